From an optimization exercise on the open Yosys and OpenROAD flow, aimed at small area; shortcuts taken in it are not production practice. RTL that was checked went through simulation tests only; none was proved equivalent to the original. Runs are listed by start time; runs that overlapped did not see each other's results, and the first one shown may already differ from the original design. Some runs may be left out. An edit can pass the tests and still lose a function that they never use. Function not checked in runs 1 to 3 and 10 to 12: the RTL went through the layout flow alone. No activity file was given, so power comes from the tool's default toggle rates. The clock port is modelled as an ideal driver; clocking choices that lean on that would not hold on a real chip.

**design/flow/config.mk**
```make
export PLATFORM = sky130hd
export DESIGN_NAME = systolic
export DESIGN_NICKNAME = systolic
export VERILOG_FILES = /design/flow/design.v
export SDC_FILE = /design/flow/constraint.sdc
export NUM_CORES = 4
export LEC_CHECK = 0
export CAP_MARGIN = 20
export CORE_MARGIN = 2
export CORE_UTILIZATION = 45
export PLACE_DENSITY = 0.6
export SLEW_MARGIN = 20
```
**design/flow/constraint.sdc**
```tcl
create_clock -name core_clock -period 8.0 [get_ports {CLK}]
set_input_delay 1.6000 -clock core_clock [delete_from_list [all_inputs] [get_ports {CLK}]]
set_output_delay 1.6000 -clock core_clock [all_outputs]
set_load 0.01 [all_outputs]
```
**design/flow/design.v**
```verilog
module pe(
    input CLK,
    input [3-1:0] Row_ID,
    input signed [8-1:0] Data_I_In, 
    input signed [8-1:0] Data_W_In,
    input EN_W_In,
    input [3-1:0] EN_ID_In,
    input signed [24-1:0] Psum_In,
    input [16-1:0] Addr_P_In,
    input [1-1:0] Valid_P_In,
    output reg [8-1:0] Data_I_Out,
    output reg signed [8-1:0] Data_W_Out,
    output reg EN_W_Out,
    output reg [3-1:0] EN_ID_Out,
    output reg signed [24-1:0] Psum_Out,
    output reg [16-1:0]   Addr_P_Out,
    output reg [1-1:0]  Valid_P_Out
);
reg signed [8-1:0] Data_W_Buf;
wire signed [8:0] Data_I_Signed = {1'b0, Data_I_In};
always @(posedge CLK) begin
    Data_I_Out <= Data_I_In;
    Data_W_Out <= Data_W_In;
    EN_W_Out <= EN_W_In;
    EN_ID_Out <= EN_ID_In;
    Addr_P_Out <= Addr_P_In;
    Valid_P_Out <= Valid_P_In;
    if (EN_W_In && (EN_ID_In == Row_ID)) 
        Data_W_Buf <= Data_W_In;
    Psum_Out <= Data_I_In * Data_W_Buf + Psum_In;
end
endmodule
module systolic(
    input CLK,
    input [8*8-1:0] i_Data_I_In,
    input [4*8-1:0] i_Data_W_In,
    input [4-1:0] i_EN_W_In,
    input [3-1:0] i_EN_ID_In,
    input [4*24-1:0] i_Psum_In,
    output [4*24-1:0] o_Psum_Out,
    input  [4*16-1:0] i_Addr_P_In,
    input  [4*1-1:0] i_Valid_P_In,
    output [4*16-1:0] o_Addr_P_Out,
    output [4*1-1:0] o_Valid_P_Out
);
wire [4*8*8-1:0] Data_I_In;
wire [4*8*8-1:0] Data_I_Out;
wire [4*8*8-1:0] Data_W_In;
wire [4*8*8-1:0] Data_W_Out;
wire [4*8-1:0] EN_W_In;
wire [4*8-1:0] EN_W_Out;
wire [4*8*3-1:0] EN_ID_In;
wire [4*8*3-1:0] EN_ID_Out;
wire [4*8*24-1:0] Psum_In;
wire [4*8*24-1:0] Psum_Out;
wire [4*8*16-1:0] Addr_P_In;
wire [4*8*1-1:0] Valid_P_In;
wire [4*8*16-1:0] Addr_P_Out;
wire [4*8*1-1:0] Valid_P_Out;
genvar i, j;
generate
    for(i = 0; i < 4; i = i + 1) begin: loop_pe_col
        assign o_Addr_P_Out[16 * i +:16] = Addr_P_Out[16 * i + 16 * 4 * (8 - 1) +: 16];
        assign o_Valid_P_Out[1 * i +:1] = Valid_P_Out[1 * i + 1 * 4 * (8 - 1) +: 1];
        assign o_Psum_Out[24 * i +:24] = Psum_Out[24 * i + 24 * 4 * (8 - 1) +: 24];
        for(j = 0; j < 8; j = j + 1) begin: loop_pe_row
            pe pe_inst (
                .CLK(CLK),
                .Row_ID(j),
                .Data_I_In(Data_I_In[8 * i + 8 * 4 * j +: 8]),
                .Data_I_Out(Data_I_Out[8 * i + 8 * 4 * j +: 8]),
                .Data_W_In(Data_W_In[8 * i + 8 * 4 * j +: 8]),
                .Data_W_Out(Data_W_Out[8 * i + 8 * 4 * j +: 8]),
                .EN_W_In(EN_W_In[i + 4 * j]),
                .EN_W_Out(EN_W_Out[i + 4 * j]),
                .EN_ID_In(EN_ID_In[3 * i + 3 * 4 * j +: 3]),
                .EN_ID_Out(EN_ID_Out[3 * i + 3 * 4 * j +: 3]),
                .Psum_In(Psum_In[24 * i + 24 * 4 * j +: 24]),
                .Psum_Out(Psum_Out[24 * i + 24 * 4 * j +: 24]),
                .Addr_P_In(Addr_P_In[16 * i + 16 * 4 * j +: 16]),
                .Valid_P_In(Valid_P_In[1 * i + 1 * 4 * j +: 1]),
                .Addr_P_Out(Addr_P_Out[16 * i + 16 * 4 * j +: 16]),
                .Valid_P_Out(Valid_P_Out[1 * i + 1 * 4 * j +: 1])
            );
            if (j > 0) begin  
                assign Data_W_In[8 * i + 8 * 4 * j +: 8] = Data_W_Out[8 * i + 8 * 4 * (j - 1) +: 8];
                assign EN_W_In[i + 4 * j] = EN_W_Out[i + 4 * (j - 1)];
                assign EN_ID_In[3 * i + 3 * 4 * j +: 3] = EN_ID_Out[3 * i + 3 * 4 * (j - 1) +: 3];
                assign Psum_In[24 * i + 24 * 4 * j +: 24] = Psum_Out[24 * i + 24 * 4 * (j - 1) +: 24];
                assign Addr_P_In[16 * i + 16 * 4 * j +: 16] = Addr_P_Out[16 * i + 16 * 4 * (j - 1) +: 16];
                assign Valid_P_In[1 * i + 1 * 4 * j +: 1] = Valid_P_Out[1 * i + 1 * 4 * (j - 1) +: 1];
            end
            else begin  
                assign Data_W_In[8 * i + 8 * 4 * j +: 8] = i_Data_W_In[8 * i +: 8];
                assign EN_W_In[i + 4 * j] = i_EN_W_In[i];
                assign EN_ID_In[3 * i + 3 * 4 * j +: 3] = i_EN_ID_In[3 * 0 +: 3];
                assign Psum_In[24 * i + 24 * 4 * j +: 24] = i_Psum_In[24 * i +: 24];
                assign Addr_P_In[16 * i + 16 * 4 * j +: 16] = i_Addr_P_In[16 * i +: 16];
                assign Valid_P_In[1 * i + 1 * 4 * j +: 1] = i_Valid_P_In[1 * i +: 1];
            end
            if (i > 0) begin  
                assign Data_I_In[8 * i + 8 * 4 * j +: 8] = Data_I_Out[8 * (i - 1) + 8 * 4 * j +: 8];
            end
            else begin  
                assign Data_I_In[8 * i + 8 * 4 * j +: 8] = i_Data_I_In[8 * j +: 8];
            end
        end
    end
endgenerate
endmodule
```
**design/flow/run.sh**
```bash
#!/bin/bash
# synth_recipe.tcl (not shown) runs the flow's synth.tcl, then flattens the netlist and writes it again
# the make line also repeats each setting of config.mk as NAME=value (left out here)
make -C /OpenROAD-flow-scripts/flow DESIGN_CONFIG=/design/flow/config.mk WORK_HOME=/design/flow/orfs CLKGATE_MAP_FILE= SYNTH_SCRIPT=/design/flow/synth_recipe.tcl finish
```
==> notes.md, run 1 <==
GRT Total Usage: 0.1911
Compound-Gate Fraction of Synth Area: 0.08334
post-synthesis adder-cell area fraction: 0.3704
WHS Endpoint: loop_pe_col[2].loop_pe_row[1].pe_inst.EN_W_Out
met2 usage: 0.3120
XOR/XNOR share of the synthesized area: 0.06831
design area: 174000 µm²
Residual DRC: 0
Inserted Clock Buffers: 233
Max Freq: 136.7 MHz
die width: 591.3 µm
relative slew slack: 0.3090
number of global-route vias before repair: 101877
Initial DRT Pass Iterations: 5
met1 Track Usage GR: 0.2745
GR peak layer: met2
cts hold-fix bufs: 0
top cell type's share of synthesized area: 0.2311
routability congestion estimate: 0.8576
synth warn: 33
clock slew at reported path FFs: 60 ps
H-tree depth: 4
IO Count: 432
Cell variety after synth: 92
status: timing/DRC/antenna clean
Post-synth EDFFs: 256
fillers: 31763
pin count of the biggest net entering global routing: 18
Synth Register Bits: 2033
fin util: 0.5069
R2R setup slack: 690 ps
final worst-path cycle share: 0.9143
RSZ-0062 raised after global routing: no
DR vias: 100621
hpwl dp: 275600 µm
# resized after CTS: 0
largest family of logic cells by synthesized area: adder cells
Starting Density: 0.4522
MaxCap Viol Count: 0
num rows: 215
WL final: 330600 µm
WS Path Type: flip-flop to flip-flop
die area: 349600 µm²
Hold Crit Depth: 0
grt total ovfl: 0
Worst Setup Start Kind: flip-flop
CTS tree: yes
Req. time, crit path: 8750 ps
commonest cells after routing, fill and taps aside: inv_1 (2868), fa_1 (1792), dfxtp_1 (1777)
Critical Path AT: 8070 ps
core area: 343300 µm²
Die Ht: 591.3 µm
Initial DRC Count: 4256
Most used DFF post-synth: dfxtp_1
Post-Synthesis Net Count: 19104
postcts setup bufs: 0
Tmin final: 7315 ps
met3 usage: 0.02212
critical path peak fanout: 8
Simple-Gate Fraction of Synth Area: 0.1270
R2R depth: 26
clock root buffer: clkbuf_16
most area-consuming cells after synthesis: fa_1 (23%), dfxtp_1 (23%), ha_1 (14%), inv_1 (6.9%), and2_1 (5.8%)
most common cell after layout, fill and taps aside: inv_1
Post-Syn Instances: 15316
Setup crit end kind: flip-flop
multiplexer share of the synthesized area: 0.002451
area leader, netlist: fa_1
first-pass GRT wire length: 539200 µm
Worst Hold Class: flip-flop to flip-flop
Avg Inst Size Synth: 10.13 µm²
Slew @ Worst Pin: 1029 ps
initial antenna violation count: 12
Mapped Area: 155200 µm²
Post-DP Area: 166000 µm²
Clock Tree Buf Depth: 4
Worst-Skew Late Latency: 940 ps
Final Max Tran Viols: 0
clk sinks: 2033
asr flop ratio synth: 0
I/O Buffers: 431
vias per cell: 4.828
Routed WL per cell: 15.86 µm
Final #Nets: 19862
layout cell share with drive strength beyond 1: 0.03901
final setup vio count: 0
Post-DRT Antenna Nets: 0
final hold vios: 0
RR Endpoint: loop_pe_col[2].loop_pe_row[2].pe_inst.Psum_Out[23]
area grow syn2layout: 12.10%
min-delay src: loop_pe_col[2].loop_pe_row[0].pe_inst.EN_W_Out
Clock Skew: 64.35 ps
sequential element share of the synthesized area: 0.2787
-- stage by stage --
step	setup WS, ps	setup TNS, ps	cells	hold WS (ps)
global placement	-88.26	-91.92	20396	309.6
global route	300.1	0	20834	310.2
detailed placement	-99.59	-177.8	20396	312.1
finish	685.3	0	20843	309.5
floorplan	498.7	0	15316	309.6
CTS	629.8	0	20833	306.3
-- worst max path at each step --
stage	startpoint	end	slack, ps
6_report	flip-flop	loop_pe_col[2].loop_pe_row[2].pe_inst.Psum_Out[23]	690
5_1_grt	flip-flop	loop_pe_col[2].loop_pe_row[2].pe_inst.Psum_Out[23]	300
4_1_cts	flip-flop	loop_pe_col[2].loop_pe_row[2].pe_inst.Psum_Out[23]	630
3_5_place_dp	i_Data_I_In[28]	loop_pe_col[0].loop_pe_row[3].pe_inst.Psum_Out[23]	-100
3_3_place_gp	i_Data_I_In[29]	loop_pe_col[0].loop_pe_row[3].pe_inst.Psum_Out[23]	-90
2_1_floorplan	i_Data_I_In[29]	loop_pe_col[0].loop_pe_row[3].pe_inst.Psum_Out[23]	500
-- per-layer routing --
metal	part of all wire	vias to the layer above
met5	0.00011	-
met4	0.017	6
met3	0.034	334
met2	0.46	1283
met1	0.49	48584
li1	-	50414
-- cells by family after synthesis --
group / count (synthesis)
adders and majority gates: 3520
DFF: 2033
xor gates and xnor gates: 1198
buffers and inverters: 2880
AOI/OAI and AO/OA: 1988
muxes: 34
and+or+nand+nor: 3663
-- flip-flops by register name (all words and copies together), names as in the netlist --
| signal | count |
|---|---|
| loop_pe_col.loop_pe_row.pe_inst.Addr_P_Out | 512 |
| loop_pe_col.loop_pe_row.pe_inst.EN_W_Out | 28 |
| loop_pe_col.loop_pe_row.pe_inst.Valid_P_Out | 32 |
| loop_pe_col.loop_pe_row.pe_inst.Psum_Out | 768 |
| loop_pe_col.loop_pe_row.pe_inst.EN_ID_Out | 21 |
| loop_pe_col.loop_pe_row.pe_inst.Data_I_Out | 192 |
| loop_pe_col.loop_pe_row.pe_inst.Data_W_Out | 224 |
| loop_pe_col.loop_pe_row.pe_inst.Data_W_Buf | 256 |
-- synth_stat cells, types with 12 or more instances --
cell type	count
a2111oi_0	17
a2111oi_2	17
a211o_1	17
a211oi_1	56
a21o_1	259
a21oi_1	700
a31o_2	21
a31oi_1	62
a41oi_1	17
and2_1	1447
and3_1	97
and4_1	16
dfxtp_1	1777
edfxtp_1	256
fa_1	1792
ha_1	1728
inv_1	2868
mux2_2	32
nand2_1	669
nand2b_1	138
nand3_1	163
nand3b_1	13
nand4_1	32
nor2_1	489
nor2b_1	273
nor3_1	189
nor4_1	16
o2111ai_1	12
o211ai_1	29
o21a_1	123
o21ai_0	247
o21ai_1	67
o21bai_1	152
o31a_1	14
o31ai_1	31
o41ai_1	17
or2_2	37
or3_1	47
xnor2_1	921
xor2_1	269
-- cell type report --
type                    instances  area [µm²]  area share
flip-flops and latches       2033       43260      0.2486
inverters                    2868       10770     0.06187
multi-input cells           10403      101100      0.5813
clock inverters               153        1674    0.009622
clock buffers                 284        6324     0.03634
repair buffers                535        5095     0.02928
well taps                    4557        5702     0.03277
diodes                         10       25.02   0.0001438
-- critical path, cell delays in order (launching register included) --
cell	delay, ps
edfxtp_1	510
and2_1	230
fa_1	500
inv_1	50
fa_1	510
inv_1	60
fa_1	540
inv_1	70
fa_1	480
inv_1	40
ha_1	320
a2111oi_0	430
nor3_1	140
and4_1	250
o31a_1	290
o21ai_1	120
nand2b_1	80
xnor2_1	360
buf_4	250
ha_1	300
and3_1	190
a21oi_1	100
o21ai_1	130
o41ai_1	490
o21bai_1	110
a21oi_1	200
xnor3_1	400
Power of run 1 is left out: the tool's default activity adds up to more than one toggle a clock period on the data nets, which glitch-free logic cannot reach.
==> run 2, diff against run 1 <==
==> design/flow/design.v (replaced) <==
module pe #(parameter ROW = 0) (
    input CLK,
    input [7:0] Data_I_In,
    input [7:0] Data_W_In,
    input EN_W_In,
    input [3-1:0] EN_ID_In,
    input [23:0] Psum_In,
    input [15:0] Addr_P_In,
    input Valid_P_In,
    output reg [7:0] Data_I_Out,
    output reg [7:0] Data_W_Out,
    output reg EN_W_Out,
    output reg [23:0] Psum_Out,
    output reg [15:0] Addr_P_Out,
    output reg Valid_P_Out
);
reg [7:0] Data_W_Buf;
wire [23:0] sum;
generate
    if (ROW == 8 - 1) begin : g_last
        mac_k u_mac (.a(Data_I_In), .w(Data_W_Buf), .p(Psum_In), .s(sum));
    end else begin : g_mid
        mac u_mac (.a(Data_I_In), .w(Data_W_Buf), .p(Psum_In), .s(sum));
    end
endgenerate
always @(posedge CLK) begin
    Data_I_Out <= Data_I_In;
    Data_W_Out <= Data_W_In;
    EN_W_Out <= EN_W_In;
    Addr_P_Out <= Addr_P_In;
    Valid_P_Out <= Valid_P_In;
    if (EN_W_In && (EN_ID_In == ROW))
        Data_W_Buf <= Data_W_In;
    Psum_Out <= sum;
end
endmodule
module mac (
    input  [7:0]  a,
    input  [7:0]  w,
    input  [23:0] p,
    output [23:0] s
);
wire one0 = w[0];
wire two0 = w[1] & ~w[0];
wire neg0 = w[1];
wire one1 = w[2] ^ w[1];
wire two1 = (w[3] & ~w[2] & ~w[1]) | (~w[3] & w[2] & w[1]);
wire neg1 = w[3];
wire one2 = w[4] ^ w[3];
wire two2 = (w[5] & ~w[4] & ~w[3]) | (~w[5] & w[4] & w[3]);
wire neg2 = w[5];
wire one3 = w[6] ^ w[5];
wire two3 = (w[7] & ~w[6] & ~w[5]) | (~w[7] & w[6] & w[5]);
wire neg3 = w[7];
wire x0_0 = ((one0 & a[0])) ^ neg0;
wire x0_1 = ((one0 & a[1]) | (two0 & a[0])) ^ neg0;
wire x0_2 = ((one0 & a[2]) | (two0 & a[1])) ^ neg0;
wire x0_3 = ((one0 & a[3]) | (two0 & a[2])) ^ neg0;
wire x0_4 = ((one0 & a[4]) | (two0 & a[3])) ^ neg0;
wire x0_5 = ((one0 & a[5]) | (two0 & a[4])) ^ neg0;
wire x0_6 = ((one0 & a[6]) | (two0 & a[5])) ^ neg0;
wire x0_7 = ((one0 & a[7]) | (two0 & a[6])) ^ neg0;
wire x0_8 = ~(((one0 & a[7]) | (two0 & a[7])) ^ neg0);
wire x1_0 = ((one1 & a[0])) ^ neg1;
wire x1_1 = ((one1 & a[1]) | (two1 & a[0])) ^ neg1;
wire x1_2 = ((one1 & a[2]) | (two1 & a[1])) ^ neg1;
wire x1_3 = ((one1 & a[3]) | (two1 & a[2])) ^ neg1;
wire x1_4 = ((one1 & a[4]) | (two1 & a[3])) ^ neg1;
wire x1_5 = ((one1 & a[5]) | (two1 & a[4])) ^ neg1;
wire x1_6 = ((one1 & a[6]) | (two1 & a[5])) ^ neg1;
wire x1_7 = ((one1 & a[7]) | (two1 & a[6])) ^ neg1;
wire x1_8 = ~(((one1 & a[7]) | (two1 & a[7])) ^ neg1);
wire x2_0 = ((one2 & a[0])) ^ neg2;
wire x2_1 = ((one2 & a[1]) | (two2 & a[0])) ^ neg2;
wire x2_2 = ((one2 & a[2]) | (two2 & a[1])) ^ neg2;
wire x2_3 = ((one2 & a[3]) | (two2 & a[2])) ^ neg2;
wire x2_4 = ((one2 & a[4]) | (two2 & a[3])) ^ neg2;
wire x2_5 = ((one2 & a[5]) | (two2 & a[4])) ^ neg2;
wire x2_6 = ((one2 & a[6]) | (two2 & a[5])) ^ neg2;
wire x2_7 = ((one2 & a[7]) | (two2 & a[6])) ^ neg2;
wire x2_8 = ~(((one2 & a[7]) | (two2 & a[7])) ^ neg2);
wire x3_0 = ((one3 & a[0])) ^ neg3;
wire x3_1 = ((one3 & a[1]) | (two3 & a[0])) ^ neg3;
wire x3_2 = ((one3 & a[2]) | (two3 & a[1])) ^ neg3;
wire x3_3 = ((one3 & a[3]) | (two3 & a[2])) ^ neg3;
wire x3_4 = ((one3 & a[4]) | (two3 & a[3])) ^ neg3;
wire x3_5 = ((one3 & a[5]) | (two3 & a[4])) ^ neg3;
wire x3_6 = ((one3 & a[6]) | (two3 & a[5])) ^ neg3;
wire x3_7 = ((one3 & a[7]) | (two3 & a[6])) ^ neg3;
wire x3_8 = ~(((one3 & a[7]) | (two3 & a[7])) ^ neg3);
wire s0 = neg0 ^ p[0] ^ x0_0;
wire c0 = (neg0 & p[0]) | (neg0 & x0_0) | (p[0] & x0_0);
assign s[0] = s0;   
wire s1 = p[1] ^ x0_1 ^ c0;
wire c1 = (p[1] & x0_1) | (p[1] & c0) | (x0_1 & c0);
assign s[1] = s1;   
wire s2 = neg1 ^ p[2] ^ x0_2;
wire c2 = (neg1 & p[2]) | (neg1 & x0_2) | (p[2] & x0_2);
wire s3 = x1_0 ^ s2 ^ c1;
wire c3 = (x1_0 & s2) | (x1_0 & c1) | (s2 & c1);
assign s[2] = s3;   
wire s4 = p[3] ^ x0_3 ^ x1_1;
wire c4 = (p[3] & x0_3) | (p[3] & x1_1) | (x0_3 & x1_1);
wire s5 = c2 ^ s4 ^ c3;
wire c5 = (c2 & s4) | (c2 & c3) | (s4 & c3);
assign s[3] = s5;   
wire s6 = neg2 ^ p[4] ^ x0_4;
wire c6 = (neg2 & p[4]) | (neg2 & x0_4) | (p[4] & x0_4);
wire s7 = x1_2 ^ x2_0 ^ c4;
wire c7 = (x1_2 & x2_0) | (x1_2 & c4) | (x2_0 & c4);
wire s8 = s6 ^ s7 ^ c5;
wire c8 = (s6 & s7) | (s6 & c5) | (s7 & c5);
assign s[4] = s8;   
wire s9 = p[5] ^ x0_5 ^ x1_3;
wire c9 = (p[5] & x0_5) | (p[5] & x1_3) | (x0_5 & x1_3);
wire s10 = x2_1 ^ c6 ^ s9;
wire c10 = (x2_1 & c6) | (x2_1 & s9) | (c6 & s9);
wire s11 = c7 ^ s10 ^ c8;
wire c11 = (c7 & s10) | (c7 & c8) | (s10 & c8);
assign s[5] = s11;   
wire s12 = neg3 ^ p[6] ^ x0_6;
wire c12 = (neg3 & p[6]) | (neg3 & x0_6) | (p[6] & x0_6);
wire s13 = x1_4 ^ x2_2 ^ x3_0;
wire c13 = (x1_4 & x2_2) | (x1_4 & x3_0) | (x2_2 & x3_0);
wire s14 = c9 ^ s12 ^ s13;
wire c14 = (c9 & s12) | (c9 & s13) | (s12 & s13);
wire s15 = c10 ^ s14 ^ c11;
wire c15 = (c10 & s14) | (c10 & c11) | (s14 & c11);
assign s[6] = s15;   
wire s16 = p[7] ^ x0_7 ^ x1_5;
wire c16 = (p[7] & x0_7) | (p[7] & x1_5) | (x0_7 & x1_5);
wire s17 = x2_3 ^ x3_1 ^ c12;
wire c17 = (x2_3 & x3_1) | (x2_3 & c12) | (x3_1 & c12);
wire s18 = c13 ^ s16 ^ c14;
wire c18 = (c13 & s16) | (c13 & c14) | (s16 & c14);
wire s19 = s17 ^ s18 ^ c15;
wire c19 = (s17 & s18) | (s17 & c15) | (s18 & c15);
assign s[7] = s19;   
wire s20 = p[8] ^ x0_8 ^ x1_6;
wire c20 = (p[8] & x0_8) | (p[8] & x1_6) | (x0_8 & x1_6);
wire s21 = x2_4 ^ x3_2 ^ c16;
wire c21 = (x2_4 & x3_2) | (x2_4 & c16) | (x3_2 & c16);
wire s22 = s20 ^ c17 ^ s21;
wire c22 = (s20 & c17) | (s20 & s21) | (c17 & s21);
wire s23 = c18 ^ s22 ^ c19;
wire c23 = (c18 & s22) | (c18 & c19) | (s22 & c19);
assign s[8] = s23;   
wire s24 = p[9] ^ x1_7 ^ x2_5;
wire c24 = (p[9] & x1_7) | (p[9] & x2_5) | (x1_7 & x2_5);
wire s25 = x3_3 ^ c20 ^ s24;
wire c25 = (x3_3 & c20) | (x3_3 & s24) | (c20 & s24);
wire s26 = c21 ^ s25 ^ c22;
wire c26 = (c21 & s25) | (c21 & c22) | (s25 & c22);
wire s27 = s26 ^ c23;
wire c27 = s26 & c23;
assign s[9] = s27;   
wire s28 = p[10] ^ x1_8 ^ x2_6;
wire c28 = (p[10] & x1_8) | (p[10] & x2_6) | (x1_8 & x2_6);
wire s29 = x3_4 ^ c24 ^ s28;
wire c29 = (x3_4 & c24) | (x3_4 & s28) | (c24 & s28);
wire s30 = c25 ^ s29 ^ c26;
wire c30 = (c25 & s29) | (c25 & c26) | (s29 & c26);
wire s31 = s30 ^ c27;
wire c31 = s30 & c27;
assign s[10] = s31;   
wire s32 = p[11] ^ x2_7 ^ x3_5;
wire c32 = (p[11] & x2_7) | (p[11] & x3_5) | (x2_7 & x3_5);
wire s33 = c28 ^ s32 ^ c29;
wire c33 = (c28 & s32) | (c28 & c29) | (s32 & c29);
wire s34 = s33 ^ c30 ^ c31;
wire c34 = (s33 & c30) | (s33 & c31) | (c30 & c31);
assign s[11] = s34;   
wire s35 = p[12] ^ x2_8 ^ x3_6;
wire c35 = (p[12] & x2_8) | (p[12] & x3_6) | (x2_8 & x3_6);
wire s36 = c32 ^ s35 ^ c33;
wire c36 = (c32 & s35) | (c32 & c33) | (s35 & c33);
wire s37 = s36 ^ c34;
wire c37 = s36 & c34;
assign s[12] = s37;   
wire s38 = p[13] ^ x3_7 ^ c35;
wire c38 = (p[13] & x3_7) | (p[13] & c35) | (x3_7 & c35);
wire s39 = s38 ^ c36 ^ c37;
wire c39 = (s38 & c36) | (s38 & c37) | (c36 & c37);
assign s[13] = s39;   
wire s40 = p[14] ^ x3_8 ^ c38;
wire c40 = (p[14] & x3_8) | (p[14] & c38) | (x3_8 & c38);
wire s41 = s40 ^ c39;
wire c41 = s40 & c39;
assign s[14] = s41;   
wire s42 = p[15] ^ c40 ^ c41;
wire c42 = (p[15] & c40) | (p[15] & c41) | (c40 & c41);
assign s[15] = s42;   
wire s43 = p[16] ^ c42;
wire c43 = p[16] & c42;
assign s[16] = s43;   
wire s44 = p[17] ^ c43;
wire c44 = p[17] & c43;
assign s[17] = s44;   
wire s45 = p[18] ^ c44;
wire c45 = p[18] & c44;
assign s[18] = s45;   
wire s46 = p[19] ^ c45;
wire c46 = p[19] & c45;
assign s[19] = s46;   
wire s47 = p[20] ^ c46;
wire c47 = p[20] & c46;
assign s[20] = s47;   
wire s48 = p[21] ^ c47;
wire c48 = p[21] & c47;
assign s[21] = s48;   
wire s49 = p[22] ^ c48;
wire c49 = p[22] & c48;
assign s[22] = s49;   
wire s50 = p[23] ^ c49;
assign s[23] = s50;   
endmodule
module mac_k (
    input  [7:0]  a,
    input  [7:0]  w,
    input  [23:0] p,
    output [23:0] s
);
wire one0 = w[0];
wire two0 = w[1] & ~w[0];
wire neg0 = w[1];
wire one1 = w[2] ^ w[1];
wire two1 = (w[3] & ~w[2] & ~w[1]) | (~w[3] & w[2] & w[1]);
wire neg1 = w[3];
wire one2 = w[4] ^ w[3];
wire two2 = (w[5] & ~w[4] & ~w[3]) | (~w[5] & w[4] & w[3]);
wire neg2 = w[5];
wire one3 = w[6] ^ w[5];
wire two3 = (w[7] & ~w[6] & ~w[5]) | (~w[7] & w[6] & w[5]);
wire neg3 = w[7];
wire x0_0 = ((one0 & a[0])) ^ neg0;
wire x0_1 = ((one0 & a[1]) | (two0 & a[0])) ^ neg0;
wire x0_2 = ((one0 & a[2]) | (two0 & a[1])) ^ neg0;
wire x0_3 = ((one0 & a[3]) | (two0 & a[2])) ^ neg0;
wire x0_4 = ((one0 & a[4]) | (two0 & a[3])) ^ neg0;
wire x0_5 = ((one0 & a[5]) | (two0 & a[4])) ^ neg0;
wire x0_6 = ((one0 & a[6]) | (two0 & a[5])) ^ neg0;
wire x0_7 = ((one0 & a[7]) | (two0 & a[6])) ^ neg0;
wire x0_8 = ~(((one0 & a[7]) | (two0 & a[7])) ^ neg0);
wire x1_0 = ((one1 & a[0])) ^ neg1;
wire x1_1 = ((one1 & a[1]) | (two1 & a[0])) ^ neg1;
wire x1_2 = ((one1 & a[2]) | (two1 & a[1])) ^ neg1;
wire x1_3 = ((one1 & a[3]) | (two1 & a[2])) ^ neg1;
wire x1_4 = ((one1 & a[4]) | (two1 & a[3])) ^ neg1;
wire x1_5 = ((one1 & a[5]) | (two1 & a[4])) ^ neg1;
wire x1_6 = ((one1 & a[6]) | (two1 & a[5])) ^ neg1;
wire x1_7 = ((one1 & a[7]) | (two1 & a[6])) ^ neg1;
wire x1_8 = ~(((one1 & a[7]) | (two1 & a[7])) ^ neg1);
wire x2_0 = ((one2 & a[0])) ^ neg2;
wire x2_1 = ((one2 & a[1]) | (two2 & a[0])) ^ neg2;
wire x2_2 = ((one2 & a[2]) | (two2 & a[1])) ^ neg2;
wire x2_3 = ((one2 & a[3]) | (two2 & a[2])) ^ neg2;
wire x2_4 = ((one2 & a[4]) | (two2 & a[3])) ^ neg2;
wire x2_5 = ((one2 & a[5]) | (two2 & a[4])) ^ neg2;
wire x2_6 = ((one2 & a[6]) | (two2 & a[5])) ^ neg2;
wire x2_7 = ((one2 & a[7]) | (two2 & a[6])) ^ neg2;
wire x2_8 = ~(((one2 & a[7]) | (two2 & a[7])) ^ neg2);
wire x3_0 = ((one3 & a[0])) ^ neg3;
wire x3_1 = ((one3 & a[1]) | (two3 & a[0])) ^ neg3;
wire x3_2 = ((one3 & a[2]) | (two3 & a[1])) ^ neg3;
wire x3_3 = ((one3 & a[3]) | (two3 & a[2])) ^ neg3;
wire x3_4 = ((one3 & a[4]) | (two3 & a[3])) ^ neg3;
wire x3_5 = ((one3 & a[5]) | (two3 & a[4])) ^ neg3;
wire x3_6 = ((one3 & a[6]) | (two3 & a[5])) ^ neg3;
wire x3_7 = ((one3 & a[7]) | (two3 & a[6])) ^ neg3;
wire x3_8 = ~(((one3 & a[7]) | (two3 & a[7])) ^ neg3);
wire s0 = neg0 ^ p[0] ^ x0_0;
wire c0 = (neg0 & p[0]) | (neg0 & x0_0) | (p[0] & x0_0);
assign s[0] = s0;   
wire s1 = p[1] ^ x0_1 ^ c0;
wire c1 = (p[1] & x0_1) | (p[1] & c0) | (x0_1 & c0);
assign s[1] = s1;   
wire s2 = neg1 ^ p[2] ^ x0_2;
wire c2 = (neg1 & p[2]) | (neg1 & x0_2) | (p[2] & x0_2);
wire s3 = x1_0 ^ s2 ^ c1;
wire c3 = (x1_0 & s2) | (x1_0 & c1) | (s2 & c1);
assign s[2] = s3;   
wire s4 = p[3] ^ x0_3 ^ x1_1;
wire c4 = (p[3] & x0_3) | (p[3] & x1_1) | (x0_3 & x1_1);
wire s5 = c2 ^ s4 ^ c3;
wire c5 = (c2 & s4) | (c2 & c3) | (s4 & c3);
assign s[3] = s5;   
wire s6 = neg2 ^ p[4] ^ x0_4;
wire c6 = (neg2 & p[4]) | (neg2 & x0_4) | (p[4] & x0_4);
wire s7 = x1_2 ^ x2_0 ^ c4;
wire c7 = (x1_2 & x2_0) | (x1_2 & c4) | (x2_0 & c4);
wire s8 = s6 ^ s7 ^ c5;
wire c8 = (s6 & s7) | (s6 & c5) | (s7 & c5);
assign s[4] = s8;   
wire s9 = p[5] ^ x0_5 ^ x1_3;
wire c9 = (p[5] & x0_5) | (p[5] & x1_3) | (x0_5 & x1_3);
wire s10 = x2_1 ^ c6 ^ s9;
wire c10 = (x2_1 & c6) | (x2_1 & s9) | (c6 & s9);
wire s11 = c7 ^ s10 ^ c8;
wire c11 = (c7 & s10) | (c7 & c8) | (s10 & c8);
assign s[5] = s11;   
wire s12 = neg3 ^ p[6] ^ x0_6;
wire c12 = (neg3 & p[6]) | (neg3 & x0_6) | (p[6] & x0_6);
wire s13 = x1_4 ^ x2_2 ^ x3_0;
wire c13 = (x1_4 & x2_2) | (x1_4 & x3_0) | (x2_2 & x3_0);
wire s14 = c9 ^ s12 ^ s13;
wire c14 = (c9 & s12) | (c9 & s13) | (s12 & s13);
wire s15 = c10 ^ s14 ^ c11;
wire c15 = (c10 & s14) | (c10 & c11) | (s14 & c11);
assign s[6] = s15;   
wire s16 = p[7] ^ x0_7 ^ x1_5;
wire c16 = (p[7] & x0_7) | (p[7] & x1_5) | (x0_7 & x1_5);
wire s17 = x2_3 ^ x3_1 ^ c12;
wire c17 = (x2_3 & x3_1) | (x2_3 & c12) | (x3_1 & c12);
wire s18 = c13 ^ s16 ^ c14;
wire c18 = (c13 & s16) | (c13 & c14) | (s16 & c14);
wire s19 = s17 ^ s18 ^ c15;
wire c19 = (s17 & s18) | (s17 & c15) | (s18 & c15);
assign s[7] = s19;   
wire s20 = p[8] ^ x0_8 ^ x1_6;
wire c20 = (p[8] & x0_8) | (p[8] & x1_6) | (x0_8 & x1_6);
wire s21 = x2_4 ^ x3_2 ^ c16;
wire c21 = (x2_4 & x3_2) | (x2_4 & c16) | (x3_2 & c16);
wire s22 = s20 ^ c17 ^ s21;
wire c22 = (s20 & c17) | (s20 & s21) | (c17 & s21);
wire s23 = c18 ^ s22 ^ c19;
wire c23 = (c18 & s22) | (c18 & c19) | (s22 & c19);
assign s[8] = s23;   
wire s24 = p[9] ^ x1_7 ^ x2_5;
wire c24 = (p[9] & x1_7) | (p[9] & x2_5) | (x1_7 & x2_5);
wire s25 = x3_3 ^ c20 ^ s24;
wire c25 = (x3_3 & c20) | (x3_3 & s24) | (c20 & s24);
wire s26 = c21 ^ s25 ^ c22;
wire c26 = (c21 & s25) | (c21 & c22) | (s25 & c22);
wire s27 = s26 ^ c23;
wire c27 = s26 & c23;
assign s[9] = s27;   
wire s28 = p[10] ^ x1_8 ^ x2_6;
wire c28 = (p[10] & x1_8) | (p[10] & x2_6) | (x1_8 & x2_6);
wire s29 = x3_4 ^ c24 ^ s28;
wire c29 = (x3_4 & c24) | (x3_4 & s28) | (c24 & s28);
wire s30 = c25 ^ s29 ^ c26;
wire c30 = (c25 & s29) | (c25 & c26) | (s29 & c26);
wire s31 = s30 ^ c27;
wire c31 = s30 & c27;
assign s[10] = s31;   
wire s32 = 1'b1 ^ p[11] ^ x2_7;
wire c32 = (1'b1 & p[11]) | (1'b1 & x2_7) | (p[11] & x2_7);
wire s33 = x3_5 ^ c28 ^ s32;
wire c33 = (x3_5 & c28) | (x3_5 & s32) | (c28 & s32);
wire s34 = c29 ^ s33 ^ c30;
wire c34 = (c29 & s33) | (c29 & c30) | (s33 & c30);
wire s35 = s34 ^ c31;
wire c35 = s34 & c31;
assign s[11] = s35;   
wire s36 = 1'b1 ^ p[12] ^ x2_8;
wire c36 = (1'b1 & p[12]) | (1'b1 & x2_8) | (p[12] & x2_8);
wire s37 = x3_6 ^ c32 ^ s36;
wire c37 = (x3_6 & c32) | (x3_6 & s36) | (c32 & s36);
wire s38 = c33 ^ s37 ^ c34;
wire c38 = (c33 & s37) | (c33 & c34) | (s37 & c34);
wire s39 = s38 ^ c35;
wire c39 = s38 & c35;
assign s[12] = s39;   
wire s40 = p[13] ^ x3_7 ^ c36;
wire c40 = (p[13] & x3_7) | (p[13] & c36) | (x3_7 & c36);
wire s41 = c37 ^ s40 ^ c38;
wire c41 = (c37 & s40) | (c37 & c38) | (s40 & c38);
wire s42 = s41 ^ c39;
wire c42 = s41 & c39;
assign s[13] = s42;   
wire s43 = 1'b1 ^ p[14] ^ x3_8;
wire c43 = (1'b1 & p[14]) | (1'b1 & x3_8) | (p[14] & x3_8);
wire s44 = s43 ^ c40 ^ c41;
wire c44 = (s43 & c40) | (s43 & c41) | (c40 & c41);
wire s45 = s44 ^ c42;
wire c45 = s44 & c42;
assign s[14] = s45;   
wire s46 = p[15] ^ c43 ^ c44;
wire c46 = (p[15] & c43) | (p[15] & c44) | (c43 & c44);
wire s47 = s46 ^ c45;
wire c47 = s46 & c45;
assign s[15] = s47;   
wire s48 = 1'b1 ^ p[16] ^ c46;
wire c48 = (1'b1 & p[16]) | (1'b1 & c46) | (p[16] & c46);
wire s49 = s48 ^ c47;
wire c49 = s48 & c47;
assign s[16] = s49;   
wire s50 = p[17] ^ c48 ^ c49;
wire c50 = (p[17] & c48) | (p[17] & c49) | (c48 & c49);
assign s[17] = s50;   
wire s51 = 1'b1 ^ p[18] ^ c50;
wire c51 = (1'b1 & p[18]) | (1'b1 & c50) | (p[18] & c50);
assign s[18] = s51;   
wire s52 = 1'b1 ^ p[19] ^ c51;
wire c52 = (1'b1 & p[19]) | (1'b1 & c51) | (p[19] & c51);
assign s[19] = s52;   
wire s53 = 1'b1 ^ p[20] ^ c52;
wire c53 = (1'b1 & p[20]) | (1'b1 & c52) | (p[20] & c52);
assign s[20] = s53;   
wire s54 = 1'b1 ^ p[21] ^ c53;
wire c54 = (1'b1 & p[21]) | (1'b1 & c53) | (p[21] & c53);
assign s[21] = s54;   
wire s55 = 1'b1 ^ p[22] ^ c54;
wire c55 = (1'b1 & p[22]) | (1'b1 & c54) | (p[22] & c54);
assign s[22] = s55;   
wire s56 = 1'b1 ^ p[23] ^ c55;
assign s[23] = s56;   
endmodule
module systolic(
    input CLK,
    input [8*8-1:0] i_Data_I_In,
    input [4*8-1:0] i_Data_W_In,
    input [4-1:0] i_EN_W_In,
    input [3-1:0] i_EN_ID_In,
    input [4*24-1:0] i_Psum_In,
    output [4*24-1:0] o_Psum_Out,
    input  [4*16-1:0] i_Addr_P_In,
    input  [4*1-1:0] i_Valid_P_In,
    output [4*16-1:0] o_Addr_P_Out,
    output [4*1-1:0] o_Valid_P_Out
);
reg [3-1:0] id_q [0:8-2];
integer k;
always @(posedge CLK) begin
    id_q[0] <= i_EN_ID_In;
    for (k = 1; k < 8 - 1; k = k + 1)
        id_q[k] <= id_q[k-1];
end
genvar c, r;
generate
    for (c = 0; c < 4; c = c + 1) begin : col
        wire [7:0]  i_d [0:8-1];    
        wire [7:0]  w_d [0:8-1];
        wire        e_d [0:8-1];
        wire [23:0] p_d [0:8-1];
        wire [15:0] a_d [0:8-1];
        wire        v_d [0:8-1];
        for (r = 0; r < 8; r = r + 1) begin : row
            wire [7:0]  a_in;
            wire [7:0]  w_in;
            wire        e_in;
            wire [2:0]  id_in;
            wire [23:0] p_in;
            wire [15:0] ad_in;
            wire        v_in;
            if (c == 0) begin : g_a0
                assign a_in = i_Data_I_In[8*r +: 8];
            end else begin : g_an
                assign a_in = col[c-1].i_d[r];
            end
            if (r == 0) begin : g_r0
                assign w_in  = i_Data_W_In[8*c +: 8];
                assign e_in  = i_EN_W_In[c];
                assign id_in = i_EN_ID_In;
                assign p_in  = i_Psum_In[24*c +: 24];
                assign ad_in = i_Addr_P_In[16*c +: 16];
                assign v_in  = i_Valid_P_In[c];
            end else begin : g_rn
                assign w_in  = w_d[r-1];
                assign e_in  = e_d[r-1];
                assign id_in = id_q[r-1];
                assign p_in  = p_d[r-1];
                assign ad_in = a_d[r-1];
                assign v_in  = v_d[r-1];
            end
            pe #(.ROW(r)) u_pe (
                .CLK(CLK),
                .Data_I_In(a_in), .Data_W_In(w_in), .EN_W_In(e_in), .EN_ID_In(id_in),
                .Psum_In(p_in), .Addr_P_In(ad_in), .Valid_P_In(v_in),
                .Data_I_Out(i_d[r]), .Data_W_Out(w_d[r]), .EN_W_Out(e_d[r]),
                .Psum_Out(p_d[r]), .Addr_P_Out(a_d[r]), .Valid_P_Out(v_d[r]));
        end
        assign o_Psum_Out[24*c +: 24]  = p_d[8-1];
        assign o_Addr_P_Out[16*c +: 16] = a_d[8-1];
        assign o_Valid_P_Out[c]         = v_d[8-1];
    end
endgenerate
endmodule
==> run 2 against run 1 <==
  * Sequential share of layout area grew 6.4 points
  * Final area fell by 21%
  * Routed wire length fell by 16%
  * Critical path depth increased by 5
  * Worst hold slack improved by 8.1 ps
==> notes.md, run 2 <==
R2R setup slack: 260 ps
most area-consuming cells after synthesis: dfxtp_1 (30%), fa_1 (20%), edfxtp_1 (6.4%), inv_1 (4.9%), ha_1 (3.9%)
crit path launch: i_Psum_In[50]
crit-path most repeated cell: fa_2
synth warn: 11
status: timing/DRC/antenna clean
routability congestion estimate: 0.8702
Cell variety after synth: 69
RSZ-0062 raised after global routing: yes
final hold vios: 0
WL final: 279200 µm
CTS tree: yes
Post-DRT Antenna Nets: 0
peak supply drop: 0.1819 mV
core area: 265800 µm²
Worst Setup Start Kind: input pin
Req. time, crit path: 8750 ps
final setup vio count: 0
initial antenna violation count: 15
final cell count without fillers: 15705
pin count of the biggest net entering global routing: 48
H-tree depth: 4
crit-path max cell delay: 510 ps
Avg Inst Size Synth: 10.33 µm²
grt total ovfl: 0
GRT Total Usage: 0.2005
area leader, netlist: dfxtp_1
cts hold-fix bufs: 0
die area: 272000 µm²
Clock Tree Buf Depth: 4
relative slew slack: 0.3909
top-count cell post-synth: dfxtp_1
Inserted Clock Buffers: 228
fin util: 0.5200
asr flop ratio synth: 0
critical path peak fanout: 1
R2R depth: 31
DR vias: 82941
Worst-Skew Late Latency: 900 ps
first-pass GRT wire length: 444500 µm
Setup crit end kind: flip-flop
Worst path slowest cell: fa_1
Post-synth EDFFs: 256
clock slew at reported path FFs: 60 ps
Final Max Tran Viols: 0
die width: 521.5 µm
clk sinks: 2033
RR Endpoint: col[2].row[2].u_pe.Psum_Out[23]
number of flip-flops in the largest register: 768
placed cells: 15248
number of global-route vias before repair: 80741
Largest regs: col.row.u_pe.Psum_Out: 768 flops, col.row.u_pe.Addr_P_Out: 512 flops, col.row.u_pe.Data_W_Buf: 256 flops
Max Freq: 127.7 MHz
Post-Syn Instances: 11663
Slew @ Worst Pin: 912.3 ps
Initial DRT Pass Iterations: 8
Tot Pwr: 43.35 mW
commonest cells after routing, fill and taps aside: dfxtp_1 (1776), inv_1 (1528), fa_1 (1050)
Post-DP Area: 129700 µm²
hpwl dp: 215500 µm
vias per cell: 5.281
Initial DRC Count: 5626
min-delay src: col[0].row[3].u_pe.Addr_P_Out[15]
Routed WL per cell: 17.78 µm
Die Ht: 521.5 µm
layout cell share with drive strength beyond 1: 0.1351
num rows: 189
area grow syn2layout: 14.68%
Synth Register Bits: 2033
Tmin final: 7830 ps
IO Count: 432
P per Cell Area: 313.7 nW/µm²
Final #Nets: 13832
sequential element share of the synthesized area: 0.3590
Pleak: 59.63 nW
design area: 138200 µm²
top cells by count, synth: dfxtp_1 (1777), inv_1 (1569), fa_1 (1216)
Post-Synthesis Net Count: 13523
Critical Path AT: 8580 ps
most flop-heavy register: col.row.u_pe.Psum_Out
fillers: 23705
most common cell after layout, fill and taps aside: dfxtp_1
R2R Path Start: col[2].row[2].u_pe.Data_W_Buf[1]
Most used DFF post-synth: dfxtp_1
final worst-path cycle share: 0.9787
Residual DRC: 0
Mapped Area: 120500 µm²
Worst Hold Class: flip-flop to flip-flop
Clock Skew: 58.70 ps
MaxCap Viol Count: 0
top cell type's share of synthesized area: 0.2952
Starting Density: 0.4534
I/O Buffers: 431
clock root buffer: clkbuf_16
WS Path Type: input pin to flip-flop
CP endpoint: col[2].row[0].u_pe.Psum_Out[23]
[run 2: changes by cell type after synthesis, sizes merged, moves of 314 or more]
cell / change
fa: -576
and2: -1336
ha: -1352
xnor2: -754
inv: -1295
buf: +759
nand2: -314
[run 2: how the worst min path moves through the flow]
stage / slack, ps / endpoint / cells past startpoint
after floorplan: 310 / col[0].row[1].u_pe.Addr_P_Out[0] / 0
after global placement: 310 / col[2].row[4].u_pe.Addr_P_Out[3] / 0
after detailed placement: 310 / col[0].row[1].u_pe.Addr_P_Out[3] / 0
after CTS: 310 / col[1].row[2].u_pe.Addr_P_Out[11] / 0
after global routing: 320 / col[1].row[2].u_pe.Addr_P_Out[11] / 0
final: 320 / col[0].row[4].u_pe.Addr_P_Out[15] / 0
[run 2: per-layer routing]
layer,global-route usage,vias up,wire (µm)
met5,0,-,41
met4,0.04614,8,6085
met3,0.02526,383,12570
met2,0.3258,2050,128400
met1,0.2847,40349,132100
li1,-,40151,-
[run 2: layout make-up]
cell class              count  area [µm²]  share of cell area
diodes                     12       30.03           0.0002173
flip-flops and latches   2033       43260              0.3130
multi-input cells        7007       67170              0.4860
clock inverters           115        1324            0.009578
clock buffers             303        6487             0.04694
inverters                1590        5974             0.04323
well taps                3533        4420             0.03198
repair buffers           1112        9538             0.06901
[run 2: metrics by stage]
| step | TNS, ps | setup slack [ps] | hold slack [ps] |
|---|---|---|---|
| final | 0 | 170.4 | 317.6 |
| after global routing | -8.195 | -4.178 | 321.7 |
| after CTS | 0 | 0.6386 | 306.3 |
| after detailed placement | -30100 | -1007 | 312.1 |
| after global placement | -25060 | -954.9 | 309.5 |
| after floorplan | -17.67 | -17.67 | 309.6 |
[run 2: power by group]
group          internal, mW  switching (mW)
combinational          8.45            9.98
sequential             13.1            1.16
clock                  6.38            4.31
[run 2: kinds of logic after synthesis]
family / Yosys count / synth area share
multiplexers: 98 / 0.008638
buffers and inverters: 2623 / 0.09177
AND/OR/NAND/NOR: 1963 / 0.08654
adder cells (fa/ha/maj): 1843 / 0.2619
flip-flops: 2033 / 0.3590
AO/OA/AOI/OAI: 2714 / 0.1637
XOR/XNOR: 389 / 0.02846
[run 2: worst max-delay path, delay by kind of cell]
kind                       cells  cell delay (ps)
adders and majority gates     22             5910
xor gates and xnor gates       1              150
buffers and inverters          8              900
[run 2: timing repair]
action	in CTS	in global routing
gates resized for setup	46	126
setup endpoints to repair	25	50
buffers inserted	12	15
pin swaps	10	49
==> run 3, diff against run 2 <==
--- a/design/flow/config.mk
+++ b/design/flow/config.mk
@@ -6,4 +6,5 @@
 export NUM_CORES = 4
 export LEC_CHECK = 0
+export ABC_AREA = 1
 export CAP_MARGIN = 20
 export CORE_MARGIN = 2
==> run 3 against run 2 <==
  * Still clean
  * Non-clock buffer count is 242 lower
  * Final area shrank 8.2%
  * Worst hold slack worse by 13 ps
  * First-iteration DRC count is 10% lower
  * Total power decreased by 3.4%
  * Clock power decreased by 4%
  * Sequential power is essentially flat
  * Critical endpoint unchanged
==> notes.md, run 3 <==
P per Cell Area: 329.9 nW/µm²
most flop-heavy register: col.row.u_pe.Psum_Out
most area-consuming cells after synthesis: dfxtp_1 (33%), fa_1 (22%), nand2_1 (11%), edfxtp_1 (7.0%), nand3_1 (6.6%)
GRT Total Usage: 0.1990
synth warn: 11
Req. time, crit path: 8760 ps
Worst path slowest cell: fa_1
Largest regs: col.row.u_pe.Psum_Out: 768 flops, col.row.u_pe.Addr_P_Out: 512 flops, col.row.u_pe.Data_W_Buf: 256 flops
Slew @ Worst Pin: 949.9 ps
number of global-route vias before repair: 75836
I/O Buffers: 431
relative slew slack: 0.3644
Mapped Area: 109400 µm²
number of flip-flops in the largest register: 768
Post-Syn Instances: 12061
Die Ht: 497 µm
IO Count: 432
Inserted Clock Buffers: 213
clock slew at reported path FFs: 60 ps
H-tree depth: 4
num rows: 180
Post-DRT Antenna Nets: 0
area leader, netlist: dfxtp_1
Initial DRC Count: 5058
critical path peak fanout: 1
Simple-Gate Fraction of Synth Area: 0.1982
Setup crit end kind: flip-flop
Clock Tree Buf Depth: 3
peak supply drop: 0.2639 mV
DR vias: 77089
crit-path max cell delay: 540 ps
top cells by count, synth: nand2_1 (3277), inv_1 (1833), dfxtp_1 (1777)
Most used DFF post-synth: dfxtp_1
final setup vio count: 0
XOR/XNOR share of the synthesized area: 0.01866
core area: 241200 µm²
routability congestion estimate: 0.8927
layout cell share with drive strength beyond 1: 0.1016
clk sinks: 2033
Post-Synthesis Net Count: 13921
WS Path Type: input pin to flip-flop
clock root buffer: clkbuf_16
sequential element share of the synthesized area: 0.3955
first-pass GRT wire length: 398900 µm
Compound-Gate Fraction of Synth Area: 0.03490
Max Freq: 128.2 MHz
hpwl dp: 199300 µm
status: timing/DRC/antenna clean
final hold vios: 0
die area: 247000 µm²
top-count cell post-synth: nand2_1
Tmin final: 7797 ps
area grow syn2layout: 16.05%
Initial DRT Pass Iterations: 8
Clock Skew: 78.05 ps
Routed WL per cell: 15.41 µm
Avg Inst Size Synth: 9.068 µm²
WL final: 247300 µm
setup tns final: 0 ps
CTS tree: yes
cts hold-fix bufs: 0
asr flop ratio synth: 0
Starting Density: 0.4534
Worst-Skew Late Latency: 890 ps
Final Max Tran Viols: 0
grt total ovfl: 0
vias per cell: 4.802
top cell type's share of synthesized area: 0.3253
pin count of the biggest net entering global routing: 19
DP Worst Slack: -1026 ps
Worst Hold Class: flip-flop to flip-flop
Pleak: 63.03 nW
fillers: 21660
final worst setup slack: 202.6 ps
Post-synth EDFFs: 256
final worst-path cycle share: 0.9747
multiplexer share of the synthesized area: 0
R2R setup slack: 330 ps
Residual DRC: 0
most common cell after layout, fill and taps aside: nand2_1
commonest cells after routing, fill and taps aside: nand2_1 (3270), inv_1 (1807), dfxtp_1 (1777)
MaxCap Viol Count: 0
Cell variety after synth: 35
Worst Setup Start Kind: input pin
largest family of logic cells by synthesized area: adder cells
initial antenna violation count: 23
Synth Register Bits: 2033
Critical Path AT: 8560 ps
post-synthesis adder-cell area fraction: 0.2656
Final #Nets: 14537
die width: 497 µm
-- run 3: cell types whose count changed after synthesis, moves of 249 or more --
| cell | previous run | this run |
|---|---|---|
| nand3_1 | 221 | 1432 |
| a21oi_1 | 496 | 135 |
| nand2_1 | 354 | 3277 |
| buf_2 | 660 | 187 |
| inv_1 | 1569 | 1833 |
| maj3_1 | 249 | 0 |
| a21o_1 | 309 | 0 |
-- run 3: layout make-up --
class | count | area, µm² | share of cell area
Antenna cell | 6 | 15.01 | 0.0001183
Clock buffer | 293 | 6193 | 0.04880
Clock inverter | 108 | 1415 | 0.01115
Inverter | 1885 | 7086 | 0.05583
Multi-Input combinational cell | 7674 | 57290 | 0.4513
Sequential cell | 2033 | 43260 | 0.3409
Tap cell | 3185 | 3985 | 0.03140
Timing Repair Buffer | 870 | 7680 | 0.06051
-- run 3: worst max-delay path: cells and delay by family --
family | cells | cell delay (ps)
xor gates and xnor gates | 1 | 160
adders and majority gates | 22 | 5900
buffers and inverters | 8 | 900
-- run 3: worst paths after layout --
path,startpoint,endpoint,cells past startpoint
max,i_Psum_In[50],col[2].row[0].u_pe.Psum_Out[23],31
min,col[1].row[5].u_pe.Data_W_Out[3],col[1].row[6].u_pe.Data_W_Out[3],0
max reg2reg,col[2].row[3].u_pe.Data_W_Buf[0],col[2].row[3].u_pe.Psum_Out[23],32
min reg2reg,col[1].row[5].u_pe.Data_W_Out[3],col[1].row[6].u_pe.Data_W_Out[3],0
-- run 3: logic make-up (layout without fill, tap and decap cells) --
kind of cell | count (synthesis) | in the layout
simple gates | 5156 | 5156
buf+inv | 2354 | 3156
flops | 2033 | 2033
fa+ha+maj | 1592 | 1592
compound gates | 693 | 693
xor+xnor | 233 | 233
other cells | 0 | 6
-- run 3: metal layers --
layer,up-vias,wire [µm],GRT usage
li1,38427,-,-
met1,36282,114500,0.2745
met2,1937,114400,0.3257
met3,419,12350,0.03031
met4,24,6006,0.05483
met5,-,148,0
-- run 3: repair_timing --
item	in CTS	in global routing
endpoints found under the setup margin	13	60
pin swaps	6	40
resized for setup	28	140
gates cloned	0	0
buffers inserted	3	41
-- run 3: through the flow --
stage	cell area (µm²)	instances	hold slack, ps	util	power, mW
2_1_floorplan	109800	12061	309.6	-	26.14
3_3_place_gp	118600	15603	309.5	0.4915	31.57
3_5_place_dp	118600	15603	312.1	0.4915	32.00
4_1_cts	126300	16007	303.0	0.5234	42.76
5_1_grt	126900	16049	316.5	0.5261	46.70
6_report	126900	16054	304.5	0.5262	41.87
-- run 3: report_power, final --
part	switching [mW]	internal (mW)	total [mW]
Clock	4.29	6.02	10.3
Sequential	1.06	13.1	14.1
Combinational	9.56	7.86	17.4
Total	14.9	27.0	41.9
==> run 4, diff against run 3 <==
==> design/flow/design.v (replaced) <==
module mac (
    input  [7:0]  a,
    input  [7:0]  w,
    input  [23:0] p,
    output [23:0] s
);
wire one0 = w[0];
wire two0 = w[1] & ~w[0];
wire neg0 = w[1];
wire one1, two1;
benc e1 (.hi(w[3]), .mid(w[2]), .lo(w[1]), .one(one1), .two(two1));
wire neg1 = w[3];
wire one2, two2;
benc e2 (.hi(w[5]), .mid(w[4]), .lo(w[3]), .one(one2), .two(two2));
wire neg2 = w[5];
wire one3, two3;
benc e3 (.hi(w[7]), .mid(w[6]), .lo(w[5]), .one(one3), .two(two3));
wire neg3 = w[7];
wire x0_0;
bpp0 p0_0 (.one(one0), .neg(neg0), .a1(a[0]), .x(x0_0));
wire x0_1;
bpp p0_1 (.one(one0), .two(two0), .neg(neg0), .a1(a[1]), .a0(a[0]), .x(x0_1));
wire x0_2;
bpp p0_2 (.one(one0), .two(two0), .neg(neg0), .a1(a[2]), .a0(a[1]), .x(x0_2));
wire x0_3;
bpp p0_3 (.one(one0), .two(two0), .neg(neg0), .a1(a[3]), .a0(a[2]), .x(x0_3));
wire x0_4;
bpp p0_4 (.one(one0), .two(two0), .neg(neg0), .a1(a[4]), .a0(a[3]), .x(x0_4));
wire x0_5;
bpp p0_5 (.one(one0), .two(two0), .neg(neg0), .a1(a[5]), .a0(a[4]), .x(x0_5));
wire x0_6;
bpp p0_6 (.one(one0), .two(two0), .neg(neg0), .a1(a[6]), .a0(a[5]), .x(x0_6));
wire x0_7;
bpp p0_7 (.one(one0), .two(two0), .neg(neg0), .a1(a[7]), .a0(a[6]), .x(x0_7));
wire x0_8;
bpp8 p0_8 (.one(one0), .two(two0), .neg(neg0), .a1(a[7]), .x(x0_8));
wire x1_0;
bpp0 p1_0 (.one(one1), .neg(neg1), .a1(a[0]), .x(x1_0));
wire x1_1;
bpp p1_1 (.one(one1), .two(two1), .neg(neg1), .a1(a[1]), .a0(a[0]), .x(x1_1));
wire x1_2;
bpp p1_2 (.one(one1), .two(two1), .neg(neg1), .a1(a[2]), .a0(a[1]), .x(x1_2));
wire x1_3;
bpp p1_3 (.one(one1), .two(two1), .neg(neg1), .a1(a[3]), .a0(a[2]), .x(x1_3));
wire x1_4;
bpp p1_4 (.one(one1), .two(two1), .neg(neg1), .a1(a[4]), .a0(a[3]), .x(x1_4));
wire x1_5;
bpp p1_5 (.one(one1), .two(two1), .neg(neg1), .a1(a[5]), .a0(a[4]), .x(x1_5));
wire x1_6;
bpp p1_6 (.one(one1), .two(two1), .neg(neg1), .a1(a[6]), .a0(a[5]), .x(x1_6));
wire x1_7;
bpp p1_7 (.one(one1), .two(two1), .neg(neg1), .a1(a[7]), .a0(a[6]), .x(x1_7));
wire x1_8;
bpp8 p1_8 (.one(one1), .two(two1), .neg(neg1), .a1(a[7]), .x(x1_8));
wire x2_0;
bpp0 p2_0 (.one(one2), .neg(neg2), .a1(a[0]), .x(x2_0));
wire x2_1;
bpp p2_1 (.one(one2), .two(two2), .neg(neg2), .a1(a[1]), .a0(a[0]), .x(x2_1));
wire x2_2;
bpp p2_2 (.one(one2), .two(two2), .neg(neg2), .a1(a[2]), .a0(a[1]), .x(x2_2));
wire x2_3;
bpp p2_3 (.one(one2), .two(two2), .neg(neg2), .a1(a[3]), .a0(a[2]), .x(x2_3));
wire x2_4;
bpp p2_4 (.one(one2), .two(two2), .neg(neg2), .a1(a[4]), .a0(a[3]), .x(x2_4));
wire x2_5;
bpp p2_5 (.one(one2), .two(two2), .neg(neg2), .a1(a[5]), .a0(a[4]), .x(x2_5));
wire x2_6;
bpp p2_6 (.one(one2), .two(two2), .neg(neg2), .a1(a[6]), .a0(a[5]), .x(x2_6));
wire x2_7;
bpp p2_7 (.one(one2), .two(two2), .neg(neg2), .a1(a[7]), .a0(a[6]), .x(x2_7));
wire x2_8;
bpp8 p2_8 (.one(one2), .two(two2), .neg(neg2), .a1(a[7]), .x(x2_8));
wire x3_0;
bpp0 p3_0 (.one(one3), .neg(neg3), .a1(a[0]), .x(x3_0));
wire x3_1;
bpp p3_1 (.one(one3), .two(two3), .neg(neg3), .a1(a[1]), .a0(a[0]), .x(x3_1));
wire x3_2;
bpp p3_2 (.one(one3), .two(two3), .neg(neg3), .a1(a[2]), .a0(a[1]), .x(x3_2));
wire x3_3;
bpp p3_3 (.one(one3), .two(two3), .neg(neg3), .a1(a[3]), .a0(a[2]), .x(x3_3));
wire x3_4;
bpp p3_4 (.one(one3), .two(two3), .neg(neg3), .a1(a[4]), .a0(a[3]), .x(x3_4));
wire x3_5;
bpp p3_5 (.one(one3), .two(two3), .neg(neg3), .a1(a[5]), .a0(a[4]), .x(x3_5));
wire x3_6;
bpp p3_6 (.one(one3), .two(two3), .neg(neg3), .a1(a[6]), .a0(a[5]), .x(x3_6));
wire x3_7;
bpp p3_7 (.one(one3), .two(two3), .neg(neg3), .a1(a[7]), .a0(a[6]), .x(x3_7));
wire x3_8;
bpp8 p3_8 (.one(one3), .two(two3), .neg(neg3), .a1(a[7]), .x(x3_8));
wire c0;
fa u0 (.a(neg0), .b(p[0]), .ci(x0_0), .s(s[0]), .co(c0));
wire c1;
fa u1 (.a(p[1]), .b(x0_1), .ci(c0), .s(s[1]), .co(c1));
wire s2, c2;
fa u2 (.a(neg1), .b(p[2]), .ci(x0_2), .s(s2), .co(c2));
wire c3;
fa u3 (.a(x1_0), .b(s2), .ci(c1), .s(s[2]), .co(c3));
wire s4, c4;
fa u4 (.a(p[3]), .b(x0_3), .ci(x1_1), .s(s4), .co(c4));
wire c5;
fa u5 (.a(c2), .b(s4), .ci(c3), .s(s[3]), .co(c5));
wire s6, c6;
fa u6 (.a(neg2), .b(p[4]), .ci(x0_4), .s(s6), .co(c6));
wire s7, c7;
fa u7 (.a(x1_2), .b(x2_0), .ci(c4), .s(s7), .co(c7));
wire c8;
fa u8 (.a(s6), .b(s7), .ci(c5), .s(s[4]), .co(c8));
wire s9, c9;
fa u9 (.a(p[5]), .b(x0_5), .ci(x1_3), .s(s9), .co(c9));
wire s10, c10;
fa u10 (.a(x2_1), .b(c6), .ci(s9), .s(s10), .co(c10));
wire c11;
fa u11 (.a(c7), .b(s10), .ci(c8), .s(s[5]), .co(c11));
wire s12, c12;
fa u12 (.a(neg3), .b(p[6]), .ci(x0_6), .s(s12), .co(c12));
wire s13, c13;
fa u13 (.a(x1_4), .b(x2_2), .ci(x3_0), .s(s13), .co(c13));
wire s14, c14;
fa u14 (.a(c9), .b(s12), .ci(s13), .s(s14), .co(c14));
wire c15;
fa u15 (.a(c10), .b(s14), .ci(c11), .s(s[6]), .co(c15));
wire s16, c16;
fa u16 (.a(p[7]), .b(x0_7), .ci(x1_5), .s(s16), .co(c16));
wire s17, c17;
fa u17 (.a(x2_3), .b(x3_1), .ci(c12), .s(s17), .co(c17));
wire s18, c18;
fa u18 (.a(c13), .b(s16), .ci(c14), .s(s18), .co(c18));
wire c19;
fa u19 (.a(s17), .b(s18), .ci(c15), .s(s[7]), .co(c19));
wire s20, c20;
fa u20 (.a(p[8]), .b(x0_8), .ci(x1_6), .s(s20), .co(c20));
wire s21, c21;
fa u21 (.a(x2_4), .b(x3_2), .ci(c16), .s(s21), .co(c21));
wire s22, c22;
fa u22 (.a(s20), .b(c17), .ci(s21), .s(s22), .co(c22));
wire c23;
fa u23 (.a(c18), .b(s22), .ci(c19), .s(s[8]), .co(c23));
wire s24, c24;
fa u24 (.a(p[9]), .b(x1_7), .ci(x2_5), .s(s24), .co(c24));
wire s25, c25;
fa u25 (.a(x3_3), .b(c20), .ci(s24), .s(s25), .co(c25));
wire s26, c26;
fa u26 (.a(c21), .b(s25), .ci(c22), .s(s26), .co(c26));
wire c27;
ha u27 (.a(s26), .b(c23), .s(s[9]), .co(c27));
wire s28, c28;
fa u28 (.a(p[10]), .b(x1_8), .ci(x2_6), .s(s28), .co(c28));
wire s29, c29;
fa u29 (.a(x3_4), .b(c24), .ci(s28), .s(s29), .co(c29));
wire s30, c30;
fa u30 (.a(c25), .b(s29), .ci(c26), .s(s30), .co(c30));
wire c31;
ha u31 (.a(s30), .b(c27), .s(s[10]), .co(c31));
wire s32, c32;
fa u32 (.a(p[11]), .b(x2_7), .ci(x3_5), .s(s32), .co(c32));
wire s33, c33;
fa u33 (.a(c28), .b(s32), .ci(c29), .s(s33), .co(c33));
wire c34;
fa u34 (.a(s33), .b(c30), .ci(c31), .s(s[11]), .co(c34));
wire s35, c35;
fa u35 (.a(p[12]), .b(x2_8), .ci(x3_6), .s(s35), .co(c35));
wire s36, c36;
fa u36 (.a(c32), .b(s35), .ci(c33), .s(s36), .co(c36));
wire c37;
ha u37 (.a(s36), .b(c34), .s(s[12]), .co(c37));
wire s38, c38;
fa u38 (.a(p[13]), .b(x3_7), .ci(c35), .s(s38), .co(c38));
wire c39;
fa u39 (.a(s38), .b(c36), .ci(c37), .s(s[13]), .co(c39));
wire s40, c40;
fa u40 (.a(p[14]), .b(x3_8), .ci(c38), .s(s40), .co(c40));
wire c41;
ha u41 (.a(s40), .b(c39), .s(s[14]), .co(c41));
wire c42;
fa u42 (.a(p[15]), .b(c40), .ci(c41), .s(s[15]), .co(c42));
wire c43;
ha u43 (.a(p[16]), .b(c42), .s(s[16]), .co(c43));
wire c44;
ha u44 (.a(p[17]), .b(c43), .s(s[17]), .co(c44));
wire c45;
ha u45 (.a(p[18]), .b(c44), .s(s[18]), .co(c45));
wire c46;
ha u46 (.a(p[19]), .b(c45), .s(s[19]), .co(c46));
wire c47;
ha u47 (.a(p[20]), .b(c46), .s(s[20]), .co(c47));
wire c48;
ha u48 (.a(p[21]), .b(c47), .s(s[21]), .co(c48));
wire c49;
ha u49 (.a(p[22]), .b(c48), .s(s[22]), .co(c49));
wire s50 = p[23] ^ c49;
assign s[23] = s50;   
endmodule
module mac_k (
    input  [7:0]  a,
    input  [7:0]  w,
    input  [23:0] p,
    output [23:0] s
);
wire one0 = w[0];
wire two0 = w[1] & ~w[0];
wire neg0 = w[1];
wire one1, two1;
benc e1 (.hi(w[3]), .mid(w[2]), .lo(w[1]), .one(one1), .two(two1));
wire neg1 = w[3];
wire one2, two2;
benc e2 (.hi(w[5]), .mid(w[4]), .lo(w[3]), .one(one2), .two(two2));
wire neg2 = w[5];
wire one3, two3;
benc e3 (.hi(w[7]), .mid(w[6]), .lo(w[5]), .one(one3), .two(two3));
wire neg3 = w[7];
wire x0_0;
bpp0 p0_0 (.one(one0), .neg(neg0), .a1(a[0]), .x(x0_0));
wire x0_1;
bpp p0_1 (.one(one0), .two(two0), .neg(neg0), .a1(a[1]), .a0(a[0]), .x(x0_1));
wire x0_2;
bpp p0_2 (.one(one0), .two(two0), .neg(neg0), .a1(a[2]), .a0(a[1]), .x(x0_2));
wire x0_3;
bpp p0_3 (.one(one0), .two(two0), .neg(neg0), .a1(a[3]), .a0(a[2]), .x(x0_3));
wire x0_4;
bpp p0_4 (.one(one0), .two(two0), .neg(neg0), .a1(a[4]), .a0(a[3]), .x(x0_4));
wire x0_5;
bpp p0_5 (.one(one0), .two(two0), .neg(neg0), .a1(a[5]), .a0(a[4]), .x(x0_5));
wire x0_6;
bpp p0_6 (.one(one0), .two(two0), .neg(neg0), .a1(a[6]), .a0(a[5]), .x(x0_6));
wire x0_7;
bpp p0_7 (.one(one0), .two(two0), .neg(neg0), .a1(a[7]), .a0(a[6]), .x(x0_7));
wire x0_8;
bpp8 p0_8 (.one(one0), .two(two0), .neg(neg0), .a1(a[7]), .x(x0_8));
wire x1_0;
bpp0 p1_0 (.one(one1), .neg(neg1), .a1(a[0]), .x(x1_0));
wire x1_1;
bpp p1_1 (.one(one1), .two(two1), .neg(neg1), .a1(a[1]), .a0(a[0]), .x(x1_1));
wire x1_2;
bpp p1_2 (.one(one1), .two(two1), .neg(neg1), .a1(a[2]), .a0(a[1]), .x(x1_2));
wire x1_3;
bpp p1_3 (.one(one1), .two(two1), .neg(neg1), .a1(a[3]), .a0(a[2]), .x(x1_3));
wire x1_4;
bpp p1_4 (.one(one1), .two(two1), .neg(neg1), .a1(a[4]), .a0(a[3]), .x(x1_4));
wire x1_5;
bpp p1_5 (.one(one1), .two(two1), .neg(neg1), .a1(a[5]), .a0(a[4]), .x(x1_5));
wire x1_6;
bpp p1_6 (.one(one1), .two(two1), .neg(neg1), .a1(a[6]), .a0(a[5]), .x(x1_6));
wire x1_7;
bpp p1_7 (.one(one1), .two(two1), .neg(neg1), .a1(a[7]), .a0(a[6]), .x(x1_7));
wire x1_8;
bpp8 p1_8 (.one(one1), .two(two1), .neg(neg1), .a1(a[7]), .x(x1_8));
wire x2_0;
bpp0 p2_0 (.one(one2), .neg(neg2), .a1(a[0]), .x(x2_0));
wire x2_1;
bpp p2_1 (.one(one2), .two(two2), .neg(neg2), .a1(a[1]), .a0(a[0]), .x(x2_1));
wire x2_2;
bpp p2_2 (.one(one2), .two(two2), .neg(neg2), .a1(a[2]), .a0(a[1]), .x(x2_2));
wire x2_3;
bpp p2_3 (.one(one2), .two(two2), .neg(neg2), .a1(a[3]), .a0(a[2]), .x(x2_3));
wire x2_4;
bpp p2_4 (.one(one2), .two(two2), .neg(neg2), .a1(a[4]), .a0(a[3]), .x(x2_4));
wire x2_5;
bpp p2_5 (.one(one2), .two(two2), .neg(neg2), .a1(a[5]), .a0(a[4]), .x(x2_5));
wire x2_6;
bpp p2_6 (.one(one2), .two(two2), .neg(neg2), .a1(a[6]), .a0(a[5]), .x(x2_6));
wire x2_7;
bpp p2_7 (.one(one2), .two(two2), .neg(neg2), .a1(a[7]), .a0(a[6]), .x(x2_7));
wire x2_8;
bpp8 p2_8 (.one(one2), .two(two2), .neg(neg2), .a1(a[7]), .x(x2_8));
wire x3_0;
bpp0 p3_0 (.one(one3), .neg(neg3), .a1(a[0]), .x(x3_0));
wire x3_1;
bpp p3_1 (.one(one3), .two(two3), .neg(neg3), .a1(a[1]), .a0(a[0]), .x(x3_1));
wire x3_2;
bpp p3_2 (.one(one3), .two(two3), .neg(neg3), .a1(a[2]), .a0(a[1]), .x(x3_2));
wire x3_3;
bpp p3_3 (.one(one3), .two(two3), .neg(neg3), .a1(a[3]), .a0(a[2]), .x(x3_3));
wire x3_4;
bpp p3_4 (.one(one3), .two(two3), .neg(neg3), .a1(a[4]), .a0(a[3]), .x(x3_4));
wire x3_5;
bpp p3_5 (.one(one3), .two(two3), .neg(neg3), .a1(a[5]), .a0(a[4]), .x(x3_5));
wire x3_6;
bpp p3_6 (.one(one3), .two(two3), .neg(neg3), .a1(a[6]), .a0(a[5]), .x(x3_6));
wire x3_7;
bpp p3_7 (.one(one3), .two(two3), .neg(neg3), .a1(a[7]), .a0(a[6]), .x(x3_7));
wire x3_8;
bpp8 p3_8 (.one(one3), .two(two3), .neg(neg3), .a1(a[7]), .x(x3_8));
wire c0;
fa u0 (.a(neg0), .b(p[0]), .ci(x0_0), .s(s[0]), .co(c0));
wire c1;
fa u1 (.a(p[1]), .b(x0_1), .ci(c0), .s(s[1]), .co(c1));
wire s2, c2;
fa u2 (.a(neg1), .b(p[2]), .ci(x0_2), .s(s2), .co(c2));
wire c3;
fa u3 (.a(x1_0), .b(s2), .ci(c1), .s(s[2]), .co(c3));
wire s4, c4;
fa u4 (.a(p[3]), .b(x0_3), .ci(x1_1), .s(s4), .co(c4));
wire c5;
fa u5 (.a(c2), .b(s4), .ci(c3), .s(s[3]), .co(c5));
wire s6, c6;
fa u6 (.a(neg2), .b(p[4]), .ci(x0_4), .s(s6), .co(c6));
wire s7, c7;
fa u7 (.a(x1_2), .b(x2_0), .ci(c4), .s(s7), .co(c7));
wire c8;
fa u8 (.a(s6), .b(s7), .ci(c5), .s(s[4]), .co(c8));
wire s9, c9;
fa u9 (.a(p[5]), .b(x0_5), .ci(x1_3), .s(s9), .co(c9));
wire s10, c10;
fa u10 (.a(x2_1), .b(c6), .ci(s9), .s(s10), .co(c10));
wire c11;
fa u11 (.a(c7), .b(s10), .ci(c8), .s(s[5]), .co(c11));
wire s12, c12;
fa u12 (.a(neg3), .b(p[6]), .ci(x0_6), .s(s12), .co(c12));
wire s13, c13;
fa u13 (.a(x1_4), .b(x2_2), .ci(x3_0), .s(s13), .co(c13));
wire s14, c14;
fa u14 (.a(c9), .b(s12), .ci(s13), .s(s14), .co(c14));
wire c15;
fa u15 (.a(c10), .b(s14), .ci(c11), .s(s[6]), .co(c15));
wire s16, c16;
fa u16 (.a(p[7]), .b(x0_7), .ci(x1_5), .s(s16), .co(c16));
wire s17, c17;
fa u17 (.a(x2_3), .b(x3_1), .ci(c12), .s(s17), .co(c17));
wire s18, c18;
fa u18 (.a(c13), .b(s16), .ci(c14), .s(s18), .co(c18));
wire c19;
fa u19 (.a(s17), .b(s18), .ci(c15), .s(s[7]), .co(c19));
wire s20, c20;
fa u20 (.a(p[8]), .b(x0_8), .ci(x1_6), .s(s20), .co(c20));
wire s21, c21;
fa u21 (.a(x2_4), .b(x3_2), .ci(c16), .s(s21), .co(c21));
wire s22, c22;
fa u22 (.a(s20), .b(c17), .ci(s21), .s(s22), .co(c22));
wire c23;
fa u23 (.a(c18), .b(s22), .ci(c19), .s(s[8]), .co(c23));
wire s24, c24;
fa u24 (.a(p[9]), .b(x1_7), .ci(x2_5), .s(s24), .co(c24));
wire s25, c25;
fa u25 (.a(x3_3), .b(c20), .ci(s24), .s(s25), .co(c25));
wire s26, c26;
fa u26 (.a(c21), .b(s25), .ci(c22), .s(s26), .co(c26));
wire c27;
ha u27 (.a(s26), .b(c23), .s(s[9]), .co(c27));
wire s28, c28;
fa u28 (.a(p[10]), .b(x1_8), .ci(x2_6), .s(s28), .co(c28));
wire s29, c29;
fa u29 (.a(x3_4), .b(c24), .ci(s28), .s(s29), .co(c29));
wire s30, c30;
fa u30 (.a(c25), .b(s29), .ci(c26), .s(s30), .co(c30));
wire c31;
ha u31 (.a(s30), .b(c27), .s(s[10]), .co(c31));
wire s32 = ~(p[11] ^ x2_7);
wire c32 = p[11] | x2_7;
wire s33, c33;
fa u33 (.a(x3_5), .b(s32), .ci(c28), .s(s33), .co(c33));
wire s34, c34;
fa u34 (.a(c29), .b(s33), .ci(c30), .s(s34), .co(c34));
wire c35;
ha u35 (.a(s34), .b(c31), .s(s[11]), .co(c35));
wire s36 = ~(p[12] ^ x2_8);
wire c36 = p[12] | x2_8;
wire s37, c37;
fa u37 (.a(x3_6), .b(c32), .ci(s36), .s(s37), .co(c37));
wire s38, c38;
fa u38 (.a(s37), .b(c33), .ci(c34), .s(s38), .co(c38));
wire c39;
ha u39 (.a(s38), .b(c35), .s(s[12]), .co(c39));
wire s40, c40;
fa u40 (.a(p[13]), .b(x3_7), .ci(c36), .s(s40), .co(c40));
wire s41, c41;
fa u41 (.a(c37), .b(s40), .ci(c38), .s(s41), .co(c41));
wire c42;
ha u42 (.a(s41), .b(c39), .s(s[13]), .co(c42));
wire s43 = ~(p[14] ^ x3_8);
wire c43 = p[14] | x3_8;
wire s44, c44;
fa u44 (.a(s43), .b(c40), .ci(c41), .s(s44), .co(c44));
wire c45;
ha u45 (.a(s44), .b(c42), .s(s[14]), .co(c45));
wire s46, c46;
fa u46 (.a(p[15]), .b(c43), .ci(c44), .s(s46), .co(c46));
wire c47;
ha u47 (.a(s46), .b(c45), .s(s[15]), .co(c47));
wire s48 = ~(p[16] ^ c46);
wire c48 = p[16] | c46;
wire c49;
ha u49 (.a(s48), .b(c47), .s(s[16]), .co(c49));
wire c50;
fa u50 (.a(p[17]), .b(c48), .ci(c49), .s(s[17]), .co(c50));
wire s51 = ~(p[18] ^ c50);
wire c51 = p[18] | c50;
assign s[18] = s51;   
wire s52 = ~(p[19] ^ c51);
wire c52 = p[19] | c51;
assign s[19] = s52;   
wire s53 = ~(p[20] ^ c52);
wire c53 = p[20] | c52;
assign s[20] = s53;   
wire s54 = ~(p[21] ^ c53);
wire c54 = p[21] | c53;
assign s[21] = s54;   
wire s55 = ~(p[22] ^ c54);
wire c55 = p[22] | c54;
assign s[22] = s55;   
wire s56 = ~(p[23] ^ c55);
wire c56 = p[23] | c55;
assign s[23] = s56;   
endmodule
module fa (input a, input b, input ci, output s, output co);
assign s = a ^ b ^ ci;
assign co = (a & b) | (a & ci) | (b & ci);
endmodule
module ha (input a, input b, output s, output co);
assign s = a ^ b;
assign co = a & b;
endmodule
module benc (input hi, input mid, input lo, output one, output two);
assign one = mid ^ lo;
assign two = (hi & ~mid & ~lo) | (~hi & mid & lo);
endmodule
module bpp (input one, input two, input neg, input a1, input a0, output x);
assign x = ((one & a1) | (two & a0)) ^ neg;
endmodule
module bpp0 (input one, input neg, input a1, output x);
assign x = (one & a1) ^ neg;
endmodule
module bpp8 (input one, input two, input neg, input a1, output x);
assign x = ~(((one | two) & a1) ^ neg);
endmodule
module systolic(
    input CLK,
    input [8*8-1:0] i_Data_I_In,
    input [4*8-1:0] i_Data_W_In,
    input [4-1:0] i_EN_W_In,
    input [3-1:0] i_EN_ID_In,
    input [4*24-1:0] i_Psum_In,
    output [4*24-1:0] o_Psum_Out,
    input  [4*16-1:0] i_Addr_P_In,
    input  [4*1-1:0] i_Valid_P_In,
    output [4*16-1:0] o_Addr_P_Out,
    output [4*1-1:0] o_Valid_P_Out
);
reg [8*8*3-1:0]  i_q;     
reg [8*7*4-1:0]  w_q;     
reg [7*4-1:0]    e_q;     
reg [3*7-1:0]    id_q;    
reg [8*8*4-1:0]  wb_q;    
reg [24*8*4-1:0] p_q;     
reg [16*8*4-1:0] a_q;     
reg [8*4-1:0]    v_q;     
genvar c, r;
generate
    for (r = 0; r < 8 - 1; r = r + 1) begin : idp
        if (r == 0) begin : g0
            always @(posedge CLK) id_q[2:0] <= i_EN_ID_In;
        end else begin : gn
            always @(posedge CLK) id_q[3*r +: 3] <= id_q[3*(r-1) +: 3];
        end
    end
    for (c = 0; c < 4; c = c + 1) begin : col
        for (r = 0; r < 8; r = r + 1) begin : row
            wire [7:0]  a_in;
            wire [7:0]  w_in;
            wire        e_in;
            wire [2:0]  id_in;
            wire [23:0] p_in;
            wire [15:0] ad_in;
            wire        v_in;
            wire [23:0] sum;
            if (c == 0) begin : g_a0
                assign a_in = i_Data_I_In[8*r +: 8];
            end else begin : g_an
                assign a_in = i_q[8*(8*(c-1)+r) +: 8];
            end
            if (r == 0) begin : g_r0
                assign w_in  = i_Data_W_In[8*c +: 8];
                assign e_in  = i_EN_W_In[c];
                assign id_in = i_EN_ID_In;
                assign p_in  = i_Psum_In[24*c +: 24];
                assign ad_in = i_Addr_P_In[16*c +: 16];
                assign v_in  = i_Valid_P_In[c];
            end else begin : g_rn
                assign w_in  = w_q[8*(7*c+r-1) +: 8];
                assign e_in  = e_q[7*c+r-1];
                assign id_in = id_q[3*(r-1) +: 3];
                assign p_in  = p_q[24*(8*c+r-1) +: 24];
                assign ad_in = a_q[16*(8*c+r-1) +: 16];
                assign v_in  = v_q[8*c+r-1];
            end
            if (r == 8 - 1) begin : g_last
                mac_k u_mac (.a(a_in), .w(wb_q[8*(8*c+r) +: 8]), .p(p_in), .s(sum));
            end else begin : g_mid
                mac u_mac (.a(a_in), .w(wb_q[8*(8*c+r) +: 8]), .p(p_in), .s(sum));
                always @(posedge CLK) begin
                    w_q[8*(7*c+r) +: 8] <= w_in;
                    e_q[7*c+r] <= e_in;
                end
            end
            if (c < 4 - 1) begin : g_i
                always @(posedge CLK) i_q[8*(8*c+r) +: 8] <= a_in;
            end
            always @(posedge CLK) begin
                if (e_in && (id_in == r))
                    wb_q[8*(8*c+r) +: 8] <= w_in;
                p_q[24*(8*c+r) +: 24] <= sum;
                a_q[16*(8*c+r) +: 16] <= ad_in;
                v_q[8*c+r] <= v_in;
            end
        end
        assign o_Psum_Out[24*c +: 24]  = p_q[24*(8*c+7) +: 24];
        assign o_Addr_P_Out[16*c +: 16] = a_q[16*(8*c+7) +: 16];
        assign o_Valid_P_Out[c]         = v_q[8*c+7];
    end
endgenerate
endmodule
--- a/design/flow/config.mk
+++ b/design/flow/config.mk
@@ -6,5 +6,4 @@
 export NUM_CORES = 4
 export LEC_CHECK = 0
-export ABC_AREA = 1
 export CAP_MARGIN = 20
 export CORE_MARGIN = 2
@@ -12,2 +11,4 @@
 export PLACE_DENSITY = 0.6
 export SLEW_MARGIN = 20
+export SYNTH_HIERARCHICAL = 1
+export SYNTH_MINIMUM_KEEP_SIZE = 0
==> run 4 against run 3 <==
  * Flip-flop and latch count did not move
  * Synthesized cell count fell by 45%
  * Sequential power rose by 5%
  * Worst setup slack got worse by 92 ps
  * Clock power barely moved
  * Global-route usage shrank 0.20 points
  * Clock skew shrank 18 ps
  * Combinational power is 5% higher
  * Routed wire length decreased by 9.4%
  * Non-clock buffer count up 135
  * Critical path depth is 5 lower
  * Clock-buffer cell count is 6 lower
  * Largest cell class unchanged
  * Largest power group unchanged
  * Highest routed layer unchanged
==> notes.md, run 4 <==
Worst Setup Start Kind: input pin
Final #Nets: 9659
WL final: 224000 µm
Pleak: 45.47 nW
top cells by count, synth: dfxtp_1 (1777), fa_1 (1248), xnor2_1 (1024)
clock root buffer: clkbuf_16
Inserted Clock Buffers: 211
vias per cell: 4.888
Worst-Skew Late Latency: 860 ps
Worst Hold Class: flip-flop to flip-flop
Post-Syn Instances: 6665
Crit path buffers/inverters: 1
placed cells: 10504
Initial DRC Count: 2368
final worst-path cycle share: 0.9862
clk sinks: 2033
Post-Synthesis Net Count: 8557
GRT Total Usage: 0.1970
grt total ovfl: 0
cts hold-fix bufs: 0
H-tree depth: 4
Clock Skew: 59.59 ps
R2R depth: 26
die area: 228100 µm²
Largest regs: p_q: 768 flops, a_q: 512 flops, wb_q: 256 flops
largest family of logic cells by synthesized area: adder cells
Post-synth EDFFs: 256
number of flip-flops in the largest register: 768
Clock Tree Buf Depth: 3
Tmin final: 7890 ps
crit-path most repeated cell: fa_2
Routed WL per cell: 20.48 µm
WHS Endpoint: w_q[38]
MaxCap Viol Count: 0
XOR/XNOR share of the synthesized area: 0.1111
synth warn: 7
commonest cells after routing, fill and taps aside: dfxtp_1 (1773), fa_1 (1102), xnor2_1 (1009)
P per Cell Area: 358.6 nW/µm²
layout cell share with drive strength beyond 1: 0.2931
setup tns final: 0 ps
Starting Density: 0.4537
die width: 477.6 µm
pin count of the biggest net entering global routing: 18
WL met2: 104700 µm
Simple-Gate Fraction of Synth Area: 0.01958
critical path peak fanout: 2
RR Endpoint: p_q[527]
top-count cell post-synth: dfxtp_1
Tot Pwr: 43.43 mW
peak supply drop: 0.2133 mV
crit-path max cell delay: 510 ps
DR WL met3: 9884 µm
number of global-route vias before repair: 58476
area leader, netlist: dfxtp_1
hpwl dp: 183200 µm
Synth Register Bits: 2033
Hold Crit Depth: 0
final hold vios: 0
Compound-Gate Fraction of Synth Area: 0.1341
sequential element share of the synthesized area: 0.4286
fin util: 0.5442
Critical Path AT: 8590 ps
Initial DRT Pass Iterations: 5
Slew @ Worst Pin: 1060 ps
final cell count without fillers: 10936
most area-consuming cells after synthesis: dfxtp_1 (35%), fa_1 (25%), a22oi_2 (11%), xnor2_1 (8.9%), edfxtp_1 (7.6%)
initial antenna violation count: 25
R2R Path Start: wb_q[169]
Mapped Area: 100900 µm²
Max Freq: 126.7 MHz
routability congestion estimate: 0.9132
wl on met1: 99910 µm
Cell variety after synth: 19
cell family with most CP delay: adder cells
uppermost routed layer: met5
asr flop ratio synth: 0
Most used DFF post-synth: dfxtp_1
core area: 222500 µm²
Req. time, crit path: 8700 ps
CTS tree: yes
status: timing/DRC/antenna clean
Setup crit end kind: flip-flop
Residual DRC: 0
multiplexer share of the synthesized area: 0
top cell type's share of synthesized area: 0.3524
Post-DRT Antenna Nets: 0
Worst path slowest cell: clkdlybuf4s50_1
post-synthesis adder-cell area fraction: 0.2941
RSZ-0062 raised after global routing: yes
Avg Inst Size Synth: 15.15 µm²
final setup vio count: 0
R2R setup slack: 250 ps
Die Ht: 477.6 µm
clock slew at reported path FFs: 60 ps
IO Count: 432
first-pass GRT wire length: 346600 µm
DR vias: 53454
WS Path Type: input pin to flip-flop
relative slew slack: 0.2918
DP Worst Slack: -905.7 ps
num rows: 173
final worst setup slack: 110.3 ps
most flop-heavy register: p_q
area grow syn2layout: 19.95%
most common cell after layout, fill and taps aside: dfxtp_1
I/O Buffers: 431
min-delay src: w_q[30]
Final Max Tran Viols: 0
## run 4: cell count changes after synthesis, sizes merged, moves of 36 or more
cell | previous run | this run
nand2 | 3333 | 224
inv | 1881 | 108
nand3 | 1432 | 0
xnor2 | 4 | 1024
a22oi | 0 | 896
o21ai | 480 | 128
nor2 | 344 | 0
buf | 294 | 116
clkbuf | 175 | 0
a21oi | 135 | 0
nand2b | 0 | 96
o22ai | 21 | 96
nor3 | 36 | 0
## run 4: worst max path at each step
stage,startpoint,end,slack [ps],depth (start not counted)
3_3_place_gp,i_Data_I_In[48],p_q[167],-870,27
4_1_cts,wb_q[177],p_q[551],10,26
3_5_place_dp,i_Psum_In[48],p_q[407],-910,25
6_report,i_Data_I_In[18],p_q[71],110,26
2_1_floorplan,i_Data_I_In[32],p_q[119],-180,27
5_1_grt,wb_q[177],p_q[551],-50,26
## run 4: cell type report
type                       instances  area [µm²]
antenna                            7       17.52
clock buffer                     287        6279
clock inverter                   113        1399
fill                           18387      101400
inverter                         108       405.4
multi-input combinational       4408       57300
sequential                      2033       43270
tap                             2975        3722
timing repair buffer            1005        8698
## run 4: logic make-up (layout without fill, tap and decap cells)
| kind of cell | after synthesis | count (layout) |
|---|---|---|
| flip-flops | 2033 | 2033 |
| adder cells (fa/ha/maj) | 1624 | 1624 |
| XOR/XNOR | 1280 | 1280 |
| AO/OA/AOI/OAI | 1120 | 1120 |
| AND/OR/NAND/NOR | 384 | 384 |
| buffers and inverters | 224 | 1513 |
| other | 0 | 7 |
## run 4: per-module statistics from Yosys (local to each module, per instance)
module	times used	cells inside	flip-flops and latches
systolic	1	2129	2033
mac_k	4	44	0
benc	96	4	0
mac	28	3	0
bpp	896	2	0
fa	1248	1	0
bpp8	128	2	0
bpp0	128	2	0
ha	340	1	0
## run 4: routing by layer
layer	global-route usage	up-vias
met2	0.3203	961
met1	0.2601	27016
met3	0.03643	373
li1	-	25080
met5	0	-
met4	0.07814	24
## run 4: power breakdown
| group | switching (mW) | total, mW | internal, mW | leakage [nW] |
|---|---|---|---|---|
| Sequential | 1.57 | 14.8 | 13.2 | 17.3 |
| Combinational | 9.22 | 18.3 | 9.06 | 24.4 |
| Clock | 4.29 | 10.4 | 6.08 | 3.72 |
| Total | 15.1 | 43.4 | 28.3 | 45.5 |
## run 4: metrics by stage
stage               instance area (µm²)  hold WS, ps
CTS                              120600        290.2
finish                           121100        301.9
global route                     121100        298.4
detailed placement               112900        312.1
floorplan                        101600        309.6
global placement                 112900        309.5
## run 4: what timing repair did
action	in CTS	in global routing
pin swaps	0	54
resized for setup	1	82
setup endpoints to repair	1	50
buffers inserted	0	25
==> run 5, diff against run 4 <==
--- a/design/flow/config.mk
+++ b/design/flow/config.mk
@@ -8,6 +8,8 @@
 export CAP_MARGIN = 20
 export CORE_MARGIN = 2
-export CORE_UTILIZATION = 45
-export PLACE_DENSITY = 0.6
+export CORE_UTILIZATION = 55
+export CTS_BUF_LIST = sky130_fd_sc_hd__clkbuf_4 sky130_fd_sc_hd__clkbuf_8
+export CTS_CLUSTER_SIZE = 30
+export PLACE_DENSITY = 0.7
 export SLEW_MARGIN = 20
 export SYNTH_HIERARCHICAL = 1
==> run 5 against run 4 <==
  * Total power is 0.52% higher
  * Highest routed layer unchanged
  * Flip-flop and latch count unchanged
  * Sequential power about the same
  * Critical path type unchanged
  * Fmax grew 1.2%
  * Global-route usage up 4.9 points
  * Final area shrank 0.99%
==> notes.md, run 5 <==
number of flip-flops in the largest register: 768
layout cell share with drive strength beyond 1: 0.3108
Largest regs: p_q: 768 flops, a_q: 512 flops, wb_q: 256 flops
initial antenna violation count: 16
MaxCap Viol Count: 0
area grow syn2layout: 18.77%
area leader, netlist: dfxtp_1
clock slew at reported path FFs: 60 ps
Clock power frac: 0.225
Final Max Tran Viols: 0
Post-DP Area: 111900 µm²
post-synthesis adder-cell area fraction: 0.2941
Switching Share: 0.3532
Req. time, crit path: 8900 ps
die width: 432.4 µm
XOR/XNOR share of the synthesized area: 0.1111
clk sinks: 2033
Worst Hold Class: flip-flop to flip-flop
number of global-route vias before repair: 59955
synth warn: 7
RSZ-0062 raised after global routing: yes
R2R depth: 26
relative slew slack: 0.2927
Die Ht: 432.4 µm
Post-Syn Instances: 6665
Pleak: 45.46 nW
DR vias: 54562
multiplexer share of the synthesized area: 0
sequential element share of the synthesized area: 0.4286
status: timing/DRC/antenna clean
Clock Tree Buf Depth: 4
CTS tree: yes
min-delay src: a_q[408]
clock root buffer: clkbuf_8
die area: 187000 µm²
WS Path Type: input pin to flip-flop
Worst Setup Start Kind: input pin
R2R setup slack: 230 ps
Inserted Clock Buffers: 342
peak supply drop: 0.1959 mV
Slew @ Worst Pin: 1058 ps
core area: 182700 µm²
Flop pwr share: 0.341
GRT Total Usage: 0.2463
first-pass GRT wire length: 350300 µm
final setup vio count: 0
routability congestion estimate: 0.9245
Setup crit end kind: flip-flop
IO Count: 432
P per Cell Area: 364.1 nW/µm²
Initial DRC Count: 2337
Post-synth EDFFs: 256
Simple-Gate Fraction of Synth Area: 0.01958
critical path peak fanout: 2
Gate power share: 0.434
Mapped Area: 100900 µm²
I/O Buffers: 431
H-tree depth: 5
pin count of the biggest net entering global routing: 17
Post-Synthesis Net Count: 8557
Initial DRT Pass Iterations: 5
Hold Crit Depth: 0
placed cells: 9889
commonest cells after routing, fill and taps aside: dfxtp_1 (1773), fa_1 (1098), xnor2_1 (1012)
design area: 119900 µm²
most common cell after layout, fill and taps aside: dfxtp_1
Critical Path AT: 8690 ps
Routed WL per cell: 21.50 µm
Tmin final: 7796 ps
top-count cell post-synth: dfxtp_1
final cell count without fillers: 10536
R2R Path Start: wb_q[224]
most flop-heavy register: p_q
P_sw: 15.42 mW
Clock Skew: 71.61 ps
Compound-Gate Fraction of Synth Area: 0.1341
WL final: 226500 µm
top cell type's share of synthesized area: 0.3524
internal power: 28.23 mW
Cell variety after synth: 19
fillers: 13273
final hold vios: 0
vias per cell: 5.179
Final #Nets: 9778
Synth Register Bits: 2033
Residual DRC: 0
asr flop ratio synth: 0
grt total ovfl: 0
RR Endpoint: p_q[695]
WHS Endpoint: a_q[424]
final worst-path cycle share: 0.9745
hpwl dp: 185000 µm
top cells by count, synth: dfxtp_1 (1777), fa_1 (1248), xnor2_1 (1024)
Worst-Skew Late Latency: 1050 ps
Most used DFF post-synth: dfxtp_1
Post-DRT Antenna Nets: 0
num rows: 157
Max Freq: 128.3 MHz
most area-consuming cells after synthesis: dfxtp_1 (35%), fa_1 (25%), a22oi_2 (11%), xnor2_1 (8.9%), edfxtp_1 (7.6%)
Starting Density: 0.5526
Avg Inst Size Synth: 15.15 µm²
largest family of logic cells by synthesized area: adder cells
==> run 5: kinds of logic (layout without fill, tap and decap cells) <==
logic type,count (synthesis),count (layout)
XOR/XNOR,1280,1280
adder cells (fa/ha/maj),1624,1624
AO/OA/AOI/OAI,1120,1120
flip-flops,2033,2033
other,0,7
AND/OR/NAND/NOR,384,384
buffers and inverters,224,1703
==> run 5: routing by layer <==
layer  track usage  up-vias  share of wire
met5             0        -        0.00044
met4       0.09687       14          0.039
met3       0.03945      385          0.036
met2        0.4281     1027           0.51
met1        0.3072    27744           0.42
li1              -    25392              -
==> run 5: Yosys stat by module (local to each module, per instance) <==
module    copies in the design  flip-flops and latches  cell area [µm²]  cells inside
mac_k                        4                       0            274.0            44
systolic                     1                    2033            44080          2129
benc                        96                       0            31.28             4
ha                         340                       0            12.51             1
fa                        1248                       0            20.02             1
bpp8                       128                       0            17.52             2
bpp0                       128                       0            12.51             2
bpp                        896                       0            21.27             2
mac                         28                       0            22.52             3
==> run 5: how the worst max path moves through the flow <==
stage,to,startpoint,slack (ps)
6_report,p_q[47],i_Data_I_In[8],200
5_1_grt,p_q[335],wb_q[105],-80
4_1_cts,p_q[455],wb_q[145],30
3_5_place_dp,p_q[407],i_Psum_In[48],-860
3_3_place_gp,p_q[407],i_Psum_In[48],-820
2_1_floorplan,p_q[119],i_Data_I_In[32],-180
==> run 5: final cells by class <==
cell class                      instances  area [µm²]  share of cell area
Tap cell                             2385        2984             0.02489
Clock inverter                         97        1104            0.009204
Multi-Input combinational cell       4408       57240              0.4774
Antenna cell                            7       17.52           0.0001461
Sequential cell                      2033       43270              0.3609
Timing Repair Buffer                  993        8556             0.07136
Clock buffer                          505        6325             0.05275
Inverter                              108       405.4            0.003381
==> run 5: power by group through the flow <==
stage               clock, mW  combinational [mW]  sequential, mW
floorplan                   0                11.8            14.6
global placement            0                18.7            15.1
detailed placement          0                19.1            15.2
CTS                      10.1                19.4            15.0
global route             10.6                21.9            15.1
finish                   9.83                18.9            14.9
==> run 5: per-stage QoR <==
| stage | setup TNS [ps] | power, mW | hold WS [ps] | utilization | setup slack [ps] |
|---|---|---|---|---|---|
| 2_1_floorplan | -1568 | 26.37 | 309.6 | - | -180.2 |
| 3_3_place_gp | -26050 | 33.88 | 309.5 | 0.6128 | -817.9 |
| 3_5_place_dp | -29710 | 34.29 | 312.1 | 0.6128 | -864.8 |
| 4_1_cts | 0 | 44.51 | 309.5 | 0.6535 | 33.49 |
| 5_1_grt | -105.4 | 47.58 | 321.1 | 0.6562 | -76.18 |
| 6_report | 0 | 43.65 | 312.3 | 0.6563 | 204.4 |
==> run 5: timing repair <==
action | in CTS | in global routing
gates cloned | 0 | 0
buffers inserted | 0 | 38
pin swaps | 0 | 13
hold buffers | 0 | 0
setup endpoints to repair | 2 | 36
gates resized for setup | 2 | 60
==> run 5: worst max-delay path, cell delays in order <==
cell and delay, ps:
clkdlybuf4s50_1 480, nand2_1 90, xnor2_2 180, fa_2 360, fa_2 360, fa_2 370
fa_2 350, fa_2 360, fa_2 370, fa_2 350, fa_2 350, fa_2 340
ha_1 190, ha_2 180, fa_2 330, ha_2 180, fa_1 360, ha_2 180
fa_2 330, ha_2 170, ha_1 180, ha_1 180, ha_1 180, ha_1 180
ha_1 180, ha_1 180, xor2_1 150
==> run 6, diff against run 5 <==
==> design/flow/flow/run.sh (new file) <==
#!/bin/bash
# Own layout flow: the standard synthesis, then area recovery on its netlist
# (flow/downsize.py puts combinational cells that abc sized up back to drive 1;
# registers are untouched), then the standard layout from floorplan to finish.
# Each step writes its full output to its own log file in this folder.
set -euo pipefail
R=orfs/results/$FLOW_PLATFORM/systolic/base
bash standard.sh synth > synth.log 2>&1
python3 flow/downsize.py $R/1_2_yosys.v \
  $FLOW_HOME/platforms/$FLOW_PLATFORM/lib/sky130_fd_sc_hd__tt_025C_1v80.lib > downsize.log 2>&1
rm -f $R/1_synth.odb
bash standard.sh finish > layout.log 2>&1
==> design/flow/flow/downsize.py (new file) <==
#!/usr/bin/env python3
"""Area recovery on the synthesised netlist: every combinational cell that abc
sized up (drive strength 2 or more) goes back to its drive-1 variant when the
library has one.  Flip-flops, buffers and adder cells are left as they are; the
layout's own repair steps size cells up again where timing needs it."""
import re
import sys

net, lib = sys.argv[1], sys.argv[2]
cells = set(re.findall(r'cell\s*\(\s*"?(sky130_fd_sc_hd__\w+?)"?\s*\)', open(lib).read()))
keep = re.compile(r"sky130_fd_sc_hd__(df|edf|sdf|dl|buf|clk|fa_|ha_|conb|tap|fill|decap|diode)")
text = open(net).read()
count = {}


def sub(m):
    name = m.group(0)
    if keep.match(name):
        return name
    base, drive = m.group(1), m.group(2)
    small = f"{base}_1"
    if drive not in ("1", "0") and small in cells:
        count[name] = count.get(name, 0) + 1
        return small
    return name


text = re.sub(r"\b(sky130_fd_sc_hd__\w+?)_(\d+)\b", sub, text)
open(net, "w").write(text)
for k, v in sorted(count.items()):
    print(f"{k} -> _1: {v}")
==> design/flow/standard.sh (new file) <==
#!/bin/bash
# synth_recipe.tcl (not shown) runs the flow's synth.tcl, then flattens the netlist and writes it again
# the make line also repeats each setting of config.mk as NAME=value (left out here)
make -C /OpenROAD-flow-scripts/flow DESIGN_CONFIG=/design/flow/config.mk WORK_HOME=/design/flow/orfs CLKGATE_MAP_FILE= SYNTH_SCRIPT=/design/flow/synth_recipe.tcl "${@:-finish}"
--- a/design/flow/config.mk
+++ b/design/flow/config.mk
@@ -8,8 +8,6 @@
 export CAP_MARGIN = 20
 export CORE_MARGIN = 2
-export CORE_UTILIZATION = 55
-export CTS_BUF_LIST = sky130_fd_sc_hd__clkbuf_4 sky130_fd_sc_hd__clkbuf_8
-export CTS_CLUSTER_SIZE = 30
-export PLACE_DENSITY = 0.7
+export CORE_UTILIZATION = 45
+export PLACE_DENSITY = 0.6
 export SLEW_MARGIN = 20
 export SYNTH_HIERARCHICAL = 1
removed: design/flow/run.sh
==> run 6 against run 5 <==
  * First-iteration DRC count up 23%
  * Sequential power about the same
  * Synthesized cell count did not move
  * Combinational power shrank 7%
  * Core utilization down 11 points
  * Largest cell class unchanged
  * Largest power group unchanged
  * Worst setup slack got worse by 95 ps
  * Clock skew fell by 28 ps
==> notes.md, run 6 <==
Routed WL per cell: 18.57 µm
Inserted Clock Buffers: 213
GRT Total Usage: 0.1846
first-pass GRT wire length: 317500 µm
Multi-input gate area: 51940 µm²
fillers: 17443
IO Count: 432
grt total ovfl: 0
Post-DRT Antenna Nets: 0
final worst-path cycle share: 0.9864
Worst Hold Class: flip-flop to flip-flop
Max Freq: 126.7 MHz
clk sinks: 2033
die width: 464.4 µm
Die Ht: 464.4 µm
hold_ws: 299.9 ps
Setup crit end kind: flip-flop
Post-Syn Instances: 6665
I/O Buffers: 431
clock root buffer: clkbuf_16
area grow syn2layout: 20.31%
met2 usage: 0.3010
number of flip-flops in the largest register: 768
met3 usage: 0.03001
setup tns final: 0 ps
synth warn: 7
die area: 215700 µm²
Reg area: 43260 µm²
Residual DRC: 0
pin count of the biggest net entering global routing: 17
Avg Inst Size Synth: 14.31 µm²
Tmin final: 7891 ps
routability congestion estimate: 0.8878
Post-DP Area: 106300 µm²
Clock Skew: 43.80 ps
design area: 114800 µm²
core area: 210200 µm²
Mapped Area: 95380 µm²
fin util: 0.5459
critical path peak fanout: 1
Worst-Skew Late Latency: 860 ps
MaxCap Viol Count: 0
layout cell share with drive strength beyond 1: 0.1441
Req. time, crit path: 8740 ps
Pleak: 44.47 nW
most common cell after layout, fill and taps aside: dfxtp_1
Clock Tree Buf Depth: 3
GR peak layer: met2
cts hold-fix bufs: 0
vias per cell: 4.931
clock slew at reported path FFs: 60 ps
Largest regs: p_q: 768 flops, a_q: 512 flops, wb_q: 256 flops
WL final: 198100 µm
initial antenna violation count: 13
peak supply drop: 0.2377 mV
status: timing/DRC/antenna clean
relative slew slack: 0.3290
Slew @ Worst Pin: 1004 ps
DR vias: 52615
hpwl dp: 158700 µm
most flop-heavy register: p_q
Final #Nets: 9567
Initial DRC Count: 2882
Final Max Tran Viols: 0
Tot Pwr: 42.56 mW
P per Cell Area: 370.9 nW/µm²
number of global-route vias before repair: 56638
CTS tree: yes
met1 Track Usage GR: 0.2547
Starting Density: 0.4538
Critical Path AT: 8630 ps
H-tree depth: 4
Initial DRT Pass Iterations: 6
Post-Synthesis Net Count: 8557
Worst Setup Start Kind: input pin
final hold vios: 0
commonest cells after routing, fill and taps aside: dfxtp_1 (1777), fa_1 (1083), xnor2_1 (1007)
WS Path Type: input pin to flip-flop
final setup vio count: 0
num rows: 168
run 6: area by class of cell:
type                    count  share of cell area
diodes                      3          0.00006542
clock buffers             288             0.05324
clock inverters           114             0.01339
inverters                 108            0.003533
multi-input cells        4408              0.4526
flip-flops and latches   2033              0.3770
well taps                2805             0.03058
repair buffers            911             0.06959
run 6: worst max-delay path, cell delays in order:
cell             delay (ps)
clkdlybuf4s50_1         430
fa_2                    360
fa_2                    400
fa_2                    370
fa_2                    380
fa_2                    380
fa_2                    380
fa_2                    370
fa_2                    370
fa_2                    370
ha_4                    180
ha_4                    150
fa_2                    370
ha_4                    170
fa_2                    330
ha_2                    200
fa_2                    470
ha_2                    210
ha_1                    180
ha_2                    170
ha_2                    160
ha_2                    160
ha_2                    160
ha_2                    160
xor2_1                  150
run 6: power breakdown:
group	switching (mW)	internal, mW	leakage [nW]	total [mW]
Combinational	8.81	8.72	23.4	17.5
Sequential	1.44	13.2	17.3	14.6
Clock	4.20	6.20	3.74	10.4
run 6: worst paths after layout:
| check | start | endpoint | slack, ps | cells past startpoint |
|---|---|---|---|---|
| max | i_Psum_In[48] | p_q[407] | 110 | 25 |
| min | a_q[483] | a_q[499] | 300 | 0 |
| max reg2reg | wb_q[104] | p_q[335] | 220 | 26 |
| min reg2reg | a_q[483] | a_q[499] | 300 | 0 |
run 6: repair_timing:
action | CTS | global route
hold endpoints to repair | 0 | 0
endpoints found under the setup margin | 7 | 53
buffers inserted | 0 | 32
resized for setup | 7 | 140
pin swaps | 2 | 58
run 6: routing by layer:
layer	part of all wire	vias to the layer above
li1	-	24874
met1	0.46	26369
met2	0.47	1069
met3	0.040	295
met4	0.023	8
met5	0.00026	-
run 6: metrics by stage:
| stage | worst slack (ps) | cells |
|---|---|---|
| 2_1_floorplan | -285.9 | 6665 |
| 3_3_place_gp | -916.4 | 10233 |
| 3_5_place_dp | -995.7 | 10233 |
| 4_1_cts | -11.55 | 10635 |
| 5_1_grt | -35.12 | 10669 |
| 6_report | 109.0 | 10670 |
==> run 7, diff against run 6 <==
==> design/flow/flow/run.sh (replaced) <==
#!/bin/bash
# Own layout flow: the standard synthesis, then area recovery on its netlist
# (flow/downsize.py puts combinational cells that abc sized up back to drive 1;
# registers are untouched), then the standard layout from floorplan to finish,
# with a clock tree built from larger sink clusters and without dummy loads.
# Each step writes its full output to its own log file in this folder.
set -euo pipefail
R=orfs/results/$FLOW_PLATFORM/systolic/base
bash standard.sh synth > synth.log 2>&1
python3 flow/downsize.py $R/1_2_yosys.v \
  $FLOW_HOME/platforms/$FLOW_PLATFORM/lib/sky130_fd_sc_hd__tt_025C_1v80.lib > downsize.log 2>&1
rm -f $R/1_synth.odb
bash standard.sh \
  CTS_ARGS="-sink_clustering_enable -repair_clock_nets -dont_use_dummy_load -sink_clustering_size 24 -sink_clustering_max_diameter 120" \
  finish > layout.log 2>&1
--- a/design/flow/config.mk
+++ b/design/flow/config.mk
@@ -8,6 +8,6 @@
 export CAP_MARGIN = 20
 export CORE_MARGIN = 2
-export CORE_UTILIZATION = 45
-export PLACE_DENSITY = 0.6
+export CORE_UTILIZATION = 55
+export PLACE_DENSITY = 0.7
 export SLEW_MARGIN = 20
 export SYNTH_HIERARCHICAL = 1
==> run 7 against run 6 <==
  * Still clean
  * Global-route usage grew 3.0 points
  * Fmax about the same
  * Synthesized cell count unchanged
  * Flip-flop and latch count unchanged
  * Critical path type unchanged
  * Critical endpoint is now p_q[599]
  * Largest power group unchanged
==> notes.md, run 7 <==
Final #Nets: 9439
most common cell after layout, fill and taps aside: dfxtp_1
Post-Syn Instances: 6665
Worst Hold Class: flip-flop to flip-flop
vias per cell: 5.289
commonest cells after routing, fill and taps aside: dfxtp_1 (1776), fa_1 (1081), xnor2_1 (1010)
Initial DRC Count: 3241
Inserted Clock Buffers: 94
H-tree depth: 3
Worst path slowest cell: fa_2
clock root buffer: clkbuf_16
layout cell share with drive strength beyond 1: 0.1178
status: timing/DRC/antenna clean
CTS tree: yes
synth warn: 7
Multi-input gate area: 52110 µm²
Routed WL per cell: 19.22 µm
DR vias: 52127
I/O Buffers: 431
Reg area: 43260 µm²
die area: 176800 µm²
crit-path max cell delay: 460 ps
Pleak: 41.81 nW
placed cells: 9730
CP Depth: 25
Post-DP Area: 105700 µm²
routability congestion estimate: 0.9036
core area: 171900 µm²
fillers: 13201
number of global-route vias before repair: 55224
Post-Synthesis Net Count: 8557
number of flip-flops in the largest register: 768
pin count of the biggest net entering global routing: 25
Final Max Tran Viols: 0
die width: 420.4 µm
final worst-path cycle share: 0.9860
critical path peak fanout: 1
Tot Pwr: 37.32 mW
Largest regs: p_q: 768 flops, a_q: 512 flops, wb_q: 256 flops
Slew @ Worst Pin: 1005 ps
IO Count: 432
WS Path Type: input pin to flip-flop
Starting Density: 0.5548
final cell count without fillers: 9856
Setup crit end kind: flip-flop
Req. time, crit path: 8630 ps
R2R depth: 26
clock slew at reported path FFs: 100 ps
design area: 108900 µm²
Mapped Area: 95380 µm²
Clock Skew: 36.12 ps
Avg Inst Size Synth: 14.31 µm²
cell family with most CP delay: adder cells
crit-path most repeated cell: fa_2
Post-DRT Antenna Nets: 0
num rows: 152
Crit path buffers/inverters: 1
WL final: 189400 µm
Hold Crit Depth: 0
most flop-heavy register: p_q
Tmin final: 7888 ps
hpwl dp: 153100 µm
P per Cell Area: 342.6 nW/µm²
initial antenna violation count: 3
Worst-Skew Late Latency: 740 ps
final setup vio count: 0
relative slew slack: 0.3285
cts hold-fix bufs: 0
Max Freq: 126.8 MHz
final hold vios: 0
Die Ht: 420.4 µm
grt total ovfl: 0
Clock Tree Buf Depth: 3
area grow syn2layout: 14.20%
clk sinks: 2033
Residual DRC: 0
Worst Setup Start Kind: input pin
GRT Total Usage: 0.2147
Critical Path AT: 8520 ps
first-pass GRT wire length: 300600 µm
Initial DRT Pass Iterations: 6
MaxCap Viol Count: 0
peak supply drop: 0.2319 mV
[run 7: cell type report]
type                            instances  area share
Antenna cell                            1  0.00002297
Clock buffer                           94     0.02160
Inverter                              108    0.003722
Multi-Input combinational cell       4408      0.4784
Sequential cell                      2033      0.3972
Tap cell                             2310     0.02653
Timing Repair Buffer                  902     0.07255
[run 7: power by group]
group	internal [mW]	switching, mW	leakage [nW]
registers	13.2	1.42	17.3
clock network	2.10	3.00	1.16
logic	8.83	8.79	23.3
[run 7: worst paths after layout]
path	start	to	slack [ps]
worst max register to register	wb_q[169]	p_q[527]	210
worst max-delay path	i_Psum_In[72]	p_q[599]	110
worst min register to register	a_q[301]	a_q[317]	320
worst min-delay path	a_q[301]	a_q[317]	320
[run 7: what timing repair did]
action | 4_1_cts | 5_1_grt
resized for setup | 6 | 188
setup buffers | 0 | 31
pin swaps | 4 | 119
endpoints found under the setup margin | 6 | 61
endpoints found under the hold margin | 0 | 0
[run 7: per-stage QoR]
step                      hold WS (ps)    util  TNS (ps)  setup slack [ps]
after floorplan                  309.6       -     -1540            -285.9
after global placement           309.6  0.6146    -26220            -889.7
after detailed placement         312.1  0.6146    -28950            -966.5
after CTS                        311.5  0.6284    -61.46            -61.46
after global routing             329.7  0.6336    -127.6            -27.38
final                            318.5  0.6336         0             112.0
[run 7: layer usage]
layer | part of all wire | track usage | wire length [µm] | vias to the layer above
met5 | 0.00012 | 0 | 23 | -
met4 | 0.024 | 0.05303 | 4627 | 4
met3 | 0.039 | 0.03075 | 7472 | 240
met2 | 0.49 | 0.3633 | 92420 | 1085
met1 | 0.45 | 0.2923 | 84890 | 26372
li1 | - | - | - | 24426
==> run 8, diff against run 7 <==
--- a/design/flow/flow/run.sh
+++ b/design/flow/flow/run.sh
@@ -3,5 +3,5 @@
 # (flow/downsize.py puts combinational cells that abc sized up back to drive 1;
 # registers are untouched), then the standard layout from floorplan to finish,
-# with a clock tree built from larger sink clusters and without dummy loads.
+# with a clock tree built from larger sink clusters and without dummy loads, and drive-1 port buffers.
 # Each step writes its full output to its own log file in this folder.
 set -euo pipefail
@@ -13,3 +13,4 @@
 bash standard.sh \
   CTS_ARGS="-sink_clustering_enable -repair_clock_nets -dont_use_dummy_load -sink_clustering_size 24 -sink_clustering_max_diameter 120" \
+  BUFFER_PORTS_ARGS="-buffer_cell sky130_fd_sc_hd__buf_1" \
   finish > layout.log 2>&1
==> run 8 against run 7 <==
  * Non-clock buffer count shrank 7
  * Worst setup slack gained 110 ps
  * Total power shrank 1.7%
  * Flip-flop and latch count is the same
  * Highest routed layer unchanged
==> notes.md, run 8 <==
Post-Syn Instances: 6665
Initial DRC Count: 2810
min-delay src: a_q[449]
Max Freq: 128.6 MHz
status: timing/DRC/antenna clean
clk sinks: 2033
Post-DRT Antenna Nets: 0
R2R setup slack: 220 ps
first-pass GRT wire length: 295900 µm
Mapped Area: 95380 µm²
RR Endpoint: p_q[647]
Post-DP Area: 102900 µm²
die width: 420.4 µm
hpwl dp: 151300 µm
WS Path Type: flip-flop to flip-flop
Post-Synthesis Net Count: 8557
final setup vio count: 0
relative slew slack: 0.3430
Clock Tree Buf Depth: 3
die area: 176800 µm²
Critical Path AT: 8440 ps
P per Cell Area: 347.0 nW/µm²
Final #Nets: 9433
number of global-route vias before repair: 54730
Pleak: 40.44 nW
Multi-input gate area: 51630 µm²
H-tree depth: 3
Initial DRT Pass Iterations: 7
Die Ht: 420.4 µm
I/O Buffers: 431
most flop-heavy register: p_q
most common cell after layout, fill and taps aside: dfxtp_1
core area: 171900 µm²
peak supply drop: 0.2364 mV
final worst setup slack: 223.2 ps
Worst Setup Start Kind: flip-flop
Inserted Clock Buffers: 95
Final Max Tran Viols: 0
R2R Path Start: wb_q[209]
commonest cells after routing, fill and taps aside: dfxtp_1 (1777), fa_1 (1111), xnor2_1 (1022)
critical path peak fanout: 6
cts hold-fix bufs: 0
GRT Total Usage: 0.2114
pin count of the biggest net entering global routing: 25
Starting Density: 0.5548
Reg area: 43260 µm²
RSZ-0062 raised after global routing: yes
Residual DRC: 0
GR peak layer: met2
DP Worst Slack: -569.3 ps
area grow syn2layout: 10.81%
synth warn: 7
clock root buffer: clkbuf_16
Worst-Skew Late Latency: 760 ps
DR vias: 51870
grt total ovfl: 0
CTS tree: yes
R2R depth: 26
design area: 105700 µm²
Hold Crit Depth: 0
Largest regs: p_q: 768 flops, a_q: 512 flops, wb_q: 256 flops
met1 Track Usage GR: 0.2905
number of flip-flops in the largest register: 768
routability congestion estimate: 0.9187
met2 usage: 0.3556
IO Count: 432
num rows: 152
Setup crit end kind: flip-flop
final worst-path cycle share: 0.9721
Avg Inst Size Synth: 14.31 µm²
met3 usage: 0.02469
fillers: 13442
MaxCap Viol Count: 0
vias per cell: 5.265
Slew @ Worst Pin: 983.0 ps
Tmin final: 7777 ps
initial antenna violation count: 7
final hold vios: 0
clock slew at reported path FFs: 90 ps
Clock Skew: 60.93 ps
Req. time, crit path: 8660 ps
Tot Pwr: 36.67 mW
layout cell share with drive strength beyond 1: 0.1032
WL final: 185400 µm
Worst Hold Class: flip-flop to flip-flop
Routed WL per cell: 18.82 µm
WHS Endpoint: a_q[465]
## run 8: final cells by class
class / count / area share
diodes: 3 / 0.00007103
clock buffers: 95 / 0.02249
inverters: 108 / 0.003836
multi-input cells: 4408 / 0.4885
flip-flops and latches: 2033 / 0.4093
well taps: 2310 / 0.02735
repair buffers: 895 / 0.04838
## run 8: timing repair
item | CTS | global route
pin swaps | 0 | 10
setup buffers | 0 | 29
resized for setup | 2 | 48
setup endpoints to repair | 2 | 34
## run 8: how the worst max path moves through the flow
stage,startpoint,to
floorplan,i_Data_I_In[32],p_q[119]
global placement,i_Data_I_In[32],p_q[119]
detailed placement,i_Data_I_In[32],p_q[119]
CTS,wb_q[105],p_q[335]
global route,wb_q[113],p_q[359]
finish,wb_q[209],p_q[647]
## run 8: worst max-delay path, cell delays in order (launching register included)
cell,delay (ps)
edfxtp_1,500
nor2b_1,200
a22oi_1,190
xnor2_1,160
fa_1,460
fa_1,420
fa_1,400
fa_1,390
fa_1,390
fa_1,400
fa_1,390
fa_1,380
ha_1,190
ha_1,190
fa_1,370
ha_1,200
fa_1,360
ha_1,200
fa_1,470
ha_1,230
ha_1,180
ha_1,180
ha_1,180
ha_1,180
ha_1,180
ha_1,180
xor2_1,150
## run 8: power breakdown
part           internal [mW]  switching [mW]
sequential              13.2            1.40
combinational           8.24            8.75
clock                   2.12            2.99
## run 8: through the flow
step,cells,setup TNS (ps),utilization,hold slack [ps]
after floorplan,6665,-1540,-,309.6
after global placement,9725,-8694,0.5988,309.6
after detailed placement,9725,-10980,0.5988,312.1
after CTS,9820,0,0.6126,263.0
after global routing,9849,-227.2,0.6147,264.4
final,9852,0,0.6147,268.7
## run 8: metal layers
layer / wire length (µm) / up-vias
met5: 42 / -
met4: 4684 / 6
met3: 7092 / 263
met2: 89810 / 1044
met1: 83780 / 26139
li1: - / 24418
==> run 9, diff against run 8 <==
--- a/design/flow/design.v
+++ b/design/flow/design.v
@@ -1,5 +1,183 @@
-module mac (
+module mac_o (
     input  [7:0]  a,
     input  [7:0]  w,
+    input  [15:0] p,
+    output        co,    
+    output [15:0] s
+);
+wire one0 = w[0];
+wire two0 = w[1] & ~w[0];
+wire neg0 = w[1];
+wire one1, two1;
+benc e1 (.hi(w[3]), .mid(w[2]), .lo(w[1]), .one(one1), .two(two1));
+wire neg1 = w[3];
+wire one2, two2;
+benc e2 (.hi(w[5]), .mid(w[4]), .lo(w[3]), .one(one2), .two(two2));
+wire neg2 = w[5];
+wire one3, two3;
+benc e3 (.hi(w[7]), .mid(w[6]), .lo(w[5]), .one(one3), .two(two3));
+wire neg3 = w[7];
+wire x0_0;
+bpp0 p0_0 (.one(one0), .neg(neg0), .a1(a[0]), .x(x0_0));
+wire x0_1;
+bpp p0_1 (.one(one0), .two(two0), .neg(neg0), .a1(a[1]), .a0(a[0]), .x(x0_1));
+wire x0_2;
+bpp p0_2 (.one(one0), .two(two0), .neg(neg0), .a1(a[2]), .a0(a[1]), .x(x0_2));
+wire x0_3;
+bpp p0_3 (.one(one0), .two(two0), .neg(neg0), .a1(a[3]), .a0(a[2]), .x(x0_3));
+wire x0_4;
+bpp p0_4 (.one(one0), .two(two0), .neg(neg0), .a1(a[4]), .a0(a[3]), .x(x0_4));
+wire x0_5;
+bpp p0_5 (.one(one0), .two(two0), .neg(neg0), .a1(a[5]), .a0(a[4]), .x(x0_5));
+wire x0_6;
+bpp p0_6 (.one(one0), .two(two0), .neg(neg0), .a1(a[6]), .a0(a[5]), .x(x0_6));
+wire x0_7;
+bpp p0_7 (.one(one0), .two(two0), .neg(neg0), .a1(a[7]), .a0(a[6]), .x(x0_7));
+wire x0_8;
+bpp8 p0_8 (.one(one0), .two(two0), .neg(neg0), .a1(a[7]), .x(x0_8));
+wire x1_0;
+bpp0 p1_0 (.one(one1), .neg(neg1), .a1(a[0]), .x(x1_0));
+wire x1_1;
+bpp p1_1 (.one(one1), .two(two1), .neg(neg1), .a1(a[1]), .a0(a[0]), .x(x1_1));
+wire x1_2;
+bpp p1_2 (.one(one1), .two(two1), .neg(neg1), .a1(a[2]), .a0(a[1]), .x(x1_2));
+wire x1_3;
+bpp p1_3 (.one(one1), .two(two1), .neg(neg1), .a1(a[3]), .a0(a[2]), .x(x1_3));
+wire x1_4;
+bpp p1_4 (.one(one1), .two(two1), .neg(neg1), .a1(a[4]), .a0(a[3]), .x(x1_4));
+wire x1_5;
+bpp p1_5 (.one(one1), .two(two1), .neg(neg1), .a1(a[5]), .a0(a[4]), .x(x1_5));
+wire x1_6;
+bpp p1_6 (.one(one1), .two(two1), .neg(neg1), .a1(a[6]), .a0(a[5]), .x(x1_6));
+wire x1_7;
+bpp p1_7 (.one(one1), .two(two1), .neg(neg1), .a1(a[7]), .a0(a[6]), .x(x1_7));
+wire x1_8;
+bpp8 p1_8 (.one(one1), .two(two1), .neg(neg1), .a1(a[7]), .x(x1_8));
+wire x2_0;
+bpp0 p2_0 (.one(one2), .neg(neg2), .a1(a[0]), .x(x2_0));
+wire x2_1;
+bpp p2_1 (.one(one2), .two(two2), .neg(neg2), .a1(a[1]), .a0(a[0]), .x(x2_1));
+wire x2_2;
+bpp p2_2 (.one(one2), .two(two2), .neg(neg2), .a1(a[2]), .a0(a[1]), .x(x2_2));
+wire x2_3;
+bpp p2_3 (.one(one2), .two(two2), .neg(neg2), .a1(a[3]), .a0(a[2]), .x(x2_3));
+wire x2_4;
+bpp p2_4 (.one(one2), .two(two2), .neg(neg2), .a1(a[4]), .a0(a[3]), .x(x2_4));
+wire x2_5;
+bpp p2_5 (.one(one2), .two(two2), .neg(neg2), .a1(a[5]), .a0(a[4]), .x(x2_5));
+wire x2_6;
+bpp p2_6 (.one(one2), .two(two2), .neg(neg2), .a1(a[6]), .a0(a[5]), .x(x2_6));
+wire x2_7;
+bpp p2_7 (.one(one2), .two(two2), .neg(neg2), .a1(a[7]), .a0(a[6]), .x(x2_7));
+wire x2_8;
+bpp8 p2_8 (.one(one2), .two(two2), .neg(neg2), .a1(a[7]), .x(x2_8));
+wire x3_0;
+bpp0 p3_0 (.one(one3), .neg(neg3), .a1(a[0]), .x(x3_0));
+wire x3_1;
+bpp p3_1 (.one(one3), .two(two3), .neg(neg3), .a1(a[1]), .a0(a[0]), .x(x3_1));
+wire x3_2;
+bpp p3_2 (.one(one3), .two(two3), .neg(neg3), .a1(a[2]), .a0(a[1]), .x(x3_2));
+wire x3_3;
+bpp p3_3 (.one(one3), .two(two3), .neg(neg3), .a1(a[3]), .a0(a[2]), .x(x3_3));
+wire x3_4;
+bpp p3_4 (.one(one3), .two(two3), .neg(neg3), .a1(a[4]), .a0(a[3]), .x(x3_4));
+wire x3_5;
+bpp p3_5 (.one(one3), .two(two3), .neg(neg3), .a1(a[5]), .a0(a[4]), .x(x3_5));
+wire x3_6;
+bpp p3_6 (.one(one3), .two(two3), .neg(neg3), .a1(a[6]), .a0(a[5]), .x(x3_6));
+wire x3_7;
+bpp p3_7 (.one(one3), .two(two3), .neg(neg3), .a1(a[7]), .a0(a[6]), .x(x3_7));
+wire x3_8;
+bpp8 p3_8 (.one(one3), .two(two3), .neg(neg3), .a1(a[7]), .x(x3_8));
+wire c0;
+fa u0 (.a(neg0), .b(p[0]), .ci(x0_0), .s(s[0]), .co(c0));
+wire c1;
+fa u1 (.a(p[1]), .b(x0_1), .ci(c0), .s(s[1]), .co(c1));
+wire s2, c2;
+fa u2 (.a(neg1), .b(p[2]), .ci(x0_2), .s(s2), .co(c2));
+wire c3;
+fa u3 (.a(x1_0), .b(s2), .ci(c1), .s(s[2]), .co(c3));
+wire s4, c4;
+fa u4 (.a(p[3]), .b(x0_3), .ci(x1_1), .s(s4), .co(c4));
+wire c5;
+fa u5 (.a(c2), .b(s4), .ci(c3), .s(s[3]), .co(c5));
+wire s6, c6;
+fa u6 (.a(neg2), .b(p[4]), .ci(x0_4), .s(s6), .co(c6));
+wire s7, c7;
+fa u7 (.a(x1_2), .b(x2_0), .ci(c4), .s(s7), .co(c7));
+wire c8;
+fa u8 (.a(s6), .b(s7), .ci(c5), .s(s[4]), .co(c8));
+wire s9, c9;
+fa u9 (.a(p[5]), .b(x0_5), .ci(x1_3), .s(s9), .co(c9));
+wire s10, c10;
+fa u10 (.a(x2_1), .b(c6), .ci(s9), .s(s10), .co(c10));
+wire c11;
+fa u11 (.a(c7), .b(s10), .ci(c8), .s(s[5]), .co(c11));
+wire s12, c12;
+fa u12 (.a(neg3), .b(p[6]), .ci(x0_6), .s(s12), .co(c12));
+wire s13, c13;
+fa u13 (.a(x1_4), .b(x2_2), .ci(x3_0), .s(s13), .co(c13));
+wire s14, c14;
+fa u14 (.a(c9), .b(s12), .ci(s13), .s(s14), .co(c14));
+wire c15;
+fa u15 (.a(c10), .b(s14), .ci(c11), .s(s[6]), .co(c15));
+wire s16, c16;
+fa u16 (.a(p[7]), .b(x0_7), .ci(x1_5), .s(s16), .co(c16));
+wire s17, c17;
+fa u17 (.a(x2_3), .b(x3_1), .ci(c12), .s(s17), .co(c17));
+wire s18, c18;
+fa u18 (.a(c13), .b(s16), .ci(c14), .s(s18), .co(c18));
+wire c19;
+fa u19 (.a(s17), .b(s18), .ci(c15), .s(s[7]), .co(c19));
+wire s20, c20;
+fa u20 (.a(p[8]), .b(x0_8), .ci(x1_6), .s(s20), .co(c20));
+wire s21, c21;
+fa u21 (.a(x2_4), .b(x3_2), .ci(c16), .s(s21), .co(c21));
+wire s22, c22;
+fa u22 (.a(s20), .b(c17), .ci(s21), .s(s22), .co(c22));
+wire c23;
+fa u23 (.a(c18), .b(s22), .ci(c19), .s(s[8]), .co(c23));
+wire s24, c24;
+fa u24 (.a(p[9]), .b(x1_7), .ci(x2_5), .s(s24), .co(c24));
+wire s25, c25;
+fa u25 (.a(x3_3), .b(c20), .ci(s24), .s(s25), .co(c25));
+wire s26, c26;
+fa u26 (.a(c21), .b(s25), .ci(c22), .s(s26), .co(c26));
+wire c27;
+ha u27 (.a(s26), .b(c23), .s(s[9]), .co(c27));
+wire s28, c28;
+fa u28 (.a(p[10]), .b(x1_8), .ci(x2_6), .s(s28), .co(c28));
+wire s29, c29;
+fa u29 (.a(x3_4), .b(c24), .ci(s28), .s(s29), .co(c29));
+wire s30, c30;
+fa u30 (.a(c25), .b(s29), .ci(c26), .s(s30), .co(c30));
+wire c31;
+ha u31 (.a(s30), .b(c27), .s(s[10]), .co(c31));
+wire s32, c32;
+fa u32 (.a(p[11]), .b(x2_7), .ci(x3_5), .s(s32), .co(c32));
+wire s33, c33;
+fa u33 (.a(c28), .b(s32), .ci(c29), .s(s33), .co(c33));
+wire c34;
+fa u34 (.a(s33), .b(c30), .ci(c31), .s(s[11]), .co(c34));
+wire s35, c35;
+fa u35 (.a(p[12]), .b(x2_8), .ci(x3_6), .s(s35), .co(c35));
+wire s36, c36;
+fa u36 (.a(c32), .b(s35), .ci(c33), .s(s36), .co(c36));
+wire c37;
+ha u37 (.a(s36), .b(c34), .s(s[12]), .co(c37));
+wire s38, c38;
+fa u38 (.a(p[13]), .b(x3_7), .ci(c35), .s(s38), .co(c38));
+wire c39;
+fa u39 (.a(s38), .b(c36), .ci(c37), .s(s[13]), .co(c39));
+wire s40, c40;
+fa u40 (.a(p[14]), .b(x3_8), .ci(c38), .s(s40), .co(c40));
+wire c41;
+ha u41 (.a(s40), .b(c39), .s(s[14]), .co(c41));
+fa u42 (.a(p[15]), .b(c40), .ci(c41), .s(s[15]), .co(co));
+endmodule
+module mac_i (
+    input  [7:0]  a,
+    input  [7:0]  w,
+    input         ci,    
     input  [23:0] p,
     output [23:0] s
@@ -176,5 +354,5 @@
 fa u42 (.a(p[15]), .b(c40), .ci(c41), .s(s[15]), .co(c42));
 wire c43;
-ha u43 (.a(p[16]), .b(c42), .s(s[16]), .co(c43));
+fa u43 (.a(p[16]), .b(ci), .ci(c42), .s(s[16]), .co(c43));
 wire c44;
 ha u44 (.a(p[17]), .b(c43), .s(s[17]), .co(c44));
@@ -192,7 +370,8 @@
 assign s[23] = s50;   
 endmodule
-module mac_k (
+module mac_i_k (
     input  [7:0]  a,
     input  [7:0]  w,
+    input         ci,    
     input  [23:0] p,
     output [23:0] s
@@ -378,8 +557,8 @@
 wire c47;
 ha u47 (.a(s46), .b(c45), .s(s[15]), .co(c47));
-wire s48 = ~(p[16] ^ c46);
-wire c48 = p[16] | c46;
+wire s48 = ~(p[16] ^ ci);
+wire c48 = p[16] | ci;
 wire c49;
-ha u49 (.a(s48), .b(c47), .s(s[16]), .co(c49));
+fa u49 (.a(s48), .b(c46), .ci(c47), .s(s[16]), .co(c49));
 wire c50;
 fa u50 (.a(p[17]), .b(c48), .ci(c49), .s(s[17]), .co(c50));
@@ -445,4 +624,5 @@
 reg [16*8*4-1:0] a_q;     
 reg [8*4-1:0]    v_q;     
+reg [8*4-1:0]    d_q;     
 genvar c, r;
 generate
@@ -484,8 +664,41 @@
                 assign v_in  = v_q[8*c+r-1];
             end
-            if (r == 8 - 1) begin : g_last
-                mac_k u_mac (.a(a_in), .w(wb_q[8*(8*c+r) +: 8]), .p(p_in), .s(sum));
-            end else begin : g_mid
-                mac u_mac (.a(a_in), .w(wb_q[8*(8*c+r) +: 8]), .p(p_in), .s(sum));
+            if (r == 0) begin : g_m0
+                wire co;
+                mac_o u_mac (.a(a_in), .w(wb_q[8*(8*c+r) +: 8]), .p(p_in[15:0]), .s(sum[15:0]), .co(co));
+                assign sum[23:16] = p_in[23:16];
+                always @(posedge CLK) d_q[8*c+r] <= co;
+            end
+            if (r == 1) begin : g_m1
+                mac_i u_mac (.a(a_in), .w(wb_q[8*(8*c+r) +: 8]), .ci(d_q[8*c+r-1]), .p(p_in), .s(sum));
+            end
+            if (r == 2) begin : g_m2
+                wire co;
+                mac_o u_mac (.a(a_in), .w(wb_q[8*(8*c+r) +: 8]), .p(p_in[15:0]), .s(sum[15:0]), .co(co));
+                assign sum[23:16] = p_in[23:16];
+                always @(posedge CLK) d_q[8*c+r] <= co;
+            end
+            if (r == 3) begin : g_m3
+                mac_i u_mac (.a(a_in), .w(wb_q[8*(8*c+r) +: 8]), .ci(d_q[8*c+r-1]), .p(p_in), .s(sum));
+            end
+            if (r == 4) begin : g_m4
+                wire co;
+                mac_o u_mac (.a(a_in), .w(wb_q[8*(8*c+r) +: 8]), .p(p_in[15:0]), .s(sum[15:0]), .co(co));
+                assign sum[23:16] = p_in[23:16];
+                always @(posedge CLK) d_q[8*c+r] <= co;
+            end
+            if (r == 5) begin : g_m5
+                mac_i u_mac (.a(a_in), .w(wb_q[8*(8*c+r) +: 8]), .ci(d_q[8*c+r-1]), .p(p_in), .s(sum));
+            end
+            if (r == 6) begin : g_m6
+                wire co;
+                mac_o u_mac (.a(a_in), .w(wb_q[8*(8*c+r) +: 8]), .p(p_in[15:0]), .s(sum[15:0]), .co(co));
+                assign sum[23:16] = p_in[23:16];
+                always @(posedge CLK) d_q[8*c+r] <= co;
+            end
+            if (r == 7) begin : g_m7
+                mac_i_k u_mac (.a(a_in), .w(wb_q[8*(8*c+r) +: 8]), .ci(d_q[8*c+r-1]), .p(p_in), .s(sum));
+            end
+            if (r < 8 - 1) begin : g_wp
                 always @(posedge CLK) begin
                     w_q[8*(7*c+r) +: 8] <= w_in;
--- a/design/flow/config.mk
+++ b/design/flow/config.mk
@@ -9,4 +9,5 @@
 export CORE_MARGIN = 2
 export CORE_UTILIZATION = 55
+export GPL_TIMING_DRIVEN = 0
 export PLACE_DENSITY = 0.7
 export SLEW_MARGIN = 20
==> run 9 against run 8 <==
  * Still clean on timing, DRC and antenna
  * Critical path type is now input pin to flip-flop
  * Sequential power is essentially flat
  * Worst setup slack lost 110 ps
  * Worst hold slack lost 2.5 ps
  * Combinational power is essentially flat
  * Largest cell class unchanged
  * Die area shrank 1.3%
==> notes.md, run 9 <==
status: timing/DRC/antenna clean
area grow syn2layout: 10.76%
H-tree depth: 3
Post-Synthesis Net Count: 8317
Post-Syn Instances: 6537
P_sw: 13.19 mW
Die Ht: 417.8 µm
Worst Hold Class: flip-flop to flip-flop
first-pass GRT wire length: 288100 µm
hpwl dp: 144300 µm
R2R Path Start: wb_q[200]
critical path peak fanout: 9
Tot Pwr: 36.96 mW
vias per cell: 5.321
Reg area: 43600 µm²
number of global-route vias before repair: 52581
Tmin final: 7882 ps
Clock Tree Buf Depth: 3
WL final: 183800 µm
clock slew at reported path FFs: 90 ps
Multi-input gate area: 51060 µm²
IO Count: 432
internal power: 23.78 mW
DR vias: 50522
synth warn: 7
clk sinks: 2049
Mapped Area: 94160 µm²
initial antenna violation count: 4
Pleak: 38.96 nW
die width: 417.8 µm
GRT Total Usage: 0.2082
Initial DRC Count: 2601
most flop-heavy register: p_q
Critical Path AT: 8510 ps
P per Cell Area: 354.4 nW/µm²
Flop pwr share: 0.398
Clock power frac: 0.138
I/O Buffers: 431
most common cell after layout, fill and taps aside: dfxtp_1
MaxCap Viol Count: 0
Post-DRT Antenna Nets: 0
number of flip-flops in the largest register: 768
Largest regs: p_q: 768 flops, a_q: 512 flops, wb_q: 256 flops
core area: 169700 µm²
cts hold-fix bufs: 0
CTS tree: yes
Routed WL per cell: 19.35 µm
Final #Nets: 9057
Switching Share: 0.3568
routability congestion estimate: 0.8850
die area: 174500 µm²
hold_ws: 266.2 ps
grt total ovfl: 0
Residual DRC: 0
Max Freq: 126.9 MHz
final setup vio count: 0
final worst-path cycle share: 0.9853
fillers: 12920
Starting Density: 0.5550
Clock Skew: 48.01 ps
layout cell share with drive strength beyond 1: 0.09911
Avg Inst Size Synth: 14.40 µm²
relative slew slack: 0.4763
Setup crit end kind: flip-flop
crit path launch: i_Data_I_In[24]
Worst Setup Start Kind: input pin
commonest cells after routing, fill and taps aside: dfxtp_1 (1782), fa_1 (1119), xnor2_1 (1017)
Initial DRT Pass Iterations: 6
pin count of the biggest net entering global routing: 25
num rows: 151
peak supply drop: 0.1969 mV
Req. time, crit path: 8630 ps
Gate power share: 0.464
Slew @ Worst Pin: 783.0 ps
WS Path Type: input pin to flip-flop
min-delay src: a_q[282]
Worst-Skew Late Latency: 750 ps
RSZ-0062 raised after global routing: yes
final hold vios: 0
clock root buffer: clkbuf_16
Inserted Clock Buffers: 96
Final Max Tran Viols: 0
[run 9: path summary, 6_finish.rpt]
check        endpoint  slack, ps  cells past startpoint
max           p_q[95]        120                     28
min          a_q[298]        270                      0
max reg2reg  p_q[623]        140                     27
min reg2reg  a_q[298]        270                      0
[run 9: power groups by stage]
stage	Clock [mW]	Sequential, mW	Combinational, mW
floorplan	0	14.6	11.5
finish	5.11	14.7	17.1
global placement	0	15.0	16.4
detailed placement	0	15.0	16.9
CTS	5.35	14.8	17.5
global route	5.68	14.9	20.4
[run 9: routing by layer]
layer | track usage | up-vias | part of all wire
li1 | - | 23638 | -
met1 | 0.2810 | 25591 | 0.44
met2 | 0.3603 | 1078 | 0.50
met3 | 0.02216 | 211 | 0.037
met4 | 0.05378 | 4 | 0.023
met5 | 0 | - | 0.00013
[run 9: repair_timing]
action | 4_1_cts | 5_1_grt
setup endpoints to repair | 59 | 35
resized for setup | 120 | 150
setup buffers | 120 | 86
hold endpoints to repair | 0 | 0
pin swaps | 22 | 73
[run 9: area by class of cell]
class	count	area share
well taps	2218	0.02661
plain buffers	100	0.007199
multi-input cells	4280	0.4896
diodes	1	0.00002400
repair buffers	642	0.03158
inverters	108	0.003887
clock buffers	96	0.02304
flip-flops and latches	2049	0.4180
[run 9: critical path: stages]
cell,delay (ps)
buf_2,190
nand2_2,90
xnor2_2,150
fa_2,360
fa_2,360
fa_2,350
fa_2,350
fa_2,350
fa_2,350
fa_2,350
fa_2,350
fa_2,370
ha_4,170
ha_4,150
fa_2,350
ha_4,170
fa_2,350
ha_4,170
fa_2,330
fa_2,390
ha_4,180
ha_4,150
ha_4,150
ha_4,160
ha_4,150
ha_4,150
xor2_1,150
buf_4,120
[run 9: stage by stage]
stage | area, µm² | util | instances | TNS [ps] | setup slack [ps]
floorplan | 94740 | - | 6537 | -538.9 | -179.6
CTS | 103000 | 0.6070 | 9407 | -96.24 | -96.24
global placement | 99130 | 0.5843 | 9186 | -26270 | -905.3
global route | 104300 | 0.6147 | 9493 | -73.42 | -34.38
finish | 104300 | 0.6147 | 9494 | 0 | 117.7
detailed placement | 99210 | 0.5848 | 9191 | -30340 | -948.3
==> run 10, diff against run 9 <==
--- a/design/flow/design.v
+++ b/design/flow/design.v
@@ -1,8 +1,8 @@
-module mac_o (
+module mac_o15 (
     input  [7:0]  a,
     input  [7:0]  w,
-    input  [15:0] p,
+    input  [23:0] p,
     output        co,    
-    output [15:0] s
+    output [15:0] y0
 );
 wire one0 = w[0];
@@ -91,15 +91,15 @@
 bpp8 p3_8 (.one(one3), .two(two3), .neg(neg3), .a1(a[7]), .x(x3_8));
 wire c0;
-fa u0 (.a(neg0), .b(p[0]), .ci(x0_0), .s(s[0]), .co(c0));
+fa u0 (.a(neg0), .b(p[0]), .ci(x0_0), .s(y0[0]), .co(c0));
 wire c1;
-fa u1 (.a(p[1]), .b(x0_1), .ci(c0), .s(s[1]), .co(c1));
+fa u1 (.a(p[1]), .b(x0_1), .ci(c0), .s(y0[1]), .co(c1));
 wire s2, c2;
 fa u2 (.a(neg1), .b(p[2]), .ci(x0_2), .s(s2), .co(c2));
 wire c3;
-fa u3 (.a(x1_0), .b(s2), .ci(c1), .s(s[2]), .co(c3));
+fa u3 (.a(x1_0), .b(s2), .ci(c1), .s(y0[2]), .co(c3));
 wire s4, c4;
 fa u4 (.a(p[3]), .b(x0_3), .ci(x1_1), .s(s4), .co(c4));
 wire c5;
-fa u5 (.a(c2), .b(s4), .ci(c3), .s(s[3]), .co(c5));
+fa u5 (.a(c2), .b(s4), .ci(c3), .s(y0[3]), .co(c5));
 wire s6, c6;
 fa u6 (.a(neg2), .b(p[4]), .ci(x0_4), .s(s6), .co(c6));
@@ -107,5 +107,5 @@
 fa u7 (.a(x1_2), .b(x2_0), .ci(c4), .s(s7), .co(c7));
 wire c8;
-fa u8 (.a(s6), .b(s7), .ci(c5), .s(s[4]), .co(c8));
+fa u8 (.a(s6), .b(s7), .ci(c5), .s(y0[4]), .co(c8));
 wire s9, c9;
 fa u9 (.a(p[5]), .b(x0_5), .ci(x1_3), .s(s9), .co(c9));
@@ -113,5 +113,5 @@
 fa u10 (.a(x2_1), .b(c6), .ci(s9), .s(s10), .co(c10));
 wire c11;
-fa u11 (.a(c7), .b(s10), .ci(c8), .s(s[5]), .co(c11));
+fa u11 (.a(c7), .b(s10), .ci(c8), .s(y0[5]), .co(c11));
 wire s12, c12;
 fa u12 (.a(neg3), .b(p[6]), .ci(x0_6), .s(s12), .co(c12));
@@ -121,5 +121,5 @@
 fa u14 (.a(c9), .b(s12), .ci(s13), .s(s14), .co(c14));
 wire c15;
-fa u15 (.a(c10), .b(s14), .ci(c11), .s(s[6]), .co(c15));
+fa u15 (.a(c10), .b(s14), .ci(c11), .s(y0[6]), .co(c15));
 wire s16, c16;
 fa u16 (.a(p[7]), .b(x0_7), .ci(x1_5), .s(s16), .co(c16));
@@ -129,5 +129,5 @@
 fa u18 (.a(c13), .b(s16), .ci(c14), .s(s18), .co(c18));
 wire c19;
-fa u19 (.a(s17), .b(s18), .ci(c15), .s(s[7]), .co(c19));
+fa u19 (.a(s17), .b(s18), .ci(c15), .s(y0[7]), .co(c19));
 wire s20, c20;
 fa u20 (.a(p[8]), .b(x0_8), .ci(x1_6), .s(s20), .co(c20));
@@ -137,5 +137,5 @@
 fa u22 (.a(s20), .b(c17), .ci(s21), .s(s22), .co(c22));
 wire c23;
-fa u23 (.a(c18), .b(s22), .ci(c19), .s(s[8]), .co(c23));
+fa u23 (.a(c18), .b(s22), .ci(c19), .s(y0[8]), .co(c23));
 wire s24, c24;
 fa u24 (.a(p[9]), .b(x1_7), .ci(x2_5), .s(s24), .co(c24));
@@ -145,5 +145,5 @@
 fa u26 (.a(c21), .b(s25), .ci(c22), .s(s26), .co(c26));
 wire c27;
-ha u27 (.a(s26), .b(c23), .s(s[9]), .co(c27));
+ha u27 (.a(s26), .b(c23), .s(y0[9]), .co(c27));
 wire s28, c28;
 fa u28 (.a(p[10]), .b(x1_8), .ci(x2_6), .s(s28), .co(c28));
@@ -153,5 +153,5 @@
 fa u30 (.a(c25), .b(s29), .ci(c26), .s(s30), .co(c30));
 wire c31;
-ha u31 (.a(s30), .b(c27), .s(s[10]), .co(c31));
+ha u31 (.a(s30), .b(c27), .s(y0[10]), .co(c31));
 wire s32, c32;
 fa u32 (.a(p[11]), .b(x2_7), .ci(x3_5), .s(s32), .co(c32));
@@ -159,5 +159,5 @@
 fa u33 (.a(c28), .b(s32), .ci(c29), .s(s33), .co(c33));
 wire c34;
-fa u34 (.a(s33), .b(c30), .ci(c31), .s(s[11]), .co(c34));
+fa u34 (.a(s33), .b(c30), .ci(c31), .s(y0[11]), .co(c34));
 wire s35, c35;
 fa u35 (.a(p[12]), .b(x2_8), .ci(x3_6), .s(s35), .co(c35));
@@ -165,21 +165,22 @@
 fa u36 (.a(c32), .b(s35), .ci(c33), .s(s36), .co(c36));
 wire c37;
-ha u37 (.a(s36), .b(c34), .s(s[12]), .co(c37));
+ha u37 (.a(s36), .b(c34), .s(y0[12]), .co(c37));
 wire s38, c38;
 fa u38 (.a(p[13]), .b(x3_7), .ci(c35), .s(s38), .co(c38));
 wire c39;
-fa u39 (.a(s38), .b(c36), .ci(c37), .s(s[13]), .co(c39));
+fa u39 (.a(s38), .b(c36), .ci(c37), .s(y0[13]), .co(c39));
 wire s40, c40;
 fa u40 (.a(p[14]), .b(x3_8), .ci(c38), .s(s40), .co(c40));
 wire c41;
-ha u41 (.a(s40), .b(c39), .s(s[14]), .co(c41));
-fa u42 (.a(p[15]), .b(c40), .ci(c41), .s(s[15]), .co(co));
+ha u41 (.a(s40), .b(c39), .s(y0[14]), .co(c41));
+fa u42 (.a(p[15]), .b(c40), .ci(c41), .s(y0[15]), .co(co));
 endmodule
-module mac_i (
+module mac_o19_i16 (
     input  [7:0]  a,
     input  [7:0]  w,
     input         ci,    
     input  [23:0] p,
-    output [23:0] s
+    output        co,    
+    output [19:0] y0
 );
 wire one0 = w[0];
@@ -268,15 +269,15 @@
 bpp8 p3_8 (.one(one3), .two(two3), .neg(neg3), .a1(a[7]), .x(x3_8));
 wire c0;
-fa u0 (.a(neg0), .b(p[0]), .ci(x0_0), .s(s[0]), .co(c0));
+fa u0 (.a(neg0), .b(p[0]), .ci(x0_0), .s(y0[0]), .co(c0));
 wire c1;
-fa u1 (.a(p[1]), .b(x0_1), .ci(c0), .s(s[1]), .co(c1));
+fa u1 (.a(p[1]), .b(x0_1), .ci(c0), .s(y0[1]), .co(c1));
 wire s2, c2;
 fa u2 (.a(neg1), .b(p[2]), .ci(x0_2), .s(s2), .co(c2));
 wire c3;
-fa u3 (.a(x1_0), .b(s2), .ci(c1), .s(s[2]), .co(c3));
+fa u3 (.a(x1_0), .b(s2), .ci(c1), .s(y0[2]), .co(c3));
 wire s4, c4;
 fa u4 (.a(p[3]), .b(x0_3), .ci(x1_1), .s(s4), .co(c4));
 wire c5;
-fa u5 (.a(c2), .b(s4), .ci(c3), .s(s[3]), .co(c5));
+fa u5 (.a(c2), .b(s4), .ci(c3), .s(y0[3]), .co(c5));
 wire s6, c6;
 fa u6 (.a(neg2), .b(p[4]), .ci(x0_4), .s(s6), .co(c6));
@@ -284,5 +285,5 @@
 fa u7 (.a(x1_2), .b(x2_0), .ci(c4), .s(s7), .co(c7));
 wire c8;
-fa u8 (.a(s6), .b(s7), .ci(c5), .s(s[4]), .co(c8));
+fa u8 (.a(s6), .b(s7), .ci(c5), .s(y0[4]), .co(c8));
 wire s9, c9;
 fa u9 (.a(p[5]), .b(x0_5), .ci(x1_3), .s(s9), .co(c9));
@@ -290,5 +291,5 @@
 fa u10 (.a(x2_1), .b(c6), .ci(s9), .s(s10), .co(c10));
 wire c11;
-fa u11 (.a(c7), .b(s10), .ci(c8), .s(s[5]), .co(c11));
+fa u11 (.a(c7), .b(s10), .ci(c8), .s(y0[5]), .co(c11));
 wire s12, c12;
 fa u12 (.a(neg3), .b(p[6]), .ci(x0_6), .s(s12), .co(c12));
@@ -298,5 +299,5 @@
 fa u14 (.a(c9), .b(s12), .ci(s13), .s(s14), .co(c14));
 wire c15;
-fa u15 (.a(c10), .b(s14), .ci(c11), .s(s[6]), .co(c15));
+fa u15 (.a(c10), .b(s14), .ci(c11), .s(y0[6]), .co(c15));
 wire s16, c16;
 fa u16 (.a(p[7]), .b(x0_7), .ci(x1_5), .s(s16), .co(c16));
@@ -306,5 +307,5 @@
 fa u18 (.a(c13), .b(s16), .ci(c14), .s(s18), .co(c18));
 wire c19;
-fa u19 (.a(s17), .b(s18), .ci(c15), .s(s[7]), .co(c19));
+fa u19 (.a(s17), .b(s18), .ci(c15), .s(y0[7]), .co(c19));
 wire s20, c20;
 fa u20 (.a(p[8]), .b(x0_8), .ci(x1_6), .s(s20), .co(c20));
@@ -314,5 +315,5 @@
 fa u22 (.a(s20), .b(c17), .ci(s21), .s(s22), .co(c22));
 wire c23;
-fa u23 (.a(c18), .b(s22), .ci(c19), .s(s[8]), .co(c23));
+fa u23 (.a(c18), .b(s22), .ci(c19), .s(y0[8]), .co(c23));
 wire s24, c24;
 fa u24 (.a(p[9]), .b(x1_7), .ci(x2_5), .s(s24), .co(c24));
@@ -322,5 +323,5 @@
 fa u26 (.a(c21), .b(s25), .ci(c22), .s(s26), .co(c26));
 wire c27;
-ha u27 (.a(s26), .b(c23), .s(s[9]), .co(c27));
+ha u27 (.a(s26), .b(c23), .s(y0[9]), .co(c27));
 wire s28, c28;
 fa u28 (.a(p[10]), .b(x1_8), .ci(x2_6), .s(s28), .co(c28));
@@ -330,5 +331,5 @@
 fa u30 (.a(c25), .b(s29), .ci(c26), .s(s30), .co(c30));
 wire c31;
-ha u31 (.a(s30), .b(c27), .s(s[10]), .co(c31));
+ha u31 (.a(s30), .b(c27), .s(y0[10]), .co(c31));
 wire s32, c32;
 fa u32 (.a(p[11]), .b(x2_7), .ci(x3_5), .s(s32), .co(c32));
@@ -336,5 +337,5 @@
 fa u33 (.a(c28), .b(s32), .ci(c29), .s(s33), .co(c33));
 wire c34;
-fa u34 (.a(s33), .b(c30), .ci(c31), .s(s[11]), .co(c34));
+fa u34 (.a(s33), .b(c30), .ci(c31), .s(y0[11]), .co(c34));
 wire s35, c35;
 fa u35 (.a(p[12]), .b(x2_8), .ci(x3_6), .s(s35), .co(c35));
@@ -342,38 +343,216 @@
 fa u36 (.a(c32), .b(s35), .ci(c33), .s(s36), .co(c36));
 wire c37;
-ha u37 (.a(s36), .b(c34), .s(s[12]), .co(c37));
+ha u37 (.a(s36), .b(c34), .s(y0[12]), .co(c37));
 wire s38, c38;
 fa u38 (.a(p[13]), .b(x3_7), .ci(c35), .s(s38), .co(c38));
 wire c39;
-fa u39 (.a(s38), .b(c36), .ci(c37), .s(s[13]), .co(c39));
+fa u39 (.a(s38), .b(c36), .ci(c37), .s(y0[13]), .co(c39));
 wire s40, c40;
 fa u40 (.a(p[14]), .b(x3_8), .ci(c38), .s(s40), .co(c40));
 wire c41;
-ha u41 (.a(s40), .b(c39), .s(s[14]), .co(c41));
+ha u41 (.a(s40), .b(c39), .s(y0[14]), .co(c41));
 wire c42;
-fa u42 (.a(p[15]), .b(c40), .ci(c41), .s(s[15]), .co(c42));
+fa u42 (.a(p[15]), .b(c40), .ci(c41), .s(y0[15]), .co(c42));
 wire c43;
-fa u43 (.a(p[16]), .b(ci), .ci(c42), .s(s[16]), .co(c43));
+fa u43 (.a(p[16]), .b(ci), .ci(c42), .s(y0[16]), .co(c43));
 wire c44;
-ha u44 (.a(p[17]), .b(c43), .s(s[17]), .co(c44));
+ha u44 (.a(p[17]), .b(c43), .s(y0[17]), .co(c44));
 wire c45;
-ha u45 (.a(p[18]), .b(c44), .s(s[18]), .co(c45));
-wire c46;
-ha u46 (.a(p[19]), .b(c45), .s(s[19]), .co(c46));
-wire c47;
-ha u47 (.a(p[20]), .b(c46), .s(s[20]), .co(c47));
-wire c48;
-ha u48 (.a(p[21]), .b(c47), .s(s[21]), .co(c48));
-wire c49;
-ha u49 (.a(p[22]), .b(c48), .s(s[22]), .co(c49));
-wire s50 = p[23] ^ c49;
-assign s[23] = s50;   
+ha u45 (.a(p[18]), .b(c44), .s(y0[18]), .co(c45));
+ha u46 (.a(p[19]), .b(c45), .s(y0[19]), .co(co));
+endmodule
+module mac_o15_i20 (
+    input  [7:0]  a,
+    input  [7:0]  w,
+    input         ci,    
+    input  [23:0] p,
+    output        co,    
+    output [15:0] y0,
+    output [23:20] y1
+);
+wire one0 = w[0];
+wire two0 = w[1] & ~w[0];
+wire neg0 = w[1];
+wire one1, two1;
+benc e1 (.hi(w[3]), .mid(w[2]), .lo(w[1]), .one(one1), .two(two1));
+wire neg1 = w[3];
+wire one2, two2;
+benc e2 (.hi(w[5]), .mid(w[4]), .lo(w[3]), .one(one2), .two(two2));
+wire neg2 = w[5];
+wire one3, two3;
+benc e3 (.hi(w[7]), .mid(w[6]), .lo(w[5]), .one(one3), .two(two3));
+wire neg3 = w[7];
+wire x0_0;
+bpp0 p0_0 (.one(one0), .neg(neg0), .a1(a[0]), .x(x0_0));
+wire x0_1;
+bpp p0_1 (.one(one0), .two(two0), .neg(neg0), .a1(a[1]), .a0(a[0]), .x(x0_1));
+wire x0_2;
+bpp p0_2 (.one(one0), .two(two0), .neg(neg0), .a1(a[2]), .a0(a[1]), .x(x0_2));
+wire x0_3;
+bpp p0_3 (.one(one0), .two(two0), .neg(neg0), .a1(a[3]), .a0(a[2]), .x(x0_3));
+wire x0_4;
+bpp p0_4 (.one(one0), .two(two0), .neg(neg0), .a1(a[4]), .a0(a[3]), .x(x0_4));
+wire x0_5;
+bpp p0_5 (.one(one0), .two(two0), .neg(neg0), .a1(a[5]), .a0(a[4]), .x(x0_5));
+wire x0_6;
+bpp p0_6 (.one(one0), .two(two0), .neg(neg0), .a1(a[6]), .a0(a[5]), .x(x0_6));
+wire x0_7;
+bpp p0_7 (.one(one0), .two(two0), .neg(neg0), .a1(a[7]), .a0(a[6]), .x(x0_7));
+wire x0_8;
+bpp8 p0_8 (.one(one0), .two(two0), .neg(neg0), .a1(a[7]), .x(x0_8));
+wire x1_0;
+bpp0 p1_0 (.one(one1), .neg(neg1), .a1(a[0]), .x(x1_0));
+wire x1_1;
+bpp p1_1 (.one(one1), .two(two1), .neg(neg1), .a1(a[1]), .a0(a[0]), .x(x1_1));
+wire x1_2;
+bpp p1_2 (.one(one1), .two(two1), .neg(neg1), .a1(a[2]), .a0(a[1]), .x(x1_2));
+wire x1_3;
+bpp p1_3 (.one(one1), .two(two1), .neg(neg1), .a1(a[3]), .a0(a[2]), .x(x1_3));
+wire x1_4;
+bpp p1_4 (.one(one1), .two(two1), .neg(neg1), .a1(a[4]), .a0(a[3]), .x(x1_4));
+wire x1_5;
+bpp p1_5 (.one(one1), .two(two1), .neg(neg1), .a1(a[5]), .a0(a[4]), .x(x1_5));
+wire x1_6;
+bpp p1_6 (.one(one1), .two(two1), .neg(neg1), .a1(a[6]), .a0(a[5]), .x(x1_6));
+wire x1_7;
+bpp p1_7 (.one(one1), .two(two1), .neg(neg1), .a1(a[7]), .a0(a[6]), .x(x1_7));
+wire x1_8;
+bpp8 p1_8 (.one(one1), .two(two1), .neg(neg1), .a1(a[7]), .x(x1_8));
+wire x2_0;
+bpp0 p2_0 (.one(one2), .neg(neg2), .a1(a[0]), .x(x2_0));
+wire x2_1;
+bpp p2_1 (.one(one2), .two(two2), .neg(neg2), .a1(a[1]), .a0(a[0]), .x(x2_1));
+wire x2_2;
+bpp p2_2 (.one(one2), .two(two2), .neg(neg2), .a1(a[2]), .a0(a[1]), .x(x2_2));
+wire x2_3;
+bpp p2_3 (.one(one2), .two(two2), .neg(neg2), .a1(a[3]), .a0(a[2]), .x(x2_3));
+wire x2_4;
+bpp p2_4 (.one(one2), .two(two2), .neg(neg2), .a1(a[4]), .a0(a[3]), .x(x2_4));
+wire x2_5;
+bpp p2_5 (.one(one2), .two(two2), .neg(neg2), .a1(a[5]), .a0(a[4]), .x(x2_5));
+wire x2_6;
+bpp p2_6 (.one(one2), .two(two2), .neg(neg2), .a1(a[6]), .a0(a[5]), .x(x2_6));
+wire x2_7;
+bpp p2_7 (.one(one2), .two(two2), .neg(neg2), .a1(a[7]), .a0(a[6]), .x(x2_7));
+wire x2_8;
+bpp8 p2_8 (.one(one2), .two(two2), .neg(neg2), .a1(a[7]), .x(x2_8));
+wire x3_0;
+bpp0 p3_0 (.one(one3), .neg(neg3), .a1(a[0]), .x(x3_0));
+wire x3_1;
+bpp p3_1 (.one(one3), .two(two3), .neg(neg3), .a1(a[1]), .a0(a[0]), .x(x3_1));
+wire x3_2;
+bpp p3_2 (.one(one3), .two(two3), .neg(neg3), .a1(a[2]), .a0(a[1]), .x(x3_2));
+wire x3_3;
+bpp p3_3 (.one(one3), .two(two3), .neg(neg3), .a1(a[3]), .a0(a[2]), .x(x3_3));
+wire x3_4;
+bpp p3_4 (.one(one3), .two(two3), .neg(neg3), .a1(a[4]), .a0(a[3]), .x(x3_4));
+wire x3_5;
+bpp p3_5 (.one(one3), .two(two3), .neg(neg3), .a1(a[5]), .a0(a[4]), .x(x3_5));
+wire x3_6;
+bpp p3_6 (.one(one3), .two(two3), .neg(neg3), .a1(a[6]), .a0(a[5]), .x(x3_6));
+wire x3_7;
+bpp p3_7 (.one(one3), .two(two3), .neg(neg3), .a1(a[7]), .a0(a[6]), .x(x3_7));
+wire x3_8;
+bpp8 p3_8 (.one(one3), .two(two3), .neg(neg3), .a1(a[7]), .x(x3_8));
+wire c0;
+fa u0 (.a(neg0), .b(p[0]), .ci(x0_0), .s(y0[0]), .co(c0));
+wire c1;
+fa u1 (.a(p[1]), .b(x0_1), .ci(c0), .s(y0[1]), .co(c1));
+wire s2, c2;
+fa u2 (.a(neg1), .b(p[2]), .ci(x0_2), .s(s2), .co(c2));
+wire c3;
+fa u3 (.a(x1_0), .b(s2), .ci(c1), .s(y0[2]), .co(c3));
+wire s4, c4;
+fa u4 (.a(p[3]), .b(x0_3), .ci(x1_1), .s(s4), .co(c4));
+wire c5;
+fa u5 (.a(c2), .b(s4), .ci(c3), .s(y0[3]), .co(c5));
+wire s6, c6;
+fa u6 (.a(neg2), .b(p[4]), .ci(x0_4), .s(s6), .co(c6));
+wire s7, c7;
+fa u7 (.a(x1_2), .b(x2_0), .ci(c4), .s(s7), .co(c7));
+wire c8;
+fa u8 (.a(s6), .b(s7), .ci(c5), .s(y0[4]), .co(c8));
+wire s9, c9;
+fa u9 (.a(p[5]), .b(x0_5), .ci(x1_3), .s(s9), .co(c9));
+wire s10, c10;
+fa u10 (.a(x2_1), .b(c6), .ci(s9), .s(s10), .co(c10));
+wire c11;
+fa u11 (.a(c7), .b(s10), .ci(c8), .s(y0[5]), .co(c11));
+wire s12, c12;
+fa u12 (.a(neg3), .b(p[6]), .ci(x0_6), .s(s12), .co(c12));
+wire s13, c13;
+fa u13 (.a(x1_4), .b(x2_2), .ci(x3_0), .s(s13), .co(c13));
+wire s14, c14;
+fa u14 (.a(c9), .b(s12), .ci(s13), .s(s14), .co(c14));
+wire c15;
+fa u15 (.a(c10), .b(s14), .ci(c11), .s(y0[6]), .co(c15));
+wire s16, c16;
+fa u16 (.a(p[7]), .b(x0_7), .ci(x1_5), .s(s16), .co(c16));
+wire s17, c17;
+fa u17 (.a(x2_3), .b(x3_1), .ci(c12), .s(s17), .co(c17));
+wire s18, c18;
+fa u18 (.a(c13), .b(s16), .ci(c14), .s(s18), .co(c18));
+wire c19;
+fa u19 (.a(s17), .b(s18), .ci(c15), .s(y0[7]), .co(c19));
+wire s20, c20;
+fa u20 (.a(p[8]), .b(x0_8), .ci(x1_6), .s(s20), .co(c20));
+wire s21, c21;
+fa u21 (.a(x2_4), .b(x3_2), .ci(c16), .s(s21), .co(c21));
+wire s22, c22;
+fa u22 (.a(s20), .b(c17), .ci(s21), .s(s22), .co(c22));
+wire c23;
+fa u23 (.a(c18), .b(s22), .ci(c19), .s(y0[8]), .co(c23));
+wire s24, c24;
+fa u24 (.a(p[9]), .b(x1_7), .ci(x2_5), .s(s24), .co(c24));
+wire s25, c25;
+fa u25 (.a(x3_3), .b(c20), .ci(s24), .s(s25), .co(c25));
+wire s26, c26;
+fa u26 (.a(c21), .b(s25), .ci(c22), .s(s26), .co(c26));
+wire c27;
+ha u27 (.a(s26), .b(c23), .s(y0[9]), .co(c27));
+wire s28, c28;
+fa u28 (.a(p[10]), .b(x1_8), .ci(x2_6), .s(s28), .co(c28));
+wire s29, c29;
+fa u29 (.a(x3_4), .b(c24), .ci(s28), .s(s29), .co(c29));
+wire s30, c30;
+fa u30 (.a(c25), .b(s29), .ci(c26), .s(s30), .co(c30));
+wire c31;
+ha u31 (.a(s30), .b(c27), .s(y0[10]), .co(c31));
+wire s32, c32;
+fa u32 (.a(p[11]), .b(x2_7), .ci(x3_5), .s(s32), .co(c32));
+wire s33, c33;
+fa u33 (.a(c28), .b(s32), .ci(c29), .s(s33), .co(c33));
+wire c34;
+fa u34 (.a(s33), .b(c30), .ci(c31), .s(y0[11]), .co(c34));
+wire s35, c35;
+fa u35 (.a(p[12]), .b(x2_8), .ci(x3_6), .s(s35), .co(c35));
+wire s36, c36;
+fa u36 (.a(c32), .b(s35), .ci(c33), .s(s36), .co(c36));
+wire c37;
+ha u37 (.a(s36), .b(c34), .s(y0[12]), .co(c37));
+wire s38, c38;
+fa u38 (.a(p[13]), .b(x3_7), .ci(c35), .s(s38), .co(c38));
+wire c39;
+fa u39 (.a(s38), .b(c36), .ci(c37), .s(y0[13]), .co(c39));
+wire s40, c40;
+fa u40 (.a(p[14]), .b(x3_8), .ci(c38), .s(s40), .co(c40));
+wire c41;
+ha u41 (.a(s40), .b(c39), .s(y0[14]), .co(c41));
+fa u42 (.a(p[15]), .b(c40), .ci(c41), .s(y0[15]), .co(co));
+wire c43;
+ha u43 (.a(p[20]), .b(ci), .s(y1[20]), .co(c43));
+wire c44;
+ha u44 (.a(p[21]), .b(c43), .s(y1[21]), .co(c44));
+wire c45;
+ha u45 (.a(p[22]), .b(c44), .s(y1[22]), .co(c45));
+wire s46 = p[23] ^ c45;
+assign y1[23] = s46;   
 endmodule
-module mac_i_k (
+module mac_i16_k (
     input  [7:0]  a,
     input  [7:0]  w,
     input         ci,    
     input  [23:0] p,
-    output [23:0] s
+    output [23:0] y0
 );
 wire one0 = w[0];
@@ -462,15 +641,15 @@
 bpp8 p3_8 (.one(one3), .two(two3), .neg(neg3), .a1(a[7]), .x(x3_8));
 wire c0;
-fa u0 (.a(neg0), .b(p[0]), .ci(x0_0), .s(s[0]), .co(c0));
+fa u0 (.a(neg0), .b(p[0]), .ci(x0_0), .s(y0[0]), .co(c0));
 wire c1;
-fa u1 (.a(p[1]), .b(x0_1), .ci(c0), .s(s[1]), .co(c1));
+fa u1 (.a(p[1]), .b(x0_1), .ci(c0), .s(y0[1]), .co(c1));
 wire s2, c2;
 fa u2 (.a(neg1), .b(p[2]), .ci(x0_2), .s(s2), .co(c2));
 wire c3;
-fa u3 (.a(x1_0), .b(s2), .ci(c1), .s(s[2]), .co(c3));
+fa u3 (.a(x1_0), .b(s2), .ci(c1), .s(y0[2]), .co(c3));
 wire s4, c4;
 fa u4 (.a(p[3]), .b(x0_3), .ci(x1_1), .s(s4), .co(c4));
 wire c5;
-fa u5 (.a(c2), .b(s4), .ci(c3), .s(s[3]), .co(c5));
+fa u5 (.a(c2), .b(s4), .ci(c3), .s(y0[3]), .co(c5));
 wire s6, c6;
 fa u6 (.a(neg2), .b(p[4]), .ci(x0_4), .s(s6), .co(c6));
@@ -478,5 +657,5 @@
 fa u7 (.a(x1_2), .b(x2_0), .ci(c4), .s(s7), .co(c7));
 wire c8;
-fa u8 (.a(s6), .b(s7), .ci(c5), .s(s[4]), .co(c8));
+fa u8 (.a(s6), .b(s7), .ci(c5), .s(y0[4]), .co(c8));
 wire s9, c9;
 fa u9 (.a(p[5]), .b(x0_5), .ci(x1_3), .s(s9), .co(c9));
@@ -484,5 +663,5 @@
 fa u10 (.a(x2_1), .b(c6), .ci(s9), .s(s10), .co(c10));
 wire c11;
-fa u11 (.a(c7), .b(s10), .ci(c8), .s(s[5]), .co(c11));
+fa u11 (.a(c7), .b(s10), .ci(c8), .s(y0[5]), .co(c11));
 wire s12, c12;
 fa u12 (.a(neg3), .b(p[6]), .ci(x0_6), .s(s12), .co(c12));
@@ -492,5 +671,5 @@
 fa u14 (.a(c9), .b(s12), .ci(s13), .s(s14), .co(c14));
 wire c15;
-fa u15 (.a(c10), .b(s14), .ci(c11), .s(s[6]), .co(c15));
+fa u15 (.a(c10), .b(s14), .ci(c11), .s(y0[6]), .co(c15));
 wire s16, c16;
 fa u16 (.a(p[7]), .b(x0_7), .ci(x1_5), .s(s16), .co(c16));
@@ -500,5 +679,5 @@
 fa u18 (.a(c13), .b(s16), .ci(c14), .s(s18), .co(c18));
 wire c19;
-fa u19 (.a(s17), .b(s18), .ci(c15), .s(s[7]), .co(c19));
+fa u19 (.a(s17), .b(s18), .ci(c15), .s(y0[7]), .co(c19));
 wire s20, c20;
 fa u20 (.a(p[8]), .b(x0_8), .ci(x1_6), .s(s20), .co(c20));
@@ -508,5 +687,5 @@
 fa u22 (.a(s20), .b(c17), .ci(s21), .s(s22), .co(c22));
 wire c23;
-fa u23 (.a(c18), .b(s22), .ci(c19), .s(s[8]), .co(c23));
+fa u23 (.a(c18), .b(s22), .ci(c19), .s(y0[8]), .co(c23));
 wire s24, c24;
 fa u24 (.a(p[9]), .b(x1_7), .ci(x2_5), .s(s24), .co(c24));
@@ -516,5 +695,5 @@
 fa u26 (.a(c21), .b(s25), .ci(c22), .s(s26), .co(c26));
 wire c27;
-ha u27 (.a(s26), .b(c23), .s(s[9]), .co(c27));
+ha u27 (.a(s26), .b(c23), .s(y0[9]), .co(c27));
 wire s28, c28;
 fa u28 (.a(p[10]), .b(x1_8), .ci(x2_6), .s(s28), .co(c28));
@@ -524,5 +703,5 @@
 fa u30 (.a(c25), .b(s29), .ci(c26), .s(s30), .co(c30));
 wire c31;
-ha u31 (.a(s30), .b(c27), .s(s[10]), .co(c31));
+ha u31 (.a(s30), .b(c27), .s(y0[10]), .co(c31));
 wire s32 = ~(p[11] ^ x2_7);
 wire c32 = p[11] | x2_7;
@@ -532,5 +711,5 @@
 fa u34 (.a(c29), .b(s33), .ci(c30), .s(s34), .co(c34));
 wire c35;
-ha u35 (.a(s34), .b(c31), .s(s[11]), .co(c35));
+ha u35 (.a(s34), .b(c31), .s(y0[11]), .co(c35));
 wire s36 = ~(p[12] ^ x2_8);
 wire c36 = p[12] | x2_8;
@@ -540,5 +719,5 @@
 fa u38 (.a(s37), .b(c33), .ci(c34), .s(s38), .co(c38));
 wire c39;
-ha u39 (.a(s38), .b(c35), .s(s[12]), .co(c39));
+ha u39 (.a(s38), .b(c35), .s(y0[12]), .co(c39));
 wire s40, c40;
 fa u40 (.a(p[13]), .b(x3_7), .ci(c36), .s(s40), .co(c40));
@@ -546,5 +725,5 @@
 fa u41 (.a(c37), .b(s40), .ci(c38), .s(s41), .co(c41));
 wire c42;
-ha u42 (.a(s41), .b(c39), .s(s[13]), .co(c42));
+ha u42 (.a(s41), .b(c39), .s(y0[13]), .co(c42));
 wire s43 = ~(p[14] ^ x3_8);
 wire c43 = p[14] | x3_8;
@@ -552,33 +731,33 @@
 fa u44 (.a(s43), .b(c40), .ci(c41), .s(s44), .co(c44));
 wire c45;
-ha u45 (.a(s44), .b(c42), .s(s[14]), .co(c45));
+ha u45 (.a(s44), .b(c42), .s(y0[14]), .co(c45));
 wire s46, c46;
 fa u46 (.a(p[15]), .b(c43), .ci(c44), .s(s46), .co(c46));
 wire c47;
-ha u47 (.a(s46), .b(c45), .s(s[15]), .co(c47));
+ha u47 (.a(s46), .b(c45), .s(y0[15]), .co(c47));
 wire s48 = ~(p[16] ^ ci);
 wire c48 = p[16] | ci;
 wire c49;
-fa u49 (.a(s48), .b(c46), .ci(c47), .s(s[16]), .co(c49));
+fa u49 (.a(s48), .b(c46), .ci(c47), .s(y0[16]), .co(c49));
 wire c50;
-fa u50 (.a(p[17]), .b(c48), .ci(c49), .s(s[17]), .co(c50));
+fa u50 (.a(p[17]), .b(c48), .ci(c49), .s(y0[17]), .co(c50));
 wire s51 = ~(p[18] ^ c50);
 wire c51 = p[18] | c50;
-assign s[18] = s51;   
+assign y0[18] = s51;   
 wire s52 = ~(p[19] ^ c51);
 wire c52 = p[19] | c51;
-assign s[19] = s52;   
+assign y0[19] = s52;   
 wire s53 = ~(p[20] ^ c52);
 wire c53 = p[20] | c52;
-assign s[20] = s53;   
+assign y0[20] = s53;   
 wire s54 = ~(p[21] ^ c53);
 wire c54 = p[21] | c53;
-assign s[21] = s54;   
+assign y0[21] = s54;   
 wire s55 = ~(p[22] ^ c54);
 wire c55 = p[22] | c54;
-assign s[22] = s55;   
+assign y0[22] = s55;   
 wire s56 = ~(p[23] ^ c55);
 wire c56 = p[23] | c55;
-assign s[23] = s56;   
+assign y0[23] = s56;   
 endmodule
 module fa (input a, input b, input ci, output s, output co);
@@ -666,37 +845,46 @@
             if (r == 0) begin : g_m0
                 wire co;
-                mac_o u_mac (.a(a_in), .w(wb_q[8*(8*c+r) +: 8]), .p(p_in[15:0]), .s(sum[15:0]), .co(co));
-                assign sum[23:16] = p_in[23:16];
+                mac_o15 u_mac (.a(a_in), .w(wb_q[8*(8*c+r) +: 8]), .p(p_in), .co(co), .y0(sum[15:0]));
                 always @(posedge CLK) d_q[8*c+r] <= co;
+                assign sum[23:16] = p_in[23:16];
             end
             if (r == 1) begin : g_m1
-                mac_i u_mac (.a(a_in), .w(wb_q[8*(8*c+r) +: 8]), .ci(d_q[8*c+r-1]), .p(p_in), .s(sum));
+                wire co;
+                mac_o19_i16 u_mac (.a(a_in), .w(wb_q[8*(8*c+r) +: 8]), .p(p_in), .ci(d_q[8*c+r-1]), .co(co), .y0(sum[19:0]));
+                always @(posedge CLK) d_q[8*c+r] <= co;
+                assign sum[23:20] = p_in[23:20];
             end
             if (r == 2) begin : g_m2
                 wire co;
-                mac_o u_mac (.a(a_in), .w(wb_q[8*(8*c+r) +: 8]), .p(p_in[15:0]), .s(sum[15:0]), .co(co));
-                assign sum[23:16] = p_in[23:16];
+                mac_o15_i20 u_mac (.a(a_in), .w(wb_q[8*(8*c+r) +: 8]), .p(p_in), .ci(d_q[8*c+r-1]), .co(co), .y0(sum[15:0]), .y1(sum[23:20]));
                 always @(posedge CLK) d_q[8*c+r] <= co;
+                assign sum[19:16] = p_in[19:16];
             end
             if (r == 3) begin : g_m3
-                mac_i u_mac (.a(a_in), .w(wb_q[8*(8*c+r) +: 8]), .ci(d_q[8*c+r-1]), .p(p_in), .s(sum));
+                wire co;
+                mac_o19_i16 u_mac (.a(a_in), .w(wb_q[8*(8*c+r) +: 8]), .p(p_in), .ci(d_q[8*c+r-1]), .co(co), .y0(sum[19:0]));
+                always @(posedge CLK) d_q[8*c+r] <= co;
+                assign sum[23:20] = p_in[23:20];
             end
             if (r == 4) begin : g_m4
                 wire co;
-                mac_o u_mac (.a(a_in), .w(wb_q[8*(8*c+r) +: 8]), .p(p_in[15:0]), .s(sum[15:0]), .co(co));
-                assign sum[23:16] = p_in[23:16];
+                mac_o15_i20 u_mac (.a(a_in), .w(wb_q[8*(8*c+r) +: 8]), .p(p_in), .ci(d_q[8*c+r-1]), .co(co), .y0(sum[15:0]), .y1(sum[23:20]));
                 always @(posedge CLK) d_q[8*c+r] <= co;
+                assign sum[19:16] = p_in[19:16];
             end
             if (r == 5) begin : g_m5
-                mac_i u_mac (.a(a_in), .w(wb_q[8*(8*c+r) +: 8]), .ci(d_q[8*c+r-1]), .p(p_in), .s(sum));
+                wire co;
+                mac_o19_i16 u_mac (.a(a_in), .w(wb_q[8*(8*c+r) +: 8]), .p(p_in), .ci(d_q[8*c+r-1]), .co(co), .y0(sum[19:0]));
+                always @(posedge CLK) d_q[8*c+r] <= co;
+                assign sum[23:20] = p_in[23:20];
             end
             if (r == 6) begin : g_m6
                 wire co;
-                mac_o u_mac (.a(a_in), .w(wb_q[8*(8*c+r) +: 8]), .p(p_in[15:0]), .s(sum[15:0]), .co(co));
-                assign sum[23:16] = p_in[23:16];
+                mac_o15_i20 u_mac (.a(a_in), .w(wb_q[8*(8*c+r) +: 8]), .p(p_in), .ci(d_q[8*c+r-1]), .co(co), .y0(sum[15:0]), .y1(sum[23:20]));
                 always @(posedge CLK) d_q[8*c+r] <= co;
+                assign sum[19:16] = p_in[19:16];
             end
             if (r == 7) begin : g_m7
-                mac_i_k u_mac (.a(a_in), .w(wb_q[8*(8*c+r) +: 8]), .ci(d_q[8*c+r-1]), .p(p_in), .s(sum));
+                mac_i16_k u_mac (.a(a_in), .w(wb_q[8*(8*c+r) +: 8]), .p(p_in), .ci(d_q[8*c+r-1]), .y0(sum[23:0]));
             end
             if (r < 8 - 1) begin : g_wp
==> run 10 against run 9 <==
  * Critical path depth decreased by 6
  * Global-route usage decreased by 1.0 points
  * Clock power about the same
  * Die area increased by 0.25%
  * Clock skew increased by 10 ps
  * Sequential power about the same
  * Combinational power decreased by 8%
  * Synthesized cell count increased by 0.18%
  * Highest routed layer is now met4
  * Sequential share of layout area increased by 1.0 points
  * Flip-flop and latch count increased by 12
  * Critical path type unchanged
==> notes.md, run 10 <==
status: timing/DRC/antenna clean
Initial DRC Count: 2504
WS Path Type: input pin to flip-flop
clk sinks: 2061
hold_ws: 304.8 ps
Switching Share: 0.3500
setup tns final: 0 ps
synth warn: 7
crit-path most repeated cell: fa_1
final worst-path cycle share: 0.9779
crit-path max cell delay: 470 ps
layout cell share with drive strength beyond 1: 0.05437
die width: 418.3 µm
Post-Synthesis Net Count: 8329
Routed WL per cell: 18.32 µm
CP cell instances: buf_1, a22oi_1, xnor2_1, fa_1, fa_1, fa_1, fa_1, fa_1, fa_2, fa_2, fa_1, ha_1, ha_1, fa_1, ha_1, fa_1, ha_1, fa_1, fa_1, ha_1, ha_1, ha_1
WL final: 172700 µm
Initial DRT Pass Iterations: 5
Largest regs: p_q: 768 flops, a_q: 512 flops, wb_q: 256 flops
grt total ovfl: 0
P per Cell Area: 346.9 nW/µm²
IO Count: 432
Mapped Area: 94400 µm²
MaxCap Viol Count: 0
Max Freq: 127.8 MHz
Worst Hold Class: flip-flop to flip-flop
Setup crit end kind: flip-flop
Reg area: 43820 µm²
critical path peak fanout: 9
number of flip-flops in the largest register: 768
H-tree depth: 3
initial antenna violation count: 0
P_sw: 12.43 mW
Tmin final: 7823 ps
Inserted Clock Buffers: 95
first-pass GRT wire length: 279000 µm
fillers: 13391
DR vias: 49719
hpwl dp: 135700 µm
Avg Inst Size Synth: 14.41 µm²
Worst path slowest cell: fa_1
Critical Path AT: 8440 ps
GRT Total Usage: 0.1980
number of global-route vias before repair: 52343
die area: 175000 µm²
Worst Setup Start Kind: input pin
CTS tree: yes
Final #Nets: 8974
final hold vios: 0
Die Ht: 418.3 µm
relative slew slack: 0.4753
Clock power frac: 0.144
final setup vio count: 0
most flop-heavy register: p_q
Final Max Tran Viols: 0
Flop pwr share: 0.414
clock slew at reported path FFs: 80 ps
core area: 171000 µm²
Clock Skew: 58.35 ps
Clock Tree Buf Depth: 3
Req. time, crit path: 8620 ps
RSZ-0062 raised after global routing: yes
Post-DRT Antenna Nets: 0
routability congestion estimate: 0.8764
num rows: 152
area grow syn2layout: 8.455%
Multi-input gate area: 49720 µm²
Post-Syn Instances: 6549
vias per cell: 5.275
Worst-Skew Late Latency: 760 ps
pin count of the biggest net entering global routing: 25
internal power: 23.09 mW
Gate power share: 0.442
Starting Density: 0.5521
Slew @ Worst Pin: 784.4 ps
Tot Pwr: 35.52 mW
Pleak: 38.60 nW
I/O Buffers: 431
clock root buffer: clkbuf_16
most common cell after layout, fill and taps aside: dfxtp_1
commonest cells after routing, fill and taps aside: dfxtp_1 (1803), fa_1 (1241), xnor2_1 (1023)
peak supply drop: 0.2204 mV
Residual DRC: 0
run 10: cell types whose count changed in the layout (fill, tap and decap cells not counted), sizes merged:
cell	delta
buf	-90
clkbuf	-5
dfxtp	+12
run 10: layout make-up:
type	count	area share
multi-input combinational	4280	0.4856
sequential	2061	0.4280
tap	2233	0.02729
timing repair buffer	548	0.02453
clock buffer	95	0.02322
buffer	100	0.007333
inverter	108	0.003960
antenna	1	0.00002444
run 10: per-layer routing:
metal	GRT usage	up-vias	wire length, µm
met5	0	-	0
met4	0.04100	0	2561
met2	0.3291	1093	82020
li1	-	23477	-
met3	0.02280	152	7508
met1	0.2822	24997	80590
run 10: worst paths after layout:
check                                startpoint  endpoint  slack [ps]  depth (start not counted)
worst min-delay path                   a_q[472]  a_q[488]         300                          0
worst max-delay path            i_Data_I_In[26]   p_q[91]         180                         22
worst min register to register         a_q[472]  a_q[488]         300                          0
worst max register to register         wb_q[72]  p_q[235]         270                         22
run 10: critical path, delay by kind of cell:
family | cells | cell delay (ps)
fa+ha+maj | 19 | 6110
buf+inv | 1 | 330
xor+xnor | 1 | 220
compound gates | 1 | 180
run 10: timing repair:
action,CTS,global route
setup endpoints to repair,25,47
resized for setup,5,68
hold buffers,0,0
pin swaps,0,8
setup buffers,45,67
run 10: stage by stage:
stage / area (µm²) / utilization / instances / worst slack (ps)
floorplan: 94430 / - / 6549 / -32.39
CTS: 101600 / 0.5945 / 9358 / 7.662
global route: 102400 / 0.5988 / 9425 / -75.49
global placement: 98840 / 0.5781 / 9213 / -975.4
finish: 102400 / 0.5988 / 9426 / 177.1
detailed placement: 98910 / 0.5785 / 9218 / -1100
run 10: power groups by stage:
stage | Clock, mW | Combinational, mW | Sequential, mW
after floorplan | 0 | 11.2 | 14.6
after global placement | 0 | 15.4 | 15.0
after detailed placement | 0 | 15.9 | 15.0
after CTS | 5.35 | 16.2 | 14.8
after global routing | 5.72 | 19.0 | 14.9
final | 5.12 | 15.7 | 14.7
==> run 11, diff against run 10 <==
--- a/design/flow/config.mk
+++ b/design/flow/config.mk
@@ -8,7 +8,7 @@
 export CAP_MARGIN = 20
 export CORE_MARGIN = 2
-export CORE_UTILIZATION = 55
+export CORE_UTILIZATION = 62
 export GPL_TIMING_DRIVEN = 0
-export PLACE_DENSITY = 0.7
+export PLACE_DENSITY = 0.75
 export SLEW_MARGIN = 20
 export SYNTH_HIERARCHICAL = 1
==> run 11 against run 10 <==
  * Sequential share of layout area rose by 0.12 points
  * Via count grew 0.78%
  * Synthesized cell count unchanged
  * Still clean on timing, DRC and antenna
  * Critical endpoint unchanged
==> notes.md, run 11 <==
Inserted Clock Buffers: 95
first-pass GRT wire length: 276900 µm
Worst path slowest cell: fa_1
Slew @ Worst Pin: 866.2 ps
cell family with most CP delay: adder cells
grt total ovfl: 0
Final Max Tran Viols: 0
most flop-heavy register: p_q
Crit path buffers/inverters: 1
GRT Total Usage: 0.2198
Post-DP Area: 98660 µm²
Post-Synthesis Net Count: 8329
most common cell after layout, fill and taps aside: dfxtp_1
Final #Nets: 8975
WS Path Type: input pin to flip-flop
die area: 155400 µm²
number of global-route vias before repair: 52939
final worst setup slack: 124.8 ps
Die Ht: 394.2 µm
vias per cell: 5.429
CP cell instances: buf_1, a22oi_1, xnor2_1, fa_1, fa_1, fa_1, fa_1, fa_1, fa_2, fa_2, fa_1, ha_1, ha_1, fa_1, ha_1, fa_1, ha_1, fa_1, fa_1, ha_1, ha_1, ha_1
core area: 151500 µm²
Max Freq: 127.0 MHz
clk sinks: 2061
Pleak: 38.59 nW
fin util: 0.6738
Clock Tree Buf Depth: 3
P per Cell Area: 345.4 nW/µm²
final cell count without fillers: 9229
initial antenna violation count: 4
Starting Density: 0.6229
DP Worst Slack: -955.9 ps
Tmin final: 7875 ps
Setup crit end kind: flip-flop
Critical Path AT: 8440 ps
Mapped Area: 94400 µm²
number of flip-flops in the largest register: 768
num rows: 143
clock root buffer: clkbuf_16
commonest cells after routing, fill and taps aside: dfxtp_1 (1803), fa_1 (1242), xnor2_1 (1024)
crit-path max cell delay: 460 ps
Residual DRC: 0
Post-Syn Instances: 6549
Initial DRT Pass Iterations: 6
layout cell share with drive strength beyond 1: 0.05339
relative slew slack: 0.4206
critical path peak fanout: 9
MaxCap Viol Count: 0
Worst-Skew Late Latency: 760 ps
pin count of the biggest net entering global routing: 25
WL final: 169900 µm
clock slew at reported path FFs: 90 ps
crit-path most repeated cell: fa_1
CTS tree: yes
Routed WL per cell: 18.41 µm
die width: 394.2 µm
H-tree depth: 3
final setup vio count: 0
Largest regs: p_q: 768 flops, a_q: 512 flops, wb_q: 256 flops
Req. time, crit path: 8560 ps
Clock Skew: 69.97 ps
design area: 102100 µm²
Worst Hold Class: flip-flop to flip-flop
area grow syn2layout: 8.164%
I/O Buffers: 431
Worst Setup Start Kind: input pin
routability congestion estimate: 0.8885
Initial DRC Count: 2505
peak supply drop: 0.2167 mV
synth warn: 7
IO Count: 432
final hold vios: 0
status: timing/DRC/antenna clean
placed cells: 9015
hpwl dp: 134200 µm
final worst-path cycle share: 0.9844
Avg Inst Size Synth: 14.41 µm²
Post-DRT Antenna Nets: 0
DR vias: 50107
-- run 11: worst register-to-register path: stages, from the launching register on --
cell and delay [ps]:
edfxtp_1 410, buf_4 200, buf_4 180, xnor2_1 150, fa_1 390, fa_1 390, fa_1 390, fa_1 420
fa_1 410, fa_1 410, fa_1 400, fa_1 390, fa_1 380, ha_1 190, ha_1 190, fa_1 370
ha_1 200, fa_1 370, ha_1 210, fa_1 380, fa_2 480, ha_1 270, ha_1 190, ha_1 260
-- run 11: final cells by class --
| class | instances | area [µm²] |
|---|---|---|
| fill | 10995 | 49440 |
| sequential | 2061 | 43820 |
| antenna | 6 | 15.01 |
| multi-input combinational | 4280 | 49680 |
| buffer | 100 | 750.7 |
| inverter | 108 | 405.4 |
| clock buffer | 95 | 2377 |
| tap | 2030 | 2540 |
| timing repair buffer | 549 | 2512 |
-- run 11: worst paths after layout --
| kind | from | end | slack [ps] | cells after the start |
|---|---|---|---|---|
| max | i_Data_I_In[26] | p_q[91] | 120 | 22 |
| min | a_q[463] | a_q[479] | 290 | 0 |
| max reg2reg | wb_q[137] | p_q[427] | 240 | 23 |
| min reg2reg | a_q[463] | a_q[479] | 290 | 0 |
-- run 11: what timing repair did --
item / CTS / global route
gates resized for setup: 6 / 55
pin swaps: 0 / 2
setup buffers: 46 / 67
endpoints found under the setup margin: 26 / 47
gates cloned: 0 / 0
hold buffers: 0 / 0
-- run 11: metal layers --
metal	up-vias	share of wire	track usage
met5	-	0	0
met4	0	0.018	0.04304
met3	188	0.050	0.03096
met2	1274	0.48	0.3710
met1	25146	0.45	0.3070
li1	23499	-	-
-- run 11: stage by stage --
stage                     total power, mW  hold WS, ps  setup TNS [ps]
after detailed placement            30.71        312.1          -13840
after CTS                           36.05        280.6               0
after global routing                39.36        294.0          -29.60
after floorplan                     25.77        309.6          -32.39
after global placement              30.12        309.5          -11850
final                               35.27        291.3               0
-- run 11: power breakdown --
| group | switching [mW] | total (mW) | internal [mW] | leakage, nW |
|---|---|---|---|---|
| sequential | 1.43 | 14.7 | 13.3 | 17.6 |
| clock | 2.93 | 5.05 | 2.12 | 1.17 |
| combinational | 7.90 | 15.5 | 7.61 | 19.9 |
| total | 12.3 | 35.3 | 23.0 | 38.6 |
==> run 12, diff against run 11 <==
--- a/design/flow/config.mk
+++ b/design/flow/config.mk
@@ -8,7 +8,7 @@
 export CAP_MARGIN = 20
 export CORE_MARGIN = 2
-export CORE_UTILIZATION = 62
-export GPL_TIMING_DRIVEN = 0
-export PLACE_DENSITY = 0.75
+export CORE_UTILIZATION = 55
+export GPL_TIMING_DRIVEN = 1
+export PLACE_DENSITY = 0.7
 export SLEW_MARGIN = 20
 export SYNTH_HIERARCHICAL = 1
==> run 12 against run 11 <==
  * Total power is 0.95% higher
  * Largest cell class unchanged
  * Clock skew is 4.3 ps lower
  * Non-clock buffer count is 11 higher
  * Worst setup slack better by 140 ps
  * Synthesized cell count stayed put
  * Still clean
  * Core utilization is 7.6 points lower
  * Largest power group unchanged
  * First-iteration DRC count is 3.3% lower
  * Sequential power hardly changed
  * Worst hold slack worse by 16 ps
  * Routed wire length is 5.7% higher
==> notes.md, run 12 <==
status: timing/DRC/antenna clean
Slew @ Worst Pin: 958.3 ps
Req. time, crit path: 8610 ps
routability congestion estimate: 0.9106
fillers: 13453
final worst-path cycle share: 0.9670
Clock Tree Buf Depth: 3
first-pass GRT wire length: 288800 µm
final setup vio count: 0
H-tree depth: 3
most common cell after layout, fill and taps aside: dfxtp_1
Post-DRT Antenna Nets: 0
die width: 418.3 µm
Initial DRC Count: 2423
Worst Hold Class: flip-flop to flip-flop
R2R setup slack: 320 ps
Initial DRT Pass Iterations: 7
Avg Inst Size Synth: 14.41 µm²
Largest regs: p_q: 768 flops, a_q: 512 flops, wb_q: 256 flops
num rows: 152
I/O Buffers: 431
number of global-route vias before repair: 52868
MaxCap Viol Count: 0
DR vias: 49919
Inserted Clock Buffers: 95
clk sinks: 2061
R2R depth: 22
Routed WL per cell: 19.03 µm
grt total ovfl: 0
RR Endpoint: p_q[619]
Worst Setup Start Kind: input pin
WL final: 179700 µm
WS Path Type: input pin to flip-flop
Setup crit end kind: flip-flop
peak supply drop: 0.1911 mV
min-delay src: a_q[488]
Pleak: 38.57 nW
die area: 175000 µm²
fin util: 0.5980
initial antenna violation count: 5
pin count of the biggest net entering global routing: 25
most flop-heavy register: p_q
hpwl dp: 143900 µm
Critical Path AT: 8340 ps
commonest cells after routing, fill and taps aside: dfxtp_1 (1805), fa_1 (1249), xnor2_1 (1024)
IO Count: 432
R2R Path Start: wb_q[200]
area grow syn2layout: 8.302%
synth warn: 7
Die Ht: 418.3 µm
core area: 171000 µm²
final hold vios: 0
Final #Nets: 8986
P per Cell Area: 348.2 nW/µm²
Worst-Skew Late Latency: 770 ps
critical path peak fanout: 2
layout cell share with drive strength beyond 1: 0.04789
clock slew at reported path FFs: 80 ps
Residual DRC: 0
Post-Syn Instances: 6549
Hold Crit Depth: 0
vias per cell: 5.289
CTS tree: yes
relative slew slack: 0.3595
WHS Endpoint: a_q[504]
setup tns final: 0 ps
Clock Skew: 65.69 ps
Tmin final: 7736 ps
Final Max Tran Viols: 0
Post-Synthesis Net Count: 8329
Starting Density: 0.5521
GRT Total Usage: 0.2075
Mapped Area: 94400 µm²
number of flip-flops in the largest register: 768
clock root buffer: clkbuf_16
Max Freq: 129.3 MHz
==> run 12: how the worst max path moves through the flow <==
stage / start / to / slack, ps / depth (start not counted)
floorplan: i_Data_I_In[56] / p_q[191] / -30 / 28
global placement: i_Data_I_In[56] / p_q[191] / -560 / 28
detailed placement: i_Data_I_In[56] / p_q[191] / -630 / 28
CTS: i_Data_I_In[56] / p_q[190] / 150 / 28
global route: i_Data_I_In[56] / p_q[190] / -6 / 28
finish: i_Data_I_In[8] / p_q[43] / 260 / 23
==> run 12: worst max-delay path, stage by stage <==
cell	delay [ps]
buf_1	90
nand2_1	70
xnor2_1	140
fa_2	350
fa_1	400
fa_1	390
fa_1	390
fa_1	390
fa_1	400
fa_2	360
fa_2	350
fa_1	370
ha_1	190
ha_1	200
fa_1	380
ha_1	210
fa_1	360
ha_1	210
fa_1	390
fa_1	440
ha_1	210
ha_1	180
ha_1	260
==> run 12: repair_timing <==
item                                    in CTS  in global routing
hold buffers                                 0                  0
endpoints found under the setup margin       0                  6
resized for setup                            0                  4
setup buffers                                0                  5
==> run 12: power by group <==
part	internal (mW)	leakage, nW	total, mW	switching, mW
clock	2.12	1.17	5.11	3.00
combinational	7.64	19.8	15.8	8.14
sequential	13.3	17.6	14.7	1.43
total	23.0	38.6	35.6	12.6
==> run 12: final cells by class <==
class,instances,area (µm²),area share
multi-input combinational,4280,49500,0.4841
sequential,2061,43820,0.4286
timing repair buffer,660,3337,0.03264
tap,2233,2794,0.02733
clock buffer,95,2377,0.02325
inverter,108,405.4,0.003965
antenna,2,5.005,0.00004895
==> run 12: layer usage <==
layer  vias up  share of wire  GRT usage  wire length, µm
met2      1045           0.48     0.3479            86790
met4         6          0.018    0.04834             3145
met3       183          0.044    0.02623             7886
met1     25159           0.46     0.2892            81820
li1      23526              -          -                -
met5         -        0.00019          0               34
==> run 12: metrics by stage <==
stage / total power [mW] / cells / cell area, µm² / worst slack, ps / hold WS [ps]
finish: 35.60 / 9439 / 102200 / 264.1 / 275.3
global route: 39.65 / 9438 / 102200 / -5.870 / 275.7
CTS: 36.41 / 9432 / 102200 / 150.4 / 281.8
detailed placement: 31.05 / 9337 / 99800 / -633.7 / 312.1
global placement: 30.54 / 9337 / 99800 / -556.2 / 309.5
floorplan: 25.77 / 6549 / 94430 / -32.39 / 309.6
==> run 13, diff against run 12 <==
--- a/design/flow/design.v
+++ b/design/flow/design.v
@@ -176,5 +176,5 @@
 fa u42 (.a(p[15]), .b(c40), .ci(c41), .s(y0[15]), .co(co));
 endmodule
-module mac_o19_i16 (
+module mac_o16_i16 (
     input  [7:0]  a,
     input  [7:0]  w,
@@ -182,5 +182,5 @@
     input  [23:0] p,
     output        co,    
-    output [19:0] y0
+    output [16:0] y0
 );
 wire one0 = w[0];
@@ -354,13 +354,7 @@
 wire c42;
 fa u42 (.a(p[15]), .b(c40), .ci(c41), .s(y0[15]), .co(c42));
-wire c43;
-fa u43 (.a(p[16]), .b(ci), .ci(c42), .s(y0[16]), .co(c43));
-wire c44;
-ha u44 (.a(p[17]), .b(c43), .s(y0[17]), .co(c44));
-wire c45;
-ha u45 (.a(p[18]), .b(c44), .s(y0[18]), .co(c45));
-ha u46 (.a(p[19]), .b(c45), .s(y0[19]), .co(co));
+fa u43 (.a(p[16]), .b(ci), .ci(c42), .s(y0[16]), .co(co));
 endmodule
-module mac_o15_i20 (
+module mac_o15_i17 (
     input  [7:0]  a,
     input  [7:0]  w,
@@ -369,5 +363,5 @@
     output        co,    
     output [15:0] y0,
-    output [23:20] y1
+    output [23:17] y1
 );
 wire one0 = w[0];
@@ -541,11 +535,17 @@
 fa u42 (.a(p[15]), .b(c40), .ci(c41), .s(y0[15]), .co(co));
 wire c43;
-ha u43 (.a(p[20]), .b(ci), .s(y1[20]), .co(c43));
+ha u43 (.a(p[17]), .b(ci), .s(y1[17]), .co(c43));
 wire c44;
-ha u44 (.a(p[21]), .b(c43), .s(y1[21]), .co(c44));
+ha u44 (.a(p[18]), .b(c43), .s(y1[18]), .co(c44));
 wire c45;
-ha u45 (.a(p[22]), .b(c44), .s(y1[22]), .co(c45));
-wire s46 = p[23] ^ c45;
-assign y1[23] = s46;   
+ha u45 (.a(p[19]), .b(c44), .s(y1[19]), .co(c45));
+wire c46;
+ha u46 (.a(p[20]), .b(c45), .s(y1[20]), .co(c46));
+wire c47;
+ha u47 (.a(p[21]), .b(c46), .s(y1[21]), .co(c47));
+wire c48;
+ha u48 (.a(p[22]), .b(c47), .s(y1[22]), .co(c48));
+wire s49 = p[23] ^ c48;
+assign y1[23] = s49;   
 endmodule
 module mac_i16_k (
@@ -851,37 +851,37 @@
             if (r == 1) begin : g_m1
                 wire co;
-                mac_o19_i16 u_mac (.a(a_in), .w(wb_q[8*(8*c+r) +: 8]), .p(p_in), .ci(d_q[8*c+r-1]), .co(co), .y0(sum[19:0]));
+                mac_o16_i16 u_mac (.a(a_in), .w(wb_q[8*(8*c+r) +: 8]), .p(p_in), .ci(d_q[8*c+r-1]), .co(co), .y0(sum[16:0]));
                 always @(posedge CLK) d_q[8*c+r] <= co;
-                assign sum[23:20] = p_in[23:20];
+                assign sum[23:17] = p_in[23:17];
             end
             if (r == 2) begin : g_m2
                 wire co;
-                mac_o15_i20 u_mac (.a(a_in), .w(wb_q[8*(8*c+r) +: 8]), .p(p_in), .ci(d_q[8*c+r-1]), .co(co), .y0(sum[15:0]), .y1(sum[23:20]));
+                mac_o15_i17 u_mac (.a(a_in), .w(wb_q[8*(8*c+r) +: 8]), .p(p_in), .ci(d_q[8*c+r-1]), .co(co), .y0(sum[15:0]), .y1(sum[23:17]));
                 always @(posedge CLK) d_q[8*c+r] <= co;
-                assign sum[19:16] = p_in[19:16];
+                assign sum[16:16] = p_in[16:16];
             end
             if (r == 3) begin : g_m3
                 wire co;
-                mac_o19_i16 u_mac (.a(a_in), .w(wb_q[8*(8*c+r) +: 8]), .p(p_in), .ci(d_q[8*c+r-1]), .co(co), .y0(sum[19:0]));
+                mac_o16_i16 u_mac (.a(a_in), .w(wb_q[8*(8*c+r) +: 8]), .p(p_in), .ci(d_q[8*c+r-1]), .co(co), .y0(sum[16:0]));
                 always @(posedge CLK) d_q[8*c+r] <= co;
-                assign sum[23:20] = p_in[23:20];
+                assign sum[23:17] = p_in[23:17];
             end
             if (r == 4) begin : g_m4
                 wire co;
-                mac_o15_i20 u_mac (.a(a_in), .w(wb_q[8*(8*c+r) +: 8]), .p(p_in), .ci(d_q[8*c+r-1]), .co(co), .y0(sum[15:0]), .y1(sum[23:20]));
+                mac_o15_i17 u_mac (.a(a_in), .w(wb_q[8*(8*c+r) +: 8]), .p(p_in), .ci(d_q[8*c+r-1]), .co(co), .y0(sum[15:0]), .y1(sum[23:17]));
                 always @(posedge CLK) d_q[8*c+r] <= co;
-                assign sum[19:16] = p_in[19:16];
+                assign sum[16:16] = p_in[16:16];
             end
             if (r == 5) begin : g_m5
                 wire co;
-                mac_o19_i16 u_mac (.a(a_in), .w(wb_q[8*(8*c+r) +: 8]), .p(p_in), .ci(d_q[8*c+r-1]), .co(co), .y0(sum[19:0]));
+                mac_o16_i16 u_mac (.a(a_in), .w(wb_q[8*(8*c+r) +: 8]), .p(p_in), .ci(d_q[8*c+r-1]), .co(co), .y0(sum[16:0]));
                 always @(posedge CLK) d_q[8*c+r] <= co;
-                assign sum[23:20] = p_in[23:20];
+                assign sum[23:17] = p_in[23:17];
             end
             if (r == 6) begin : g_m6
                 wire co;
-                mac_o15_i20 u_mac (.a(a_in), .w(wb_q[8*(8*c+r) +: 8]), .p(p_in), .ci(d_q[8*c+r-1]), .co(co), .y0(sum[15:0]), .y1(sum[23:20]));
+                mac_o15_i17 u_mac (.a(a_in), .w(wb_q[8*(8*c+r) +: 8]), .p(p_in), .ci(d_q[8*c+r-1]), .co(co), .y0(sum[15:0]), .y1(sum[23:17]));
                 always @(posedge CLK) d_q[8*c+r] <= co;
-                assign sum[19:16] = p_in[19:16];
+                assign sum[16:16] = p_in[16:16];
             end
             if (r == 7) begin : g_m7
--- a/design/flow/config.mk
+++ b/design/flow/config.mk
@@ -9,5 +9,5 @@
 export CORE_MARGIN = 2
 export CORE_UTILIZATION = 55
-export GPL_TIMING_DRIVEN = 1
+export GPL_TIMING_DRIVEN = 0
 export PLACE_DENSITY = 0.7
 export SLEW_MARGIN = 20
==> run 13 against run 12 <==
  * Total power shrank 0.56%
  * Core utilization shrank 0.27 points
  * Final area shrank 0.45%
  * Flip-flop and latch count is the same
  * Register-to-register slack lost 50 ps
  * Clock power is essentially flat
  * Cell count shrank 0.77%
  * Sequential share of layout area grew 0.19 points
  * First-iteration DRC count shrank 2.1%
  * Global-route usage shrank 0.81 points
  * Combinational power is essentially flat
  * Clock skew grew 21 ps
  * Largest power group unchanged
==> notes.md, run 13 <==
cts hold-fix bufs: 0
core area: 171000 µm²
WL met2: 82690 µm
Die Ht: 418.3 µm
clock root buffer: clkbuf_16
Multi-input gate area: 49570 µm²
clock slew at reported path FFs: 90 ps
IO Count: 432
first-pass GRT wire length: 280600 µm
Tmin final: 7733 ps
Worst Setup Start Kind: flip-flop
Worst-Skew Late Latency: 740 ps
R2R Path Start: wb_q[121]
layout cell share with drive strength beyond 1: 0.03997
number of flip-flops in the largest register: 768
Residual DRC: 0
CTS tree: yes
final setup vio count: 0
Critical Path AT: 8440 ps
fillers: 13533
critical path peak fanout: 9
Post-DRT Antenna Nets: 0
num rows: 152
Reg area: 43820 µm²
Initial DRC Count: 2371
Routed WL per cell: 18.47 µm
GRT Total Usage: 0.1994
Pleak: 38.28 nW
Tot Pwr: 35.40 mW
uppermost routed layer: met5
Hold Crit Depth: 0
die area: 175000 µm²
Inserted Clock Buffers: 96
Max Freq: 129.3 MHz
Post-Synthesis Net Count: 8329
I/O Buffers: 431
MaxCap Viol Count: 0
grt total ovfl: 0
die width: 418.3 µm
number of global-route vias before repair: 52211
H-tree depth: 3
wl on met1: 79750 µm
hold_ws: 289.5 ps
Setup crit end kind: flip-flop
R2R depth: 24
Avg Inst Size Synth: 14.41 µm²
Post-DP Area: 98890 µm²
pin count of the biggest net entering global routing: 25
Final #Nets: 8913
final hold vios: 0
vias per cell: 5.305
Req. time, crit path: 8710 ps
WL final: 172900 µm
status: timing/DRC/antenna clean
area grow syn2layout: 7.815%
WS Path Type: flip-flop to flip-flop
fin util: 0.5953
Slew @ Worst Pin: 799.8 ps
RR Endpoint: p_q[383]
Worst Hold Class: flip-flop to flip-flop
peak supply drop: 0.1999 mV
design area: 101800 µm²
Clock Tree Buf Depth: 3
relative slew slack: 0.4650
DR vias: 49682
Starting Density: 0.5521
hpwl dp: 137000 µm
initial antenna violation count: 4
min-delay src: a_q[74]
Largest regs: p_q: 768 flops, a_q: 512 flops, wb_q: 256 flops
P per Cell Area: 347.8 nW/µm²
final worst-path cycle share: 0.9666
most common cell after layout, fill and taps aside: dfxtp_1
R2R setup slack: 270 ps
most flop-heavy register: p_q
Final Max Tran Viols: 0
Initial DRT Pass Iterations: 5
WHS Endpoint: a_q[90]
clk sinks: 2061
Mapped Area: 94400 µm²
commonest cells after routing, fill and taps aside: dfxtp_1 (1805), fa_1 (1255), xnor2_1 (1024)
Clock Skew: 86.92 ps
DR WL met3: 7331 µm
synth warn: 7
routability congestion estimate: 0.8978
Post-Syn Instances: 6549
==> run 13: power breakdown <==
part | switching [mW] | internal, mW | total, mW
Sequential | 1.45 | 13.2 | 14.7
Combinational | 7.99 | 7.62 | 15.6
Clock | 2.97 | 2.14 | 5.11
==> run 13: cell type report <==
| type | count | area share |
|---|---|---|
| Buffer | 100 | 0.007376 |
| Clock buffer | 96 | 0.02360 |
| Timing Repair Buffer | 486 | 0.01994 |
| Sequential cell | 2061 | 0.4306 |
| Multi-Input combinational cell | 4280 | 0.4870 |
| Tap cell | 2233 | 0.02745 |
| Antenna cell | 2 | 0.00004917 |
| Inverter | 108 | 0.003983 |
==> run 13: worst max path at each step <==
stage,startpoint,to,slack [ps],depth (start not counted)
2_1_floorplan,i_Data_I_In[56],p_q[191],8,28
3_3_place_gp,i_Data_I_In[56],p_q[191],-880,29
3_5_place_dp,i_Data_I_In[56],p_q[191],-920,29
4_1_cts,i_Data_I_In[58],p_q[191],6,28
5_1_grt,wb_q[249],p_q[767],-1,28
6_report,wb_q[121],p_q[383],270,24
==> run 13: metal layers <==
metal / vias to the layer above / global-route usage
met5: - / 0
met4: 2 / 0.04124
met3: 176 / 0.02343
met2: 1089 / 0.3321
met1: 25067 / 0.2833
li1: 23348 / -
==> run 13: worst max-delay path: stages (launching register included) <==
cell and delay (ps):
edfxtp_1 480, xor2_1 620, a22oi_1 220, xnor2_1 170, fa_1 420, fa_1 460, fa_1 390, fa_1 390
fa_1 390, fa_1 380, fa_1 400, fa_1 390, fa_1 390, fa_1 440, ha_1 230, fa_1 490
fa_1 400, inv_1 60, ha_1 140, ha_1 140, ha_1 140, ha_1 140, ha_1 150, xor2_1 130
buf_4 110
==> run 13: timing repair <==
item / CTS / global route
setup buffers: 22 / 28
pin swaps: 0 / 2
resized for setup: 2 / 26
endpoints found under the setup margin: 8 / 12
==> run 13: through the flow <==
step | setup TNS (ps) | cells | setup WS, ps
6_report | 0 | 9366 | 267.4
5_1_grt | -1.411 | 9364 | -1.411
4_1_cts | 0 | 9336 | 5.878
3_5_place_dp | -6114 | 9218 | -923.2
3_3_place_gp | -5556 | 9213 | -879.4
2_1_floorplan | 0 | 6549 | 7.922
==> run 14, diff against run 13 <==
--- a/design/flow/config.mk
+++ b/design/flow/config.mk
@@ -6,10 +6,10 @@
 export NUM_CORES = 4
 export LEC_CHECK = 0
-export CAP_MARGIN = 20
+export CAP_MARGIN = 5
 export CORE_MARGIN = 2
 export CORE_UTILIZATION = 55
 export GPL_TIMING_DRIVEN = 0
 export PLACE_DENSITY = 0.7
-export SLEW_MARGIN = 20
+export SLEW_MARGIN = 5
 export SYNTH_HIERARCHICAL = 1
 export SYNTH_MINIMUM_KEEP_SIZE = 0
==> run 14 against run 13 <==
  * Still clean on timing, DRC and antenna
  * Worst hold slack got worse by 5.4 ps
  * Flip-flop and latch count unchanged
  * Routed wire length increased by 0.21%
  * Clock power about the same
  * Via count about the same
  * First-iteration DRC count increased by 9.2%
  * Synthesized area unchanged
  * Cell count unchanged
  * Critical path depth increased by 5
  * Largest cell class unchanged
==> notes.md, run 14 <==
die area: 175000 µm²
Worst Hold Class: flip-flop to flip-flop
fin util: 0.5955
die width: 418.3 µm
Mapped Area: 94400 µm²
area grow syn2layout: 7.852%
number of flip-flops in the largest register: 768
Initial DRT Pass Iterations: 5
final hold vios: 0
Reg area: 43820 µm²
Multi-input gate area: 49590 µm²
hpwl dp: 136900 µm
cts hold-fix bufs: 0
Post-DRT Antenna Nets: 0
hold_ws: 284.1 ps
pin count of the biggest net entering global routing: 25
Initial DRC Count: 2588
critical path peak fanout: 9
IO Count: 432
Worst Setup Start Kind: input pin
I/O Buffers: 431
grt total ovfl: 0
Clock Skew: 75.86 ps
layout cell share with drive strength beyond 1: 0.04039
crit-path max cell delay: 430 ps
Routed WL per cell: 18.50 µm
GRT Total Usage: 0.1997
Post-Synthesis Net Count: 8329
routability congestion estimate: 0.8978
MaxCap Viol Count: 0
P per Cell Area: 348.1 nW/µm²
Worst path slowest cell: fa_2
relative slew slack: 0.4303
Inserted Clock Buffers: 96
Residual DRC: 0
Worst-Skew Late Latency: 760 ps
H-tree depth: 3
Slew @ Worst Pin: 852.3 ps
Req. time, crit path: 8710 ps
synth warn: 7
Final #Nets: 8913
met3 usage: 0.02343
clock root buffer: clkbuf_16
crit-path most repeated cell: ha_1
Max Freq: 129.9 MHz
num rows: 152
clk sinks: 2061
Largest regs: p_q: 768 flops, a_q: 512 flops, wb_q: 256 flops
Starting Density: 0.5521
most common cell after layout, fill and taps aside: dfxtp_1
initial antenna violation count: 3
core area: 171000 µm²
WS Path Type: input pin to flip-flop
fillers: 13502
WL final: 173300 µm
Final Max Tran Viols: 0
vias per cell: 5.309
CTS tree: yes
most flop-heavy register: p_q
Setup crit end kind: flip-flop
DR vias: 49726
met1 Track Usage GR: 0.2837
first-pass GRT wire length: 280800 µm
Post-Syn Instances: 6549
Avg Inst Size Synth: 14.41 µm²
Critical Path AT: 8410 ps
peak supply drop: 0.1903 mV
commonest cells after routing, fill and taps aside: dfxtp_1 (1805), fa_1 (1255), xnor2_1 (1024)
Tmin final: 7696 ps
GR peak layer: met2
Clock Tree Buf Depth: 3
clock slew at reported path FFs: 90 ps
Pleak: 38.27 nW
met2 usage: 0.3310
final worst-path cycle share: 0.9620
final setup vio count: 0
number of global-route vias before repair: 52059
status: timing/DRC/antenna clean
Die Ht: 418.3 µm
-- run 14: repair_timing --
item                       in CTS  in global routing
setup buffers                  21                 29
gates cloned                    0                  0
pin swaps                       0                  2
resized for setup               2                 30
setup endpoints to repair       9                 13
-- run 14: report_power, final --
part           internal [mW]  switching, mW
clock                   2.14           2.98
sequential              13.2           1.45
combinational           7.64           8.01
total                   23.0           12.4
-- run 14: final timing paths --
kind                                       from        to  slack, ps  cells past startpoint
worst max-delay path            i_Data_I_In[56]  p_q[191]        300                     29
worst min-delay path                    p_q[67]   p_q[91]        280                      0
worst max register to register        wb_q[121]  p_q[383]        320                     24
worst min register to register          p_q[67]   p_q[91]        280                      0
-- run 14: worst max-delay path, delay by kind of cell --
| kind | cells | cell delay (ps) |
|---|---|---|
| AND/OR/NAND/NOR | 1 | 80 |
| XOR/XNOR | 2 | 310 |
| adder cells (fa/ha/maj) | 23 | 6070 |
| buffers and inverters | 3 | 350 |
-- run 14: final cells by class --
class | count | share of cell area
Antenna cell | 2 | 0.00004916
Buffer | 100 | 0.007374
Clock buffer | 96 | 0.02360
Inverter | 108 | 0.003982
Multi-Input combinational cell | 4280 | 0.4871
Sequential cell | 2061 | 0.4304
Tap cell | 2233 | 0.02744
Timing Repair Buffer | 486 | 0.02006
-- run 14: routing by layer --
metal / share of wire / routed length, µm
met5: 0.000081 / 14
met4: 0.021 / 3651
met3: 0.041 / 7049
met2: 0.48 / 82870
met1: 0.46 / 79720
-- run 14: through the flow --
step / setup TNS (ps) / std cells / power (mW) / cell area (µm²) / setup WS, ps
floorplan: 0 / 6549 / 25.63 / 94410 / 7.922
global placement: -5556 / 9213 / 30.32 / 98820 / -879.4
detailed placement: -6135 / 9218 / 30.92 / 98900 / -937.3
CTS: 0 / 9335 / 36.32 / 101500 / 36.09
global route: -46.08 / 9365 / 39.55 / 101800 / -46.02
finish: 0 / 9366 / 35.44 / 101800 / 304.1
==> run 15, diff against run 14 <==
--- a/design/flow/flow/run.sh
+++ b/design/flow/flow/run.sh
@@ -12,5 +12,5 @@
 rm -f $R/1_synth.odb
 bash standard.sh \
-  CTS_ARGS="-sink_clustering_enable -repair_clock_nets -dont_use_dummy_load -sink_clustering_size 24 -sink_clustering_max_diameter 120" \
+  CTS_ARGS="-sink_clustering_enable -repair_clock_nets -dont_use_dummy_load -sink_clustering_size 32 -sink_clustering_max_diameter 140" \
   BUFFER_PORTS_ARGS="-buffer_cell sky130_fd_sc_hd__buf_1" \
   finish > layout.log 2>&1
--- a/design/flow/config.mk
+++ b/design/flow/config.mk
@@ -6,10 +6,10 @@
 export NUM_CORES = 4
 export LEC_CHECK = 0
-export CAP_MARGIN = 5
+export CAP_MARGIN = 20
 export CORE_MARGIN = 2
 export CORE_UTILIZATION = 55
 export GPL_TIMING_DRIVEN = 0
 export PLACE_DENSITY = 0.7
-export SLEW_MARGIN = 5
+export SLEW_MARGIN = 20
 export SYNTH_HIERARCHICAL = 1
 export SYNTH_MINIMUM_KEEP_SIZE = 0
==> run 15 against run 14 <==
  * Worst setup slack got worse by 38 ps
  * Via count decreased by 0.56%
  * Core utilization decreased by 0.35 points
  * Die area unchanged
  * Critical path type unchanged
  * Largest power group unchanged
==> notes.md, run 15 <==
MaxCap Viol Count: 0
die width: 418.3 µm
core area: 171000 µm²
critical path peak fanout: 9
cts hold-fix bufs: 0
number of global-route vias before repair: 51902
die area: 175000 µm²
Avg Inst Size Synth: 14.41 µm²
RSZ-0062 raised after global routing: yes
clock root buffer: clkbuf_16
Mapped Area: 94400 µm²
Die Ht: 418.3 µm
peak supply drop: 0.2127 mV
Clock Skew: 63.63 ps
Starting Density: 0.5521
Req. time, crit path: 8680 ps
Max Freq: 129.3 MHz
layout cell share with drive strength beyond 1: 0.03630
most flop-heavy register: p_q
Initial DRC Count: 2473
Post-DP Area: 98890 µm²
commonest cells after routing, fill and taps aside: dfxtp_1 (1805), fa_1 (1256), xnor2_1 (1024)
clk sinks: 2061
final hold vios: 0
hpwl dp: 137000 µm
Initial DRT Pass Iterations: 5
most common cell after layout, fill and taps aside: dfxtp_1
Pleak: 37.99 nW
status: timing/DRC/antenna clean
design area: 101200 µm²
Slew @ Worst Pin: 798.4 ps
Final Max Tran Viols: 0
first-pass GRT wire length: 279900 µm
Worst Setup Start Kind: input pin
IO Count: 432
Routed WL per cell: 18.46 µm
num rows: 152
initial antenna violation count: 3
Inserted Clock Buffers: 74
synth warn: 7
CTS tree: yes
GRT Total Usage: 0.1990
H-tree depth: 3
relative slew slack: 0.4659
setup tns final: 0 ps
fillers: 13617
Final #Nets: 8889
clock slew at reported path FFs: 100 ps
Critical Path AT: 8420 ps
final setup vio count: 0
WS Path Type: input pin to flip-flop
final worst-path cycle share: 0.9667
grt total ovfl: 0
Largest regs: p_q: 768 flops, a_q: 512 flops, wb_q: 256 flops
WL final: 172500 µm
P per Cell Area: 344.4 nW/µm²
Post-DRT Antenna Nets: 0
area grow syn2layout: 7.213%
vias per cell: 5.293
Worst-Skew Late Latency: 750 ps
Clock Tree Buf Depth: 3
Residual DRC: 0
Setup crit end kind: flip-flop
routability congestion estimate: 0.8978
Post-Synthesis Net Count: 8329
Worst Hold Class: flip-flop to flip-flop
number of flip-flops in the largest register: 768
Tmin final: 7733 ps
hold_ws: 280.6 ps
I/O Buffers: 431
pin count of the biggest net entering global routing: 33
Post-Syn Instances: 6549
DR vias: 49449
run 15: timing repair:
item | 4_1_cts | 5_1_grt
pin swaps | 0 | 1
resized for setup | 3 | 23
setup endpoints to repair | 9 | 12
setup buffers | 22 | 26
run 15: worst paths after layout:
check                           endpoint  cells after the start       startpoint  slack, ps
worst max-delay path            p_q[191]                     24  i_Data_I_In[60]        270
worst min-delay path             a_q[17]                      0           a_q[1]        280
worst max register to register  p_q[383]                     24        wb_q[121]        280
worst min register to register   a_q[17]                      0           a_q[1]        280
run 15: layout make-up:
cell class / instances / area, µm² / area share
Clock buffer: 74 / 1852 / 0.01830
Multi-Input combinational cell: 4280 / 49560 / 0.4897
Antenna cell: 3 / 7.507 / 0.00007417
Tap cell: 2233 / 2794 / 0.02761
Buffer: 100 / 750.7 / 0.007417
Inverter: 108 / 405.4 / 0.004005
Timing Repair Buffer: 484 / 2017 / 0.01993
Sequential cell: 2061 / 43820 / 0.4330
run 15: metrics by stage:
stage,total power [mW],utilization,cells,setup slack (ps)
after detailed placement,30.92,0.5784,9218,-923.2
final,34.86,0.5920,9343,266.6
after global routing,38.92,0.5919,9340,-24.08
after CTS,35.72,0.5903,9314,12.91
after global placement,30.32,0.5780,9213,-879.4
after floorplan,25.63,-,6549,7.922
run 15: critical path, cell delays in order:
cell and delay (ps):
buf_1 370, a22oi_1 150, xnor2_1 170, fa_1 410, fa_1 460, fa_1 400, fa_1 390, fa_1 390
fa_1 390, fa_1 390, fa_1 380, fa_1 390, fa_1 440, ha_1 240, fa_2 430, fa_1 380
inv_1 60, ha_1 130, ha_1 140, ha_1 140, ha_1 140, ha_1 160, xor2_1 140, buf_4 120
run 15: report_power, final:
group | total (mW) | internal, mW | switching, mW
combinational | 15.6 | 7.63 | 8.00
sequential | 14.7 | 13.2 | 1.45
clock | 4.56 | 1.68 | 2.88
run 15: per-layer routing:
layer  track usage  vias up  part of all wire
met5             0        -          0.000081
met4       0.04179        2             0.015
met3       0.02162      154             0.046
met2        0.3317     1084              0.48
met1        0.2834    24913              0.46
li1              -    23296                 -

## re-timing with driven ports
The flow's constraints put no driver on any port. The routed layouts listed below were extracted and timed again, unchanged, in two steps.
Step 1, drivers: a clkbuf_16 drives CLK and a buf_2 each remaining input, both assumed.
Step 2 adds t to the input delays and takes it off the output delays; t is the mean of the earliest and latest rising clock arrival at the registers after step 1. Input paths then give back, and output paths get back, about the clock's delay inside the block.
Three values: ideal ports, drivers, drivers and shift; two values: the first two.
run | shift t [ns] | setup slack, ns | worst setup path at the end | clock arrival spread, ns | cell pins on the clock port's net
run 1 | 1.006 | 0.685 / 0.685 / -0.044 | input to register | 0.077 / 0.077 | 1
run 2 | 0.969 | 0.170 / 0.236 / -0.733 | input to register | 0.071 / 0.070 | 1
run 3 | 0.938 | 0.203 / 0.223 / -0.715 | input to register | 0.088 / 0.088 | 1
run 4 | 0.931 | 0.110 / 0.095 / -0.837 | input to register | 0.061 / 0.061 | 1
run 5 | 1.105 | 0.204 / 0.213 / -0.892 | input to register | 0.078 / 0.078 | 1
run 6 | 0.943 | 0.109 / 0.173 / -0.770 | input to register | 0.060 / 0.060 | 1
run 7 | 0.815 | 0.112 / 0.140 / -0.675 | input to register | 0.051 / 0.052 | 1
run 8 | 0.800 | 0.223 / 0.223 / -0.483 | input to register | 0.101 / 0.101 | 1
run 9 | 0.815 | 0.118 / 0.138 / -0.677 | input to register | 0.061 / 0.061 | 1
run 10 | 0.829 | 0.177 / 0.204 / -0.625 | input to register | 0.073 / 0.074 | 1
run 11 | 0.795 | 0.125 / 0.133 / -0.663 | input to register | 0.095 / 0.095 | 1
run 12 | 0.823 | 0.264 / 0.311 / -0.512 | input to register | 0.069 / 0.069 | 1
run 13 | 0.790 | 0.267 / 0.267 / -0.444 | input to register | 0.105 / 0.105 | 1
run 14 | 0.792 | 0.304 / 0.322 / -0.440 | input to register | 0.111 / 0.110 | 1
run 15 | 0.792 | 0.267 / 0.281 / -0.493 | input to register | 0.103 / 0.103 | 1
Met with ideal ports but missed after step 2: setup timing in every run listed. The setup slack of run 5, which loses most, moves by +0.009 ns with the drivers and by -1.096 ns with both steps.
